From an optimization exercise on the open Yosys and OpenROAD flow, aimed at small area; shortcuts taken in it are not production practice.
At most, simulation tests tie the RTL to the original design; equivalence was not proved.
The runs stand in the order in which they began. Some may have run side by side, so a run need not build on the results above it, and the first need not be the original design.
Some runs may be left out. An edit can pass the tests and still lose a function that they never use.
For runs 5, 6 and 9, only the layout was checked, not whether the RTL still works.

$ cat design.v
module line_buf
    #(
    parameter DEPTH = 64
    )
    (
        input               clock,
        input       [7:0]   data,
        input               rdreq,
        input               wrreq,
        input               sclr,
        output reg  [7:0]   q
    );
    localparam AW = $clog2(DEPTH);
    reg [7:0]   mem [0:DEPTH-1];
    reg [AW-1:0] wr_ptr;
    reg [AW-1:0] rd_ptr;
    reg [AW:0]   count;
    wire empty = (count == 0);
    wire full  = (count == DEPTH);
    wire do_rd = rdreq && !empty;
    wire do_wr = wrreq && !full;
    always @(posedge clock) begin
        if (do_wr)
            mem[wr_ptr] <= data;
        if (do_rd)
            q <= mem[rd_ptr];
        if (sclr) begin
            wr_ptr <= 0;
            rd_ptr <= 0;
            count  <= 0;
        end else begin
            if (do_wr)
                wr_ptr <= (wr_ptr == DEPTH - 1) ? 0 : wr_ptr + 1;
            if (do_rd)
                rd_ptr <= (rd_ptr == DEPTH - 1) ? 0 : rd_ptr + 1;
            count <= count + do_wr - do_rd;
        end
    end
endmodule
module debayer
    #(
    parameter line_length = 64
    )
    (
        input               clk,
        input               reset,
        input               sof_in,
        input [9:0]         pixel_data,
        input               pixel_data_valid,
        output logic [15:0] pixel_out_data,
        output logic        pixel_out_data_valid,
        output logic        sof,
        output logic        sof_2
    );
    assign sof_2 = sof;
    typedef enum {ST_WAITFIRSTLINES, ST_WAITFIRSTPIX, ST_G_B, ST_G_R, ST_R, ST_B} statetype_debayer;
    statetype_debayer db_state;
    statetype_debayer last_db_state;
    logic [23:0]    pixels_received;
    logic [3:0][23:0] pixels_recd_delay;
    logic [9:0]     pixel;
    logic [5:0]     pixel_valid;
    logic flip_bit_old;
    logic [3:0]         fifo_wr;
    logic [3:0]         fifo_rd;
    logic [3:0]         fifo_rd_data_valid;
    logic [3:0][9:0]    fifo_wr_data;
    logic [3:0][9:0]    fifo_out;
    logic [2:0][9:0]    colors;    
    logic [9:0] buf_pixel;
    logic [9:0] buf2_pixel;
    logic [4:0][4:0][9:0]   pix_sreg;
    logic [19:0]            center_pix_buf;
    logic [31:0]            pixel_x;
    logic [15:0]            line_num;
    logic [9:0]     gatrb;
    logic [11:0]    gatrb_4x1accum;
    logic [11:0]    gatrb_1x4accum;
    logic [12:0]    gatrb_4x2accum;
    logic [14:0]    gatrb_accum;
    logic [9:0]     ratg_r_b;
    logic [12:0]    ratg_r_b_2x4_accum;
    logic [12:0]    ratg_r_b_1x5_accum;
    logic [12:0]    ratg_r_b_6x1_accum;
    logic [12:0]    ratg_r_b_2x0p5_accum;
    logic [14:0]    ratg_r_b_accum;
    logic [9:0]     ratg_b_r;
    logic [12:0]    ratg_b_r_2x4_accum;
    logic [12:0]    ratg_b_r_6x1_accum;
    logic [12:0]    ratg_b_r_2x0p5_accum;
    logic [14:0]    ratg_b_r_accum;
    logic [9:0]     ratb_b_b;
    logic [12:0]    ratb_b_b_4x2_accum;
    logic [12:0]    ratb_b_b_1x6_accum;
    logic [12:0]    ratb_b_b_4x1p5_accum_neg;
    logic [14:0]    ratb_b_b_accum;
    logic [9:0]     batg_b_r;  
    logic [9:0]     batg_r_b;  
    logic [29:0] rgb_pixel;
    logic        rgb_pixel_valid;
    assign rgb_pixel = {colors[2], colors[1], colors[0]};  
    logic sclr;
    logic [3:0][7:0] fifo_out_i;
    assign fifo_out[0] = {fifo_out_i[0], 2'b10};
    assign fifo_out[1] = {fifo_out_i[1], 2'b10};
    assign fifo_out[2] = {fifo_out_i[2], 2'b10};
    assign fifo_out[3] = {fifo_out_i[3], 2'b10};
    genvar lb;
    generate
        for (lb = 0; lb < 4; lb++) begin : line_bufs
            line_buf #(.DEPTH(line_length)) line_buf_i (
                .clock(clk),
                .data ( fifo_wr_data[lb][9:2] ),
                .rdreq ( fifo_rd[lb] ),
                .wrreq ( fifo_wr[lb] ),
                .q ( fifo_out_i[lb] ),
                .sclr( sclr )
                );
        end
    endgenerate
    assign pixel = pixel_data;
    assign pixel_valid[0] = pixel_data_valid;
    logic [15:0] rgb_pix_count;
    always @(posedge clk)
    begin
        if ((reset) || (sof_in)) begin
            db_state            <= ST_WAITFIRSTLINES;
            pixels_received     <= 0;
            pixels_recd_delay   <= 0;
            fifo_wr             <= 0;
            fifo_rd             <= 0;
            pixel_x             <= 0;
            line_num            <= 0;
            pixel_valid[5:1]    <= 0;
            rgb_pix_count       <= 0;
            sclr                <= 1;
            sof                     <= 0;
            pixel_out_data_valid    <= 0;
            rgb_pixel_valid         <= 0;
        end else begin
            pixel_out_data_valid    <= rgb_pixel_valid;
            pixel_out_data          <= {rgb_pixel[29:25], rgb_pixel[19:14], rgb_pixel[9:5]};
            sclr <= 0;
            if (rgb_pixel_valid) rgb_pix_count <= rgb_pix_count + 1;
            pixel_valid[5:1]    <= pixel_valid[4:0];
            pixels_recd_delay   <= {pixels_recd_delay[2:0], pixels_received};
            buf_pixel           <= pixel;
            buf2_pixel          <= buf_pixel;
            center_pix_buf[19:10] <= pix_sreg[2][2];
            center_pix_buf[9:0]   <= center_pix_buf[19:10];
            fifo_rd <= 0;
            if (pixel_valid[0]) begin
                pixels_received     <= pixels_received + 1;
                if (pixels_received > (line_length - 2)) begin  
                    fifo_rd[3]      <= 1;
                    if (pixels_received > (line_length * 2 - 7)) begin
                        fifo_rd[2]  <= 1;
                        if (pixels_received > (line_length * 3 - 12)) begin
                            fifo_rd[1] <= 1;
                            if (pixels_received > (line_length * 4 - 17))
                                fifo_rd[0] <= 1;
                        end
                    end
                end
            end
            if (pixel_valid[2]) begin
                pix_sreg[4][4]      <= buf2_pixel;
                pix_sreg[4][3:0]    <= pix_sreg[4][4:1];
                if (pixels_recd_delay[0] > 4) begin
                    fifo_wr[3]          <= 1;
                    fifo_wr_data[3]     <= pix_sreg[4][0];
                end
            end else begin 
                fifo_wr[3] <= 0;
            end
            if (pixel_valid[4]) begin
                if (pixels_recd_delay[2] == (line_length * 4 + 5)) begin
                    db_state <= ST_G_R; 
                    sof      <= 1;
                end
            end
            for (int i = 0; i < 4; i++) begin
                if (fifo_rd[i]) begin
                    fifo_rd_data_valid[i]   <= 1;
                end else fifo_rd_data_valid[i] <= 0;
                if (fifo_rd_data_valid[i]) begin
                    pix_sreg[i][4]      <= fifo_out[i];
                    pix_sreg[i][3:0]    <= pix_sreg[i][4:1];
                    if (i > 0) begin
                        fifo_wr_data[i - 1] <= pix_sreg[i][0];
                        fifo_wr[i - 1]      <= 1;
                    end
                end else if (i > 0) fifo_wr[i - 1] <= 0;
            end
            case (db_state)
                ST_WAITFIRSTLINES: begin
                    rgb_pixel_valid <= 0;
                end
                ST_R: begin
                    sof <= 0;
                    colors[0] <= center_pix_buf[9:0];
                    colors[1] <= gatrb;
                    colors[2] <= ratb_b_b;
                    if (pixel_valid[5]) begin
                        rgb_pixel_valid <= 1;
                        if (pixel_x == (line_length - 6)) begin
                            db_state        <= ST_WAITFIRSTPIX;
                            last_db_state   <= ST_R;
                            pixel_x         <= pixel_x + 2;
                        end else begin
                            db_state    <= ST_G_R;
                            pixel_x     <= pixel_x + 2;
                        end
                    end else rgb_pixel_valid    <= 0;
                end
                ST_G_R: begin
                    colors[0] <= ratg_r_b;
                    colors[1] <= center_pix_buf[9:0];
                    colors[2] <= batg_r_b;
                    if (pixel_valid[5]) begin
                        rgb_pixel_valid      <= 1;
                        db_state             <= ST_R;
                    end else rgb_pixel_valid <= 0;
                end
                ST_G_B: begin
                    colors[0] <= ratg_b_r;
                    colors[1] <= center_pix_buf[9:0];
                    colors[2] <= batg_b_r;
                    if (pixel_valid[5]) begin
                        rgb_pixel_valid     <= 1;
                        if (pixel_x == (line_length - 6)) begin
                            db_state        <= ST_WAITFIRSTPIX;
                            last_db_state   <= ST_G_B;
                            pixel_x         <= pixel_x + 2;
                        end else begin
                            db_state    <= ST_B;
                            pixel_x     <= pixel_x + 2;
                        end
                    end else rgb_pixel_valid    <= 0;
                end
                ST_B: begin  
                    colors[0] <= ratb_b_b;
                    colors[1] <= gatrb;  
                    colors[2] <= center_pix_buf[9:0];
                    if (pixel_valid[5]) begin
                        rgb_pixel_valid      <= 1;
                        db_state            <= ST_G_B;
                    end else rgb_pixel_valid <= 0;
                end
                ST_WAITFIRSTPIX: begin
                    rgb_pixel_valid <= 0;
                    if (pixel_valid[5]) begin
                        if (pixel_x == (line_length - 1)) begin
                            pixel_x     <= 0;
                            if (last_db_state == ST_G_B)
                                db_state    <= ST_G_R;
                            else
                                db_state    <= ST_B;
                        end else pixel_x <= pixel_x + 1;
                    end
                end
            endcase
        end
    end
    always @(posedge clk) begin
        gatrb_1x4accum  <= pix_sreg[2][2] << 2;
        gatrb_4x2accum  <= (pix_sreg[1][2] + pix_sreg[2][1] + pix_sreg[2][3] + pix_sreg[3][2]) << 1;
        gatrb_4x1accum  <= pix_sreg[0][2] + pix_sreg[2][0] + pix_sreg[2][4] + pix_sreg[4][2];
        gatrb_accum     <= (gatrb_1x4accum + gatrb_4x2accum - gatrb_4x1accum);  
        ratg_r_b_1x5_accum  <= (pix_sreg[2][2] << 2) + pix_sreg[2][2];
        ratg_r_b_2x4_accum  <= (pix_sreg[2][1] + pix_sreg[2][3]) << 2;
        ratg_r_b_6x1_accum  <= pix_sreg[2][0] + pix_sreg[1][1] + pix_sreg[3][1] + pix_sreg[1][3] + pix_sreg[2][4] + pix_sreg[3][3];
        ratg_r_b_2x0p5_accum <= (pix_sreg[0][2] + pix_sreg[4][2]) >> 1;
        ratg_r_b_accum      <= ratg_r_b_1x5_accum + ratg_r_b_2x4_accum + ratg_r_b_2x0p5_accum - ratg_r_b_6x1_accum;  
        ratg_b_r_2x4_accum  <= (pix_sreg[1][2] + pix_sreg[3][2]) << 2;
        ratg_b_r_2x0p5_accum <= (pix_sreg[2][0] + pix_sreg[2][4]) >> 1;
        ratg_b_r_6x1_accum  <= pix_sreg[0][2] + pix_sreg[1][1] + pix_sreg[3][1] + pix_sreg[1][3] + pix_sreg[4][2] + pix_sreg[3][3];
        ratg_b_r_accum      <= ratg_r_b_1x5_accum + ratg_b_r_2x4_accum + ratg_b_r_2x0p5_accum - ratg_b_r_6x1_accum;  
        ratb_b_b_1x6_accum      <= (pix_sreg[2][2] << 2) + (pix_sreg[2][2] << 1);
        ratb_b_b_4x2_accum      <= (pix_sreg[1][1] + pix_sreg[1][3] + pix_sreg[3][1] + pix_sreg[3][3]) << 1;
        ratb_b_b_4x1p5_accum_neg  <= (pix_sreg[0][2] + (pix_sreg[0][2] >> 1))
                                    + (pix_sreg[2][0] + (pix_sreg[2][0] >> 1))
                                    + (pix_sreg[2][4] + (pix_sreg[2][4] >> 1))
                                    + (pix_sreg[4][2] + (pix_sreg[4][2] >> 1));
        ratb_b_b_accum          <= ratb_b_b_1x6_accum + ratb_b_b_4x2_accum - ratb_b_b_4x1p5_accum_neg;  
    end
    always_comb begin
        ratb_b_b    = ratb_b_b_accum[14] ? 0 : (ratb_b_b_accum[13] ? 10'h3FF : ratb_b_b_accum[12:3]);
        ratg_b_r    = ratg_b_r_accum[14] ? 0 : (ratg_b_r_accum[13] ? 10'h3FF : ratg_b_r_accum[12:3]);
        ratg_r_b    = ratg_r_b_accum[14] ? 0 : (ratg_r_b_accum[13] ? 10'h3FF : ratg_r_b_accum[12:3]);
        gatrb       = gatrb_accum[14] ? 0 : (gatrb_accum[13] ? 10'h3FF : gatrb_accum[12:3]);
        batg_b_r    = ratg_r_b;  
        batg_r_b    = ratg_b_r;  
    end
endmodule
$ cat run.sh
#!/bin/bash
# synth_recipe.tcl (not shown) runs the flow's synth.tcl, then flattens the netlist and writes it again
# the make line also repeats each setting of config.mk as NAME=value (left out here)
make -C /OpenROAD-flow-scripts/flow DESIGN_CONFIG=/design/flow/config.mk WORK_HOME=/design/flow/orfs CLKGATE_MAP_FILE= SYNTH_SCRIPT=/design/flow/synth_recipe.tcl finish
$ cat config.mk
export PLATFORM = sky130hd
export DESIGN_NAME = debayer
export DESIGN_NICKNAME = debayer
export VERILOG_FILES = /design/flow/design.v
export SDC_FILE = /design/flow/constraint.sdc
export NUM_CORES = 4
export LEC_CHECK = 0
export CAP_MARGIN = 20
export CORE_MARGIN = 2
export CORE_UTILIZATION = 40
export SLEW_MARGIN = 20
$ cat constraint.sdc
create_clock -name core_clock -period 6.0 [get_ports {clk}]
set_input_delay 1.2000 -clock core_clock [delete_from_list [all_inputs] [get_ports {clk}]]
set_output_delay 1.2000 -clock core_clock [all_outputs]
set_load 0.01 [all_outputs]
==> results of run 1 <==
## critical path, delay by kind of cell, from the launching register on
family | cells | cell delay, ns
DFF | 1 | 0.49
and+or+nand+nor | 2 | 0.14
buffers and inverters | 4 | 0.29
adders and majority gates | 6 | 2.67
AOI/OAI and AO/OA | 5 | 0.92
## logic make-up after synthesis
group / Yosys count
muxes: 684
and+or+nand+nor: 1007
buffers and inverters: 741
adders and majority gates: 478
AOI/OAI and AO/OA: 406
DFF: 2784
xor gates and xnor gates: 165
## metrics by stage
step	hold WS, ns	utilization	cell area [um2]	std cells
finish	0.414	0.452	128000	10400
CTS	0.412	0.451	128000	10400
floorplan	0.348	-	114000	6265
global placement	0.401	0.418	119000	9888
detailed placement	0.405	0.418	119000	9888
global route	0.423	0.452	128000	10400
## final cells by class
class	instances	area [um2]
fillers	24000	156000
flip-flops and latches	2784	79500
multi-input cells	2740	31700
clock buffers	372	7880
well taps	3762	4710
inverters	494	1860
clock inverters	161	1630
repair buffers	108	991
diodes	6	15.0
## worst paths after layout
kind | startpoint | endpoint | slack, ns | cells after the start
max | pix_sreg[144] | ratb_b_b_4x1p5_accum_neg[12] | 1.41 | 17
min | pix_sreg[99] | pix_sreg[89] | 0.41 | 0
max reg2reg | pix_sreg[144] | ratb_b_b_4x1p5_accum_neg[12] | 1.41 | 17
min reg2reg | pix_sreg[99] | pix_sreg[89] | 0.41 | 0
## placed cells by master (no fill, tap or decap), types with 30 or more instances in the layout
master,instances
edfxtp_1,2372
mux4_2,672
inv_1,493
nor2_1,427
dfxtp_1,399
clkbuf_16,298
ha_1,260
fa_1,218
a21oi_1,138
nand2_1,128
and2_1,115
o21ai_0,103
xnor2_1,88
xor2_1,77
buf_4,68
nand3_1,65
clkbuf_1,58
clkinv_2,50
clkinv_1,42
nor3_1,40
a21o_1,35
nand4_1,35
or3_1,35
o21bai_1,33
clkdlybuf4s50_1,32
nor4_1,30
## sequential cells by signal, indices dropped and copies added (netlist names), 11 cells and up
register                     cells
colors                          16
ratg_r_b_6x1_accum              11
line_bufs.line_buf_i.mem      2048
pix_sreg                       190
pixels_received                 24
line_bufs.line_buf_i.q          32
pixel_x                         32
fifo_wr_data                    32
pixel_out_data                  16
center_pix_buf                  12
ratb_b_b_4x1p5_accum_neg        13
pixels_recd_delay               72
line_bufs.line_buf_i.rd_ptr     24
line_bufs.line_buf_i.wr_ptr     24
ratg_b_r_6x1_accum              13
db_state                        32
line_bufs.line_buf_i.count      28
## cells in the mapped netlist (41+ instances only)
cell type  number
a21oi_1       138
nand3_1        65
o21ai_0       103
xnor2_1        88
ha_1          260
dfxtp_1       412
nand2_1       128
and2_1        119
fa_1          218
buf_1          72
edfxtp_1     2372
inv_1         494
nor3_1         41
xor2_1         77
mux4_2        672
clkbuf_1      169
nor2_1        428
## routing by layer
| layer | vias up | track usage |
|---|---|---|
| met4 | 0 | 0.0400 |
| met1 | 29200 | 0.250 |
| met2 | 1426 | 0.279 |
| li1 | 24400 | - |
| met3 | 338 | 0.0251 |
| met5 | - | 0 |
==> flow_metrics.tcl, run 1 <==
set metrics [dict create \
    cts_hold_buffers 0 \
    synthSimpleGateAreaFrac 0.0430 \
    synth_ff_type "edfxtp_1" \
    num_io_pins 33 \
    maxSlewHeadroom 0.267 \
    worst-endpoint-arrival_ns 5.34 \
    grt_util_all_layers 0.173 \
    hold_path.class "flip-flop to flip-flop" \
    yosysUniqueCellTypes 70 \
    start_util 0.401 \
    tns_ns 0 \
    finalCritPeriodShare 0.764 \
    synthAdderAreaFrac 0.0668 \
    die-area_um2 289000 \
    drt-met1-wl_mm 113 \
    wirelength_mm 251 \
    grt_pass1_vias 56600 \
    drc 0 \
    final_nets 6915 \
    path_clk_slew_ns 0.06 \
    die_h_um 538 \
    synth_area_leader_cell "edfxtp_1" \
    synthArstFlopShare 0 \
    area_growth_pct 12.6 \
    dp_hpwl_mm 160 \
    yosys_warnings 2 \
    synth_seq_cells 2784 \
    clock-sinks 2784 \
    end_kind "flip-flop" \
    avgSynthCellArea_um2 18.2 \
    drive_gt1_frac 0.184 \
    drtIter0Drc 5070 \
    synth_top_family_by_area "multiplexers" \
    setup_ws_ns 1.41 \
    clockBufferDepth 4 \
    fin_crit_ns 4.59 \
    setup_viol 0 \
    grt_max_degree 72 \
    cts_inserted_buffers 295 \
    synth_edf_count 2372 \
    synth.area.mux_share 0.134 \
    rows 196 \
    core_um2 284000 \
    post-place-ws_ns 1.40 \
    crit_chain "inv_1 -> fa_1 -> inv_1 -> fa_1 -> fa_1 -> inv_1 -> fa_1 -> inv_1 -> ha_1 -> fa_1 -> a21o_1 -> a21oi_1 -> o21bai_1 -> a21oi_1 -> nor2b_1 -> o21ai_0 -> nand2b_1" \
    cp_common_cell "fa_1" \
    grt.overflow.total 0 \
    highest_layer "met4" \
    slowest_stage "fa_1" \
    synth-xor-area-share 0.0127 \
    hold_violations 0 \
    wl_met2_mm 120 \
    vias 55300 \
    ant_nets 0 \
    place_congestion 0.841 \
    yosys.area.top_type_share 0.625 \
    slowest_delay_ns 0.52 \
    antenna_found_initial 12 \
    clock_latency_ns 0.87 \
    postCtsSetupBuffers 0 \
    die_w_um 538 \
    status "timing/DRC/antenna clean" \
    fmax_ghz 0.218 \
    crit_fanout 5 \
    cts-root-buf "clkbuf_16" \
    cts_tree "done" \
    start_kind "flip-flop" \
    worst_pin_slew_ns 1.10 \
    crit_required_ns 6.76 \
    netlist_area_um2 114000 \
    port_buffers 32 \
    grt_first_pass_wirelength_mm 375 \
    rsz0062_at_grt "false" \
    dr_wl_met3_mm 12.9 \
    wl_per_cell_um 24.1 \
    first_pass_iters 5 \
    slew_viol_final 0 \
    drv_cap 0 \
    synth_compound_area_frac 0.0220 \
    seq_area_frac_synth 0.697 \
    ctsHtreeMaxLevel 5 \
    syn_inst 6265 \
    synthTopCellsByArea "edfxtp_1, mux4_2, dfxtp_1" \
    cts_resized 0 \
    path_class "flip-flop to flip-flop" \
    via_per_inst 5.30 \
    worst_clock_skew_ns 0.0810 \
]
Power of run 1 is not shown: the default activity estimate is doubtful for this run.
==> inputs of run 2 (changes only) <==
==> design.v (replaced) <==
module debayer
    #(
    parameter line_length = 64
    )
    (
        input               clk,
        input               reset,
        input               sof_in,
        input [9:0]         pixel_data,
        input               pixel_data_valid,
        output logic [15:0] pixel_out_data,
        output logic        pixel_out_data_valid,
        output logic        sof,
        output logic        sof_2
    );
    assign sof_2 = sof;
    localparam [2:0] ST_WAITFIRSTLINES = 3'd0,
                     ST_WAITFIRSTPIX   = 3'd1,
                     ST_G_B            = 3'd2,
                     ST_G_R            = 3'd3,
                     ST_R              = 3'd4,
                     ST_B              = 3'd5;
    localparam SEG = line_length - 5;    
    wire rst = reset | sof_in;
    logic [2:0]  db_state;
    logic        last_gb;
    logic [5:0]  pixel_x;
    logic [5:1]  pixel_valid;
    logic [8:0]  pixels_received;        
    logic [4:1]  hit;                    
    logic        sclr;
    logic [1:0]  rd_lvl;                 
    logic [1:0]  rd_lvl_d;
    logic [2:0]  xtra;                   
    logic        rgb_pixel_valid;
    logic [9:0]  buf_pixel, buf2_pixel;
    wire sh = pixel_valid[2] & ~rst;
    logic [4:0][9:0] w4;
    logic [4:0][7:0] w3, w2, w1;
    logic [4:2][7:0] w0;
    logic [SEG-1:0][7:0] d3;
    logic [SEG:0][7:0]   d2, d1, d0;
    always @(posedge clk) begin
        if (sh) begin
            w4 <= {buf2_pixel, w4[4:1]};
            d3 <= {d3[SEG-2:0], w4[0][9:2]};
            w3 <= {d3[SEG-1], w3[4:1]};
            d2 <= {d2[SEG-1:0], w3[0]};
            w2 <= {(xtra[2] ? d2[SEG] : d2[SEG-1]), w2[4:1]};
            d1 <= {d1[SEG-1:0], w2[0]};
            w1 <= {(xtra[1] ? d1[SEG] : d1[SEG-1]), w1[4:1]};
            d0 <= {d0[SEG-1:0], w1[0]};
            w0 <= {(xtra[0] ? d0[SEG] : d0[SEG-1]), w0[4:3]};
        end
    end
    function automatic [9:0] ex(input [7:0] v);
        ex = {v, 2'b10};
    endfunction
    wire [9:0] p02 = ex(w0[2]);
    wire [9:0] p11 = ex(w1[1]), p12 = ex(w1[2]), p13 = ex(w1[3]);
    wire [9:0] p20 = ex(w2[0]), p21 = ex(w2[1]), p22 = ex(w2[2]), p23 = ex(w2[3]), p24 = ex(w2[4]);
    wire [9:0] p31 = ex(w3[1]), p32 = ex(w3[2]), p33 = ex(w3[3]);
    wire [9:0] p42 = w4[2];
    wire signed [15:0] s_gatrb = 16'sd0 + (p22 << 2) + ((p12 + p21 + p23 + p32) << 1)
                                 - (p02 + p20 + p24 + p42);
    wire signed [15:0] s_ratg_r_b = 16'sd0 + (p22 << 2) + p22 + ((p21 + p23) << 2)
                                 + ((p02 + p42) >> 1)
                                 - (p20 + p11 + p31 + p13 + p24 + p33);
    wire signed [15:0] s_ratg_b_r = 16'sd0 + (p22 << 2) + p22 + ((p12 + p32) << 2)
                                 + ((p20 + p24) >> 1)
                                 - (p02 + p11 + p31 + p13 + p42 + p33);
    wire signed [15:0] s_ratb = 16'sd0 + (p22 << 2) + (p22 << 1) + ((p11 + p13 + p31 + p33) << 1)
                                 - ((p02 + (p02 >> 1)) + (p20 + (p20 >> 1))
                                  + (p24 + (p24 >> 1)) + (p42 + (p42 >> 1)));
    function automatic [5:0] top6(input signed [15:0] s);
        top6 = s[15] ? 6'd0 : (s[14] | s[13]) ? 6'h3F : s[12:7];
    endfunction
    logic [5:0] k_g;         
    logic [4:0] k_b;         
    logic [4:0] k_rgb;       
    logic [4:0] k_rgr;       
    logic [5:0] k_c;         
    always @(posedge clk) begin
        k_g   <= top6(s_gatrb);
        k_b   <= top6(s_ratb) >> 1;
        k_rgb <= top6(s_ratg_r_b) >> 1;
        k_rgr <= top6(s_ratg_b_r) >> 1;
        k_c   <= p22[9:4];
    end
    logic [2:0] nstate;
    logic       n_last_gb;
    logic [5:0] n_pixel_x;
    always_comb begin
        nstate    = db_state;
        n_last_gb = last_gb;
        n_pixel_x = pixel_x;
        if (pixel_valid[4] && hit[4])
            nstate = ST_G_R;
        case (db_state)
            ST_R: if (pixel_valid[5]) begin
                n_pixel_x = pixel_x + 6'd2;
                if (pixel_x == line_length - 6) begin
                    nstate    = ST_WAITFIRSTPIX;
                    n_last_gb = 1'b0;
                end else
                    nstate = ST_G_R;
            end
            ST_G_R: if (pixel_valid[5]) nstate = ST_R;
            ST_G_B: if (pixel_valid[5]) begin
                n_pixel_x = pixel_x + 6'd2;
                if (pixel_x == line_length - 6) begin
                    nstate    = ST_WAITFIRSTPIX;
                    n_last_gb = 1'b1;
                end else
                    nstate = ST_B;
            end
            ST_B: if (pixel_valid[5]) nstate = ST_G_B;
            ST_WAITFIRSTPIX: if (pixel_valid[5]) begin
                if (pixel_x == line_length - 1) begin
                    n_pixel_x = 6'd0;
                    nstate    = last_gb ? ST_G_R : ST_B;
                end else
                    n_pixel_x = pixel_x + 6'd1;
            end
            default: ;
        endcase
    end
    logic [15:0] c1, colors;
    always @(posedge clk) begin
        case (nstate)
            ST_R:    c1 <= {k_b,          k_g,      k_c[5:1]};
            ST_G_R:  c1 <= {k_rgr,        k_c,      k_rgb};
            ST_G_B:  c1 <= {k_rgb,        k_c,      k_rgr};
            default: c1 <= {k_c[5:1],     k_g,      k_b};
        endcase
        colors         <= c1;
        pixel_out_data <= colors;
    end
    always @(posedge clk) begin
        buf_pixel  <= pixel_data;
        buf2_pixel <= buf_pixel;
        sclr       <= rst;
        if (rst) begin
            db_state             <= ST_WAITFIRSTLINES;
            pixel_x              <= 6'd0;
            pixel_valid          <= 5'd0;
            pixels_received      <= 9'd0;
            hit                  <= 4'd0;
            rd_lvl               <= 2'd0;
            sof                  <= 1'b0;
            rgb_pixel_valid      <= 1'b0;
            pixel_out_data_valid <= 1'b0;
        end else begin
            pixel_valid          <= {pixel_valid[4:1], pixel_data_valid};
            pixel_out_data_valid <= rgb_pixel_valid;
            rd_lvl_d             <= rd_lvl;
            if (sclr)
                xtra <= (rd_lvl_d == 2'd3) ? 3'b111 : (rd_lvl_d == 2'd2) ? 3'b110 :
                        (rd_lvl_d == 2'd1) ? 3'b100 : 3'b000;
            rd_lvl <= 2'd0;
            hit    <= {hit[3:1], 1'b0};
            if (pixel_data_valid) begin
                if (pixels_received != 9'd261)
                    pixels_received <= pixels_received + 9'd1;
                hit[1] <= (pixels_received == 9'd260);
                rd_lvl <= (pixels_received > 9'd180) ? 2'd3 :
                          (pixels_received > 9'd121) ? 2'd2 :
                          (pixels_received > 9'd62)  ? 2'd1 : 2'd0;
            end
            if (pixel_valid[4] && hit[4])
                sof <= 1'b1;
            if (db_state == ST_R)
                sof <= 1'b0;
            db_state <= nstate;
            last_gb  <= n_last_gb;
            pixel_x  <= n_pixel_x;
            rgb_pixel_valid <= (db_state == ST_R || db_state == ST_G_R ||
                                db_state == ST_G_B || db_state == ST_B) && pixel_valid[5];
        end
    end
endmodule
==> run 2 against run 1 <==
The layout now fails its checks (setup timing); die area decreased by 31%; global-route usage is 5.0 points lower; first-iteration DRC count shrank 48%; critical endpoint is now k_rgr[1]; highest routed layer unchanged.
==> flow_metrics.tcl, run 2 <==
set metrics [dict create \
    drc 0 \
    start_kind "flip-flop" \
    fmax_ghz 0.157 \
    yosys.area.top_type_share 0.808 \
    drive_gt1_frac 0.173 \
    dp_hpwl_mm 76.8 \
    final_cell_mix "edfxtp_1, inv_1, buf_4" \
    die-area_um2 200000 \
    place_congestion 0.850 \
    rsz0062_at_grt "true" \
    worst-endpoint-arrival_ns 7.02 \
    avgSynthCellArea_um2 21.6 \
    core_um2 195000 \
    wirelength_mm 122 \
    slowest_stage "fa_1" \
    crit_required_ns 6.66 \
    slew_viol_final 0 \
    first_pass_iters 5 \
    synth_area_leader_cell "edfxtp_1" \
    drv_cap 0 \
    netlist_area_um2 78400 \
    path_clk_slew_ns 0.07 \
    slowest_delay_ns 0.52 \
    synth_most_common_cell "edfxtp_1" \
    grt_max_degree 132 \
    synth_common_cells "edfxtp_1, inv_1, fa_1, ha_1, dfxtp_1" \
    cts_inserted_buffers 200 \
    clockBufferDepth 3 \
    fin_crit_ns 6.37 \
    final_nets 4581 \
    finalCritPeriodShare 1.06 \
    final_common_cell "edfxtp_1" \
    crit_fanout 4 \
    setup_viol 10 \
    reg.largest.list "d0 x480, d1 x480, d2 x480" \
    path_class "flip-flop to flip-flop" \
    grt_util_all_layers 0.123 \
    wl_per_cell_um 17.6 \
    yosysUniqueCellTypes 75 \
    ctsHtreeMaxLevel 4 \
    worst_clock_skew_ns 0.0367 \
    port_buffers 32 \
    clock-sinks 2236 \
    die_h_um 447 \
    num_io_pins 33 \
    dpl.cell_count 6511 \
    via_per_inst 4.49 \
    status "finished with violations" \
    synth_ff_type "edfxtp_1" \
    setup_ws_ns -0.367 \
    hold_violations 0 \
    synthTopCellsByArea "edfxtp_1, fa_1, dfxtp_1" \
    end_kind "flip-flop" \
    grt_pass1_vias 31600 \
    hold_path.class "flip-flop to flip-flop" \
    cts-root-buf "clkbuf_16" \
    ant_nets 0 \
    violations "setup timing" \
    die_w_um 447 \
    drtIter0Drc 2646 \
    antenna_found_initial 4 \
    cts_hold_buffers 0 \
    cts_tree "done" \
    start_util 0.402 \
    clock_latency_ns 0.82 \
    seq_area_frac_synth 0.840 \
    worst_pin_slew_ns 1.10 \
    synth_seq_cells 2236 \
    yosys_warnings 1 \
    vias 31100 \
    holdWs_ns 0.325 \
    maxSlewHeadroom 0.269 \
    synthArstFlopShare 0 \
    area_growth_pct 16.8 \
    rows 162 \
    syn_inst 3634 \
    synth_edf_count 2108 \
    instances_no_fill 6926 \
    grt.overflow.total 0 \
    grt_first_pass_wirelength_mm 187 \
]
-- run 2: cell count changes after synthesis, moves of 53 or more --
cell / before / now
mux4_2: 672 / 0
edfxtp_1: 2372 / 2108
nor2_1: 428 / 74
nand2_1: 128 / 37
ha_1: 260 / 192
and2_1: 119 / 17
dfxtp_1: 412 / 128
o21ai_0: 103 / 38
clkbuf_1: 169 / 10
inv_1: 494 / 394
buf_1: 72 / 0
nand3_1: 65 / 12
a21oi_1: 138 / 53
-- run 2: per-stage QoR --
stage,setup slack (ns),setup TNS (ns),util,cell area (um2)
5_1_grt,-0.584,-5.70,0.470,91500
6_report,-0.367,-2.12,0.470,91500
4_1_cts,-0.291,-2.13,0.467,91000
3_3_place_gp,-0.545,-8.73,0.431,84000
2_1_floorplan,-10.37,-,-,78400
3_5_place_dp,-0.637,-10.79,0.431,84000
-- run 2: repair_timing --
item,in CTS,in global routing
setup buffers,25,22
resized for setup,109,73
pin swaps,102,94
setup endpoints to repair,21,21
-- run 2: cell families after synthesis --
logic type / Yosys count / share of synthesized area
AOI/OAI and AO/OA: 221 / 0.0197
muxes: 44 / 0.00610
DFF: 2236 / 0.840
buffers and inverters: 413 / 0.0200
xor gates and xnor gates: 66 / 0.00747
and+or+nand+nor: 221 / 0.0143
adders and majority gates: 433 / 0.0922
-- run 2: cell type report --
| type | instances | area [um2] |
|---|---|---|
| Tap cell | 2624 | 3280 |
| Sequential cell | 2236 | 65900 |
| Clock buffer | 247 | 5250 |
| Antenna cell | 4 | 10.0 |
| Multi-Input combinational cell | 985 | 11800 |
| Fill cell | 16000 | 103000 |
| Timing Repair Buffer | 316 | 2780 |
| Inverter | 395 | 1500 |
| Clock inverter | 119 | 1100 |
-- run 2: final timing paths --
kind                  start           endpoint  slack (ns)  cells past startpoint
setup / recovery     w2[33]           k_rgr[1]       -0.37                     27
hold / removal    colors[5]  pixel_out_data[5]        0.33                      0
setup reg to reg     w2[33]           k_rgr[1]       -0.37                     27
hold reg to reg   colors[5]  pixel_out_data[5]        0.33                      0
-- run 2: critical path, delay by kind of cell, from the launching register on --
kind	cells	cell delay [ns]
AO/OA/AOI/OAI	10	1.61
XOR/XNOR	1	0.09
adder cells (fa/ha/maj)	6	2.54
buffers and inverters	5	0.53
flip-flops	1	0.43
AND/OR/NAND/NOR	5	1.00
-- run 2: routing by layer --
layer | wire, um | share of wire | GRT usage | vias to the layer above
met2 | 53800 | 0.44 | 0.181 | 516
li1 | - | - | - | 14500
met4 | 2590 | 0.021 | 0.0336 | 0
met1 | 60300 | 0.49 | 0.186 | 15900
met5 | 0 | 0 | 0 | -
met3 | 5160 | 0.042 | 0.0247 | 190
Power of run 2 is not shown: the default activity estimate is doubtful for this run.
==> inputs of run 3 (changes only) <==
--- a/design.v
+++ b/design.v
@@ -53,27 +53,31 @@
             w0 <= {(xtra[0] ? d0[SEG] : d0[SEG-1]), w0[4:3]};
         end
     end
-    function automatic [9:0] ex(input [7:0] v);
-        ex = {v, 2'b10};
+    wire [7:0] q02 = w0[2];
+    wire [7:0] q11 = w1[1], q12 = w1[2], q13 = w1[3];
+    wire [7:0] q20 = w2[0], q21 = w2[1], q22 = w2[2], q23 = w2[3], q24 = w2[4];
+    wire [7:0] q31 = w3[1], q32 = w3[2], q33 = w3[3];
+    wire [9:0] r   = w4[2];
+    wire [15:0] s_gatrb = 16'd18 + {q22, 4'd0}
+                        + {q12, 3'd0} + {q21, 3'd0} + {q23, 3'd0} + {q32, 3'd0}
+                        - {q02, 2'd0} - {q20, 2'd0} - {q24, 2'd0} - r;
+    wire [15:0] s2_ratg_r_b = 16'd30 + {q22, 5'd0} + {q22, 3'd0}
+                        + {q21, 5'd0} + {q23, 5'd0} + {q02, 2'd0} + {r[9:1], 1'b0}
+                        - {q20, 3'd0} - {q24, 3'd0}
+                        - {q11, 3'd0} - {q13, 3'd0} - {q31, 3'd0} - {q33, 3'd0};
+    wire [15:0] s2_ratg_b_r = 16'd36 + {q22, 5'd0} + {q22, 3'd0}
+                        + {q12, 5'd0} + {q32, 5'd0} + {q20, 2'd0} + {q24, 2'd0}
+                        - {q02, 3'd0} - {r, 1'b0}
+                        - {q11, 3'd0} - {q13, 3'd0} - {q31, 3'd0} - {q33, 3'd0};
+    wire [15:0] s2_ratb = 16'd38 + {q22, 5'd0} + {q22, 4'd0}
+                        + {q11, 4'd0} + {q13, 4'd0} + {q31, 4'd0} + {q33, 4'd0}
+                        - {q02, 3'd0} - {q02, 2'd0} - {q20, 3'd0} - {q20, 2'd0}
+                        - {q24, 3'd0} - {q24, 2'd0} - {r, 1'b0} - r + r[0];
+    function automatic [5:0] top6(input [15:0] s);
+        top6 = s[15] ? 6'd0 : (s[14] | s[13]) ? 6'h3F : s[12:7];
     endfunction
-    wire [9:0] p02 = ex(w0[2]);
-    wire [9:0] p11 = ex(w1[1]), p12 = ex(w1[2]), p13 = ex(w1[3]);
-    wire [9:0] p20 = ex(w2[0]), p21 = ex(w2[1]), p22 = ex(w2[2]), p23 = ex(w2[3]), p24 = ex(w2[4]);
-    wire [9:0] p31 = ex(w3[1]), p32 = ex(w3[2]), p33 = ex(w3[3]);
-    wire [9:0] p42 = w4[2];
-    wire signed [15:0] s_gatrb = 16'sd0 + (p22 << 2) + ((p12 + p21 + p23 + p32) << 1)
-                                 - (p02 + p20 + p24 + p42);
-    wire signed [15:0] s_ratg_r_b = 16'sd0 + (p22 << 2) + p22 + ((p21 + p23) << 2)
-                                 + ((p02 + p42) >> 1)
-                                 - (p20 + p11 + p31 + p13 + p24 + p33);
-    wire signed [15:0] s_ratg_b_r = 16'sd0 + (p22 << 2) + p22 + ((p12 + p32) << 2)
-                                 + ((p20 + p24) >> 1)
-                                 - (p02 + p11 + p31 + p13 + p42 + p33);
-    wire signed [15:0] s_ratb = 16'sd0 + (p22 << 2) + (p22 << 1) + ((p11 + p13 + p31 + p33) << 1)
-                                 - ((p02 + (p02 >> 1)) + (p20 + (p20 >> 1))
-                                  + (p24 + (p24 >> 1)) + (p42 + (p42 >> 1)));
-    function automatic [5:0] top6(input signed [15:0] s);
-        top6 = s[15] ? 6'd0 : (s[14] | s[13]) ? 6'h3F : s[12:7];
+    function automatic [5:0] top6x2(input [15:0] s2);
+        top6x2 = s2[15] ? 6'd0 : s2[14] ? 6'h3F : s2[13:8];
     endfunction
     logic [5:0] k_g;         
     logic [4:0] k_b;         
@@ -82,10 +86,10 @@
     logic [5:0] k_c;         
     always @(posedge clk) begin
         k_g   <= top6(s_gatrb);
-        k_b   <= top6(s_ratb) >> 1;
-        k_rgb <= top6(s_ratg_r_b) >> 1;
-        k_rgr <= top6(s_ratg_b_r) >> 1;
-        k_c   <= p22[9:4];
+        k_b   <= top6x2(s2_ratb) >> 1;
+        k_rgb <= top6x2(s2_ratg_r_b) >> 1;
+        k_rgr <= top6x2(s2_ratg_b_r) >> 1;
+        k_c   <= q22[7:2];
     end
     logic [2:0] nstate;
     logic       n_last_gb;
--- a/config.mk
+++ b/config.mk
@@ -8,4 +8,6 @@
 export CAP_MARGIN = 20
 export CORE_MARGIN = 2
 export CORE_UTILIZATION = 40
+export CTS_BUF_LIST = sky130_fd_sc_hd__clkbuf_4 sky130_fd_sc_hd__clkbuf_8
+export CTS_CLUSTER_SIZE = 30
 export SLEW_MARGIN = 20
==> run 3 against run 2 <==
The run now finishes clean; synthesized cell count shrank 5.2%; via count fell by 3.3%; routed wire length decreased by 0.69%; area after synthesis decreased by 1.2%; global-route usage up 0.065 points; worst setup slack gained 0.64 ns; maximum frequency up 11%; first-iteration DRC count down 11%; critical path depth is 10 lower; clock-buffer cell count is 248 higher; critical path type unchanged; critical endpoint is now k_rgb[1]; largest cell class unchanged; highest routed layer is now met5.
==> flow_metrics.tcl, run 3 <==
set metrics [dict create \
    synth_most_common_cell "edfxtp_1" \
    worst_pin_slew_ns 0.878 \
    via_per_inst 4.50 \
    grt_first_pass_wirelength_mm 185 \
    synthArstFlopShare 0 \
    drtIter0Drc 2356 \
    area_growth_pct 14.4 \
    finalCritPeriodShare 0.955 \
    die_h_um 444 \
    num_io_pins 33 \
    reg.largest.list "d0 x480, d1 x480, d2 x480" \
    grt_pass1_vias 31100 \
    drive_gt1_frac 0.162 \
    synth_seq_cells 2236 \
    drc 0 \
    wirelength_mm 121 \
    avgSynthCellArea_um2 22.5 \
    rows 161 \
    yosys_warnings 1 \
    syn_inst 3445 \
    instances_no_fill 6688 \
    reg2regPathDepth 17 \
    seq_area_frac_synth 0.850 \
    crit_fanout 4 \
    r2r-start "w2[4]" \
    synth_common_cells "edfxtp_1, inv_1, fa_1, dfxtp_1, ha_1" \
    path_class "flip-flop to flip-flop" \
    synth_ff_type "edfxtp_1" \
    slew_viol_final 0 \
    dp_hpwl_mm 72.1 \
    core_um2 193000 \
    cp-startpoint "w2[4]" \
    drv_cap 0 \
    wl_per_cell_um 18.1 \
    crit_required_ns 6.96 \
    synth_area_leader_cell "edfxtp_1" \
    cts_inserted_buffers 363 \
    clock_latency_ns 1.04 \
    reg2reg_slack_ns 0.27 \
    synthTopCellsByArea "edfxtp_1, fa_1, dfxtp_1" \
    rr_endpoint "k_rgb[1]" \
    die_w_um 444 \
    cts-root-buf "clkbuf_8" \
    hold_violations 0 \
    fin_crit_ns 5.73 \
    antenna_found_initial 8 \
    holdWs_ns 0.325 \
    final_nets 4320 \
    final_cell_mix "edfxtp_1, inv_1, clkbuf_8" \
    end_kind "flip-flop" \
    port_buffers 32 \
    clockBufferDepth 4 \
    clock-sinks 2236 \
    first_pass_iters 7 \
    rsz0062_at_grt "false" \
    worst_clock_skew_ns 0.110 \
    final_common_cell "edfxtp_1" \
    grt.overflow.total 0 \
    place_congestion 0.849 \
    cts_tree "done" \
    grt_max_degree 158 \
    start_kind "flip-flop" \
    fmax_ghz 0.175 \
    yosys.area.top_type_share 0.817 \
    grt_util_all_layers 0.123 \
    fill_cells 16000 \
    ant_nets 0 \
    status "timing/DRC/antenna clean" \
    postCtsSetupBuffers 0 \
    dpl.cell_count 6050 \
    path_clk_slew_ns 0.06 \
    hold_path.class "flip-flop to flip-flop" \
    tns_ns 0 \
    yosysUniqueCellTypes 83 \
    die-area_um2 197000 \
    vias 30100 \
    synth_edf_count 2108 \
    ctsHtreeMaxLevel 5 \
    netlist_area_um2 77500 \
    cts_resized 0 \
    start_util 0.402 \
    crit_end "k_rgb[1]" \
    maxSlewHeadroom 0.415 \
    cts_hold_buffers 0 \
    worst-endpoint-arrival_ns 6.69 \
    setup_viol 0 \
]
==> run 3: cell types whose count changed after synthesis, sizes merged, moves of 11 or more <==
cell	delta
xor2	-14
mux2i	-13
nand2b	-11
ha	-65
fa	+49
xnor2	-22
a21oi	-34
o21ai	-18
nor2	-28
o21bai	-12
a21o	-19
nor2b	-13
==> run 3: critical path, stage by stage, from the launching register on <==
cell and delay, ns:
edfxtp_1 0.49, inv_1 0.18, fa_1 0.53, inv_1 0.06
fa_1 0.50, fa_1 0.57, inv_1 0.07, fa_1 0.53
inv_1 0.05, fa_1 0.52, inv_1 0.04, ha_1 0.27
o21a_1 0.20, o21ai_0 0.41, a211oi_1 0.22, o31a_1 0.31
or3b_2 0.50, a32oi_1 0.24
==> run 3: worst min path at each step <==
stage / startpoint / end / slack, ns / depth (start not counted)
2_1_floorplan: buf_pixel[0] / buf2_pixel[0] / 0.31 / 0
3_3_place_gp: colors[12] / pixel_out_data[12] / 0.31 / 0
6_report: c1[8] / colors[8] / 0.32 / 0
4_1_cts: colors[8] / pixel_out_data[8] / 0.32 / 0
3_5_place_dp: colors[12] / pixel_out_data[12] / 0.31 / 0
5_1_grt: c1[5] / colors[5] / 0.33 / 0
==> run 3: kinds of logic (layout without fill, tap and decap cells) <==
group,Yosys count,count (layout),synth area share
AOI/OAI and AO/OA,152,152,0.0150
xor gates and xnor gates,30,30,0.00339
adders and majority gates,417,417,0.0955
buffers and inverters,419,1131,0.0205
DFF,2236,2236,0.850
muxes,31,31,0.00449
other,0,5,0
and+or+nand+nor,160,160,0.0110
==> run 3: routing by layer <==
| metal | wire [um] | vias up | global-route usage |
|---|---|---|---|
| met5 | 12 | - | 0 |
| met1 | 59000 | 15500 | 0.184 |
| met4 | 3500 | 2 | 0.0504 |
| met2 | 52700 | 575 | 0.172 |
| li1 | - | 13700 | - |
| met3 | 5890 | 257 | 0.0326 |
==> run 3: per-stage QoR <==
stage          worst slack [ns]  instance area [um2]  utilization
2_1_floorplan            -10.43                77500            -
3_3_place_gp              0.274                81600        0.424
3_5_place_dp              0.208                81600        0.424
4_1_cts                   0.224                88600        0.460
5_1_grt                  0.0108                88600        0.460
6_report                  0.272                88700        0.460
==> run 3: cell type report <==
type	count	area, um2	area share
clock buffers	495	6140	0.0692
multi-input cells	790	10000	0.113
flip-flops and latches	2236	65900	0.743
repair buffers	95	1030	0.0116
well taps	2526	3160	0.0357
clock inverters	138	913	0.0103
diodes	5	12.5	0.000141
inverters	403	1510	0.0171
Power of run 3 is not shown: the default activity estimate is doubtful for this run.
==> inputs of run 4 (changes only) <==
--- a/config.mk
+++ b/config.mk
@@ -8,6 +8,4 @@
 export CAP_MARGIN = 20
 export CORE_MARGIN = 2
 export CORE_UTILIZATION = 40
-export CTS_BUF_LIST = sky130_fd_sc_hd__clkbuf_4 sky130_fd_sc_hd__clkbuf_8
-export CTS_CLUSTER_SIZE = 30
 export SLEW_MARGIN = 20
==> run 4 against run 3 <==
Still clean on timing, DRC and antenna; worst setup slack gained 0.0035 ns; non-clock buffer count rose by 1; utilization increased by 0.053 points; sequential share of layout area decreased by 0.085 points; critical path type unchanged; critical endpoint is now k_b[0]; largest cell class unchanged.
==> flow_metrics.tcl, run 4 <==
set metrics [dict create \
    status "timing/DRC/antenna clean" \
    crit_fanout 4 \
    wl_per_cell_um 18.4 \
    hold_path.startpoint "colors[14]" \
    synthArstFlopShare 0 \
    dp_hpwl_mm 72.1 \
    start_kind "flip-flop" \
    cp_common_cell "fa_1" \
    maxSlewHeadroom 0.416 \
    fill_cells 15900 \
    fmax_ghz 0.175 \
    dpl.cell_count 6050 \
    post-place-ws_ns 0.208 \
    synthAdderAreaFrac 0.0955 \
    synth_ff_type "edfxtp_1" \
    reg.largest.list "d0 x480, d1 x480, d2 x480" \
    yosysUniqueCellTypes 83 \
    die-area_um2 197000 \
    num_io_pins 33 \
    synth_common_cells "edfxtp_1, inv_1, fa_1, dfxtp_1, ha_1" \
    antenna_found_initial 7 \
    avgSynthCellArea_um2 22.5 \
    utilization 0.461 \
    seq_area_frac_synth 0.850 \
    r2r-start "w4[25]" \
    start_util 0.402 \
    setup_ws_ns 0.275 \
    drtIter0Drc 2325 \
    synthSimpleGateAreaFrac 0.0110 \
    path_clk_slew_ns 0.06 \
    cts_inserted_buffers 217 \
    hold_violations 0 \
    instances_no_fill 6456 \
    clockBufferDepth 3 \
    grt_first_pass_wirelength_mm 181 \
    tns_ns 0 \
    crit_required_ns 6.74 \
    cpLargestDelayFamily "adder cells" \
    cts_tree "done" \
    worst_clock_skew_ns 0.0713 \
    grt_max_degree 158 \
    clock_latency_ns 0.84 \
    netlist_area_um2 77500 \
    slowest_delay_ns 0.55 \
    synth-xor-area-share 0.00339 \
    grt_pass1_vias 29800 \
    via_per_inst 4.54 \
    final_cell_mix "edfxtp_1, inv_1, fa_1" \
    port_buffers 32 \
    drive_gt1_frac 0.109 \
    slowest_stage "fa_1" \
    finalCritPeriodShare 0.954 \
    multi_input_area_um2 10000 \
    cp-startpoint "w4[25]" \
    drv_cap 0 \
    synthTopCellsByArea "edfxtp_1, fa_1, dfxtp_1" \
    core_um2 193000 \
    final_common_cell "edfxtp_1" \
    slew_viol_final 0 \
    path_class "flip-flop to flip-flop" \
    synth_top_family_by_area "adder cells" \
    grt.overflow.total 0 \
    cp_num_buf_inv 6 \
    drc 0 \
    grt_util_all_layers 0.121 \
    wirelength_mm 119 \
    cts_hold_buffers 0 \
    synth_most_common_cell "edfxtp_1" \
    cts-root-buf "clkbuf_16" \
    rows 161 \
    end_kind "flip-flop" \
    hold_path.class "flip-flop to flip-flop" \
    first_pass_iters 5 \
    synth_seq_cells 2236 \
    ant_nets 0 \
    area_growth_pct 14.6 \
    worst_pin_slew_ns 0.875 \
    crit_chain "inv_1 -> fa_1 -> inv_1 -> fa_1 -> inv_1 -> fa_1 -> fa_1 -> fa_1 -> inv_1 -> fa_1 -> inv_1 -> ha_1 -> nand4_1 -> a221oi_1 -> buf_4 -> a21o_1 -> a21oi_1 -> a211oi_1 -> o21a_1" \
    setup_viol 0 \
    yosys.area.top_type_share 0.817 \
    place_congestion 0.849 \
    synth.area.mux_share 0.00449 \
    synth_edf_count 2108 \
    clock-sinks 2236 \
    final_nets 4175 \
    synth_compound_area_frac 0.0150 \
    rsz0062_at_grt "false" \
    worst-endpoint-arrival_ns 6.47 \
    ff_latch_area_um2 65900 \
    syn_inst 3445 \
    synth_area_leader_cell "edfxtp_1" \
    vias 29300 \
    die_h_um 444 \
    yosys_warnings 1 \
    fin_crit_ns 5.72 \
    ctsHtreeMaxLevel 4 \
    die_w_um 444 \
]
## run 4: cell counts after synthesis
No cell type changed its count.
## run 4: path summary, 6_finish.rpt
check | end | slack [ns] | cells past startpoint
min | pixel_out_data[14] | 0.31 | 0
max reg2reg | k_b[0] | 0.28 | 19
max | k_b[0] | 0.28 | 19
min reg2reg | pixel_out_data[14] | 0.31 | 0
## run 4: timing repair
action | CTS | global route
buffers inserted | 0 | 1
gates resized for setup | 0 | 1
endpoints found under the setup margin | 0 | 3
## run 4: layout make-up
class / instances / share of cell area
Antenna cell: 2 / 0.0000564
Clock buffer: 269 / 0.0647
Inverter: 403 / 0.0170
Multi-Input combinational cell: 790 / 0.113
Timing Repair Buffer: 96 / 0.0117
Clock inverter: 134 / 0.0159
Tap cell: 2526 / 0.0356
Sequential cell: 2236 / 0.742
## run 4: through the flow
| stage | instance area (um2) | hold WS, ns |
|---|---|---|
| 5_1_grt | 88800 | 0.332 |
| 6_report | 88800 | 0.313 |
| 3_5_place_dp | 81600 | 0.313 |
| 4_1_cts | 88700 | 0.326 |
| 2_1_floorplan | 77500 | 0.310 |
| 3_3_place_gp | 81600 | 0.313 |
## run 4: worst reg2reg max path, cell delays in order, from the launching register on
cell	delay (ns)
edfxtp_1	0.46
inv_1	0.15
fa_1	0.53
inv_1	0.06
fa_1	0.51
inv_1	0.06
fa_1	0.55
fa_1	0.44
fa_1	0.50
inv_1	0.05
fa_1	0.47
inv_1	0.04
ha_1	0.26
nand4_1	0.16
a221oi_1	0.41
buf_4	0.20
a21o_1	0.14
a21oi_1	0.08
a211oi_1	0.41
o21a_1	0.19
## run 4: kinds of logic after synthesis
logic type / count (synthesis)
compound gates: 152
fa+ha+maj: 417
mux: 31
xor+xnor: 30
buf+inv: 419
flops: 2236
simple gates: 160
## run 4: routing by layer
metal | share of wire | GRT usage | routed length (um) | vias up
met5 | 0.00010 | 0 | 12 | -
met4 | 0.028 | 0.0418 | 3330 | 2
met3 | 0.046 | 0.0299 | 5480 | 234
met2 | 0.43 | 0.170 | 51100 | 455
met1 | 0.49 | 0.182 | 58600 | 15200
li1 | - | - | - | 13400
Power of run 4 is not shown: the default activity estimate is doubtful for this run.
==> inputs of run 5 (changes only) <==
--- a/design.v
+++ b/design.v
@@ -58,39 +58,39 @@
     wire [7:0] q20 = w2[0], q21 = w2[1], q22 = w2[2], q23 = w2[3], q24 = w2[4];
     wire [7:0] q31 = w3[1], q32 = w3[2], q33 = w3[3];
     wire [9:0] r   = w4[2];
-    wire [15:0] s_gatrb = 16'd18 + {q22, 4'd0}
-                        + {q12, 3'd0} + {q21, 3'd0} + {q23, 3'd0} + {q32, 3'd0}
-                        - {q02, 2'd0} - {q20, 2'd0} - {q24, 2'd0} - r;
-    wire [15:0] s2_ratg_r_b = 16'd30 + {q22, 5'd0} + {q22, 3'd0}
-                        + {q21, 5'd0} + {q23, 5'd0} + {q02, 2'd0} + {r[9:1], 1'b0}
-                        - {q20, 3'd0} - {q24, 3'd0}
-                        - {q11, 3'd0} - {q13, 3'd0} - {q31, 3'd0} - {q33, 3'd0};
-    wire [15:0] s2_ratg_b_r = 16'd36 + {q22, 5'd0} + {q22, 3'd0}
-                        + {q12, 5'd0} + {q32, 5'd0} + {q20, 2'd0} + {q24, 2'd0}
-                        - {q02, 3'd0} - {r, 1'b0}
-                        - {q11, 3'd0} - {q13, 3'd0} - {q31, 3'd0} - {q33, 3'd0};
-    wire [15:0] s2_ratb = 16'd38 + {q22, 5'd0} + {q22, 4'd0}
-                        + {q11, 4'd0} + {q13, 4'd0} + {q31, 4'd0} + {q33, 4'd0}
-                        - {q02, 3'd0} - {q02, 2'd0} - {q20, 3'd0} - {q20, 2'd0}
-                        - {q24, 3'd0} - {q24, 2'd0} - {r, 1'b0} - r + r[0];
+    logic [7:0] pa, pb;          
+    logic [8:0] pnh, pnv, pfh;   
+    logic [9:0] pr, pd;          
+    always @(posedge clk) begin
+        pa  <= q22;
+        pb  <= q02;
+        pnh <= q21 + q23;
+        pnv <= q12 + q32;
+        pfh <= q20 + q24;
+        pr  <= r;
+        pd  <= q11 + q13 + q31 + q33;
+    end
+    wire [15:0] s_gatrb = 16'd18 + {pa, 4'd0} + {pnh, 3'd0} + {pnv, 3'd0}
+                        - {pfh, 2'd0} - {pb, 2'd0} - pr;
+    wire [15:0] x40 = {pa, 5'd0} + {pa, 3'd0} - {pd, 3'd0};
+    wire [15:0] s2_ratg_r_b = 16'd30 + x40 + {pnh, 5'd0}
+                        + {pb, 2'd0} + {pr[9:1], 1'b0} - {pfh, 3'd0};
+    wire [15:0] s2_ratg_b_r = 16'd36 + x40 + {pnv, 5'd0}
+                        + {pfh, 2'd0} - {pb, 3'd0} - {pr, 1'b0};
+    wire [15:0] s2_ratb = 16'd38 + {pa, 5'd0} + {pa, 4'd0} + {pd, 4'd0}
+                        - {pfh, 3'd0} - {pfh, 2'd0} - {pb, 3'd0} - {pb, 2'd0}
+                        - {pr, 1'b0} - pr + pr[0];
     function automatic [5:0] top6(input [15:0] s);
         top6 = s[15] ? 6'd0 : (s[14] | s[13]) ? 6'h3F : s[12:7];
     endfunction
     function automatic [5:0] top6x2(input [15:0] s2);
         top6x2 = s2[15] ? 6'd0 : s2[14] ? 6'h3F : s2[13:8];
     endfunction
-    logic [5:0] k_g;         
-    logic [4:0] k_b;         
-    logic [4:0] k_rgb;       
-    logic [4:0] k_rgr;       
-    logic [5:0] k_c;         
-    always @(posedge clk) begin
-        k_g   <= top6(s_gatrb);
-        k_b   <= top6x2(s2_ratb) >> 1;
-        k_rgb <= top6x2(s2_ratg_r_b) >> 1;
-        k_rgr <= top6x2(s2_ratg_b_r) >> 1;
-        k_c   <= q22[7:2];
-    end
+    wire [5:0] k_g   = top6(s_gatrb);            
+    wire [4:0] k_b   = top6x2(s2_ratb) >> 1;      
+    wire [4:0] k_rgb = top6x2(s2_ratg_r_b) >> 1;  
+    wire [4:0] k_rgr = top6x2(s2_ratg_b_r) >> 1;  
+    wire [5:0] k_c   = pa[7:2];                   
     logic [2:0] nstate;
     logic       n_last_gb;
     logic [5:0] n_pixel_x;
--- a/config.mk
+++ b/config.mk
@@ -8,4 +8,6 @@
 export CAP_MARGIN = 20
 export CORE_MARGIN = 2
 export CORE_UTILIZATION = 40
+export CTS_CLUSTER_DIAMETER = 100
+export CTS_CLUSTER_SIZE = 30
 export SLEW_MARGIN = 20
==> run 5 against run 4 <==
Register-to-register slack improved by 0.04 ns; critical path depth rose by 5; global-route usage fell by 1.6 points; final area fell by 6.3%; critical path type unchanged; sequential share of layout area rose by 5.9 points; clock skew fell by 0.014 ns; non-clock buffer count fell by 4; via count fell by 4.9%; clock-buffer cell count fell by 138; still clean; maximum frequency rose by 0.78%.
==> flow_metrics.tcl, run 5 <==
set metrics [dict create \
    hold_path.class "flip-flop to flip-flop" \
    maxSlewHeadroom 0.392 \
    slew_viol_final 0 \
    via_per_inst 4.56 \
    grt_max_degree 144 \
    setup_viol 0 \
    crit_fanout 4 \
    avgSynthCellArea_um2 22.6 \
    synthTopCellsByArea "edfxtp_1, dfxtp_1, fa_1" \
    path_clk_slew_ns 0.12 \
    drv_cap 0 \
    seq_area_frac_synth 0.874 \
    cts_hold_buffers 0 \
    synthArstFlopShare 0 \
    cts_inserted_buffers 89 \
    rows 160 \
    hold_violations 0 \
    final_common_cell "edfxtp_1" \
    synth_edf_count 2108 \
    die-area_um2 194000 \
    cts-root-buf "clkbuf_16" \
    cts_tree "done" \
    start_util 0.402 \
    synth_common_cells "edfxtp_1, inv_1, ha_1, dfxtp_1, fa_1" \
    worst-endpoint-arrival_ns 6.33 \
    worst_pin_slew_ns 0.911 \
    crit_required_ns 6.65 \
    stdcell_area_um2 83100 \
    wl_per_cell_um 16.8 \
    setup_ws_ns 0.319 \
    clock_latency_ns 0.77 \
    syn_inst 3373 \
    netlist_area_um2 76100 \
    yosys_warnings 1 \
    start_kind "flip-flop" \
    area_growth_pct 9.16 \
    first_pass_iters 5 \
    yosysUniqueCellTypes 72 \
    ff_latch_area_um2 66600 \
    wirelength_mm 103 \
    yosys.area.top_type_share 0.831 \
    fmax_ghz 0.176 \
    ant_nets 0 \
    num_io_pins 33 \
    end_kind "flip-flop" \
    placed_area_um2 80200 \
    finalCritPeriodShare 0.947 \
    holdWs_ns 0.325 \
    reg2regPathDepth 24 \
    vias 27900 \
    grt_first_pass_wirelength_mm 158 \
    grt_pass1_vias 27300 \
    ctsHtreeMaxLevel 3 \
    clock-sinks 2272 \
    reg.largest.list "d0 x480, d1 x480, d2 x480" \
    synth_ff_type "edfxtp_1" \
    worst_clock_skew_ns 0.0571 \
    place_congestion 0.804 \
    fin_crit_ns 5.68 \
    fill_cells 15900 \
    drive_gt1_frac 0.0650 \
    hold_depth 0 \
    status "timing/DRC/antenna clean" \
    antenna_found_initial 8 \
    dp_hpwl_mm 61.5 \
    final_nets 3882 \
    die_h_um 440 \
    grt_util_all_layers 0.105 \
    path_class "flip-flop to flip-flop" \
    port_buffers 32 \
    drtIter0Drc 2541 \
    drc 0 \
    post-place-ws_ns 0.107 \
    tns_ns 0 \
    multi_input_area_um2 8690 \
    synth_area_leader_cell "edfxtp_1" \
    die_w_um 440 \
    synth_most_common_cell "edfxtp_1" \
    clockBufferDepth 3 \
    rsz0062_at_grt "false" \
    core_um2 190000 \
    synth_seq_cells 2272 \
    grt.overflow.total 0 \
    final_cell_mix "edfxtp_1, inv_1, ha_1" \
]
==> run 5: cell count changes after synthesis, moves of 19 or more <==
| cell | before | now |
|---|---|---|
| inv_1 | 403 | 255 |
| xnor2_1 | 16 | 40 |
| nor2_1 | 46 | 65 |
| fa_1 | 290 | 155 |
| dfxtp_1 | 128 | 164 |
| a21oi_1 | 20 | 55 |
| ha_1 | 127 | 171 |
==> run 5: through the flow <==
| stage | util | std cells |
|---|---|---|
| after global placement | 0.423 | 5960 |
| after floorplan | - | 3373 |
| after global routing | 0.438 | 6111 |
| final | 0.438 | 6111 |
| after CTS | 0.438 | 6108 |
| after detailed placement | 0.423 | 5960 |
==> run 5: path summary, 6_finish.rpt <==
| path | startpoint | endpoint | slack, ns |
|---|---|---|---|
| max | pa[0] | c1[12] | 0.32 |
| min | buf_pixel[0] | buf2_pixel[0] | 0.32 |
| max reg2reg | pa[0] | c1[12] | 0.32 |
| min reg2reg | buf_pixel[0] | buf2_pixel[0] | 0.32 |
==> run 5: layout make-up <==
class	count	area share
flip-flops and latches	2272	0.801
multi-input cells	831	0.104
well taps	2511	0.0378
clock buffers	131	0.0288
repair buffers	92	0.0123
inverters	256	0.0116
clock inverters	17	0.00403
diodes	1	0.0000301
==> run 5: logic make-up (layout without fill, tap and decap cells) <==
group	count (synthesis)	in the layout	synth area share
adders and majority gates	326	326	0.0688
AOI/OAI and AO/OA	213	213	0.0189
muxes	27	27	0.00396
xor gates and xnor gates	62	62	0.00713
and+or+nand+nor	203	203	0.0133
DFF	2272	2272	0.874
other	0	1	0
buffers and inverters	270	496	0.0135
==> run 5: timing repair <==
| action | in CTS | in global routing |
|---|---|---|
| buffers inserted | 0 | 2 |
| gates resized for setup | 0 | 31 |
| endpoints found under the setup margin | 0 | 10 |
| endpoints found under the hold margin | 0 | 0 |
==> run 5: layer usage <==
layer	part of all wire	GRT usage	routed length (um)	vias to the layer above
li1	-	-	-	13000
met1	0.52	0.168	53300	14400
met2	0.42	0.146	43200	337
met3	0.038	0.0184	3900	122
met4	0.023	0.0289	2410	0
met5	0	0	0	-
==> run 5: worst max-delay path, cell delays in order, from the launching register on <==
cell and delay [ns]:
dfxtp_2 0.36, inv_1 0.08, fa_1 0.53, inv_1 0.04
ha_1 0.35, o21a_1 0.12, o21ai_0 0.15, nand2b_1 0.10
a21oi_1 0.22, o21bai_1 0.09, a21o_1 0.19, a21oi_2 0.18
xor2_2 0.22, fa_1 0.44, inv_1 0.06, ha_1 0.23
ha_1 0.30, ha_1 0.33, and3_1 0.17, a31oi_2 0.19
and2_1 0.18, o21ai_0 0.13, or3_4 0.43, o21a_1 0.21
a221oi_2 0.26
Power of run 5 is not shown: the default activity estimate is doubtful for this run.
==> inputs of run 6 (changes only) <==
--- a/config.mk
+++ b/config.mk
@@ -7,7 +7,7 @@
 export LEC_CHECK = 0
 export CAP_MARGIN = 20
 export CORE_MARGIN = 2
-export CORE_UTILIZATION = 40
+export CORE_UTILIZATION = 60
 export CTS_CLUSTER_DIAMETER = 100
 export CTS_CLUSTER_SIZE = 30
 export SLEW_MARGIN = 20
==> run 6 against run 5 <==
Critical path depth is the same; utilization increased by 21 points; maximum frequency is 1.2% lower; global-route usage rose by 5.8 points; clock-buffer cell count increased by 20; clock skew is 0.028 ns lower; final cell count is 14% lower; synthesized cell count unchanged; flip-flop and latch count is the same; non-clock buffer count rose by 12; first-iteration DRC count shrank 6.0%.
==> flow_metrics.tcl, run 6 <==
set metrics [dict create \
    status "timing/DRC/antenna clean" \
    start_util 0.606 \
    cts_hold_buffers 0 \
    worst-endpoint-arrival_ns 6.37 \
    path_class "flip-flop to flip-flop" \
    slew_viol_final 0 \
    hold_depth 0 \
    synth_ff_type "edfxtp_1" \
    drtIter0Drc 2388 \
    hold_path.startpoint "buf_pixel[6]" \
    syn_inst 3373 \
    reg2reg_slack_ns 0.25 \
    maxSlewHeadroom 0.405 \
    insertedDiodeCount 0 \
    drv_cap 0 \
    hold_violations 0 \
    final_nets 3891 \
    hold_end "buf2_pixel[6]" \
    vias 28000 \
    cts-root-buf "clkbuf_16" \
    num_io_pins 33 \
    multi_input_area_um2 8660 \
    crit_fanout 9 \
    avgSynthCellArea_um2 22.6 \
    holdWs_ns 0.324 \
    worst_clock_skew_ns 0.0286 \
    reg.largest.list "d0 x480, d1 x480, d2 x480" \
    synthTopCellsByArea "edfxtp_1, dfxtp_1, fa_1" \
    grt_first_pass_wirelength_mm 162 \
    fill_cells 8109 \
    wl_per_cell_um 19.9 \
    ff_latch_area_um2 66600 \
    die_h_um 360 \
    drc 0 \
    setup_viol 0 \
    synth_seq_cells 2272 \
    via_per_inst 5.31 \
    synthArstFlopShare 0 \
    crit_required_ns 6.62 \
    yosys_warnings 1 \
    fin_crit_ns 5.75 \
    port_buffers 32 \
    rows 130 \
    clock-sinks 2272 \
    clock_latency_ns 0.73 \
    grt_max_degree 150 \
    seq_area_frac_synth 0.874 \
    ctsHtreeMaxLevel 3 \
    end_kind "flip-flop" \
    area_growth_pct 7.59 \
    utilization 0.652 \
    clockBufferDepth 3 \
    cts_inserted_buffers 86 \
    worst_pin_slew_ns 0.893 \
    dr_wl_met3_mm 3.54 \
    path_clk_slew_ns 0.10 \
    ant_nets 0 \
    dp_hpwl_mm 65.0 \
    hold_path.class "flip-flop to flip-flop" \
    finalCritPeriodShare 0.958 \
    rr_endpoint "c1[12]" \
    antenna_found_initial 5 \
    r2r-start "pa[0]" \
    drive_gt1_frac 0.0643 \
    synth_common_cells "edfxtp_1, inv_1, ha_1, dfxtp_1, fa_1" \
    die_w_um 360 \
    grt_pass1_vias 28000 \
    drt-met1-wl_mm 52.7 \
    grt.overflow.total 0 \
    grt_util_all_layers 0.163 \
    core_um2 126000 \
    synth_most_common_cell "edfxtp_1" \
    yosysUniqueCellTypes 72 \
    wirelength_mm 105 \
    reg2regPathDepth 24 \
    place_congestion 0.834 \
    netlist_area_um2 76100 \
    start_kind "flip-flop" \
    fmax_ghz 0.174 \
    yosys.area.top_type_share 0.831 \
    die-area_um2 130000 \
    wl_met2_mm 46.6 \
    final_common_cell "edfxtp_1" \
    synth_edf_count 2108 \
    final_cell_mix "edfxtp_1, inv_1, ha_1" \
    highest_layer "met4" \
    synth_area_leader_cell "edfxtp_1" \
    first_pass_iters 8 \
    cts_tree "done" \
]
run 6: cell count changes in the layout (fill, tap and decap cells not counted), sizes merged:
cell    previous run  this run
clkbuf           131       151
buf               60        72
inv              262       258
bufinv             2         0
clkinv             9         7
diode              1         0
run 6: worst max-delay path by stage:
stage | startpoint | endpoint | slack [ns] | cells past startpoint
2_1_floorplan | sof_in | d0[0] | -10.45 | 3
3_3_place_gp | pa[0] | c1[12] | -0.004 | 24
3_5_place_dp | pa[0] | c1[12] | -0.12 | 24
4_1_cts | pa[0] | c1[12] | 0.005 | 24
5_1_grt | pa[0] | c1[12] | -0.03 | 25
6_report | pa[0] | c1[12] | 0.25 | 24
run 6: logic make-up after synthesis:
kind of cell	share of synthesized area
AO/OA/AOI/OAI	0.0189
XOR/XNOR	0.00713
adder cells (fa/ha/maj)	0.0688
buffers and inverters	0.0135
flip-flops	0.874
multiplexers	0.00396
AND/OR/NAND/NOR	0.0133
run 6: area by class of cell:
| class | instances | area share |
|---|---|---|
| clock inverter | 9 | 0.00168 |
| timing repair buffer | 104 | 0.0133 |
| sequential | 2272 | 0.813 |
| tap | 1650 | 0.0252 |
| multi-input combinational | 831 | 0.106 |
| inverter | 256 | 0.0117 |
| clock buffer | 151 | 0.0296 |
run 6: critical path, cell delays in order (launching register included):
cell and delay [ns]:
dfxtp_2 0.36, inv_2 0.07, fa_1 0.53, inv_1 0.04
ha_1 0.35, a21oi_1 0.17, o21bai_1 0.10, a21oi_2 0.18
nor2_1 0.06, nor2_1 0.19, o21ai_0 0.18, a2111oi_1 0.42
nand3b_1 0.21, ha_1 0.25, inv_1 0.06, ha_1 0.16
fa_1 0.42, ha_2 0.42, nor2b_1 0.17, nor2_1 0.07
xnor2_1 0.17, o21ai_1 0.14, or3_4 0.43, o21a_1 0.22
a221oi_2 0.28
run 6: metal layers:
layer,track usage,up-vias
met5,0,-
met4,0.0413,0
met3,0.0232,139
met2,0.238,444
met1,0.264,14400
li1,-,13000
run 6: what timing repair did:
item,4_1_cts,5_1_grt
setup buffers,1,0
pin swaps,2,3
endpoints found under the setup margin,6,10
resized for setup,5,26
run 6: stage by stage:
step / setup TNS [ns] / cells / instance area (um2) / worst slack [ns]
2_1_floorplan: - / 3373 / 76200 / -10.45
3_3_place_gp: -0.00447 / 5112 / 79200 / -0.00447
3_5_place_dp: -0.328 / 5112 / 79200 / -0.123
4_1_cts: 0 / 5273 / 81800 / 0.00465
5_1_grt: -0.0314 / 5273 / 81900 / -0.0314
6_report: 0 / 5273 / 81900 / 0.252
Power of run 6 is not shown: the default activity estimate is doubtful for this run.
==> inputs of run 7 (changes only) <==
--- a/design.v
+++ b/design.v
@@ -70,16 +70,16 @@
         pr  <= r;
         pd  <= q11 + q13 + q31 + q33;
     end
+    wire [15:0] x40 = {pa, 5'd0} + {pa, 3'd0} - {pd, 3'd0};    
+    wire [15:0] g   = pfh + pb;
     wire [15:0] s_gatrb = 16'd18 + {pa, 4'd0} + {pnh, 3'd0} + {pnv, 3'd0}
-                        - {pfh, 2'd0} - {pb, 2'd0} - pr;
-    wire [15:0] x40 = {pa, 5'd0} + {pa, 3'd0} - {pd, 3'd0};
+                        - {g, 2'd0} - pr;
     wire [15:0] s2_ratg_r_b = 16'd30 + x40 + {pnh, 5'd0}
                         + {pb, 2'd0} + {pr[9:1], 1'b0} - {pfh, 3'd0};
     wire [15:0] s2_ratg_b_r = 16'd36 + x40 + {pnv, 5'd0}
                         + {pfh, 2'd0} - {pb, 3'd0} - {pr, 1'b0};
-    wire [15:0] s2_ratb = 16'd38 + {pa, 5'd0} + {pa, 4'd0} + {pd, 4'd0}
-                        - {pfh, 3'd0} - {pfh, 2'd0} - {pb, 3'd0} - {pb, 2'd0}
-                        - {pr, 1'b0} - pr + pr[0];
+    wire [15:0] s2_ratb = 16'd38 + {pa, 7'd0} - {x40, 1'b0}
+                        - {g, 3'd0} - {g, 2'd0} - {pr, 1'b0} - pr + pr[0];
     function automatic [5:0] top6(input [15:0] s);
         top6 = s[15] ? 6'd0 : (s[14] | s[13]) ? 6'h3F : s[12:7];
     endfunction
--- a/config.mk
+++ b/config.mk
@@ -9,5 +9,5 @@
 export CORE_MARGIN = 2
 export CORE_UTILIZATION = 60
 export CTS_CLUSTER_DIAMETER = 100
-export CTS_CLUSTER_SIZE = 30
+export CTS_CLUSTER_SIZE = 25
 export SLEW_MARGIN = 20
==> run 7 against run 6 <==
Still clean; via count shrank 0.40%; routed wire length shrank 0.36%; worst hold slack gained 0.010 ns; utilization grew 0.20 points.
==> flow_metrics.tcl, run 7 <==
set metrics [dict create \
    synth_common_cells "edfxtp_1, inv_1, dfxtp_1, ha_1, fa_1" \
    hold_path.startpoint "buf_pixel[3]" \
    dp_hpwl_mm 63.1 \
    die-area_um2 129000 \
    setup_viol 0 \
    crit_chain "inv_1 -> fa_1 -> inv_1 -> ha_1 -> o21a_1 -> o21a_1 -> o22ai_1 -> xnor2_1 -> inv_1 -> fa_1 -> inv_1 -> fa_1 -> fa_1 -> inv_1 -> ha_1 -> a21o_1 -> a21oi_2 -> a21boi_2 -> or3_4 -> o2bb2a_2 -> o221ai_1" \
    hold_path.class "flip-flop to flip-flop" \
    clock-sinks 2272 \
    port_buffers 32 \
    hold_violations 0 \
    hold_depth 0 \
    ant_nets 0 \
    fin_crit_ns 5.72 \
    slew_viol_final 0 \
    synth_ff_type "edfxtp_1" \
    die_w_um 359 \
    grt_pass1_vias 28400 \
    via_per_inst 5.27 \
    netlist_area_um2 75700 \
    core_um2 125000 \
    syn_inst 3372 \
    path_class "flip-flop to flip-flop" \
    worst_pin_slew_ns 1.04 \
    hold_end "buf2_pixel[3]" \
    rows 130 \
    synthTopCellsByArea "edfxtp_1, dfxtp_1, fa_1" \
    final_common_cell "edfxtp_1" \
    instances_no_fill 5294 \
    clockBufferDepth 3 \
    final_cell_mix "edfxtp_1, inv_1, dfxtp_1" \
    end_kind "flip-flop" \
    grt_first_pass_wirelength_mm 163 \
    cp_common_cell "inv_1" \
    avgSynthCellArea_um2 22.5 \
    final_nets 3884 \
    yosysUniqueCellTypes 76 \
    drive_gt1_frac 0.0757 \
    num_io_pins 33 \
    vias 27900 \
    cts-root-buf "clkbuf_16" \
    synth_most_common_cell "edfxtp_1" \
    yosys_warnings 1 \
    path_clk_slew_ns 0.09 \
    clock_latency_ns 0.74 \
    reg2regPathDepth 21 \
    r2r-start "pa[4]" \
    place_congestion 0.818 \
    slowest_stage "fa_1" \
    reg2reg_slack_ns 0.28 \
    antenna_found_initial 3 \
    first_pass_iters 6 \
    maxSlewHeadroom 0.308 \
    status "timing/DRC/antenna clean" \
    synth_seq_cells 2272 \
    grt.overflow.total 0 \
    tns_ns 0 \
    reg.largest.list "d0 x480, d1 x480, d2 x480" \
    worst_clock_skew_ns 0.0309 \
    finalCritPeriodShare 0.953 \
    drc 0 \
    rr_endpoint "c1[4]" \
    die_h_um 359 \
    cts_inserted_buffers 101 \
    ctsHtreeMaxLevel 3 \
    area_growth_pct 8.26 \
    fmax_ghz 0.175 \
    wirelength_mm 104 \
    insertedDiodeCount 0 \
    yosys.area.top_type_share 0.836 \
    drv_cap 0 \
    dpl.cell_count 5127 \
    wl_per_cell_um 19.7 \
    worst-endpoint-arrival_ns 6.31 \
    synthArstFlopShare 0 \
    start_kind "flip-flop" \
    synth_edf_count 2108 \
    slowest_delay_ns 0.56 \
    grt_max_degree 156 \
    grt_util_all_layers 0.164 \
    seq_area_frac_synth 0.879 \
    cts_tree "done" \
    crit_required_ns 6.59 \
    start_util 0.604 \
    crit_fanout 5 \
    synth_area_leader_cell "edfxtp_1" \
    drtIter0Drc 2363 \
]
## run 7: changes by cell type after synthesis, sizes merged, moves of 8 or more
cell,delta
ha,-8
a21oi,+16
fa,-30
a31oi,-9
xnor2,+9
inv,+17
## run 7: timing repair
action,CTS,global route
hold buffers,0,0
setup buffers,0,2
resized for setup,0,35
setup endpoints to repair,0,15
## run 7: layer usage
metal | up-vias | routed length [um] | global-route usage
met2 | 396 | 46900 | 0.243
met5 | - | 0 | 0
met3 | 118 | 3260 | 0.0210
li1 | 13100 | - | -
met4 | 0 | 1940 | 0.0437
met1 | 14300 | 52200 | 0.263
## run 7: stage by stage
step | util | instance area (um2) | setup slack (ns) | hold WS (ns)
floorplan | - | 75700 | -10.44 | 0.310
global placement | 0.629 | 78900 | 0.0642 | 0.311
detailed placement | 0.629 | 78900 | 0.0482 | 0.312
CTS | 0.652 | 81800 | 0.0302 | 0.334
global route | 0.654 | 82000 | -0.0138 | 0.341
finish | 0.654 | 82000 | 0.282 | 0.334
## run 7: critical path: cells and delay by family (launching register included)
family / cells / cell delay [ns]
simple gates: 1 / 0.37
xor+xnor: 1 / 0.20
compound gates: 8 / 1.48
flops: 1 / 0.37
fa+ha+maj: 6 / 2.76
buf+inv: 5 / 0.39
## run 7: logic make-up after synthesis
group / synth area share
AOI/OAI and AO/OA: 0.0195
adders and majority gates: 0.0607
DFF: 0.879
buffers and inverters: 0.0144
muxes: 0.00411
xor gates and xnor gates: 0.00844
and+or+nand+nor: 0.0135
## run 7: final cells by class
class,instances,area [um2]
Clock inverter,9,155
Clock buffer,156,2730
Inverter,273,1020
Tap cell,1650,2060
Fill cell,8046,43400
Timing Repair Buffer,120,1180
Sequential cell,2272,66600
Multi-Input combinational cell,814,8220
## run 7: worst max-delay path by stage
stage / from / end / cells past startpoint
2_1_floorplan: sof_in / d0[0] / 3
3_3_place_gp: pa[0] / c1[4] / 23
3_5_place_dp: pa[0] / c1[13] / 25
4_1_cts: pa[0] / c1[13] / 25
5_1_grt: pfh[0] / c1[4] / 23
6_report: pa[4] / c1[4] / 21
Power of run 7 is not shown: the default activity estimate is doubtful for this run.
==> inputs of run 8 (changes only) <==
==> flow/run.sh (new file) <==
#!/bin/bash
set -euo pipefail
export CTS_ARGS="-sink_clustering_enable -repair_clock_nets -dont_use_dummy_load -buf_list sky130_fd_sc_hd__clkbuf_8 -sink_clustering_size 18 -sink_clustering_max_diameter 60 -sink_clustering_levels 2"
bash standard.sh > run_standard.log 2>&1
==> standard.sh (new file) <==
#!/bin/bash
# synth_recipe.tcl (not shown) runs the flow's synth.tcl, then flattens the netlist and writes it again
# the make line also repeats each setting of config.mk as NAME=value (left out here)
make -C /OpenROAD-flow-scripts/flow DESIGN_CONFIG=/design/flow/config.mk WORK_HOME=/design/flow/orfs CLKGATE_MAP_FILE= SYNTH_SCRIPT=/design/flow/synth_recipe.tcl "${@:-finish}"
--- a/config.mk
+++ b/config.mk
@@ -8,6 +8,4 @@
 export CAP_MARGIN = 20
 export CORE_MARGIN = 2
 export CORE_UTILIZATION = 60
-export CTS_CLUSTER_DIAMETER = 100
-export CTS_CLUSTER_SIZE = 25
 export SLEW_MARGIN = 20
removed: run.sh
==> run 8 against run 7 <==
Critical endpoint is now c1[11]; utilization is 0.64 points lower; die area stayed put; flip-flop and latch count stayed put; critical path type unchanged; worst setup slack worse by 0.023 ns; first-iteration DRC count is 0.13% lower.
==> flow_metrics.tcl, run 8 <==
set metrics [dict create \
    status "timing/DRC/antenna clean" \
    slowest_stage "fa_1" \
    end_kind "flip-flop" \
    cp_common_cell "a21o_1" \
    placed_area_um2 78900 \
    drc 0 \
    stdcell_area_um2 81200 \
    drive_gt1_frac 0.0873 \
    rows 130 \
    hold_path.class "flip-flop to flip-flop" \
    worst_clock_skew_ns 0.0798 \
    synth_edf_count 2108 \
    wirelength_mm 106 \
    crit_required_ns 6.69 \
    netlist_area_um2 75700 \
    place_congestion 0.818 \
    drv_cap 0 \
    grt_first_pass_wirelength_mm 164 \
    path_clk_slew_ns 0.10 \
    fmax_ghz 0.174 \
    clock-sinks 2272 \
    fill_cells 8090 \
    die_w_um 359 \
    final_common_cell "edfxtp_1" \
    slew_viol_final 0 \
    finalCritPeriodShare 0.957 \
    cts-root-buf "clkbuf_8" \
    crit_fanout 5 \
    ant_nets 0 \
    drtIter0Drc 2360 \
    fin_crit_ns 5.74 \
    cpLargestDelayFamily "adder cells" \
    grt.overflow.total 0 \
    clockBufferDepth 3 \
    synthTopCellsByArea "edfxtp_1, dfxtp_1, fa_1" \
    maxSlewHeadroom 0.317 \
    area_growth_pct 7.20 \
    cts_tree "done" \
    cts_hold_buffers 0 \
    cp_num_buf_inv 4 \
    setup_viol 0 \
    worst-endpoint-arrival_ns 6.43 \
    first_pass_iters 5 \
    start_kind "flip-flop" \
    num_io_pins 33 \
    hold_violations 0 \
    ctsHtreeMaxLevel 4 \
    synth_most_common_cell "edfxtp_1" \
    cts_inserted_buffers 150 \
    core_um2 125000 \
    clock_latency_ns 0.90 \
    synthArstFlopShare 0 \
    wl_per_cell_um 20.0 \
    syn_inst 3372 \
    dp_hpwl_mm 63.1 \
    die_h_um 359 \
    final_cell_mix "edfxtp_1, inv_1, ha_1, dfxtp_1, clkbuf_8" \
    crit_chain "buf_4 -> fa_1 -> ha_1 -> o21ai_1 -> nand2b_1 -> a21o_1 -> a21o_1 -> a21o_1 -> a21o_1 -> xnor2_2 -> buf_4 -> fa_1 -> inv_1 -> fa_1 -> ha_4 -> nand3_1 -> or3b_4 -> o211ai_4 -> o21ai_2 -> a311oi_4 -> buf_4 -> a211oi_1 -> a21oi_1 -> o211ai_1" \
    reg.largest.list "d0 x480, d1 x480, d2 x480" \
    worst_pin_slew_ns 1.03 \
    start_util 0.604 \
    yosysUniqueCellTypes 76 \
    synth_seq_cells 2272 \
    port_buffers 32 \
    via_per_inst 5.31 \
    avgSynthCellArea_um2 22.5 \
    antenna_found_initial 4 \
    yosys.area.top_type_share 0.836 \
    grt_max_degree 156 \
    tns_ns 0 \
    reg2reg_slack_ns 0.26 \
    slowest_delay_ns 0.51 \
    grt_pass1_vias 28900 \
    yosys_warnings 1 \
    utilization 0.647 \
    synth_area_leader_cell "edfxtp_1" \
    grt_util_all_layers 0.166 \
    synth_common_cells "edfxtp_1, inv_1, dfxtp_1, ha_1, fa_1" \
    final_nets 3934 \
    path_class "flip-flop to flip-flop" \
    seq_area_frac_synth 0.879 \
    vias 28100 \
    synth_ff_type "edfxtp_1" \
    die-area_um2 129000 \
]
run 8: repair_timing:
| item | in CTS | in global routing |
|---|---|---|
| gates resized for setup | 0 | 36 |
| endpoints found under the setup margin | 1 | 15 |
| setup buffers | 0 | 3 |
| pin swaps | 1 | 10 |
run 8: area by class of cell:
cell class                 count  area [um2]  share of cell area
sequential                  2272       66600               0.820
multi-input combinational    814        8230               0.101
clock buffer                 150        2060              0.0254
tap                         1650        2060              0.0254
timing repair buffer         121        1190              0.0146
inverter                     273        1020              0.0126
antenna                        1        2.50           0.0000308
run 8: stage by stage:
stage,hold slack (ns),setup WS (ns),std cells
CTS,0.307,0.0143,5277
floorplan,0.310,-10.44,3372
finish,0.314,0.259,5281
global route,0.317,-0.00703,5281
detailed placement,0.312,0.0482,5127
global placement,0.311,0.0642,5127
run 8: cells by family after synthesis:
group,Yosys count,synth area share
buffers and inverters,286,0.0144
XOR/XNOR,73,0.00844
flip-flops,2272,0.879
multiplexers,28,0.00411
adder cells (fa/ha/maj),293,0.0607
AO/OA/AOI/OAI,221,0.0195
AND/OR/NAND/NOR,199,0.0135
run 8: final timing paths:
kind | startpoint | endpoint | cells past startpoint
min reg2reg | buf_pixel[2] | buf2_pixel[2] | 0
max | pa[1] | c1[11] | 24
max reg2reg | pa[1] | c1[11] | 24
min | buf_pixel[2] | buf2_pixel[2] | 0
run 8: routing by layer:
layer	global-route usage	vias up	share of wire
met3	0.0294	186	0.036
met1	0.263	14400	0.50
met4	0.0477	0	0.022
met2	0.243	434	0.45
met5	0	-	0
li1	-	13100	-
Power of run 8 is not shown: the default activity estimate is doubtful for this run.
==> inputs of run 9 (changes only) <==
--- a/design.v
+++ b/design.v
@@ -33,25 +33,36 @@
     logic [1:0]  rd_lvl_d;
     logic [2:0]  xtra;                   
     logic        rgb_pixel_valid;
-    logic [9:0]  buf_pixel, buf2_pixel;
-    wire sh = pixel_valid[2] & ~rst;
+    logic [9:0]  buf_pixel, buf2_pixel, buf3_pixel;
+    logic sh, hold;
+    always @(posedge clk) begin
+        sh   <= pixel_valid[2] & ~rst;
+        hold <= ~(pixel_valid[2] & ~rst);
+    end
     logic [4:0][9:0] w4;
     logic [4:0][7:0] w3, w2, w1;
     logic [4:2][7:0] w0;
     logic [SEG-1:0][7:0] d3;
     logic [SEG:0][7:0]   d2, d1, d0;
+    wire [4:0][9:0]     w4_n = {buf3_pixel, w4[4:1]};
+    wire [SEG-1:0][7:0] d3_n = {d3[SEG-2:0], w4[0][9:2]};
+    wire [4:0][7:0]     w3_n = {d3[SEG-1], w3[4:1]};
+    wire [SEG:0][7:0]   d2_n = {d2[SEG-1:0], w3[0]};
+    wire [4:0][7:0]     w2_n = {(xtra[2] ? d2[SEG] : d2[SEG-1]), w2[4:1]};
+    wire [SEG:0][7:0]   d1_n = {d1[SEG-1:0], w2[0]};
+    wire [4:0][7:0]     w1_n = {(xtra[1] ? d1[SEG] : d1[SEG-1]), w1[4:1]};
+    wire [SEG:0][7:0]   d0_n = {d0[SEG-1:0], w1[0]};
+    wire [4:2][7:0]     w0_n = {(xtra[0] ? d0[SEG] : d0[SEG-1]), w0[4:3]};
     always @(posedge clk) begin
-        if (sh) begin
-            w4 <= {buf2_pixel, w4[4:1]};
-            d3 <= {d3[SEG-2:0], w4[0][9:2]};
-            w3 <= {d3[SEG-1], w3[4:1]};
-            d2 <= {d2[SEG-1:0], w3[0]};
-            w2 <= {(xtra[2] ? d2[SEG] : d2[SEG-1]), w2[4:1]};
-            d1 <= {d1[SEG-1:0], w2[0]};
-            w1 <= {(xtra[1] ? d1[SEG] : d1[SEG-1]), w1[4:1]};
-            d0 <= {d0[SEG-1:0], w1[0]};
-            w0 <= {(xtra[0] ? d0[SEG] : d0[SEG-1]), w0[4:3]};
-        end
+        w4 <= (w4_n & {$bits(w4){sh}}) | (w4 & {$bits(w4){hold}});
+        d3 <= (d3_n & {$bits(d3){sh}}) | (d3 & {$bits(d3){hold}});
+        w3 <= (w3_n & {$bits(w3){sh}}) | (w3 & {$bits(w3){hold}});
+        d2 <= (d2_n & {$bits(d2){sh}}) | (d2 & {$bits(d2){hold}});
+        w2 <= (w2_n & {$bits(w2){sh}}) | (w2 & {$bits(w2){hold}});
+        d1 <= (d1_n & {$bits(d1){sh}}) | (d1 & {$bits(d1){hold}});
+        w1 <= (w1_n & {$bits(w1){sh}}) | (w1 & {$bits(w1){hold}});
+        d0 <= (d0_n & {$bits(d0){sh}}) | (d0 & {$bits(d0){hold}});
+        w0 <= (w0_n & {$bits(w0){sh}}) | (w0 & {$bits(w0){hold}});
     end
     wire [7:0] q02 = w0[2];
     wire [7:0] q11 = w1[1], q12 = w1[2], q13 = w1[3];
@@ -129,20 +140,20 @@
             default: ;
         endcase
     end
-    logic [15:0] c1, colors;
+    logic [15:0] colors;
     always @(posedge clk) begin
-        case (nstate)
-            ST_R:    c1 <= {k_b,          k_g,      k_c[5:1]};
-            ST_G_R:  c1 <= {k_rgr,        k_c,      k_rgb};
-            ST_G_B:  c1 <= {k_rgb,        k_c,      k_rgr};
-            default: c1 <= {k_c[5:1],     k_g,      k_b};
+        case (db_state)
+            ST_R:    colors <= {k_b,          k_g,      k_c[5:1]};
+            ST_G_R:  colors <= {k_rgr,        k_c,      k_rgb};
+            ST_G_B:  colors <= {k_rgb,        k_c,      k_rgr};
+            default: colors <= {k_c[5:1],     k_g,      k_b};
         endcase
-        colors         <= c1;
         pixel_out_data <= colors;
     end
     always @(posedge clk) begin
         buf_pixel  <= pixel_data;
         buf2_pixel <= buf_pixel;
+        buf3_pixel <= buf2_pixel;
         sclr       <= rst;
         if (rst) begin
             db_state             <= ST_WAITFIRSTLINES;
==> run.sh (new file) <==
#!/bin/bash
# synth_recipe.tcl (not shown) runs the flow's synth.tcl, then flattens the netlist and writes it again
# the make line also repeats each setting of config.mk as NAME=value (left out here)
make -C /OpenROAD-flow-scripts/flow DESIGN_CONFIG=/design/flow/config.mk WORK_HOME=/design/flow/orfs CLKGATE_MAP_FILE= SYNTH_SCRIPT=/design/flow/synth_recipe.tcl finish
--- a/config.mk
+++ b/config.mk
@@ -8,4 +8,6 @@
 export CAP_MARGIN = 20
 export CORE_MARGIN = 2
 export CORE_UTILIZATION = 60
+export CTS_CLUSTER_DIAMETER = 100
+export CTS_CLUSTER_SIZE = 25
 export SLEW_MARGIN = 20
removed: flow/run.sh
removed: standard.sh
==> run 9 against run 8 <==
Non-clock buffer count fell by 20; critical path depth stayed put; clock skew fell by 0.054 ns; utilization down 0.99 points; routed wire length increased by 28%; synthesized cell count grew 76%; worst hold slack better by 0.015 ns; maximum frequency shrank 0.47%; area after synthesis fell by 1.4%; flip-flop and latch count decreased by 4; clock-buffer cell count fell by 43.
==> flow_metrics.tcl, run 9 <==
set metrics [dict create \
    status "timing/DRC/antenna clean" \
    core_um2 124000 \
    synth.area.mux_share 0.00391 \
    worst_pin_slew_ns 1.08 \
    grt_util_all_layers 0.208 \
    synthSimpleGateAreaFrac 0.0124 \
    dp_hpwl_mm 85.2 \
    drtIter0Drc 3288 \
    final_nets 5960 \
    num_io_pins 33 \
    path_class "flip-flop to flip-flop" \
    start_util 0.604 \
    syn_inst 5937 \
    place_congestion 0.874 \
    yosys_warnings 1 \
    netlist_area_um2 74700 \
    synth-xor-area-share 0.00845 \
    die_w_um 357 \
    ant_nets 0 \
    slowest_delay_ns 0.53 \
    synthTopCellsByArea "dfxtp_1, a22o_1, fa_1" \
    post-place-ws_ns 0.157 \
    synthAdderAreaFrac 0.0615 \
    final_common_cell "dfxtp_1" \
    synth_compound_area_frac 0.266 \
    cts_tree "done" \
    fmax_ghz 0.173 \
    grt_max_degree 234 \
    synth_top_family_by_area "compound AO/OA/AOI/OAI gates" \
    clock-sinks 2268 \
    synth_edf_count 6 \
    synthArstFlopShare 0 \
    crit_chain "inv_1 -> fa_1 -> inv_1 -> ha_1 -> nor2b_1 -> o21a_1 -> o21a_1 -> o21ai_1 -> nand2b_1 -> xnor2_1 -> buf_4 -> fa_1 -> inv_1 -> fa_1 -> inv_1 -> fa_1 -> ha_4 -> nand2_1 -> a211o_1 -> a31o_1 -> a221o_1 -> xor2_1 -> a21boi_1 -> a221o_1" \
    drc 0 \
    worst_clock_skew_ns 0.0259 \
    rows 129 \
    grt_pass1_vias 40800 \
    start_kind "flip-flop" \
    drv_cap 0 \
    final_cell_mix "dfxtp_1, a22o_1, inv_1" \
    crit_required_ns 6.63 \
    cts-root-buf "clkbuf_16" \
    grt.overflow.total 0 \
    first_pass_iters 5 \
    seq_area_frac_synth 0.609 \
    cts_hold_buffers 0 \
    slowest_stage "fa_1" \
    area_growth_pct 5.55 \
    synth_common_cells "dfxtp_1, a22o_1, clkbuf_1, inv_1, ha_1" \
    finalCritPeriodShare 0.961 \
    avgSynthCellArea_um2 12.6 \
    cts_inserted_buffers 101 \
    port_buffers 32 \
    die-area_um2 127000 \
    via_per_inst 5.88 \
    multi_input_area_um2 26400 \
    wl_per_cell_um 18.5 \
    ctsHtreeMaxLevel 3 \
    setup_viol 0 \
    drive_gt1_frac 0.0408 \
    synth_ff_type "dfxtp_1" \
    worst-endpoint-arrival_ns 6.40 \
    hold_violations 0 \
    grt_first_pass_wirelength_mm 220 \
    yosysUniqueCellTypes 61 \
    yosys.area.top_type_share 0.607 \
    crit_fanout 4 \
    clockBufferDepth 3 \
    hold_path.class "flip-flop to flip-flop" \
    slew_viol_final 0 \
    clock_latency_ns 0.73 \
    die_h_um 357 \
    vias 42900 \
    synth_most_common_cell "dfxtp_1" \
    wirelength_mm 135 \
    insertedDiodeCount 0 \
    fill_cells 9742 \
    reg.largest.list "d0 x480, d1 x480, d2 x480" \
    antenna_found_initial 2 \
    end_kind "flip-flop" \
    path_clk_slew_ns 0.10 \
    fin_crit_ns 5.77 \
    setup_ws_ns 0.231 \
    synth_seq_cells 2268 \
    ff_latch_area_um2 45500 \
    maxSlewHeadroom 0.283 \
    synth_area_leader_cell "dfxtp_1" \
]
run 9: cell types whose count changed in the layout (fill, tap and decap cells not counted), moves of 10 or more:
cell       previous run  this run
a22o_1                1      2104
clkbuf_8            150         0
dfxtp_1             159      2259
o21ai_0              22        40
clkbuf_16             0       103
a21oi_1              68        56
buf_4                73        46
inv_1               271       281
edfxtp_1           2108         6
run 9: final timing paths:
path,startpoint,endpoint,slack (ns),cells past startpoint
max,pa[0],colors[3],0.23,24
min reg2reg,buf_pixel[0],buf2_pixel[0],0.33,0
max reg2reg,pa[0],colors[3],0.23,24
min,buf_pixel[0],buf2_pixel[0],0.33,0
run 9: routing by layer:
layer  up-vias  global-route usage  share of wire
li1      21500                   -              -
met1     21000               0.302           0.50
met2       308               0.330           0.46
met3       147              0.0249          0.023
met4         0              0.0583          0.022
met5         -                   0              0
run 9: what timing repair did:
action | 4_1_cts | 5_1_grt
setup endpoints to repair | 0 | 15
buffers inserted | 0 | 4
gates resized for setup | 0 | 20
endpoints found under the hold margin | 0 | 0
run 9: worst max-delay path: cells and delay by family (launching register included):
kind | cells | cell delay (ns)
adder cells (fa/ha/maj) | 6 | 2.56
AO/OA/AOI/OAI | 8 | 1.82
buffers and inverters | 5 | 0.35
flip-flops | 1 | 0.33
XOR/XNOR | 2 | 0.32
AND/OR/NAND/NOR | 3 | 0.30
run 9: kinds of logic (layout without fill, tap and decap cells):
kind of cell / Yosys count / in the layout
XOR/XNOR: 72 / 72
AND/OR/NAND/NOR: 189 / 189
flip-flops: 2268 / 2268
multiplexers: 26 / 26
buffers and inverters: 764 / 495
AO/OA/AOI/OAI: 2325 / 2325
adder cells (fa/ha/maj): 293 / 293
run 9: cell type report:
cell class | count | area share
clock buffer | 107 | 0.0329
clock inverter | 6 | 0.00113
tap | 1637 | 0.0260
multi-input combinational | 2905 | 0.335
inverter | 281 | 0.0134
timing repair buffer | 101 | 0.0143
sequential | 2268 | 0.577
run 9: metrics by stage:
stage / hold slack (ns) / setup TNS [ns] / instances / cell area (um2) / util
6_report: 0.328 / 0 / 7305 / 78800 / 0.637
5_1_grt: 0.341 / -0.00652 / 7305 / 78800 / 0.637
4_1_cts: 0.332 / 0 / 7301 / 78700 / 0.636
3_5_place_dp: 0.313 / 0 / 7188 / 76000 / 0.615
3_3_place_gp: 0.312 / 0 / 7188 / 76000 / 0.615
2_1_floorplan: 0.310 / 0 / 5937 / 74700 / -
Power of run 9 is not shown: the default activity estimate is doubtful for this run.
==> inputs of run 10 (changes only) <==
--- a/design.v
+++ b/design.v
@@ -54,15 +54,15 @@
     wire [SEG:0][7:0]   d0_n = {d0[SEG-1:0], w1[0]};
     wire [4:2][7:0]     w0_n = {(xtra[0] ? d0[SEG] : d0[SEG-1]), w0[4:3]};
     always @(posedge clk) begin
-        w4 <= (w4_n & {$bits(w4){sh}}) | (w4 & {$bits(w4){hold}});
-        d3 <= (d3_n & {$bits(d3){sh}}) | (d3 & {$bits(d3){hold}});
-        w3 <= (w3_n & {$bits(w3){sh}}) | (w3 & {$bits(w3){hold}});
-        d2 <= (d2_n & {$bits(d2){sh}}) | (d2 & {$bits(d2){hold}});
-        w2 <= (w2_n & {$bits(w2){sh}}) | (w2 & {$bits(w2){hold}});
-        d1 <= (d1_n & {$bits(d1){sh}}) | (d1 & {$bits(d1){hold}});
-        w1 <= (w1_n & {$bits(w1){sh}}) | (w1 & {$bits(w1){hold}});
-        d0 <= (d0_n & {$bits(d0){sh}}) | (d0 & {$bits(d0){hold}});
-        w0 <= (w0_n & {$bits(w0){sh}}) | (w0 & {$bits(w0){hold}});
+        w4 <= (w4_n & {50{sh}}) | (w4 & {50{hold}});
+        d3 <= (d3_n & {SEG*8{sh}}) | (d3 & {SEG*8{hold}});
+        w3 <= (w3_n & {40{sh}}) | (w3 & {40{hold}});
+        d2 <= (d2_n & {(SEG+1)*8{sh}}) | (d2 & {(SEG+1)*8{hold}});
+        w2 <= (w2_n & {40{sh}}) | (w2 & {40{hold}});
+        d1 <= (d1_n & {(SEG+1)*8{sh}}) | (d1 & {(SEG+1)*8{hold}});
+        w1 <= (w1_n & {40{sh}}) | (w1 & {40{hold}});
+        d0 <= (d0_n & {(SEG+1)*8{sh}}) | (d0 & {(SEG+1)*8{hold}});
+        w0 <= (w0_n & {24{sh}}) | (w0 & {24{hold}});
     end
     wire [7:0] q02 = w0[2];
     wire [7:0] q11 = w1[1], q12 = w1[2], q13 = w1[3];
==> run 10 against run 9 <==
Register-to-register slack is essentially flat; synthesized cell count stayed put; via count unchanged; maximum frequency did not move; worst hold slack unchanged; die area did not move; utilization is the same; final cell count unchanged; first-iteration DRC count is the same; final area did not move; area after synthesis unchanged.
==> flow_metrics.tcl, run 10 <==
set metrics [dict create \
    start_kind "flip-flop" \
    finalCritPeriodShare 0.961 \
    cts_inserted_buffers 101 \
    grt_util_all_layers 0.208 \
    synth_edf_count 6 \
    area_growth_pct 5.55 \
    cts_tree "done" \
    insertedDiodeCount 0 \
    synth_area_leader_cell "dfxtp_1" \
    grt_first_pass_wirelength_mm 220 \
    drc 0 \
    final_common_cell "dfxtp_1" \
    avgSynthCellArea_um2 12.6 \
    via_per_inst 5.88 \
    instances_no_fill 7305 \
    clock_latency_ns 0.73 \
    seq_area_frac_synth 0.609 \
    synth_ff_type "dfxtp_1" \
    yosys.area.top_type_share 0.607 \
    die-area_um2 127000 \
    crit_required_ns 6.63 \
    synth_common_cells "dfxtp_1, a22o_1, clkbuf_1, inv_1, ha_1" \
    slew_viol_final 0 \
    antenna_found_initial 2 \
    synth_most_common_cell "dfxtp_1" \
    grt_pass1_vias 40800 \
    crit_fanout 4 \
    fin_crit_ns 5.77 \
    num_io_pins 33 \
    drive_gt1_frac 0.0408 \
    die_h_um 357 \
    synth_seq_cells 2268 \
    crit_chain "inv_1 -> fa_1 -> inv_1 -> ha_1 -> nor2b_1 -> o21a_1 -> o21a_1 -> o21ai_1 -> nand2b_1 -> xnor2_1 -> buf_4 -> fa_1 -> inv_1 -> fa_1 -> inv_1 -> fa_1 -> ha_4 -> nand2_1 -> a211o_1 -> a31o_1 -> a221o_1 -> xor2_1 -> a21boi_1 -> a221o_1" \
    worst_clock_skew_ns 0.0259 \
    first_pass_iters 5 \
    slowest_delay_ns 0.53 \
    ff_latch_area_um2 45500 \
    clockBufferDepth 3 \
    reg2reg_slack_ns 0.23 \
    fill_cells 9742 \
    status "timing/DRC/antenna clean" \
    final_cell_mix "dfxtp_1, a22o_1, inv_1" \
    final_nets 5960 \
    worst-endpoint-arrival_ns 6.40 \
    synthTopCellsByArea "dfxtp_1, a22o_1, fa_1" \
    ctsHtreeMaxLevel 3 \
    path_clk_slew_ns 0.10 \
    clock-sinks 2268 \
    worst_pin_slew_ns 1.08 \
    wirelength_mm 135 \
    vias 42900 \
    place_congestion 0.874 \
    dpl.cell_count 7188 \
    hold_violations 0 \
    netlist_area_um2 74700 \
    dp_hpwl_mm 85.2 \
    fmax_ghz 0.173 \
    yosysUniqueCellTypes 61 \
    setup_viol 0 \
    slowest_stage "fa_1" \
    die_w_um 357 \
    drtIter0Drc 3288 \
    drv_cap 0 \
    syn_inst 5937 \
    cts-root-buf "clkbuf_16" \
    hold_path.class "flip-flop to flip-flop" \
    path_class "flip-flop to flip-flop" \
    maxSlewHeadroom 0.283 \
    wl_per_cell_um 18.5 \
    grt.overflow.total 0 \
    rows 129 \
    ant_nets 0 \
    grt_max_degree 234 \
    yosys_warnings 1 \
    multi_input_area_um2 26400 \
    end_kind "flip-flop" \
    start_util 0.604 \
    core_um2 124000 \
    reg.largest.list "d0 x480, d1 x480, d2 x480" \
    port_buffers 32 \
    synthArstFlopShare 0 \
]
-- run 10: cell families after synthesis --
kind of cell    synth area share
compound gates             0.266
xor+xnor                 0.00845
fa+ha+maj                 0.0615
buf+inv                   0.0385
flops                      0.609
mux                      0.00391
simple gates              0.0124
-- run 10: layer usage --
metal	routed length [um]	global-route usage	part of all wire
met1	67100	0.302	0.50
met2	62100	0.330	0.46
met3	3160	0.0249	0.023
met4	3020	0.0583	0.022
met5	0	0	0
-- run 10: layout make-up --
cell class	instances	share of cell area
flip-flops and latches	2268	0.577
well taps	1637	0.0260
clock buffers	107	0.0329
clock inverters	6	0.00113
multi-input cells	2905	0.335
repair buffers	101	0.0143
inverters	281	0.0134
-- run 10: critical path: cells and delay by family (launching register included) --
kind / cells / cell delay (ns)
buffers and inverters: 5 / 0.35
XOR/XNOR: 2 / 0.32
AO/OA/AOI/OAI: 8 / 1.82
flip-flops: 1 / 0.33
adder cells (fa/ha/maj): 6 / 2.56
AND/OR/NAND/NOR: 3 / 0.30
-- run 10: through the flow --
stage	setup TNS (ns)	util	cell area [um2]	hold slack (ns)	worst slack (ns)
2_1_floorplan	0	-	74700	0.310	0.412
3_3_place_gp	0	0.615	76000	0.312	0.184
3_5_place_dp	0	0.615	76000	0.313	0.157
4_1_cts	0	0.636	78700	0.332	0.144
5_1_grt	-0.00652	0.637	78800	0.341	-0.00652
6_report	0	0.637	78800	0.328	0.231
-- run 10: final timing paths --
kind / to / startpoint / cells past startpoint
setup reg to reg: colors[3] / pa[0] / 24
hold / removal: buf2_pixel[0] / buf_pixel[0] / 0
setup / recovery: colors[3] / pa[0] / 24
hold reg to reg: buf2_pixel[0] / buf_pixel[0] / 0
-- run 10: repair_timing --
| action | 4_1_cts | 5_1_grt |
|---|---|---|
| resized for setup | 0 | 20 |
| endpoints found under the setup margin | 0 | 15 |
| setup buffers | 0 | 4 |
| hold buffers | 0 | 0 |
Power of run 10 is not shown: the default activity estimate is doubtful for this run.
==> inputs of run 11 (changes only) <==
==> flow/run.sh (new file) <==
#!/bin/bash
set -euo pipefail
export CTS_ARGS="-sink_clustering_enable -repair_clock_nets -dont_use_dummy_load -buf_list sky130_fd_sc_hd__clkbuf_8 -sink_clustering_size 18 -sink_clustering_max_diameter 60 -sink_clustering_levels 2"
bash standard.sh > run_standard.log 2>&1
==> standard.sh (new file) <==
#!/bin/bash
# synth_recipe.tcl (not shown) runs the flow's synth.tcl, then flattens the netlist and writes it again
# the make line also repeats each setting of config.mk as NAME=value (left out here)
make -C /OpenROAD-flow-scripts/flow DESIGN_CONFIG=/design/flow/config.mk WORK_HOME=/design/flow/orfs CLKGATE_MAP_FILE= SYNTH_SCRIPT=/design/flow/synth_recipe.tcl "${@:-finish}"
--- a/config.mk
+++ b/config.mk
@@ -8,6 +8,4 @@
 export CAP_MARGIN = 20
 export CORE_MARGIN = 2
 export CORE_UTILIZATION = 60
-export CTS_CLUSTER_DIAMETER = 100
-export CTS_CLUSTER_SIZE = 25
 export SLEW_MARGIN = 20
removed: run.sh
==> run 11 against run 10 <==
Still clean; utilization shrank 0.46 points; sequential share of layout area grew 0.42 points; area after synthesis is the same; clock skew grew 0.076 ns; routed wire length grew 0.29%; global-route usage grew 0.057 points; critical path depth is the same; highest routed layer unchanged.
==> flow_metrics.tcl, run 11 <==
set metrics [dict create \
    setup_viol 0 \
    synth_seq_cells 2268 \
    area_growth_pct 4.79 \
    syn_inst 5937 \
    synth_common_cells "dfxtp_1, a22o_1, clkbuf_1, inv_1, ha_1" \
    maxSlewHeadroom 0.281 \
    rr_endpoint "colors[3]" \
    vias 43200 \
    slowest_stage "fa_1" \
    wirelength_mm 136 \
    worst_pin_slew_ns 1.08 \
    via_per_inst 5.88 \
    die-area_um2 127000 \
    path_class "flip-flop to flip-flop" \
    seq_area_frac_synth 0.609 \
    synthArstFlopShare 0 \
    reg2regPathDepth 24 \
    grt.overflow.total 0 \
    hold_path.startpoint "w2[16]" \
    wl_per_cell_um 18.5 \
    final_common_cell "dfxtp_1" \
    grt_max_degree 234 \
    cts_hold_buffers 0 \
    rows 129 \
    core_um2 124000 \
    cts_inserted_buffers 150 \
    grt_util_all_layers 0.209 \
    yosysUniqueCellTypes 61 \
    clock-sinks 2268 \
    finalCritPeriodShare 0.961 \
    crit_required_ns 6.70 \
    hold_depth 0 \
    clockBufferDepth 3 \
    slowest_delay_ns 0.53 \
    end_kind "flip-flop" \
    cp_num_buf_inv 5 \
    num_io_pins 33 \
    synth_edf_count 6 \
    reg.largest.list "d0 x480, d1 x480, d2 x480" \
    hold_end "pa[0]" \
    synthTopCellsByArea "dfxtp_1, a22o_1, fa_1" \
    synth_most_common_cell "dfxtp_1" \
    drive_gt1_frac 0.0487 \
    dp_hpwl_mm 85.2 \
    ctsHtreeMaxLevel 4 \
    tns_ns 0 \
    place_congestion 0.874 \
    start_util 0.604 \
    final_nets 6009 \
    cts-root-buf "clkbuf_8" \
    die_h_um 357 \
    reg2reg_slack_ns 0.24 \
    synth_area_leader_cell "dfxtp_1" \
    cpLargestDelayFamily "adder cells" \
    final_cell_mix "dfxtp_1, a22o_1, inv_1" \
    yosys.area.top_type_share 0.607 \
    crit_fanout 4 \
    first_pass_iters 5 \
    worst_clock_skew_ns 0.102 \
    crit_chain "inv_1 -> fa_1 -> inv_1 -> ha_4 -> nor2b_1 -> o21a_1 -> o21a_1 -> o21ai_1 -> nand2b_1 -> xnor2_1 -> buf_4 -> fa_1 -> inv_1 -> fa_1 -> inv_1 -> fa_1 -> ha_4 -> nand2_1 -> a211o_1 -> a31o_1 -> a221o_1 -> xor2_1 -> a21boi_2 -> a221o_1" \
    clock_latency_ns 0.86 \
    avgSynthCellArea_um2 12.6 \
    hold_violations 0 \
    grt_first_pass_wirelength_mm 220 \
    start_kind "flip-flop" \
    synth_ff_type "dfxtp_1" \
    fmax_ghz 0.173 \
    drc 0 \
    fin_crit_ns 5.76 \
    path_clk_slew_ns 0.11 \
    antenna_found_initial 3 \
    drv_cap 0 \
    status "timing/DRC/antenna clean" \
    grt_pass1_vias 41000 \
    port_buffers 32 \
    cts_tree "done" \
    yosys_warnings 1 \
    drtIter0Drc 3296 \
    ant_nets 0 \
    holdWs_ns 0.289 \
    netlist_area_um2 74700 \
    worst-endpoint-arrival_ns 6.47 \
    die_w_um 357 \
    hold_path.class "flip-flop to flip-flop" \
    slew_viol_final 0 \
    r2r-start "pa[0]" \
]
[run 11: logic make-up (layout without fill, tap and decap cells)]
group | after synthesis | count (layout) | share of synthesized area
compound gates | 2325 | 2325 | 0.266
flops | 2268 | 2268 | 0.609
buf+inv | 764 | 532 | 0.0385
fa+ha+maj | 293 | 293 | 0.0615
simple gates | 189 | 189 | 0.0124
xor+xnor | 72 | 72 | 0.00845
mux | 26 | 26 | 0.00391
other cells | 0 | 1 | 0
[run 11: stage by stage]
stage          cells  area [um2]  utilization  setup WS [ns]
4_1_cts         7338       78100        0.631         0.0634
3_3_place_gp    7188       76000        0.615          0.184
2_1_floorplan   5937       74700            -          0.412
6_report        7343       78200        0.633          0.235
3_5_place_dp    7188       76000        0.615          0.157
5_1_grt         7343       78200        0.633        -0.0246
[run 11: cell type report]
class	instances	area (um2)
fill	9849	45400
antenna	1	2.50
timing repair buffer	101	1130
clock buffer	150	2060
sequential	2268	45500
inverter	281	1050
multi-input combinational	2905	26500
tap	1637	2050
[run 11: repair_timing]
action                                  in CTS  in global routing
endpoints found under the setup margin       0                 15
gates resized for setup                      0                 28
setup buffers                                0                  4
[run 11: worst max-delay path by stage]
stage,start,to,slack [ns],depth (start not counted)
global placement,pa[0],colors[3],0.18,24
detailed placement,pa[0],colors[3],0.16,24
CTS,pa[0],colors[3],0.06,24
global route,pa[0],colors[3],-0.02,24
finish,pa[0],colors[3],0.24,24
floorplan,pa[0],colors[3],0.41,23
[run 11: routing by layer]
metal / share of wire / GRT usage / wire length [um] / up-vias
met5: 0 / 0 / 0 / -
met4: 0.022 / 0.0584 / 2970 / 0
met3: 0.022 / 0.0291 / 3030 / 166
met2: 0.46 / 0.328 / 61800 / 350
met1: 0.50 / 0.302 / 68000 / 21100
li1: - / - / - / 21600
Power of run 11 is not shown: the default activity estimate is doubtful for this run.
==> inputs of run 12 (changes only) <==
--- a/config.mk
+++ b/config.mk
@@ -7,5 +7,5 @@
 export LEC_CHECK = 0
 export CAP_MARGIN = 20
 export CORE_MARGIN = 2
-export CORE_UTILIZATION = 60
+export CORE_UTILIZATION = 70
 export SLEW_MARGIN = 20
==> run 12 against run 11 <==
Critical path depth decreased by 2; maximum frequency rose by 0.47%; utilization is 10 points higher; clock-buffer cell count decreased by 1; flip-flop and latch count stayed put; area after synthesis unchanged; first-iteration DRC count is 1.7% higher; die area down 14%; non-clock buffer count rose by 10; still clean on timing, DRC and antenna; sequential share of layout area up 0.27 points; routed wire length grew 1.3%.
==> flow_metrics.tcl, run 12 <==
set metrics [dict create \
    fin_crit_ns 5.74 \
    netlist_area_um2 74700 \
    final_cell_mix "dfxtp_1, a22o_1, inv_1" \
    clock-sinks 2268 \
    reg.largest.list "d0 x480, d1 x480, d2 x480" \
    ctsHtreeMaxLevel 4 \
    slowest_stage "fa_1" \
    grt_max_degree 246 \
    seq_area_frac_synth 0.609 \
    place_congestion 0.892 \
    fmax_ghz 0.174 \
    cp_common_cell "fa_1" \
    area_growth_pct 4.31 \
    start_util 0.707 \
    grt_util_all_layers 0.248 \
    rows 119 \
    finalCritPeriodShare 0.956 \
    yosys_warnings 1 \
    clockBufferDepth 3 \
    vias 43600 \
    grt.overflow.total 0 \
    core_um2 106000 \
    grt_pass1_vias 41600 \
    end_kind "flip-flop" \
    synth_edf_count 6 \
    setup_viol 0 \
    ff_latch_area_um2 45500 \
    slew_viol_final 0 \
    clock_latency_ns 0.85 \
    first_pass_iters 5 \
    synth_area_leader_cell "dfxtp_1" \
    path_clk_slew_ns 0.10 \
    die_h_um 331 \
    wirelength_mm 138 \
    synth_most_common_cell "dfxtp_1" \
    synthTopCellsByArea "dfxtp_1, a22o_1, fa_1" \
    cts_tree "done" \
    hold_path.class "flip-flop to flip-flop" \
    antenna_found_initial 4 \
    drv_cap 0 \
    utilization 0.738 \
    fill_cells 7229 \
    crit_required_ns 6.65 \
    synth_common_cells "dfxtp_1, a22o_1, clkbuf_1, inv_1, ha_1" \
    synth_ff_type "dfxtp_1" \
    die_w_um 331 \
    slowest_delay_ns 0.51 \
    ant_nets 0 \
    crit_chain "ha_1 -> a21o_1 -> a21oi_1 -> o21ai_0 -> a21oi_2 -> o21bai_1 -> a21oi_1 -> xor2_1 -> buf_4 -> fa_1 -> inv_1 -> fa_1 -> inv_1 -> fa_1 -> ha_1 -> o221ai_2 -> a211o_1 -> a31o_1 -> a221o_2 -> xor2_2 -> a21boi_4 -> a221o_1" \
    drtIter0Drc 3352 \
    syn_inst 5937 \
    start_kind "flip-flop" \
    worst_pin_slew_ns 1.14 \
    cts_hold_buffers 0 \
    avgSynthCellArea_um2 12.6 \
    reg2reg_slack_ns 0.26 \
    hold_violations 0 \
    status "timing/DRC/antenna clean" \
    final_common_cell "dfxtp_1" \
    yosysUniqueCellTypes 61 \
    via_per_inst 6.14 \
    maxSlewHeadroom 0.241 \
    drc 0 \
    synth_seq_cells 2268 \
    drive_gt1_frac 0.0494 \
    multi_input_area_um2 26400 \
    port_buffers 32 \
    worst_clock_skew_ns 0.0920 \
    dp_hpwl_mm 88.5 \
    final_nets 6018 \
    cts-root-buf "clkbuf_8" \
    path_class "flip-flop to flip-flop" \
    crit_fanout 4 \
    cts_inserted_buffers 149 \
    die-area_um2 109000 \
    synthArstFlopShare 0 \
    grt_first_pass_wirelength_mm 222 \
    wl_per_cell_um 19.4 \
    num_io_pins 33 \
    yosys.area.top_type_share 0.607 \
    worst-endpoint-arrival_ns 6.39 \
]
-- run 12: worst max-delay path, delay by kind of cell (launching register included) --
kind | cells | cell delay, ns
flip-flops | 1 | 0.40
XOR/XNOR | 2 | 0.31
AO/OA/AOI/OAI | 12 | 2.61
adder cells (fa/ha/maj) | 5 | 2.03
buffers and inverters | 3 | 0.27
-- run 12: final timing paths --
path,startpoint,endpoint,depth (start not counted)
max,pfh[1],colors[3],22
min,colors[13],pixel_out_data[13],0
max reg2reg,pfh[1],colors[3],22
min reg2reg,colors[13],pixel_out_data[13],0
-- run 12: area by class of cell --
type	count	area share
diodes	2	0.0000643
repair buffers	111	0.0143
inverters	281	0.0135
well taps	1391	0.0223
multi-input cells	2905	0.339
flip-flops and latches	2268	0.584
clock buffers	149	0.0263
-- run 12: cells by family (layout without fill, tap and decap cells) --
group,Yosys count,after routing,synth area share
AOI/OAI and AO/OA,2325,2325,0.266
xor gates and xnor gates,72,72,0.00845
adders and majority gates,293,293,0.0615
buffers and inverters,764,541,0.0385
DFF,2268,2268,0.609
muxes,26,26,0.00391
other,0,2,0
and+or+nand+nor,189,189,0.0124
-- run 12: timing repair --
action                                 CTS  global route
setup buffers                            0             1
endpoints found under the hold margin    0             0
setup endpoints to repair                1            10
gates resized for setup                  1            24
pin swaps                                0             8
-- run 12: routing by layer --
layer  wire length [um]  GRT usage  share of wire
met3               3540     0.0305          0.026
met4               3610     0.0749          0.026
met1              65300      0.351           0.47
met5                  0          0              0
met2              65100      0.402           0.47
-- run 12: stage by stage --
stage                     instance area (um2)  setup TNS, ns  worst slack, ns  instances  hold WS [ns]
after floorplan                         74700              0            0.412       5937         0.310
after global placement                  75700              0            0.162       6955         0.311
after detailed placement                75700              0            0.140       6955         0.312
after CTS                               77700              0           0.0356       7104         0.302
after global routing                    77900       -0.00248         -0.00248       7107         0.319
final                                   77900              0            0.262       7107         0.310
Power of run 12 is not shown: the default activity estimate is doubtful for this run.
==> inputs of run 13 (changes only) <==
==> config.mk (replaced) <==
export PLATFORM = sky130hd
export DESIGN_NAME = debayer
export DESIGN_NICKNAME = debayer
export VERILOG_FILES = /design/flow/design.v
export SDC_FILE = /design/flow/constraint.sdc
export NUM_CORES = 4
export LEC_CHECK = 0
export CAP_MARGIN = 5
export CORE_MARGIN = 2
export CORE_UTILIZATION = 60
export SLEW_MARGIN = 5
==> run 13 against run 12 <==
Still clean; routed wire length shrank 1.3%; first-iteration DRC count decreased by 4.4%; clock skew grew 0.011 ns; clock-buffer cell count up 1; final cell count increased by 3.3%; worst setup slack got worse by 0.029 ns; maximum frequency fell by 0.51%; synthesized cell count unchanged; global-route usage is 3.9 points lower; critical path depth increased by 2; via count shrank 0.94%; highest routed layer unchanged.
==> flow_metrics.tcl, run 13 <==
set metrics [dict create \
    status "timing/DRC/antenna clean" \
    start_kind "flip-flop" \
    drive_gt1_frac 0.0493 \
    hold_path.class "flip-flop to flip-flop" \
    clock-sinks 2268 \
    synth_top_family_by_area "compound AO/OA/AOI/OAI gates" \
    dpl.cell_count 7188 \
    wirelength_mm 136 \
    final_cell_mix "dfxtp_1, a22o_1, inv_1" \
    grt_max_degree 234 \
    drv_cap 0 \
    cts_inserted_buffers 150 \
    synthSimpleGateAreaFrac 0.0124 \
    worst_pin_slew_ns 1.12 \
    hold_violations 0 \
    grt_first_pass_wirelength_mm 220 \
    die_h_um 357 \
    antenna_found_initial 3 \
    instances_no_fill 7343 \
    die-area_um2 127000 \
    reg2reg_slack_ns 0.23 \
    synth_compound_area_frac 0.266 \
    finalCritPeriodShare 0.961 \
    first_pass_iters 5 \
    synth_edf_count 6 \
    drc 0 \
    synth_ff_type "dfxtp_1" \
    num_io_pins 33 \
    hold_end "pa[0]" \
    die_w_um 357 \
    worst_clock_skew_ns 0.103 \
    yosys_warnings 1 \
    synth-xor-area-share 0.00845 \
    ctsHtreeMaxLevel 4 \
    avgSynthCellArea_um2 12.6 \
    crit_required_ns 6.70 \
    yosys.area.top_type_share 0.607 \
    clock_latency_ns 0.86 \
    vias 43200 \
    rr_endpoint "colors[3]" \
    synth_area_leader_cell "dfxtp_1" \
    ant_nets 0 \
    rows 129 \
    synth_most_common_cell "dfxtp_1" \
    crit_chain "inv_1 -> fa_1 -> inv_2 -> ha_4 -> nor2b_1 -> o21a_1 -> o21a_1 -> o21ai_1 -> nand2b_1 -> xnor2_1 -> buf_4 -> fa_1 -> inv_1 -> fa_1 -> inv_1 -> fa_1 -> ha_4 -> nand2_1 -> a211o_1 -> a31o_1 -> a221o_1 -> xor2_1 -> a21boi_2 -> a221o_1" \
    cp_common_cell "fa_1" \
    drtIter0Drc 3204 \
    holdWs_ns 0.290 \
    cts-root-buf "clkbuf_8" \
    via_per_inst 5.89 \
    maxSlewHeadroom 0.254 \
    reg.largest.list "d0 x480, d1 x480, d2 x480" \
    synth_common_cells "dfxtp_1, a22o_1, clkbuf_1, inv_1, ha_1" \
    end_kind "flip-flop" \
    setup_viol 0 \
    grt_pass1_vias 41000 \
    slowest_delay_ns 0.54 \
    synth_seq_cells 2268 \
    grt_util_all_layers 0.209 \
    start_util 0.604 \
    path_clk_slew_ns 0.11 \
    dp_hpwl_mm 85.2 \
    cts_tree "done" \
    hold_depth 0 \
    reg2regPathDepth 24 \
    synthAdderAreaFrac 0.0615 \
    fill_cells 9848 \
    worst-endpoint-arrival_ns 6.47 \
    clockBufferDepth 3 \
    grt.overflow.total 0 \
    core_um2 124000 \
    seq_area_frac_synth 0.609 \
    fmax_ghz 0.173 \
    area_growth_pct 4.81 \
    syn_inst 5937 \
    final_common_cell "dfxtp_1" \
    fin_crit_ns 5.77 \
    cpLargestDelayFamily "adder cells" \
    slowest_stage "fa_1" \
    synth.area.mux_share 0.00391 \
    port_buffers 32 \
    cp_num_buf_inv 5 \
    yosysUniqueCellTypes 61 \
    crit_fanout 4 \
    synthArstFlopShare 0 \
    netlist_area_um2 74700 \
    final_nets 6009 \
    path_class "flip-flop to flip-flop" \
    wl_per_cell_um 18.5 \
    r2r-start "pa[0]" \
    place_congestion 0.874 \
    slew_viol_final 0 \
    hold_path.startpoint "w2[16]" \
    synthTopCellsByArea "dfxtp_1, a22o_1, fa_1" \
]
## run 13: cell types whose count changed in the layout (fill, tap and decap cells not counted), sizes merged
| cell | before | now |
|---|---|---|
| diode | 2 | 1 |
| buf | 79 | 69 |
| clkbuf | 149 | 150 |
## run 13: worst register-to-register path, delay by kind of cell, from the launching register on
| kind | cells | cell delay [ns] |
|---|---|---|
| xor gates and xnor gates | 2 | 0.33 |
| AOI/OAI and AO/OA | 8 | 1.83 |
| buffers and inverters | 5 | 0.35 |
| DFF | 1 | 0.34 |
| and+or+nand+nor | 3 | 0.29 |
| adders and majority gates | 6 | 2.49 |
## run 13: how the worst max path moves through the flow
stage / start / to / cells past startpoint
floorplan: pa[0] / colors[3] / 23
global placement: pa[0] / colors[3] / 24
detailed placement: pa[0] / colors[3] / 24
CTS: pa[0] / colors[3] / 24
global route: pa[0] / colors[3] / 24
finish: pa[0] / colors[3] / 24
## run 13: cells by family (layout without fill, tap and decap cells)
group	Yosys count	in the layout
buffers and inverters	764	532
AOI/OAI and AO/OA	2325	2325
DFF	2268	2268
muxes	26	26
xor gates and xnor gates	72	72
adders and majority gates	293	293
and+or+nand+nor	189	189
other	0	1
## run 13: area by class of cell
type,count,area [um2],share of cell area
diodes,1,2.50,0.0000320
repair buffers,101,1130,0.0144
well taps,1637,2050,0.0262
clock buffers,150,2060,0.0264
inverters,281,1050,0.0135
multi-input cells,2905,26500,0.338
flip-flops and latches,2268,45500,0.581
## run 13: metal layers
layer,up-vias,track usage,part of all wire
li1,21600,-,-
met1,21200,0.302,0.50
met2,332,0.328,0.46
met3,169,0.0291,0.022
met4,0,0.0584,0.022
met5,-,0,0
## run 13: stage by stage
stage	setup WS (ns)	setup TNS (ns)	instance area, um2	utilization
final	0.233	0	78200	0.633
after floorplan	0.412	0	74700	-
after global placement	0.184	0	76000	0.615
after detailed placement	0.157	0	76000	0.615
after CTS	0.0634	0	78100	0.631
after global routing	-0.0201	-0.0201	78200	0.633
## run 13: timing repair
action                     in CTS  in global routing
setup endpoints to repair       0                 15
hold endpoints to repair        0                  0
buffers inserted                0                  4
gates resized for setup         0                 31
hold buffers                    0                  0
Power of run 13 is not shown: the default activity estimate is doubtful for this run.
==> inputs of run 14 (changes only) <==
--- a/design.v
+++ b/design.v
@@ -81,27 +81,32 @@
         pr  <= r;
         pd  <= q11 + q13 + q31 + q33;
     end
-    wire [15:0] x40 = {pa, 5'd0} + {pa, 3'd0} - {pd, 3'd0};    
-    wire [15:0] g   = pfh + pb;
-    wire [15:0] s_gatrb = 16'd18 + {pa, 4'd0} + {pnh, 3'd0} + {pnv, 3'd0}
-                        - {g, 2'd0} - pr;
-    wire [15:0] s2_ratg_r_b = 16'd30 + x40 + {pnh, 5'd0}
-                        + {pb, 2'd0} + {pr[9:1], 1'b0} - {pfh, 3'd0};
-    wire [15:0] s2_ratg_b_r = 16'd36 + x40 + {pnv, 5'd0}
-                        + {pfh, 2'd0} - {pb, 3'd0} - {pr, 1'b0};
-    wire [15:0] s2_ratb = 16'd38 + {pa, 7'd0} - {x40, 1'b0}
-                        - {g, 3'd0} - {g, 2'd0} - {pr, 1'b0} - pr + pr[0];
-    function automatic [5:0] top6(input [15:0] s);
-        top6 = s[15] ? 6'd0 : (s[14] | s[13]) ? 6'h3F : s[12:7];
-    endfunction
+    logic is_g;              
+    always_comb is_g = (db_state == ST_G_R) || (db_state == ST_G_B);
+    wire [15:0] x = (is_g ? 16'd53294 : 16'd57398)
+                  + {pa, 5'd0} + {~pfh, 3'd0}
+                  + (is_g ? {pnh, 5'd0} : {pnh, 4'd0})
+                  + (is_g ? 16'd0 : {pnv, 4'd0})
+                  + (is_g ? {pb, 2'd0} : {~pb, 3'd0})
+                  + (is_g ? {pr[9:1], 1'b0} : {~pr, 1'b0})
+                  + (is_g ? {~pd, 3'd0} : 16'd0)
+                  + (is_g ? {pa, 3'd0} : 16'd0);
+    wire [15:0] y = (is_g ? 16'd53302 : 16'd53313)
+                  + {pa, 5'd0} + {pa, 3'd0} + {~pb, 3'd0} + {~pr, 1'b0}
+                  + (is_g ? {~pd, 3'd0} : {pd, 4'd0})
+                  + (is_g ? {pnv, 5'd0} : 16'd0)
+                  + (is_g ? {pfh, 2'd0} : {~pfh, 2'd0})
+                  + (is_g ? 16'd0 : {~pfh, 3'd0})
+                  + (is_g ? 16'd0 : {pa, 3'd0})
+                  + (is_g ? 16'd0 : {~pb, 2'd0})
+                  + (is_g ? 16'd0 : {6'd0, ~pr})
+                  + (is_g ? 16'd0 : {15'd0, pr[0]});
     function automatic [5:0] top6x2(input [15:0] s2);
         top6x2 = s2[15] ? 6'd0 : s2[14] ? 6'h3F : s2[13:8];
     endfunction
-    wire [5:0] k_g   = top6(s_gatrb);            
-    wire [4:0] k_b   = top6x2(s2_ratb) >> 1;      
-    wire [4:0] k_rgb = top6x2(s2_ratg_r_b) >> 1;  
-    wire [4:0] k_rgr = top6x2(s2_ratg_b_r) >> 1;  
-    wire [5:0] k_c   = pa[7:2];                   
+    wire [5:0] kx = top6x2(x);       
+    wire [4:0] ky = top6x2(y) >> 1;  
+    wire [5:0] k_c = pa[7:2];        
     logic [2:0] nstate;
     logic       n_last_gb;
     logic [5:0] n_pixel_x;
@@ -143,10 +148,10 @@
     logic [15:0] colors;
     always @(posedge clk) begin
         case (db_state)
-            ST_R:    colors <= {k_b,          k_g,      k_c[5:1]};
-            ST_G_R:  colors <= {k_rgr,        k_c,      k_rgb};
-            ST_G_B:  colors <= {k_rgb,        k_c,      k_rgr};
-            default: colors <= {k_c[5:1],     k_g,      k_b};
+            ST_R:    colors <= {ky,           kx,       k_c[5:1]};
+            ST_G_R:  colors <= {ky,           k_c,      kx[5:1]};
+            ST_G_B:  colors <= {kx[5:1],      k_c,      ky};
+            default: colors <= {k_c[5:1],     kx,       ky};
         endcase
         pixel_out_data <= colors;
     end
--- a/config.mk
+++ b/config.mk
@@ -5,7 +5,7 @@
 export SDC_FILE = /design/flow/constraint.sdc
 export NUM_CORES = 4
 export LEC_CHECK = 0
-export CAP_MARGIN = 5
+export CAP_MARGIN = 20
 export CORE_MARGIN = 2
-export CORE_UTILIZATION = 60
-export SLEW_MARGIN = 5
+export CORE_UTILIZATION = 70
+export SLEW_MARGIN = 20
==> run 14 against run 13 <==
Synthesized cell count decreased by 2.2%; area after synthesis shrank 1.2%; maximum frequency grew 1.5%; worst hold slack gained 0.0026 ns; final area shrank 2.0%; highest routed layer unchanged; critical endpoint is now colors[13].
==> flow_metrics.tcl, run 14 <==
set metrics [dict create \
    cp_common_cell "fa_1" \
    die_w_um 329 \
    rsz0062_at_grt "false" \
    grt_max_degree 264 \
    reg2regPathDepth 20 \
    fin_crit_ns 5.68 \
    core_um2 105000 \
    dp_hpwl_mm 73.5 \
    syn_inst 5806 \
    grt.overflow.total 0 \
    synth_ff_type "dfxtp_1" \
    status "timing/DRC/antenna clean" \
    drv_cap 0 \
    antenna_found_initial 3 \
    grt_pass1_vias 39900 \
    slew_viol_final 0 \
    vias 42400 \
    cpLargestDelayFamily "adder cells" \
    cp-startpoint "db_state[1]" \
    crit_fanout 18 \
    drc 0 \
    r2r-start "db_state[1]" \
    die-area_um2 108000 \
    setup_viol 0 \
    clockBufferDepth 3 \
    synth_area_leader_cell "dfxtp_1" \
    hold_depth 0 \
    final_nets 5800 \
    wl_per_cell_um 17.5 \
    reg.largest.list "d0 x480, d1 x480, d2 x480" \
    cp_num_buf_inv 6 \
    wirelength_mm 122 \
    ant_nets 0 \
    final_cell_mix "dfxtp_1, a22o_1, inv_1" \
    clock_latency_ns 0.85 \
    via_per_inst 6.12 \
    crit_required_ns 6.73 \
    placed_area_um2 74600 \
    synth_most_common_cell "dfxtp_1" \
    path_class "flip-flop to flip-flop" \
    stdcell_area_um2 76700 \
    ctsHtreeMaxLevel 4 \
    synth_common_cells "dfxtp_1, a22o_1, clkbuf_1, inv_1, fa_1" \
    synth_edf_count 6 \
    crit_chain "nor2b_4 -> inv_4 -> buf_4 -> and2_1 -> fa_1 -> inv_1 -> fa_1 -> inv_1 -> fa_1 -> fa_1 -> inv_1 -> fa_1 -> inv_1 -> ha_1 -> and3_1 -> and3_1 -> o41ai_2 -> mux2i_1 -> or2_2 -> o211ai_1" \
    yosysUniqueCellTypes 71 \
    fmax_ghz 0.176 \
    grt_util_all_layers 0.222 \
    worst-endpoint-arrival_ns 6.41 \
    cts_tree "done" \
    yosys_warnings 1 \
    die_h_um 329 \
    yosys.area.top_type_share 0.614 \
    slowest_delay_ns 0.52 \
    port_buffers 32 \
    path_clk_slew_ns 0.10 \
    num_io_pins 33 \
    end_kind "flip-flop" \
    clock-sinks 2268 \
    start_util 0.703 \
    slowest_stage "fa_1" \
    synth_seq_cells 2268 \
    hold_path.startpoint "colors[14]" \
    area_growth_pct 3.98 \
    worst_pin_slew_ns 1.10 \
    netlist_area_um2 73700 \
    cp.depth 20 \
    rows 119 \
    avgSynthCellArea_um2 12.7 \
    drive_gt1_frac 0.0460 \
    grt_first_pass_wirelength_mm 203 \
    first_pass_iters 7 \
    cts-root-buf "clkbuf_8" \
    maxSlewHeadroom 0.269 \
    drtIter0Drc 3184 \
    hold_path.class "flip-flop to flip-flop" \
    tns_ns 0 \
    place_congestion 0.860 \
    worst_clock_skew_ns 0.0870 \
    seq_area_frac_synth 0.617 \
    hold_violations 0 \
    synthArstFlopShare 0 \
    fill_cells 7331 \
    start_kind "flip-flop" \
    final_common_cell "dfxtp_1" \
    cts_inserted_buffers 150 \
    synthTopCellsByArea "dfxtp_1, a22o_1, fa_1" \
    finalCritPeriodShare 0.947 \
]
run 14: changes by cell type after synthesis, sizes merged, moves of 15 or more:
cell,delta
xnor2,-17
inv,-107
ha,-61
nand2,+62
a21oi,-15
run 14: timing repair:
action	in CTS	in global routing
resized for setup	0	1
hold buffers	0	0
setup endpoints to repair	0	1
setup buffers	0	0
run 14: logic make-up (layout without fill, tap and decap cells):
group	Yosys count	after routing	share of synthesized area
fa+ha+maj	240	240	0.0548
mux	32	32	0.00477
xor+xnor	47	47	0.00584
flops	2268	2268	0.617
compound gates	2280	2280	0.266
other cells	1	4	0.0000509
buf+inv	672	409	0.0345
simple gates	266	266	0.0174
run 14: area by class of cell:
class                      count  area, um2  area share
antenna                        2       5.00   0.0000653
sequential                  2268      45500       0.593
clock buffer                 150       2060      0.0269
timing repair buffer          85        988      0.0129
tap                         1391       1740      0.0227
inverter                     174        656     0.00855
multi-input combinational   2867      25700       0.336
run 14: worst paths after layout:
path,end,slack [ns]
worst max-delay path,colors[13],0.32
worst min-delay path,pixel_out_data[14],0.29
worst max register to register,colors[13],0.32
worst min register to register,pixel_out_data[14],0.29
run 14: metrics by stage:
| step | setup slack, ns | std cells | utilization | hold slack (ns) |
|---|---|---|---|---|
| 6_report | 0.320 | 6937 | 0.731 | 0.293 |
| 3_5_place_dp | 0.260 | 6784 | 0.711 | 0.312 |
| 5_1_grt | 0.0445 | 6936 | 0.731 | 0.287 |
| 3_3_place_gp | 0.323 | 6784 | 0.711 | 0.311 |
| 2_1_floorplan | 0.0722 | 5807 | - | 0.310 |
| 4_1_cts | 0.285 | 6934 | 0.731 | 0.298 |
run 14: worst register-to-register path: stages (launching register included):
cell      delay, ns
dfxtp_1        0.33
nor2b_4        0.24
inv_4          0.13
buf_4          0.23
and2_1         0.18
fa_1           0.50
inv_1          0.06
fa_1           0.52
inv_1          0.05
fa_1           0.45
fa_1           0.49
inv_1          0.05
fa_1           0.48
inv_1          0.05
ha_1           0.34
and3_1         0.19
and3_1         0.21
o41ai_2        0.41
mux2i_1        0.43
or2_2          0.18
o211ai_1       0.07
run 14: per-layer routing:
metal  vias up  share of wire  global-route usage
met5         -              0                   0
met4         0          0.018              0.0557
met3       168          0.030              0.0326
met2       446           0.44               0.331
met1     20800           0.51               0.339
li1      21000              -                   -
Power of run 14 is not shown: the default activity estimate is doubtful for this run.
==> inputs of run 15 (changes only) <==
--- a/design.v
+++ b/design.v
@@ -174,9 +174,15 @@
             pixel_valid          <= {pixel_valid[4:1], pixel_data_valid};
             pixel_out_data_valid <= rgb_pixel_valid;
             rd_lvl_d             <= rd_lvl;
-            if (sclr)
-                xtra <= (rd_lvl_d == 2'd3) ? 3'b111 : (rd_lvl_d == 2'd2) ? 3'b110 :
-                        (rd_lvl_d == 2'd1) ? 3'b100 : 3'b000;
+            if (sclr) begin
+                xtra <= 3'b000;
+                if (rd_lvl_d[1] | rd_lvl_d[0])
+                    xtra[2] <= 1'b1;
+                if (rd_lvl_d[1])
+                    xtra[1] <= 1'b1;
+                if (rd_lvl_d[1] & rd_lvl_d[0])
+                    xtra[0] <= 1'b1;
+            end
             rd_lvl <= 2'd0;
             hit    <= {hit[3:1], 1'b0};
             if (pixel_data_valid) begin
==> flow/run.sh (replaced) <==
#!/bin/bash
set -euo pipefail
export BUFFER_PORTS_ARGS="-buffer_cell sky130_fd_sc_hd__buf_1"
export CTS_ARGS="-sink_clustering_enable -repair_clock_nets -dont_use_dummy_load -buf_list sky130_fd_sc_hd__clkbuf_8 -sink_clustering_size 18 -sink_clustering_max_diameter 60 -sink_clustering_levels 2"
bash standard.sh > run_standard.log 2>&1
--- a/config.mk
+++ b/config.mk
@@ -7,5 +7,5 @@
 export LEC_CHECK = 0
 export CAP_MARGIN = 20
 export CORE_MARGIN = 2
-export CORE_UTILIZATION = 70
+export CORE_UTILIZATION = 80
 export SLEW_MARGIN = 20
==> run 15 against run 14 <==
Sequential share of layout area up 0.29 points; critical endpoint is now colors[3]; clock skew fell by 0.0092 ns; largest cell class unchanged; final cell count is 2.7% lower; routed wire length rose by 7.7%; non-clock buffer count is 16 higher.
==> flow_metrics.tcl, run 15 <==
set metrics [dict create \
    slowest_stage "fa_1" \
    seq_area_frac_synth 0.616 \
    first_pass_iters 5 \
    core_um2 91500 \
    final_common_cell "dfxtp_1" \
    vias 43500 \
    dr_wl_met3_mm 4.17 \
    drive_gt1_frac 0.0464 \
    rows 111 \
    fin_crit_ns 5.75 \
    utilization 0.834 \
    highest_layer "met4" \
    worst_pin_slew_ns 1.23 \
    slew_viol_final 0 \
    hold_violations 0 \
    drv_cap 0 \
    die_w_um 308 \
    synth.area.mux_share 0.00463 \
    hold_path.class "flip-flop to flip-flop" \
    cp_common_cell "fa_1" \
    clock-sinks 2268 \
    setup_ws_ns 0.249 \
    status "timing/DRC/antenna clean" \
    final_nets 5821 \
    yosys.area.top_type_share 0.614 \
    crit_fanout 21 \
    avgSynthCellArea_um2 12.7 \
    yosysUniqueCellTypes 63 \
    fmax_ghz 0.174 \
    final_cell_mix "dfxtp_1, a22o_1, inv_1" \
    crit_required_ns 6.74 \
    synthTopCellsByArea "dfxtp_1, a22o_1, fa_1" \
    synthSimpleGateAreaFrac 0.0161 \
    ctsHtreeMaxLevel 4 \
    post-place-ws_ns 0.0257 \
    start_kind "flip-flop" \
    slowest_delay_ns 0.57 \
    clock_latency_ns 0.86 \
    wl_per_cell_um 19.4 \
    end_kind "flip-flop" \
    syn_inst 5818 \
    yosys_warnings 1 \
    port_buffers 32 \
    maxSlewHeadroom 0.179 \
    clockBufferDepth 3 \
    die_h_um 308 \
    synthArstFlopShare 0 \
    dp_hpwl_mm 81.3 \
    wirelength_mm 131 \
    synth_common_cells "dfxtp_1, a22o_1, clkbuf_1, inv_1, fa_1" \
    synth_top_family_by_area "compound AO/OA/AOI/OAI gates" \
    path_class "flip-flop to flip-flop" \
    die-area_um2 94600 \
    cp_num_buf_inv 3 \
    ant_nets 0 \
    via_per_inst 6.44 \
    grt_util_all_layers 0.272 \
    finalCritPeriodShare 0.958 \
    drtIter0Drc 3650 \
    place_congestion 0.887 \
    cpLargestDelayFamily "adder cells" \
    num_io_pins 33 \
    area_growth_pct 3.45 \
    synth_ff_type "dfxtp_1" \
    drc 0 \
    cts_tree "done" \
    cts-root-buf "clkbuf_8" \
    synth_compound_area_frac 0.268 \
    start_util 0.806 \
    grt.overflow.total 0 \
    cts_inserted_buffers 146 \
    synth_seq_cells 2268 \
    setup_viol 0 \
    path_clk_slew_ns 0.10 \
    grt_first_pass_wirelength_mm 215 \
    synthAdderAreaFrac 0.0548 \
    crit_chain "nor2b_4 -> inv_4 -> buf_12 -> and2_1 -> fa_1 -> fa_1 -> fa_1 -> fa_1 -> fa_1 -> ha_1 -> a211o_1 -> a41oi_2 -> o21bai_1 -> a211oi_1 -> xnor2_1 -> o21ai_0 -> buf_4 -> o21a_1 -> a211oi_1" \
    worst-endpoint-arrival_ns 6.50 \
    synth_most_common_cell "dfxtp_1" \
    worst_clock_skew_ns 0.0778 \
    wl_met2_mm 61.8 \
    grt_pass1_vias 41900 \
    netlist_area_um2 73700 \
    synth_edf_count 6 \
    grt_max_degree 266 \
    synth-xor-area-share 0.00570 \
    reg.largest.list "d0 x480, d1 x480, d2 x480" \
    drt-met1-wl_mm 62.4 \
    antenna_found_initial 1 \
    synth_area_leader_cell "dfxtp_1" \
]
## run 15: cell types whose count changed in the layout (fill, tap and decap cells not counted), moves of 5 or more
cell,previous run,this run
nand2_1,101,74
a21oi_1,43,62
o21ai_1,5,13
nor2_1,66,58
a21o_1,26,18
o21bai_1,4,19
buf_1,0,32
inv_1,173,178
nand3_1,4,12
clkdlybuf4s50_1,32,0
o211ai_1,8,3
buf_4,32,49
## run 15: per-layer routing
layer | vias to the layer above | GRT usage
met5 | - | 0
met4 | 0 | 0.0774
met3 | 185 | 0.0368
met2 | 637 | 0.435
met1 | 21500 | 0.390
li1 | 21200 | -
## run 15: final timing paths
| kind | to | cells past startpoint | from | slack, ns |
|---|---|---|---|---|
| hold reg to reg | pixel_out_data[10] | 0 | colors[10] | 0.30 |
| setup reg to reg | colors[3] | 19 | db_state[1] | 0.25 |
| setup / recovery | colors[3] | 19 | db_state[1] | 0.25 |
| hold / removal | pixel_out_data[10] | 0 | colors[10] | 0.30 |
## run 15: what timing repair did
| action | CTS | global route |
|---|---|---|
| hold buffers | 0 | 0 |
| setup buffers | 0 | 1 |
| setup endpoints to repair | 0 | 10 |
| gates resized for setup | 0 | 9 |
## run 15: stage by stage
| step | hold slack [ns] | cell area, um2 | setup TNS [ns] | std cells |
|---|---|---|---|---|
| 3_3_place_gp | 0.311 | 74200 | 0 | 6603 |
| 6_report | 0.296 | 76300 | 0 | 6752 |
| 2_1_floorplan | 0.310 | 73800 | 0 | 5819 |
| 5_1_grt | 0.318 | 76300 | -0.0171 | 6752 |
| 4_1_cts | 0.303 | 76200 | 0 | 6749 |
| 3_5_place_dp | 0.313 | 74200 | 0 | 6603 |
## run 15: kinds of logic (layout without fill, tap and decap cells)
family                     after synthesis  in the layout
AOI/OAI and AO/OA                     2307           2307
DFF                                   2268           2268
buffers and inverters                  681            427
and+or+nand+nor                        242            242
adders and majority gates              240            240
xor gates and xnor gates                48             48
muxes                                   31             31
other                                    1              3
## run 15: final cells by class
| type | count | area [um2] |
|---|---|---|
| sequential | 2268 | 45500 |
| multi-input combinational | 2870 | 25800 |
| fill | 5040 | 15200 |
| clock buffer | 146 | 2010 |
| tap | 1186 | 1480 |
| timing repair buffer | 101 | 893 |
| inverter | 180 | 678 |
| antenna | 1 | 2.50 |
Power of run 15 is not shown: the default activity estimate is doubtful for this run.
==> inputs of run 16 (changes only) <==
--- a/config.mk
+++ b/config.mk
@@ -7,5 +7,6 @@
 export LEC_CHECK = 0
 export CAP_MARGIN = 20
 export CORE_MARGIN = 2
-export CORE_UTILIZATION = 80
+export CORE_UTILIZATION = 70
+export GPL_TIMING_DRIVEN = 0
 export SLEW_MARGIN = 20
==> run 16 against run 15 <==
The layout now fails its checks (setup timing); critical path type unchanged; routed wire length increased by 5.0%; final area increased by 2.6%; non-clock buffer count increased by 461; flip-flop and latch count unchanged; worst setup slack got worse by 0.29 ns; synthesized cell count unchanged; maximum frequency decreased by 4.8%.
==> flow_metrics.tcl, run 16 <==
set metrics [dict create \
    post-place-ws_ns -1.04 \
    synth_seq_cells 2268 \
    setup_ws_ns -0.0434 \
    wl_per_cell_um 18.6 \
    hold_path.class "flip-flop to flip-flop" \
    via_per_inst 6.13 \
    grt_util_all_layers 0.250 \
    die-area_um2 108000 \
    grt_max_degree 19 \
    yosys.area.top_type_share 0.614 \
    netlist_area_um2 73700 \
    placed_area_um2 75600 \
    synth_most_common_cell "dfxtp_1" \
    drv_cap 0 \
    clockBufferDepth 3 \
    worst-endpoint-arrival_ns 6.72 \
    crit_required_ns 6.68 \
    place_congestion 0.925 \
    final_nets 6283 \
    end_kind "flip-flop" \
    antenna_found_initial 1 \
    ctsHtreeMaxLevel 4 \
    maxSlewHeadroom 0.277 \
    hold_depth 0 \
    cts-root-buf "clkbuf_8" \
    cts_hold_buffers 0 \
    drtIter0Drc 2896 \
    port_buffers 32 \
    yosysUniqueCellTypes 63 \
    grt_pass1_vias 44500 \
    final_cell_mix "dfxtp_1, a22o_1, clkbuf_1" \
    start_kind "flip-flop" \
    area_growth_pct 6.13 \
    synthTopCellsByArea "dfxtp_1, a22o_1, fa_1" \
    seq_area_frac_synth 0.616 \
    num_io_pins 33 \
    ff_latch_area_um2 45500 \
    start_util 0.704 \
    fin_crit_ns 6.04 \
    dpl.cell_count 7242 \
    dp_hpwl_mm 94.8 \
    reg.largest.list "d0 x480, d1 x480, d2 x480" \
    synth_ff_type "dfxtp_1" \
    die_w_um 329 \
    instances_no_fill 7420 \
    drive_gt1_frac 0.0456 \
    avgSynthCellArea_um2 12.7 \
    cts_inserted_buffers 147 \
    worst_pin_slew_ns 1.08 \
    crit_fanout 6 \
    fill_cells 7169 \
    setup_viol 5 \
    path_clk_slew_ns 0.10 \
    cts_tree "done" \
    core_um2 105000 \
    worst_clock_skew_ns 0.0825 \
    slew_viol_final 0 \
    synth_edf_count 6 \
    multi_input_area_um2 26000 \
    drc 0 \
    synthArstFlopShare 0 \
    finalCritPeriodShare 1.01 \
    die_h_um 329 \
    synth_common_cells "dfxtp_1, a22o_1, clkbuf_1, inv_1, fa_1" \
    clock-sinks 2268 \
    hold_violations 0 \
    vias 45500 \
    first_pass_iters 7 \
    synth_area_leader_cell "dfxtp_1" \
    wirelength_mm 138 \
    grt.overflow.total 0 \
    syn_inst 5818 \
    rows 119 \
    rsz0062_at_grt "true" \
    path_class "flip-flop to flip-flop" \
    clock_latency_ns 0.85 \
    stdcell_area_um2 78300 \
    ant_nets 0 \
    fmax_ghz 0.165 \
    grt_first_pass_wirelength_mm 227 \
    yosys_warnings 1 \
    final_common_cell "dfxtp_1" \
    violations "setup timing" \
    status "finished with violations" \
    reg2regPathDepth 24 \
]
-- run 16: cell counts after synthesis --
Identical to the previous run, type by type.
-- run 16: final timing paths --
| check | startpoint | endpoint | slack, ns |
|---|---|---|---|
| worst min register to register | buf_pixel[3] | buf2_pixel[3] | 0.33 |
| worst max-delay path | db_state[1] | colors[3] | -0.04 |
| worst max register to register | db_state[1] | colors[3] | -0.04 |
| worst min-delay path | buf_pixel[3] | buf2_pixel[3] | 0.33 |
-- run 16: area by class of cell --
type / instances / share of cell area
antenna: 2 / 0.0000639
clock buffer: 147 / 0.0259
timing repair buffer: 63 / 0.00473
inverter: 180 / 0.00873
buffer: 499 / 0.0255
sequential: 2268 / 0.581
tap: 1391 / 0.0222
multi-input combinational: 2870 / 0.332
-- run 16: kinds of logic (layout without fill, tap and decap cells) --
| kind of cell | after synthesis | after routing | share of synthesized area |
|---|---|---|---|
| AO/OA/AOI/OAI | 2307 | 2307 | 0.268 |
| flip-flops | 2268 | 2268 | 0.616 |
| buffers and inverters | 681 | 889 | 0.0348 |
| AND/OR/NAND/NOR | 242 | 242 | 0.0161 |
| adder cells (fa/ha/maj) | 240 | 240 | 0.0548 |
| XOR/XNOR | 48 | 48 | 0.00570 |
| multiplexers | 31 | 31 | 0.00463 |
| other | 1 | 4 | 0.0000508 |
-- run 16: metal layers --
| metal | GRT usage | share of wire | wire length [um] |
|---|---|---|---|
| met5 | 0 | 0 | 0 |
| met1 | 0.361 | 0.48 | 66700 |
| met2 | 0.396 | 0.45 | 62300 |
| met4 | 0.0652 | 0.021 | 2940 |
| met3 | 0.0393 | 0.042 | 5820 |
-- run 16: timing repair --
action                                  in CTS  in global routing
endpoints found under the setup margin      16                 15
gates cloned                                 0                  1
gates resized for setup                     58                 44
buffers inserted                             7                 23
pin swaps                                   12                 34
-- run 16: metrics by stage --
stage | hold slack (ns) | TNS [ns] | util
floorplan | 0.310 | 0 | -
global placement | 0.310 | -11.66 | 0.721
detailed placement | 0.312 | -13.08 | 0.721
CTS | 0.327 | 0 | 0.744
global route | 0.333 | -1.90 | 0.747
finish | 0.328 | -0.115 | 0.747
-- run 16: critical path, cell delays in order, from the launching register on --
cell       delay [ns]
dfxtp_4          0.39
nor2b_4          0.14
buf_6            0.14
inv_8            0.04
clkbuf_16        0.15
clkbuf_16        0.16
buf_12           0.14
ha_4             0.26
inv_2            0.03
fa_1             0.46
fa_1             0.54
fa_1             0.44
fa_1             0.53
inv_2            0.04
fa_1             0.51
inv_2            0.05
ha_4             0.16
a211o_1          0.34
a41oi_4          0.32
o21ai_2          0.13
a21oi_2          0.16
mux2_2           0.36
o21ai_2          0.15
and3_4           0.20
a211oi_2         0.05
Power of run 16 is not shown: the default activity estimate is doubtful for this run.
==> inputs of run 17 (changes only) <==
--- a/config.mk
+++ b/config.mk
@@ -8,5 +8,4 @@
 export CAP_MARGIN = 20
 export CORE_MARGIN = 2
 export CORE_UTILIZATION = 70
-export GPL_TIMING_DRIVEN = 0
 export SLEW_MARGIN = 20
==> run 17 against run 16 <==
The run now finishes clean; clock skew increased by 0.0013 ns; sequential share of layout area increased by 1.3 points; utilization decreased by 1.6 points; worst hold slack got worse by 0.041 ns.
==> flow_metrics.tcl, run 17 <==
set metrics [dict create \
    status "timing/DRC/antenna clean" \
    synth_seq_cells 2268 \
    die_w_um 329 \
    grt_max_degree 248 \
    end_kind "flip-flop" \
    cts_inserted_buffers 148 \
    fin_crit_ns 5.78 \
    multi_input_area_um2 25800 \
    dp_hpwl_mm 78.7 \
    drtIter0Drc 3087 \
    grt_util_all_layers 0.234 \
    cts_hold_buffers 0 \
    clock-sinks 2268 \
    worst-endpoint-arrival_ns 6.43 \
    yosys.area.top_type_share 0.614 \
    fmax_ghz 0.173 \
    ant_nets 0 \
    die_h_um 329 \
    die-area_um2 108000 \
    hold_path.class "flip-flop to flip-flop" \
    yosysUniqueCellTypes 63 \
    hold_depth 0 \
    grt_pass1_vias 40200 \
    final_cell_mix "dfxtp_1, a22o_1, inv_1" \
    final_common_cell "dfxtp_1" \
    seq_area_frac_synth 0.616 \
    clockBufferDepth 3 \
    maxSlewHeadroom 0.213 \
    netlist_area_um2 73700 \
    ff_latch_area_um2 45500 \
    slew_viol_final 0 \
    via_per_inst 6.13 \
    clock_latency_ns 0.84 \
    reg2reg_slack_ns 0.22 \
    reg2regPathDepth 19 \
    start_kind "flip-flop" \
    synth_most_common_cell "dfxtp_1" \
    fill_cells 7337 \
    syn_inst 5818 \
    first_pass_iters 7 \
    setup_viol 0 \
    yosys_warnings 1 \
    drc 0 \
    synth_area_leader_cell "dfxtp_1" \
    path_class "flip-flop to flip-flop" \
    r2r-start "db_state[1]" \
    hold_path.startpoint "colors[8]" \
    tns_ns 0 \
    crit_required_ns 6.64 \
    synthTopCellsByArea "dfxtp_1, a22o_1, fa_1" \
    grt.overflow.total 0 \
    rows 119 \
    cts_tree "done" \
    cts-root-buf "clkbuf_8" \
    finalCritPeriodShare 0.964 \
    avgSynthCellArea_um2 12.7 \
    rsz0062_at_grt "false" \
    hold_end "pixel_out_data[8]" \
    synthArstFlopShare 0 \
    ctsHtreeMaxLevel 4 \
    grt_first_pass_wirelength_mm 211 \
    vias 42600 \
    synth_ff_type "dfxtp_1" \
    worst_clock_skew_ns 0.0838 \
    synth_common_cells "dfxtp_1, a22o_1, clkbuf_1, inv_1, fa_1" \
    worst_pin_slew_ns 1.18 \
    reg.largest.list "d0 x480, d1 x480, d2 x480" \
    path_clk_slew_ns 0.10 \
    start_util 0.704 \
    rr_endpoint "colors[3]" \
    wirelength_mm 128 \
    crit_fanout 32 \
    drv_cap 0 \
    area_growth_pct 3.79 \
    final_nets 5809 \
    core_um2 105000 \
    hold_violations 0 \
    port_buffers 32 \
    place_congestion 0.846 \
    num_io_pins 33 \
    antenna_found_initial 2 \
    wl_per_cell_um 18.5 \
    drive_gt1_frac 0.0443 \
    synth_edf_count 6 \
]
[run 17: logic make-up after synthesis]
| group | count (synthesis) | synth area share |
|---|---|---|
| XOR/XNOR | 48 | 0.00570 |
| AO/OA/AOI/OAI | 2307 | 0.268 |
| AND/OR/NAND/NOR | 242 | 0.0161 |
| flip-flops | 2268 | 0.616 |
| other | 1 | 0.0000508 |
| adder cells (fa/ha/maj) | 240 | 0.0548 |
| multiplexers | 31 | 0.00463 |
| buffers and inverters | 681 | 0.0348 |
[run 17: final cells by class]
class                      instances  area share
sequential                      2268       0.594
multi-input combinational       2870       0.337
clock buffer                     148      0.0266
tap                             1391      0.0227
timing repair buffer              87      0.0110
inverter                         180     0.00886
antenna                            2   0.0000654
[run 17: through the flow]
stage | instance area, um2 | hold WS [ns] | std cells | utilization | worst slack [ns]
after global placement | 74400 | 0.310 | 6792 | 0.710 | 0.170
after floorplan | 73800 | 0.310 | 5819 | - | 0.0848
after detailed placement | 74400 | 0.312 | 6792 | 0.710 | 0.0172
after CTS | 76500 | 0.293 | 6940 | 0.729 | 0.0741
after global routing | 76500 | 0.276 | 6945 | 0.730 | 0.0223
final | 76500 | 0.288 | 6946 | 0.730 | 0.215
[run 17: timing repair]
item | 4_1_cts | 5_1_grt
pin swaps | 0 | 1
gates resized for setup | 1 | 8
gates cloned | 0 | 1
setup endpoints to repair | 3 | 10
setup buffers | 0 | 3
[run 17: worst max path at each step]
stage | from | slack, ns | cells after the start | to
floorplan | db_state[2] | 0.08 | 23 | colors[3]
global placement | db_state[1] | 0.17 | 20 | colors[1]
detailed placement | db_state[2] | 0.02 | 19 | colors[2]
CTS | db_state[1] | 0.07 | 21 | colors[1]
global route | db_state[1] | 0.02 | 21 | colors[3]
finish | db_state[1] | 0.22 | 19 | colors[3]
[run 17: critical path, stage by stage (launching register included)]
cell	delay, ns
dfxtp_1	0.35
nor2b_4	0.20
buf_4	0.14
buf_12	0.19
nand2b_1	0.13
nand2_1	0.10
fa_1	0.43
fa_1	0.52
fa_1	0.45
fa_1	0.52
fa_1	0.42
ha_1	0.32
a211o_1	0.31
a41oi_2	0.25
o21ai_1	0.14
a21oi_1	0.21
mux2_1	0.33
o21ai_0	0.33
and3_1	0.21
a211oi_1	0.04
[run 17: layer usage]
| metal | up-vias | global-route usage | share of wire |
|---|---|---|---|
| met5 | - | 0 | 0 |
| met4 | 0 | 0.0532 | 0.017 |
| met3 | 163 | 0.0324 | 0.028 |
| met2 | 433 | 0.361 | 0.45 |
| met1 | 20900 | 0.351 | 0.50 |
| li1 | 21100 | - | - |
Power of run 17 is not shown: the default activity estimate is doubtful for this run.
==> inputs of run 18 (changes only) <==
--- a/design.v
+++ b/design.v
@@ -72,14 +72,32 @@
     logic [7:0] pa, pb;          
     logic [8:0] pnh, pnv, pfh;   
     logic [9:0] pr, pd;          
+    function automatic [8:0] radd8(input [7:0] a, input [7:0] b);
+        logic c;
+        c = 1'b0;
+        for (int i = 0; i < 8; i++) begin
+            radd8[i] = a[i] ^ b[i] ^ c;
+            c = (a[i] & b[i]) | (c & (a[i] ^ b[i]));
+        end
+        radd8[8] = c;
+    endfunction
+    function automatic [9:0] radd9(input [8:0] a, input [8:0] b);
+        logic c;
+        c = 1'b0;
+        for (int i = 0; i < 9; i++) begin
+            radd9[i] = a[i] ^ b[i] ^ c;
+            c = (a[i] & b[i]) | (c & (a[i] ^ b[i]));
+        end
+        radd9[9] = c;
+    endfunction
     always @(posedge clk) begin
         pa  <= q22;
         pb  <= q02;
-        pnh <= q21 + q23;
-        pnv <= q12 + q32;
-        pfh <= q20 + q24;
+        pnh <= radd8(q21, q23);
+        pnv <= radd8(q12, q32);
+        pfh <= radd8(q20, q24);
         pr  <= r;
-        pd  <= q11 + q13 + q31 + q33;
+        pd  <= radd9(radd8(q11, q13), radd8(q31, q33));
     end
     logic is_g;              
     always_comb is_g = (db_state == ST_G_R) || (db_state == ST_G_B);
==> run 18 against run 17 <==
Non-clock buffer count increased by 26; utilization rose by 0.61 points; global-route usage grew 0.18 points; synthesized cell count shrank 0.98%.
==> flow_metrics.tcl, run 18 <==
set metrics [dict create \
    start_util 0.708 \
    cp_num_buf_inv 5 \
    use_met2 0.376 \
    dpl.cell_count 6756 \
    drv_cap 0 \
    fill_cells 7181 \
    cts-root-buf "clkbuf_8" \
    rows 118 \
    seq_area_frac_synth 0.618 \
    synth_area_leader_cell "dfxtp_1" \
    port_buffers 32 \
    via_per_inst 6.14 \
    grt_util_all_layers 0.236 \
    final_cell_mix "dfxtp_1, a22o_1, inv_1" \
    clock-sinks 2268 \
    die_h_um 328 \
    grt-busiest-layer "met2" \
    clock_latency_ns 0.86 \
    rsz0062_at_grt "false" \
    slew_viol_final 0 \
    maxSlewHeadroom 0.326 \
    ant_nets 0 \
    grt_pass1_vias 40600 \
    hold_path.class "flip-flop to flip-flop" \
    die-area_um2 108000 \
    path_clk_slew_ns 0.11 \
    final_nets 5778 \
    dp_hpwl_mm 80.0 \
    yosys_warnings 1 \
    wirelength_mm 128 \
    worst_pin_slew_ns 1.01 \
    yosysUniqueCellTypes 74 \
    status "timing/DRC/antenna clean" \
    instances_no_fill 6907 \
    fin_crit_ns 5.77 \
    synthArstFlopShare 0 \
    tns_ns 0 \
    grt_first_pass_wirelength_mm 211 \
    netlist_area_um2 73500 \
    path_class "flip-flop to flip-flop" \
    vias 42400 \
    setup_viol 0 \
    drive_gt1_frac 0.0499 \
    crit_fanout 15 \
    synth_most_common_cell "dfxtp_1" \
    ctsHtreeMaxLevel 4 \
    area_growth_pct 3.96 \
    reg.largest.list "d0 x480, d1 x480, d2 x480" \
    grt_max_degree 236 \
    cpLargestDelayFamily "adder cells" \
    slowest_delay_ns 0.56 \
    num_io_pins 33 \
    place_congestion 0.850 \
    worst_clock_skew_ns 0.0988 \
    cts_inserted_buffers 148 \
    slowest_stage "fa_1" \
    met3_usage 0.0321 \
    synthTopCellsByArea "dfxtp_1, a22o_1, fa_1" \
    clockBufferDepth 3 \
    use_met1 0.340 \
    worst-endpoint-arrival_ns 6.50 \
    final_common_cell "dfxtp_1" \
    wl_per_cell_um 18.5 \
    fmax_ghz 0.173 \
    crit_required_ns 6.73 \
    drc 0 \
    synth_common_cells "dfxtp_1, a22o_1, clkbuf_1, inv_1, fa_1" \
    antenna_found_initial 1 \
    crit_chain "nor2b_4 -> clkinvlp_4 -> buf_4 -> nand2_1 -> fa_1 -> fa_1 -> inv_1 -> fa_1 -> fa_1 -> fa_1 -> ha_1 -> inv_1 -> o41ai_4 -> a31oi_4 -> o21ba_4 -> o311ai_4 -> o211a_1 -> buf_4 -> a21oi_1 -> o22ai_1" \
    end_kind "flip-flop" \
    synth_edf_count 6 \
    cts_tree "done" \
    synth_ff_type "dfxtp_1" \
    drtIter0Drc 2996 \
    cp_common_cell "fa_1" \
    core_um2 104000 \
    hold_violations 0 \
    synth_seq_cells 2268 \
    die_w_um 328 \
    first_pass_iters 5 \
    syn_inst 5761 \
    grt.overflow.total 0 \
    start_kind "flip-flop" \
    yosys.area.top_type_share 0.616 \
    avgSynthCellArea_um2 12.8 \
    finalCritPeriodShare 0.962 \
]
==> run 18: cell count changes in the layout (fill, tap and decap cells not counted), sizes merged, moves of 22 or more <==
cell	change
a21oi	-22
buf	+27
fa	+26
ha	-30
inv	+49
o21ai	-22
==> run 18: cells by family after synthesis <==
logic type                 after synthesis  share of synthesized area
AOI/OAI and AO/OA                     2237                      0.263
buffers and inverters                  727                     0.0376
adders and majority gates              236                     0.0569
and+or+nand+nor                        226                     0.0147
xor gates and xnor gates                29                    0.00345
muxes                                   37                    0.00553
DFF                                   2268                      0.618
other                                    1                  0.0000510
==> run 18: metrics by stage <==
| stage | area, um2 | setup WS [ns] | utilization | hold slack, ns |
|---|---|---|---|---|
| final | 76400 | 0.231 | 0.736 | 0.325 |
| after CTS | 76400 | 0.222 | 0.736 | 0.334 |
| after floorplan | 73500 | 0.0226 | - | 0.310 |
| after global routing | 76400 | 0.00284 | 0.736 | 0.341 |
| after global placement | 74300 | 0.242 | 0.716 | 0.311 |
| after detailed placement | 74300 | 0.185 | 0.716 | 0.312 |
==> run 18: area by class of cell <==
cell class	count	area, um2	share of cell area
flip-flops and latches	2268	45500	0.595
multi-input cells	2767	25300	0.331
clock buffers	148	2040	0.0267
well taps	1380	1730	0.0226
repair buffers	113	1010	0.0132
inverters	230	867	0.0113
diodes	1	2.50	0.0000327
==> run 18: path summary, 6_finish.rpt <==
| check | start | to | slack (ns) | cells after the start |
|---|---|---|---|---|
| worst max-delay path | db_state[1] | colors[12] | 0.23 | 20 |
| worst min-delay path | w0[5] | pb[5] | 0.32 | 0 |
| worst max register to register | db_state[1] | colors[12] | 0.23 | 20 |
| worst min register to register | w0[5] | pb[5] | 0.32 | 0 |
==> run 18: repair_timing <==
item	in CTS	in global routing
gates resized for setup	0	4
hold endpoints to repair	0	0
buffers inserted	0	1
hold buffers	0	0
setup endpoints to repair	0	2
==> run 18: worst register-to-register path: cells and delay by family, from the launching register on <==
family | cells | cell delay, ns
compound gates | 7 | 1.65
flops | 1 | 0.33
simple gates | 2 | 0.34
fa+ha+maj | 6 | 2.68
buf+inv | 5 | 0.73
==> run 18: per-layer routing <==
layer  part of all wire  wire [um]  up-vias
met5                  0          0        -
met4              0.020       2570        0
met3              0.029       3690      171
met2               0.47      60100      509
met1               0.48      61600    20800
li1                   -          -    20900
Power of run 18 is not shown: the default activity estimate is doubtful for this run.
==> inputs of run 19 (changes only) <==
--- a/design.v
+++ b/design.v
@@ -100,7 +100,6 @@
         pd  <= radd9(radd8(q11, q13), radd8(q31, q33));
     end
     logic is_g;              
-    always_comb is_g = (db_state == ST_G_R) || (db_state == ST_G_B);
     wire [15:0] x = (is_g ? 16'd53294 : 16'd57398)
                   + {pa, 5'd0} + {~pfh, 3'd0}
                   + (is_g ? {pnh, 5'd0} : {pnh, 4'd0})
@@ -216,6 +215,7 @@
             if (db_state == ST_R)
                 sof <= 1'b0;
             db_state <= nstate;
+            is_g     <= (nstate == ST_G_R) || (nstate == ST_G_B);
             last_gb  <= n_last_gb;
             pixel_x  <= n_pixel_x;
             rgb_pixel_valid <= (db_state == ST_R || db_state == ST_G_R ||
==> run 19 against run 18 <==
Worst hold slack lost 0.044 ns; maximum frequency grew 4.2%; highest routed layer unchanged; critical endpoint is now colors[1]; still clean; clock-buffer cell count is the same; worst setup slack gained 0.23 ns; largest cell class unchanged; final area shrank 0.13%.
==> flow_metrics.tcl, run 19 <==
set metrics [dict create \
    first_pass_iters 7 \
    clock-sinks 2269 \
    rows 119 \
    worst-endpoint-arrival_ns 6.24 \
    hold_violations 0 \
    grt_max_degree 268 \
    end_kind "flip-flop" \
    finalCritPeriodShare 0.922 \
    ctsHtreeMaxLevel 4 \
    synth_seq_cells 2269 \
    final_nets 5753 \
    netlist_area_um2 73700 \
    wirelength_mm 126 \
    die_w_um 329 \
    wl_per_cell_um 18.2 \
    synth_edf_count 7 \
    ant_nets 0 \
    status "timing/DRC/antenna clean" \
    synth_ff_type "dfxtp_1" \
    vias 42100 \
    rsz0062_at_grt "false" \
    fmax_ghz 0.181 \
    setup_viol 0 \
    die_h_um 329 \
    cts-root-buf "clkbuf_8" \
    path_clk_slew_ns 0.10 \
    cts_resized 0 \
    final_cell_mix "dfxtp_1, a22o_1, inv_1" \
    tns_ns 0 \
    grt_first_pass_wirelength_mm 206 \
    setup_ws_ns 0.465 \
    synthTopCellsByArea "dfxtp_1, a22o_1, fa_1" \
    slowest_stage "fa_1" \
    slew_viol_final 0 \
    worst_clock_skew_ns 0.0756 \
    num_io_pins 33 \
    final_common_cell "dfxtp_1" \
    crit_required_ns 6.71 \
    placed_area_um2 74300 \
    crit_chain "clkinv_1 -> buf_12 -> ha_1 -> inv_1 -> fa_1 -> inv_1 -> fa_1 -> fa_1 -> fa_1 -> inv_1 -> fa_1 -> inv_1 -> ha_1 -> o211ai_1 -> a21o_2 -> o21a_4 -> o21ai_2 -> mux2_4 -> nor2b_4 -> a211o_1" \
    crit_fanout 53 \
    drc 0 \
    clockBufferDepth 3 \
    slowest_delay_ns 0.57 \
    hold_path.class "flip-flop to flip-flop" \
    synth_area_leader_cell "dfxtp_1" \
    maxSlewHeadroom 0.176 \
    synth_most_common_cell "dfxtp_1" \
    yosys.area.top_type_share 0.614 \
    grt.overflow.total 0 \
    avgSynthCellArea_um2 12.8 \
    place_congestion 0.824 \
    dp_hpwl_mm 77.3 \
    stdcell_area_um2 76300 \
    die-area_um2 108000 \
    postCtsSetupBuffers 0 \
    start_kind "flip-flop" \
    core_um2 105000 \
    path_class "flip-flop to flip-flop" \
    fin_crit_ns 5.53 \
    yosysUniqueCellTypes 77 \
    yosys_warnings 1 \
    seq_area_frac_synth 0.617 \
    antenna_found_initial 2 \
    cts_hold_buffers 0 \
    synthArstFlopShare 0 \
    drv_cap 0 \
    synth_common_cells "dfxtp_1, a22o_1, clkbuf_1, inv_1, fa_1" \
    reg.largest.list "d0 x480, d1 x480, d2 x480" \
    worst_pin_slew_ns 1.24 \
    drive_gt1_frac 0.0457 \
    clock_latency_ns 0.84 \
    syn_inst 5765 \
    cts_tree "done" \
    cp_common_cell "fa_1" \
    start_util 0.703 \
    via_per_inst 6.11 \
    cts_inserted_buffers 148 \
    grt_pass1_vias 39700 \
    drtIter0Drc 2914 \
    post-place-ws_ns 0.413 \
    grt_util_all_layers 0.229 \
    area_growth_pct 3.55 \
    port_buffers 32 \
]
==> run 19: cell types whose count changed in the layout (fill, tap and decap cells not counted), moves of 8 or more <==
cell     previous run  this run
buf_4              59        22
nand2_1            79        60
a21oi_1            39        26
nand3_1             7        17
ha_1               72        81
o22ai_1             8         0
==> run 19: kinds of logic (layout without fill, tap and decap cells) <==
group / count (synthesis) / count (layout) / share of synthesized area
adders and majority gates: 243 / 243 / 0.0577
other: 1 / 4 / 0.0000509
buffers and inverters: 729 / 457 / 0.0375
muxes: 50 / 50 / 0.00740
AOI/OAI and AO/OA: 2229 / 2229 / 0.262
DFF: 2269 / 2269 / 0.617
xor gates and xnor gates: 25 / 25 / 0.00307
and+or+nand+nor: 219 / 219 / 0.0149
==> run 19: per-layer routing <==
layer  GRT usage  up-vias  part of all wire
met5           0        -                 0
met4      0.0654        0             0.022
met3      0.0298      182             0.027
met2       0.361      437              0.46
met1       0.333    20600              0.49
li1            -    20800                 -
==> run 19: worst max-delay path: cells and delay by family, from the launching register on <==
family,cells,cell delay (ns)
simple gates,1,0.13
flops,1,0.43
mux,1,0.35
compound gates,5,0.99
buf+inv,6,0.56
fa+ha+maj,7,2.99
==> run 19: layout make-up <==
type,instances,area (um2)
flip-flops and latches,2269,45500
clock buffers,148,2040
fillers,7304,28500
well taps,1391,1740
diodes,2,5.00
inverters,234,878
multi-input cells,2768,25500
repair buffers,75,706
==> run 19: final timing paths <==
kind                            startpoint                  to  slack, ns  cells after the start
worst min register to register  colors[13]  pixel_out_data[13]       0.28                      0
worst max register to register        is_g           colors[1]       0.47                     20
worst max-delay path                  is_g           colors[1]       0.47                     20
worst min-delay path            colors[13]  pixel_out_data[13]       0.28                      0
==> run 19: per-stage QoR <==
step / hold WS [ns] / instances / util
global route: 0.270 / 6887 / 0.728
global placement: 0.310 / 6737 / 0.709
floorplan: 0.310 / 5766 / -
CTS: 0.284 / 6885 / 0.728
finish: 0.281 / 6887 / 0.728
detailed placement: 0.312 / 6737 / 0.709
Power of run 19 is not shown: the default activity estimate is doubtful for this run.
==> inputs of run 20 (changes only) <==
==> run.sh (new file) <==
#!/bin/bash
# synth_recipe.tcl (not shown) runs the flow's synth.tcl, then flattens the netlist and writes it again
# the make line also repeats each setting of config.mk as NAME=value (left out here)
make -C /OpenROAD-flow-scripts/flow DESIGN_CONFIG=/design/flow/config.mk WORK_HOME=/design/flow/orfs CLKGATE_MAP_FILE= SYNTH_SCRIPT=/design/flow/synth_recipe.tcl finish
--- a/config.mk
+++ b/config.mk
@@ -8,4 +8,6 @@
 export CAP_MARGIN = 20
 export CORE_MARGIN = 2
 export CORE_UTILIZATION = 70
+export CTS_CLUSTER_DIAMETER = 100
+export CTS_CLUSTER_SIZE = 25
 export SLEW_MARGIN = 20
removed: flow/run.sh
removed: standard.sh
==> run 20 against run 19 <==
Maximum frequency is 0.90% lower; global-route usage grew 0.53 points; largest cell class unchanged; critical endpoint unchanged; non-clock buffer count up 8; sequential share of layout area fell by 0.75 points; die area unchanged; still clean on timing, DRC and antenna; via count is 0.22% higher; worst setup slack lost 0.050 ns; clock skew decreased by 0.043 ns; flip-flop and latch count unchanged.
==> flow_metrics.tcl, run 20 <==
set metrics [dict create \
    rows 119 \
    fin_crit_ns 5.58 \
    hold_path.class "flip-flop to flip-flop" \
    yosys_warnings 1 \
    postCtsSetupBuffers 0 \
    num_io_pins 33 \
    yosysUniqueCellTypes 77 \
    rr_endpoint "colors[1]" \
    path_class "flip-flop to flip-flop" \
    place_congestion 0.833 \
    final_cell_mix "dfxtp_1, a22o_1, inv_1" \
    area_growth_pct 4.87 \
    reg.largest.list "d0 x480, d1 x480, d2 x480" \
    vias 42200 \
    utilization 0.737 \
    drc 0 \
    wl_per_cell_um 18.8 \
    synth_area_leader_cell "dfxtp_1" \
    crit_chain "clkinv_1 -> buf_12 -> ha_1 -> inv_1 -> fa_1 -> fa_1 -> fa_1 -> fa_1 -> fa_1 -> ha_1 -> a2111oi_4 -> a21boi_2 -> o21a_4 -> o21ai_2 -> mux2_4 -> nor2b_4 -> a211o_1" \
    cts_resized 0 \
    drtIter0Drc 3167 \
    yosys.area.top_type_share 0.614 \
    cp_num_buf_inv 3 \
    cts-root-buf "clkbuf_16" \
    end_kind "flip-flop" \
    start_util 0.703 \
    clock_latency_ns 0.72 \
    finalCritPeriodShare 0.931 \
    crit_fanout 53 \
    die_w_um 329 \
    slowest_delay_ns 0.55 \
    hold_violations 0 \
    status "timing/DRC/antenna clean" \
    slowest_stage "fa_1" \
    ant_nets 0 \
    tns_ns 0 \
    avgSynthCellArea_um2 12.8 \
    final_nets 5714 \
    die_h_um 329 \
    final_common_cell "dfxtp_1" \
    drv_cap 0 \
    seq_area_frac_synth 0.617 \
    syn_inst 5765 \
    die-area_um2 108000 \
    antenna_found_initial 3 \
    grt_util_all_layers 0.234 \
    start_kind "flip-flop" \
    clock-sinks 2269 \
    placed_area_um2 74600 \
    cpLargestDelayFamily "adder cells" \
    synth_seq_cells 2269 \
    cp-startpoint "is_g" \
    first_pass_iters 5 \
    r2r-start "is_g" \
    core_um2 105000 \
    crit_end "colors[1]" \
    maxSlewHeadroom 0.244 \
    drive_gt1_frac 0.0401 \
    rsz0062_at_grt "false" \
    worst-endpoint-arrival_ns 6.20 \
    slew_viol_final 0 \
    stdcell_area_um2 77300 \
    netlist_area_um2 73700 \
    port_buffers 32 \
    cts_hold_buffers 0 \
    fmax_ghz 0.179 \
    cts_inserted_buffers 101 \
    crit_required_ns 6.62 \
    wirelength_mm 129 \
    cp.depth 17 \
    insertedDiodeCount 0 \
    via_per_inst 6.15 \
    ctsHtreeMaxLevel 3 \
    grt_first_pass_wirelength_mm 211 \
    synth_common_cells "dfxtp_1, a22o_1, clkbuf_1, inv_1, fa_1" \
    synthArstFlopShare 0 \
    dp_hpwl_mm 79.9 \
    grt.overflow.total 0 \
    setup_viol 0 \
    grt_max_degree 282 \
    synth_ff_type "dfxtp_1" \
    clockBufferDepth 3 \
    reg2reg_slack_ns 0.42 \
    grt_pass1_vias 40300 \
    synthTopCellsByArea "dfxtp_1, a22o_1, fa_1" \
    path_clk_slew_ns 0.10 \
    synth_edf_count 7 \
    synth_most_common_cell "dfxtp_1" \
    reg2regPathDepth 17 \
    worst_pin_slew_ns 1.13 \
    worst_clock_skew_ns 0.0322 \
    cts_tree "done" \
    cp_common_cell "fa_1" \
]
-- run 20: changes by cell type in the layout (fill, tap and decap cells not counted), moves of 5 or more --
cell,before,now
clkbuf_8,148,0
buf_1,32,0
clkbuf_1,0,5
buf_4,22,27
clkdlybuf4s50_1,0,32
clkbuf_16,0,104
-- run 20: worst min-delay path by stage --
stage,endpoint,cells past startpoint,slack [ns],startpoint
2_1_floorplan,buf2_pixel[0],0,0.31,buf_pixel[0]
3_3_place_gp,buf2_pixel[9],0,0.31,buf_pixel[9]
3_5_place_dp,buf3_pixel[6],0,0.31,buf2_pixel[6]
4_1_cts,buf2_pixel[2],0,0.33,buf_pixel[2]
5_1_grt,buf3_pixel[6],0,0.34,buf2_pixel[6]
6_report,buf2_pixel[2],0,0.33,buf_pixel[2]
-- run 20: per-layer routing --
metal  track usage  wire [um]  vias up
met3        0.0311       3600      149
met4        0.0721       3490        6
met1         0.330      61300    20800
met5             0         40        -
li1              -          -    20800
met2         0.378      60500      392
-- run 20: per-stage QoR --
step                      instances  setup WS, ns  hold slack, ns
after floorplan                5766         0.110           0.310
after global placement         6744         0.458           0.311
after detailed placement       6744         0.454           0.312
after CTS                      6858         0.419           0.331
after global routing           6859         0.111           0.337
final                          6859         0.415           0.329
-- run 20: final cells by class --
cell class	count	area, um2
Multi-Input combinational cell	2768	25500
Clock buffer	109	2620
Inverter	234	878
Clock inverter	5	86.3
Tap cell	1391	1740
Fill cell	7171	27500
Sequential cell	2269	45500
Timing Repair Buffer	83	1010
-- run 20: cell families after synthesis --
| family | count (synthesis) | synth area share |
|---|---|---|
| flops | 2269 | 0.617 |
| buf+inv | 729 | 0.0375 |
| fa+ha+maj | 243 | 0.0577 |
| simple gates | 219 | 0.0149 |
| mux | 50 | 0.00740 |
| compound gates | 2229 | 0.262 |
| xor+xnor | 25 | 0.00307 |
| other cells | 1 | 0.0000509 |
Power of run 20 is not shown: the default activity estimate is doubtful for this run.
==> inputs of run 21 (changes only) <==
--- a/design.v
+++ b/design.v
@@ -100,24 +100,305 @@
         pd  <= radd9(radd8(q11, q13), radd8(q31, q33));
     end
     logic is_g;              
-    wire [15:0] x = (is_g ? 16'd53294 : 16'd57398)
-                  + {pa, 5'd0} + {~pfh, 3'd0}
-                  + (is_g ? {pnh, 5'd0} : {pnh, 4'd0})
-                  + (is_g ? 16'd0 : {pnv, 4'd0})
-                  + (is_g ? {pb, 2'd0} : {~pb, 3'd0})
-                  + (is_g ? {pr[9:1], 1'b0} : {~pr, 1'b0})
-                  + (is_g ? {~pd, 3'd0} : 16'd0)
-                  + (is_g ? {pa, 3'd0} : 16'd0);
-    wire [15:0] y = (is_g ? 16'd53302 : 16'd53313)
-                  + {pa, 5'd0} + {pa, 3'd0} + {~pb, 3'd0} + {~pr, 1'b0}
-                  + (is_g ? {~pd, 3'd0} : {pd, 4'd0})
-                  + (is_g ? {pnv, 5'd0} : 16'd0)
-                  + (is_g ? {pfh, 2'd0} : {~pfh, 2'd0})
-                  + (is_g ? 16'd0 : {~pfh, 3'd0})
-                  + (is_g ? 16'd0 : {pa, 3'd0})
-                  + (is_g ? 16'd0 : {~pb, 2'd0})
-                  + (is_g ? 16'd0 : {6'd0, ~pr})
-                  + (is_g ? 16'd0 : {15'd0, pr[0]});
+    wire [8:0] pr_h = pr[9:1];
+    wire x_t1 = (is_g & pa[1]) ^ (is_g & ~pd[1]) ^ (is_g ? pr_h[3] : ~pr[3]);
+    wire x_t2 = ((is_g & pa[1]) & (is_g & ~pd[1])) | ((is_g ? pr_h[3] : ~pr[3]) & ((is_g & pa[1]) ^ (is_g & ~pd[1])));
+    wire x_t3 = (is_g & pa[2]) ^ (is_g & ~pd[2]) ^ (is_g ? pr_h[4] : ~pr[4]);
+    wire x_t4 = ((is_g & pa[2]) & (is_g & ~pd[2])) | ((is_g ? pr_h[4] : ~pr[4]) & ((is_g & pa[2]) ^ (is_g & ~pd[2])));
+    wire x_t5 = (is_g ? pb[3] : ~pb[2]) ^ (~is_g & pnv[1]) ^ (is_g ? pnh[0] : pnh[1]);
+    wire x_t6 = ((is_g ? pb[3] : ~pb[2]) & (~is_g & pnv[1])) | ((is_g ? pnh[0] : pnh[1]) & ((is_g ? pb[3] : ~pb[2]) ^ (~is_g & pnv[1])));
+    wire x_t7 = (is_g & pa[3]) ^ (is_g & ~pd[3]) ^ (is_g ? pr_h[5] : ~pr[5]);
+    wire x_t8 = ((is_g & pa[3]) & (is_g & ~pd[3])) | ((is_g ? pr_h[5] : ~pr[5]) & ((is_g & pa[3]) ^ (is_g & ~pd[3])));
+    wire x_t9 = (is_g ? pb[4] : ~pb[3]) ^ (~is_g & pnv[2]) ^ (is_g ? pnh[1] : pnh[2]);
+    wire x_t10 = ((is_g ? pb[4] : ~pb[3]) & (~is_g & pnv[2])) | ((is_g ? pnh[1] : pnh[2]) & ((is_g ? pb[4] : ~pb[3]) ^ (~is_g & pnv[2])));
+    wire x_t11 = (is_g & pa[4]) ^ (is_g & ~pd[4]) ^ (is_g ? pr_h[6] : ~pr[6]);
+    wire x_t12 = ((is_g & pa[4]) & (is_g & ~pd[4])) | ((is_g ? pr_h[6] : ~pr[6]) & ((is_g & pa[4]) ^ (is_g & ~pd[4])));
+    wire x_t13 = (is_g ? pb[5] : ~pb[4]) ^ (~is_g & pnv[3]) ^ (is_g ? pnh[2] : pnh[3]);
+    wire x_t14 = ((is_g ? pb[5] : ~pb[4]) & (~is_g & pnv[3])) | ((is_g ? pnh[2] : pnh[3]) & ((is_g ? pb[5] : ~pb[4]) ^ (~is_g & pnv[3])));
+    wire x_t15 = (is_g & pa[5]) ^ (is_g & ~pd[5]) ^ (is_g ? pr_h[7] : ~pr[7]);
+    wire x_t16 = ((is_g & pa[5]) & (is_g & ~pd[5])) | ((is_g ? pr_h[7] : ~pr[7]) & ((is_g & pa[5]) ^ (is_g & ~pd[5])));
+    wire x_t17 = (is_g ? pb[6] : ~pb[5]) ^ (~is_g & pnv[4]) ^ (is_g ? pnh[3] : pnh[4]);
+    wire x_t18 = ((is_g ? pb[6] : ~pb[5]) & (~is_g & pnv[4])) | ((is_g ? pnh[3] : pnh[4]) & ((is_g ? pb[6] : ~pb[5]) ^ (~is_g & pnv[4])));
+    wire x_t19 = (is_g & pa[6]) ^ (is_g & ~pd[6]) ^ (is_g ? pr_h[8] : ~pr[8]);
+    wire x_t20 = ((is_g & pa[6]) & (is_g & ~pd[6])) | ((is_g ? pr_h[8] : ~pr[8]) & ((is_g & pa[6]) ^ (is_g & ~pd[6])));
+    wire x_t21 = (is_g ? pb[7] : ~pb[6]) ^ (~is_g & pnv[5]) ^ (is_g ? pnh[4] : pnh[5]);
+    wire x_t22 = ((is_g ? pb[7] : ~pb[6]) & (~is_g & pnv[5])) | ((is_g ? pnh[4] : pnh[5]) & ((is_g ? pb[7] : ~pb[6]) ^ (~is_g & pnv[5])));
+    wire x_t23 = (is_g & pa[7]) ^ (is_g & ~pd[7]) ^ (~is_g & ~pr[9]);
+    wire x_t24 = ((is_g & pa[7]) & (is_g & ~pd[7])) | ((~is_g & ~pr[9]) & ((is_g & pa[7]) ^ (is_g & ~pd[7])));
+    wire x_t25 = (~is_g & ~pb[7]) ^ (~is_g & pnv[6]) ^ (is_g ? pnh[5] : pnh[6]);
+    wire x_t26 = ((~is_g & ~pb[7]) & (~is_g & pnv[6])) | ((is_g ? pnh[5] : pnh[6]) & ((~is_g & ~pb[7]) ^ (~is_g & pnv[6])));
+    wire x_t27 = (is_g & ~pd[8]) ^ (~is_g & pnv[7]);
+    wire x_t28 = (is_g & ~pd[8]) & (~is_g & pnv[7]);
+    wire x_t29 = (is_g & pa[0]) ^ (is_g & ~pd[0]) ^ (is_g ? pr_h[2] : ~pr[2]);
+    wire x_t30 = ((is_g & pa[0]) & (is_g & ~pd[0])) | ((is_g ? pr_h[2] : ~pr[2]) & ((is_g & pa[0]) ^ (is_g & ~pd[0])));
+    wire x_t31 = (is_g ? pb[2] : ~pb[1]) ^ (~is_g & pnv[0]) ^ (~is_g & pnh[0]);
+    wire x_t32 = ((is_g ? pb[2] : ~pb[1]) & (~is_g & pnv[0])) | ((~is_g & pnh[0]) & ((is_g ? pb[2] : ~pb[1]) ^ (~is_g & pnv[0])));
+    wire x_t33 = ~pfh[1] ^ ~is_g;
+    wire x_t34 = ~pfh[1] & ~is_g;
+    wire x_t35 = ~pfh[2] ^ pa[0] ^ 1'b1;
+    wire x_t36 = (~pfh[2] & pa[0]) | (1'b1 & (~pfh[2] ^ pa[0]));
+    wire x_t37 = x_t5 ^ x_t3 ^ x_t2;
+    wire x_t38 = (x_t5 & x_t3) | (x_t2 & (x_t5 ^ x_t3));
+    wire x_t39 = ~pfh[3] ^ pa[1] ^ x_t9;
+    wire x_t40 = (~pfh[3] & pa[1]) | (x_t9 & (~pfh[3] ^ pa[1]));
+    wire x_t41 = x_t7 ^ x_t6 ^ x_t4;
+    wire x_t42 = (x_t7 & x_t6) | (x_t4 & (x_t7 ^ x_t6));
+    wire x_t43 = ~pfh[4] ^ pa[2] ^ x_t13;
+    wire x_t44 = (~pfh[4] & pa[2]) | (x_t13 & (~pfh[4] ^ pa[2]));
+    wire x_t45 = x_t11 ^ x_t10 ^ x_t8;
+    wire x_t46 = (x_t11 & x_t10) | (x_t8 & (x_t11 ^ x_t10));
+    wire x_t47 = ~pfh[5] ^ pa[3] ^ x_t17;
+    wire x_t48 = (~pfh[5] & pa[3]) | (x_t17 & (~pfh[5] ^ pa[3]));
+    wire x_t49 = x_t15 ^ x_t14 ^ x_t12;
+    wire x_t50 = (x_t15 & x_t14) | (x_t12 & (x_t15 ^ x_t14));
+    wire x_t51 = ~pfh[6] ^ pa[4] ^ x_t21;
+    wire x_t52 = (~pfh[6] & pa[4]) | (x_t21 & (~pfh[6] ^ pa[4]));
+    wire x_t53 = x_t19 ^ x_t18 ^ x_t16;
+    wire x_t54 = (x_t19 & x_t18) | (x_t16 & (x_t19 ^ x_t18));
+    wire x_t55 = ~pfh[7] ^ pa[5] ^ x_t25;
+    wire x_t56 = (~pfh[7] & pa[5]) | (x_t25 & (~pfh[7] ^ pa[5]));
+    wire x_t57 = x_t23 ^ x_t22 ^ x_t20;
+    wire x_t58 = (x_t23 & x_t22) | (x_t20 & (x_t23 ^ x_t22));
+    wire x_t59 = (is_g ? pnh[6] : pnh[7]) ^ ~pfh[8] ^ pa[6];
+    wire x_t60 = ((is_g ? pnh[6] : pnh[7]) & ~pfh[8]) | (pa[6] & ((is_g ? pnh[6] : pnh[7]) ^ ~pfh[8]));
+    wire x_t61 = x_t27 ^ x_t26 ^ x_t24;
+    wire x_t62 = (x_t27 & x_t26) | (x_t24 & (x_t27 ^ x_t26));
+    wire x_t63 = (is_g & ~pd[9]) ^ (~is_g & pnv[8]) ^ (is_g ? pnh[7] : pnh[8]);
+    wire x_t64 = ((is_g & ~pd[9]) & (~is_g & pnv[8])) | ((is_g ? pnh[7] : pnh[8]) & ((is_g & ~pd[9]) ^ (~is_g & pnv[8])));
+    wire x_t65 = pa[7] ^ is_g ^ x_t28;
+    wire x_t66 = (pa[7] & is_g) | (x_t28 & (pa[7] ^ is_g));
+    wire x_t67 = (is_g ? pb[1] : ~pb[0]) ^ ~pfh[0];
+    wire x_t68 = (is_g ? pb[1] : ~pb[0]) & ~pfh[0];
+    wire x_t69 = x_t1 ^ x_t33 ^ x_t31;
+    wire x_t70 = (x_t1 & x_t33) | (x_t31 & (x_t1 ^ x_t33));
+    wire x_t71 = x_t37 ^ x_t35 ^ x_t34;
+    wire x_t72 = (x_t37 & x_t35) | (x_t34 & (x_t37 ^ x_t35));
+    wire x_t73 = x_t41 ^ x_t39 ^ x_t38;
+    wire x_t74 = (x_t41 & x_t39) | (x_t38 & (x_t41 ^ x_t39));
+    wire x_t75 = x_t45 ^ x_t43 ^ x_t42;
+    wire x_t76 = (x_t45 & x_t43) | (x_t42 & (x_t45 ^ x_t43));
+    wire x_t77 = x_t49 ^ x_t47 ^ x_t46;
+    wire x_t78 = (x_t49 & x_t47) | (x_t46 & (x_t49 ^ x_t47));
+    wire x_t79 = x_t53 ^ x_t51 ^ x_t50;
+    wire x_t80 = (x_t53 & x_t51) | (x_t50 & (x_t53 ^ x_t51));
+    wire x_t81 = x_t57 ^ x_t55 ^ x_t54;
+    wire x_t82 = (x_t57 & x_t55) | (x_t54 & (x_t57 ^ x_t55));
+    wire x_t83 = x_t61 ^ x_t59 ^ x_t58;
+    wire x_t84 = (x_t61 & x_t59) | (x_t58 & (x_t61 ^ x_t59));
+    wire x_t85 = x_t65 ^ x_t63 ^ x_t62;
+    wire x_t86 = (x_t65 & x_t63) | (x_t62 & (x_t65 ^ x_t63));
+    wire x_t87 = (is_g & pnh[8]) ^ ~is_g ^ x_t66;
+    wire x_t88 = ((is_g & pnh[8]) & ~is_g) | (x_t66 & ((is_g & pnh[8]) ^ ~is_g));
+    wire x_t89 = (is_g ? pr_h[1] : ~pr[1]) ^ (is_g & pb[0]);
+    wire x_t90 = (is_g ? pr_h[1] : ~pr[1]) & (is_g & pb[0]);
+    wire x_t91 = is_g ^ x_t29 ^ x_t67;
+    wire x_t92 = (is_g & x_t29) | (x_t67 & (is_g ^ x_t29));
+    wire x_t93 = x_t30 ^ x_t69 ^ x_t68;
+    wire x_t94 = (x_t30 & x_t69) | (x_t68 & (x_t30 ^ x_t69));
+    wire x_t95 = x_t32 ^ x_t71 ^ x_t70;
+    wire x_t96 = (x_t32 & x_t71) | (x_t70 & (x_t32 ^ x_t71));
+    wire x_t97 = x_t36 ^ x_t73 ^ x_t72;
+    wire x_t98 = (x_t36 & x_t73) | (x_t72 & (x_t36 ^ x_t73));
+    wire x_t99 = x_t40 ^ x_t75 ^ x_t74;
+    wire x_t100 = (x_t40 & x_t75) | (x_t74 & (x_t40 ^ x_t75));
+    wire x_t101 = x_t44 ^ x_t77 ^ x_t76;
+    wire x_t102 = (x_t44 & x_t77) | (x_t76 & (x_t44 ^ x_t77));
+    wire x_t103 = x_t48 ^ x_t79 ^ x_t78;
+    wire x_t104 = (x_t48 & x_t79) | (x_t78 & (x_t48 ^ x_t79));
+    wire x_t105 = x_t52 ^ x_t81 ^ x_t80;
+    wire x_t106 = (x_t52 & x_t81) | (x_t80 & (x_t52 ^ x_t81));
+    wire x_t107 = x_t56 ^ x_t83 ^ x_t82;
+    wire x_t108 = (x_t56 & x_t83) | (x_t82 & (x_t56 ^ x_t83));
+    wire x_t109 = x_t60 ^ x_t85 ^ x_t84;
+    wire x_t110 = (x_t60 & x_t85) | (x_t84 & (x_t60 ^ x_t85));
+    wire x_t111 = x_t64 ^ x_t87 ^ x_t86;
+    wire x_t112 = (x_t64 & x_t87) | (x_t86 & (x_t64 ^ x_t87));
+    wire x_t113 = 1'b1 ^ x_t88;
+    wire x_t114 = 1'b1 & x_t88;
+    wire [15:0] x = {x_t114 , x_t112 , x_t110 , x_t108 , x_t106 , x_t104 , x_t102 , x_t100 , x_t98 , x_t96 , x_t94 , x_t92 , x_t90 , x_t89 , 1'b1 , 1'b0}
+                    + {1'b1 , x_t113 , x_t111 , x_t109 , x_t107 , x_t105 , x_t103 , x_t101 , x_t99 , x_t97 , x_t95 , x_t93 , x_t91 , 1'b1 , (is_g ? pr_h[0] : ~pr[0]) , 1'b0};
+    wire y_t1 = (~is_g & ~pr[4]) ^ (~is_g & ~pb[2]);
+    wire y_t2 = (~is_g & ~pr[4]) & (~is_g & ~pb[2]);
+    wire y_t3 = (~is_g & ~pr[5]) ^ (~is_g & ~pb[3]) ^ (~is_g & pa[2]);
+    wire y_t4 = ((~is_g & ~pr[5]) & (~is_g & ~pb[3])) | ((~is_g & pa[2]) & ((~is_g & ~pr[5]) ^ (~is_g & ~pb[3])));
+    wire y_t5 = (~is_g & ~pfh[2]) ^ (is_g ? pfh[3] : ~pfh[3]) ^ (is_g & pnv[0]);
+    wire y_t6 = ((~is_g & ~pfh[2]) & (is_g ? pfh[3] : ~pfh[3])) | ((is_g & pnv[0]) & ((~is_g & ~pfh[2]) ^ (is_g ? pfh[3] : ~pfh[3])));
+    wire y_t7 = (~is_g & ~pr[6]) ^ (~is_g & ~pb[4]) ^ (~is_g & pa[3]);
+    wire y_t8 = ((~is_g & ~pr[6]) & (~is_g & ~pb[4])) | ((~is_g & pa[3]) & ((~is_g & ~pr[6]) ^ (~is_g & ~pb[4])));
+    wire y_t9 = (~is_g & ~pfh[3]) ^ (is_g ? pfh[4] : ~pfh[4]) ^ (is_g & pnv[1]);
+    wire y_t10 = ((~is_g & ~pfh[3]) & (is_g ? pfh[4] : ~pfh[4])) | ((is_g & pnv[1]) & ((~is_g & ~pfh[3]) ^ (is_g ? pfh[4] : ~pfh[4])));
+    wire y_t11 = (is_g ? ~pd[3] : pd[2]) ^ ~pr[5];
+    wire y_t12 = (is_g ? ~pd[3] : pd[2]) & ~pr[5];
+    wire y_t13 = (~is_g & ~pr[7]) ^ (~is_g & ~pb[5]) ^ (~is_g & pa[4]);
+    wire y_t14 = ((~is_g & ~pr[7]) & (~is_g & ~pb[5])) | ((~is_g & pa[4]) & ((~is_g & ~pr[7]) ^ (~is_g & ~pb[5])));
+    wire y_t15 = (~is_g & ~pfh[4]) ^ (is_g ? pfh[5] : ~pfh[5]) ^ (is_g & pnv[2]);
+    wire y_t16 = ((~is_g & ~pfh[4]) & (is_g ? pfh[5] : ~pfh[5])) | ((is_g & pnv[2]) & ((~is_g & ~pfh[4]) ^ (is_g ? pfh[5] : ~pfh[5])));
+    wire y_t17 = (is_g ? ~pd[4] : pd[3]) ^ ~pr[6];
+    wire y_t18 = (is_g ? ~pd[4] : pd[3]) & ~pr[6];
+    wire y_t19 = (~is_g & ~pr[8]) ^ (~is_g & ~pb[6]) ^ (~is_g & pa[5]);
+    wire y_t20 = ((~is_g & ~pr[8]) & (~is_g & ~pb[6])) | ((~is_g & pa[5]) & ((~is_g & ~pr[8]) ^ (~is_g & ~pb[6])));
+    wire y_t21 = (~is_g & ~pfh[5]) ^ (is_g ? pfh[6] : ~pfh[6]) ^ (is_g & pnv[3]);
+    wire y_t22 = ((~is_g & ~pfh[5]) & (is_g ? pfh[6] : ~pfh[6])) | ((is_g & pnv[3]) & ((~is_g & ~pfh[5]) ^ (is_g ? pfh[6] : ~pfh[6])));
+    wire y_t23 = (is_g ? ~pd[5] : pd[4]) ^ ~pr[7];
+    wire y_t24 = (is_g ? ~pd[5] : pd[4]) & ~pr[7];
+    wire y_t25 = (~is_g & ~pr[9]) ^ (~is_g & ~pb[7]) ^ (~is_g & pa[6]);
+    wire y_t26 = ((~is_g & ~pr[9]) & (~is_g & ~pb[7])) | ((~is_g & pa[6]) & ((~is_g & ~pr[9]) ^ (~is_g & ~pb[7])));
+    wire y_t27 = (~is_g & ~pfh[6]) ^ (is_g ? pfh[7] : ~pfh[7]) ^ (is_g & pnv[4]);
+    wire y_t28 = ((~is_g & ~pfh[6]) & (is_g ? pfh[7] : ~pfh[7])) | ((is_g & pnv[4]) & ((~is_g & ~pfh[6]) ^ (is_g ? pfh[7] : ~pfh[7])));
+    wire y_t29 = (is_g ? ~pd[6] : pd[5]) ^ ~pr[8];
+    wire y_t30 = (is_g ? ~pd[6] : pd[5]) & ~pr[8];
+    wire y_t31 = (~is_g & pa[7]) ^ (~is_g & ~pfh[7]) ^ (is_g ? pfh[8] : ~pfh[8]);
+    wire y_t32 = ((~is_g & pa[7]) & (~is_g & ~pfh[7])) | ((is_g ? pfh[8] : ~pfh[8]) & ((~is_g & pa[7]) ^ (~is_g & ~pfh[7])));
+    wire y_t33 = (is_g & pnv[5]) ^ (is_g ? ~pd[7] : pd[6]);
+    wire y_t34 = (is_g & pnv[5]) & (is_g ? ~pd[7] : pd[6]);
+    wire y_t35 = (~is_g & ~pr[3]) ^ (~is_g & ~pb[1]) ^ (~is_g & pa[0]);
+    wire y_t36 = ((~is_g & ~pr[3]) & (~is_g & ~pb[1])) | ((~is_g & pa[0]) & ((~is_g & ~pr[3]) ^ (~is_g & ~pb[1])));
+    wire y_t37 = (~is_g & ~pfh[0]) ^ (is_g ? pfh[1] : ~pfh[1]);
+    wire y_t38 = (~is_g & ~pfh[0]) & (is_g ? pfh[1] : ~pfh[1]);
+    wire y_t39 = (~is_g & pa[1]) ^ (~is_g & ~pfh[1]) ^ (is_g ? pfh[2] : ~pfh[2]);
+    wire y_t40 = ((~is_g & pa[1]) & (~is_g & ~pfh[1])) | ((is_g ? pfh[2] : ~pfh[2]) & ((~is_g & pa[1]) ^ (~is_g & ~pfh[1])));
+    wire y_t41 = (is_g ? ~pd[1] : pd[0]) ^ ~pr[3] ^ ~pb[1];
+    wire y_t42 = ((is_g ? ~pd[1] : pd[0]) & ~pr[3]) | (~pb[1] & ((is_g ? ~pd[1] : pd[0]) ^ ~pr[3]));
+    wire y_t43 = pa[1] ^ is_g;
+    wire y_t44 = pa[1] & is_g;
+    wire y_t45 = (is_g ? ~pd[2] : pd[1]) ^ ~pr[4] ^ ~pb[2];
+    wire y_t46 = ((is_g ? ~pd[2] : pd[1]) & ~pr[4]) | (~pb[2] & ((is_g ? ~pd[2] : pd[1]) ^ ~pr[4]));
+    wire y_t47 = pa[2] ^ pa[0] ^ is_g;
+    wire y_t48 = (pa[2] & pa[0]) | (is_g & (pa[2] ^ pa[0]));
+    wire y_t49 = y_t5 ^ y_t3 ^ y_t2;
+    wire y_t50 = (y_t5 & y_t3) | (y_t2 & (y_t5 ^ y_t3));
+    wire y_t51 = ~pb[3] ^ pa[3] ^ pa[1];
+    wire y_t52 = (~pb[3] & pa[3]) | (pa[1] & (~pb[3] ^ pa[3]));
+    wire y_t53 = ~is_g ^ y_t11 ^ y_t9;
+    wire y_t54 = (~is_g & y_t11) | (y_t9 & (~is_g ^ y_t11));
+    wire y_t55 = y_t7 ^ y_t6 ^ y_t4;
+    wire y_t56 = (y_t7 & y_t6) | (y_t4 & (y_t7 ^ y_t6));
+    wire y_t57 = ~pb[4] ^ pa[4] ^ pa[2];
+    wire y_t58 = (~pb[4] & pa[4]) | (pa[2] & (~pb[4] ^ pa[4]));
+    wire y_t59 = y_t17 ^ y_t15 ^ y_t13;
+    wire y_t60 = (y_t17 & y_t15) | (y_t13 & (y_t17 ^ y_t15));
+    wire y_t61 = y_t12 ^ y_t10 ^ y_t8;
+    wire y_t62 = (y_t12 & y_t10) | (y_t8 & (y_t12 ^ y_t10));
+    wire y_t63 = ~pb[5] ^ pa[5] ^ pa[3];
+    wire y_t64 = (~pb[5] & pa[5]) | (pa[3] & (~pb[5] ^ pa[5]));
+    wire y_t65 = y_t23 ^ y_t21 ^ y_t19;
+    wire y_t66 = (y_t23 & y_t21) | (y_t19 & (y_t23 ^ y_t21));
+    wire y_t67 = y_t18 ^ y_t16 ^ y_t14;
+    wire y_t68 = (y_t18 & y_t16) | (y_t14 & (y_t18 ^ y_t16));
+    wire y_t69 = ~pb[6] ^ pa[6] ^ pa[4];
+    wire y_t70 = (~pb[6] & pa[6]) | (pa[4] & (~pb[6] ^ pa[6]));
+    wire y_t71 = y_t29 ^ y_t27 ^ y_t25;
+    wire y_t72 = (y_t29 & y_t27) | (y_t25 & (y_t29 ^ y_t27));
+    wire y_t73 = y_t24 ^ y_t22 ^ y_t20;
+    wire y_t74 = (y_t24 & y_t22) | (y_t20 & (y_t24 ^ y_t22));
+    wire y_t75 = ~pr[9] ^ ~pb[7] ^ pa[7];
+    wire y_t76 = (~pr[9] & ~pb[7]) | (pa[7] & (~pr[9] ^ ~pb[7]));
+    wire y_t77 = pa[5] ^ y_t33 ^ y_t31;
+    wire y_t78 = (pa[5] & y_t33) | (y_t31 & (pa[5] ^ y_t33));
+    wire y_t79 = y_t30 ^ y_t28 ^ y_t26;
+    wire y_t80 = (y_t30 & y_t28) | (y_t26 & (y_t30 ^ y_t28));
+    wire y_t81 = (~is_g & ~pfh[8]) ^ (is_g & pnv[6]) ^ (is_g ? ~pd[8] : pd[7]);
+    wire y_t82 = ((~is_g & ~pfh[8]) & (is_g & pnv[6])) | ((is_g ? ~pd[8] : pd[7]) & ((~is_g & ~pfh[8]) ^ (is_g & pnv[6])));
+    wire y_t83 = pa[6] ^ y_t34;
+    wire y_t84 = pa[6] & y_t34;
+    wire y_t85 = (~is_g & ~pr[2]) ^ (~is_g & ~pb[0]);
+    wire y_t86 = (~is_g & ~pr[2]) & (~is_g & ~pb[0]);
+    wire y_t87 = (is_g & ~pd[0]) ^ ~pr[2] ^ ~pb[0];
+    wire y_t88 = ((is_g & ~pd[0]) & ~pr[2]) | (~pb[0] & ((is_g & ~pd[0]) ^ ~pr[2]));
+    wire y_t89 = pa[0] ^ y_t37;
+    wire y_t90 = pa[0] & y_t37;
+    wire y_t91 = y_t1 ^ y_t43 ^ y_t41;
+    wire y_t92 = (y_t1 & y_t43) | (y_t41 & (y_t1 ^ y_t43));
+    wire y_t93 = y_t39 ^ y_t38 ^ y_t36;
+    wire y_t94 = (y_t39 & y_t38) | (y_t36 & (y_t39 ^ y_t38));
+    wire y_t95 = y_t49 ^ y_t47 ^ y_t45;
+    wire y_t96 = (y_t49 & y_t47) | (y_t45 & (y_t49 ^ y_t47));
+    wire y_t97 = y_t44 ^ y_t42 ^ y_t40;
+    wire y_t98 = (y_t44 & y_t42) | (y_t40 & (y_t44 ^ y_t42));
+    wire y_t99 = y_t55 ^ y_t53 ^ y_t51;
+    wire y_t100 = (y_t55 & y_t53) | (y_t51 & (y_t55 ^ y_t53));
+    wire y_t101 = y_t50 ^ y_t48 ^ y_t46;
+    wire y_t102 = (y_t50 & y_t48) | (y_t46 & (y_t50 ^ y_t48));
+    wire y_t103 = y_t61 ^ y_t59 ^ y_t57;
+    wire y_t104 = (y_t61 & y_t59) | (y_t57 & (y_t61 ^ y_t59));
+    wire y_t105 = y_t56 ^ y_t54 ^ y_t52;
+    wire y_t106 = (y_t56 & y_t54) | (y_t52 & (y_t56 ^ y_t54));
+    wire y_t107 = y_t67 ^ y_t65 ^ y_t63;
+    wire y_t108 = (y_t67 & y_t65) | (y_t63 & (y_t67 ^ y_t65));
+    wire y_t109 = y_t62 ^ y_t60 ^ y_t58;
+    wire y_t110 = (y_t62 & y_t60) | (y_t58 & (y_t62 ^ y_t60));
+    wire y_t111 = y_t73 ^ y_t71 ^ y_t69;
+    wire y_t112 = (y_t73 & y_t71) | (y_t69 & (y_t73 ^ y_t71));
+    wire y_t113 = y_t68 ^ y_t66 ^ y_t64;
+    wire y_t114 = (y_t68 & y_t66) | (y_t64 & (y_t68 ^ y_t66));
+    wire y_t115 = y_t79 ^ y_t77 ^ y_t75;
+    wire y_t116 = (y_t79 & y_t77) | (y_t75 & (y_t79 ^ y_t77));
+    wire y_t117 = y_t74 ^ y_t72 ^ y_t70;
+    wire y_t118 = (y_t74 & y_t72) | (y_t70 & (y_t74 ^ y_t72));
+    wire y_t119 = y_t32 ^ y_t83 ^ y_t81;
+    wire y_t120 = (y_t32 & y_t83) | (y_t81 & (y_t32 ^ y_t83));
+    wire y_t121 = y_t80 ^ y_t78 ^ y_t76;
+    wire y_t122 = (y_t80 & y_t78) | (y_t76 & (y_t80 ^ y_t78));
+    wire y_t123 = (is_g & pnv[7]) ^ (is_g ? ~pd[9] : pd[8]) ^ pa[7];
+    wire y_t124 = ((is_g & pnv[7]) & (is_g ? ~pd[9] : pd[8])) | (pa[7] & ((is_g & pnv[7]) ^ (is_g ? ~pd[9] : pd[8])));
+    wire y_t125 = 1'b1 ^ y_t84 ^ y_t82;
+    wire y_t126 = (1'b1 & y_t84) | (y_t82 & (1'b1 ^ y_t84));
+    wire y_t127 = (is_g ? pfh[0] : ~pfh[0]) ^ ~pr[1];
+    wire y_t128 = (is_g ? pfh[0] : ~pfh[0]) & ~pr[1];
+    wire y_t129 = y_t35 ^ y_t89 ^ y_t87;
+    wire y_t130 = (y_t35 & y_t89) | (y_t87 & (y_t35 ^ y_t89));
+    wire y_t131 = y_t93 ^ y_t91 ^ y_t90;
+    wire y_t132 = (y_t93 & y_t91) | (y_t90 & (y_t93 ^ y_t91));
+    wire y_t133 = y_t97 ^ y_t95 ^ y_t94;
+    wire y_t134 = (y_t97 & y_t95) | (y_t94 & (y_t97 ^ y_t95));
+    wire y_t135 = y_t101 ^ y_t99 ^ y_t98;
+    wire y_t136 = (y_t101 & y_t99) | (y_t98 & (y_t101 ^ y_t99));
+    wire y_t137 = y_t105 ^ y_t103 ^ y_t102;
+    wire y_t138 = (y_t105 & y_t103) | (y_t102 & (y_t105 ^ y_t103));
+    wire y_t139 = y_t109 ^ y_t107 ^ y_t106;
+    wire y_t140 = (y_t109 & y_t107) | (y_t106 & (y_t109 ^ y_t107));
+    wire y_t141 = y_t113 ^ y_t111 ^ y_t110;
+    wire y_t142 = (y_t113 & y_t111) | (y_t110 & (y_t113 ^ y_t111));
+    wire y_t143 = y_t117 ^ y_t115 ^ y_t114;
+    wire y_t144 = (y_t117 & y_t115) | (y_t114 & (y_t117 ^ y_t115));
+    wire y_t145 = y_t121 ^ y_t119 ^ y_t118;
+    wire y_t146 = (y_t121 & y_t119) | (y_t118 & (y_t121 ^ y_t119));
+    wire y_t147 = y_t125 ^ y_t123 ^ y_t122;
+    wire y_t148 = (y_t125 & y_t123) | (y_t122 & (y_t125 ^ y_t123));
+    wire y_t149 = (is_g & pnv[8]) ^ (~is_g & pd[9]) ^ y_t126;
+    wire y_t150 = ((is_g & pnv[8]) & (~is_g & pd[9])) | (y_t126 & ((is_g & pnv[8]) ^ (~is_g & pd[9])));
+    wire y_t151 = (~is_g & pr[0]) ^ (~is_g & ~pr[0]);
+    wire y_t152 = (~is_g & pr[0]) & (~is_g & ~pr[0]);
+    wire y_t153 = (~is_g & ~pr[1]) ^ ~pr[0] ^ is_g;
+    wire y_t154 = ((~is_g & ~pr[1]) & ~pr[0]) | (is_g & ((~is_g & ~pr[1]) ^ ~pr[0]));
+    wire y_t155 = is_g ^ y_t85 ^ y_t127;
+    wire y_t156 = (is_g & y_t85) | (y_t127 & (is_g ^ y_t85));
+    wire y_t157 = y_t86 ^ y_t129 ^ y_t128;
+    wire y_t158 = (y_t86 & y_t129) | (y_t128 & (y_t86 ^ y_t129));
+    wire y_t159 = y_t88 ^ y_t131 ^ y_t130;
+    wire y_t160 = (y_t88 & y_t131) | (y_t130 & (y_t88 ^ y_t131));
+    wire y_t161 = y_t92 ^ y_t133 ^ y_t132;
+    wire y_t162 = (y_t92 & y_t133) | (y_t132 & (y_t92 ^ y_t133));
+    wire y_t163 = y_t96 ^ y_t135 ^ y_t134;
+    wire y_t164 = (y_t96 & y_t135) | (y_t134 & (y_t96 ^ y_t135));
+    wire y_t165 = y_t100 ^ y_t137 ^ y_t136;
+    wire y_t166 = (y_t100 & y_t137) | (y_t136 & (y_t100 ^ y_t137));
+    wire y_t167 = y_t104 ^ y_t139 ^ y_t138;
+    wire y_t168 = (y_t104 & y_t139) | (y_t138 & (y_t104 ^ y_t139));
+    wire y_t169 = y_t108 ^ y_t141 ^ y_t140;
+    wire y_t170 = (y_t108 & y_t141) | (y_t140 & (y_t108 ^ y_t141));
+    wire y_t171 = y_t112 ^ y_t143 ^ y_t142;
+    wire y_t172 = (y_t112 & y_t143) | (y_t142 & (y_t112 ^ y_t143));
+    wire y_t173 = y_t116 ^ y_t145 ^ y_t144;
+    wire y_t174 = (y_t116 & y_t145) | (y_t144 & (y_t116 ^ y_t145));
+    wire y_t175 = y_t120 ^ y_t147 ^ y_t146;
+    wire y_t176 = (y_t120 & y_t147) | (y_t146 & (y_t120 ^ y_t147));
+    wire y_t177 = y_t124 ^ y_t149 ^ y_t148;
+    wire y_t178 = (y_t124 & y_t149) | (y_t148 & (y_t124 ^ y_t149));
+    wire y_t179 = 1'b1 ^ y_t150;
+    wire y_t180 = 1'b1 & y_t150;
+    wire [15:0] y = {y_t180 , y_t178 , y_t176 , y_t174 , y_t172 , y_t170 , y_t168 , y_t166 , y_t164 , y_t162 , y_t160 , y_t158 , y_t156 , y_t154 , y_t152 , y_t151}
+                    + {1'b1 , y_t179 , y_t177 , y_t175 , y_t173 , y_t171 , y_t169 , y_t167 , y_t165 , y_t163 , y_t161 , y_t159 , y_t157 , y_t155 , y_t153 , ~is_g};
     function automatic [5:0] top6x2(input [15:0] s2);
         top6x2 = s2[15] ? 6'd0 : s2[14] ? 6'h3F : s2[13:8];
     endfunction
==> flow/run.sh (new file) <==
#!/bin/bash
set -euo pipefail
export BUFFER_PORTS_ARGS="-buffer_cell sky130_fd_sc_hd__buf_1"
export CTS_ARGS="-sink_clustering_enable -repair_clock_nets -dont_use_dummy_load -buf_list sky130_fd_sc_hd__clkbuf_8 -sink_clustering_size 18 -sink_clustering_max_diameter 60 -sink_clustering_levels 2"
bash standard.sh > run_standard.log 2>&1
==> standard.sh (new file) <==
#!/bin/bash
# synth_recipe.tcl (not shown) runs the flow's synth.tcl, then flattens the netlist and writes it again
# the make line also repeats each setting of config.mk as NAME=value (left out here)
make -C /OpenROAD-flow-scripts/flow DESIGN_CONFIG=/design/flow/config.mk WORK_HOME=/design/flow/orfs CLKGATE_MAP_FILE= SYNTH_SCRIPT=/design/flow/synth_recipe.tcl "${@:-finish}"
--- a/config.mk
+++ b/config.mk
@@ -8,6 +8,4 @@
 export CAP_MARGIN = 20
 export CORE_MARGIN = 2
 export CORE_UTILIZATION = 70
-export CTS_CLUSTER_DIAMETER = 100
-export CTS_CLUSTER_SIZE = 25
 export SLEW_MARGIN = 20
removed: run.sh
==> run 21 against run 20 <==
Still clean; global-route usage fell by 0.61 points; worst hold slack got worse by 0.0047 ns; final cell count rose by 0.58%; clock-buffer cell count rose by 41; via count fell by 0.23%; synthesized cell count rose by 0.19%; critical path type unchanged.
==> flow_metrics.tcl, run 21 <==
set metrics [dict create \
    hold_violations 0 \
    netlist_area_um2 73500 \
    area_growth_pct 3.67 \
    slew_viol_final 0 \
    wirelength_mm 123 \
    avgSynthCellArea_um2 12.7 \
    clockBufferDepth 3 \
    cts_resized 0 \
    grt_max_degree 274 \
    reg.largest.list "d0 x480, d1 x480, d2 x480" \
    syn_inst 5776 \
    rows 118 \
    final_cell_mix "dfxtp_1, a22o_1, inv_1" \
    cp_common_cell "fa_1" \
    fin_crit_ns 5.55 \
    drv_cap 0 \
    final_common_cell "dfxtp_1" \
    grt.overflow.total 0 \
    grt_util_all_layers 0.228 \
    slowest_delay_ns 0.54 \
    final_nets 5770 \
    finalCritPeriodShare 0.926 \
    worst_pin_slew_ns 1.18 \
    slowest_stage "fa_1" \
    antenna_found_initial 3 \
    tns_ns 0 \
    clock-sinks 2269 \
    start_kind "flip-flop" \
    cp_num_buf_inv 3 \
    path_clk_slew_ns 0.08 \
    end_kind "flip-flop" \
    rsz0062_at_grt "false" \
    synth_edf_count 7 \
    grt_pass1_vias 40000 \
    place_congestion 0.848 \
    num_io_pins 33 \
    die_h_um 328 \
    vias 42100 \
    synth_seq_cells 2269 \
    synthTopCellsByArea "dfxtp_1, a22o_1, fa_1" \
    synth_area_leader_cell "dfxtp_1" \
    start_util 0.709 \
    synthArstFlopShare 0 \
    grt_first_pass_wirelength_mm 207 \
    first_pass_iters 5 \
    cts_inserted_buffers 150 \
    synth_common_cells "dfxtp_1, a22o_1, clkbuf_1, inv_1, fa_1" \
    crit_required_ns 6.72 \
    cts_tree "done" \
    setup_viol 0 \
    fill_cells 7186 \
    crit_chain "clkinv_1 -> buf_4 -> ha_1 -> fa_1 -> inv_1 -> fa_1 -> fa_1 -> fa_1 -> fa_1 -> ha_1 -> a2111o_1 -> o211ai_1 -> nand3b_1 -> xor2_2 -> nor2_1 -> o221ai_1" \
    die_w_um 328 \
    cpLargestDelayFamily "adder cells" \
    seq_area_frac_synth 0.619 \
    synth_ff_type "dfxtp_1" \
    drc 0 \
    postCtsSetupBuffers 0 \
    core_um2 104000 \
    hold_path.class "flip-flop to flip-flop" \
    wl_per_cell_um 17.9 \
    yosys_warnings 1 \
    yosysUniqueCellTypes 57 \
    ctsHtreeMaxLevel 4 \
    drive_gt1_frac 0.0439 \
    port_buffers 32 \
    via_per_inst 6.10 \
    yosys.area.top_type_share 0.616 \
    synth_most_common_cell "dfxtp_1" \
    ant_nets 0 \
    status "timing/DRC/antenna clean" \
    setup_ws_ns 0.446 \
    die-area_um2 108000 \
    path_class "flip-flop to flip-flop" \
    clock_latency_ns 0.85 \
    worst_clock_skew_ns 0.0968 \
    post-place-ws_ns 0.223 \
    cts_hold_buffers 0 \
    fmax_ghz 0.180 \
    drtIter0Drc 3198 \
    cts-root-buf "clkbuf_8" \
    crit_fanout 11 \
    dp_hpwl_mm 75.2 \
    stdcell_area_um2 76200 \
    placed_area_um2 74100 \
    maxSlewHeadroom 0.217 \
    worst-endpoint-arrival_ns 6.27 \
]
run 21: cell count changes in the layout (fill, tap and decap cells not counted), moves of 9 or more:
cell | before | now
clkbuf_8 | 0 | 150
inv_1 | 232 | 267
ha_1 | 81 | 72
buf_1 | 0 | 32
a21o_1 | 13 | 23
clkdlybuf4s50_1 | 32 | 0
nor2_1 | 57 | 76
o211ai_1 | 7 | 16
clkbuf_16 | 104 | 0
run 21: layout make-up:
type,instances,area [um2],share of cell area
multi-input cells,2749,25200,0.331
flip-flops and latches,2269,45500,0.597
clock buffers,150,2060,0.0271
diodes,2,5.00,0.0000656
inverters,268,1010,0.0132
well taps,1380,1730,0.0226
repair buffers,81,733,0.00962
run 21: final timing paths:
| check | from | depth (start not counted) | endpoint | slack [ns] |
|---|---|---|---|---|
| min reg2reg | w0[2] | 0 | pb[2] | 0.32 |
| max | is_g | 16 | colors[15] | 0.45 |
| max reg2reg | is_g | 16 | colors[15] | 0.45 |
| min | w0[2] | 0 | pb[2] | 0.32 |
run 21: cells by family (layout without fill, tap and decap cells):
group,after synthesis,after routing,share of synthesized area
compound gates,2241,2241,0.264
xor+xnor,16,16,0.00191
fa+ha+maj,237,237,0.0572
buf+inv,758,499,0.0388
flops,2269,2269,0.619
mux,45,45,0.00667
other cells,0,2,0
simple gates,210,210,0.0133
run 21: per-layer routing:
metal | routed length, um | up-vias | global-route usage
met5 | 0 | - | 0
met2 | 56000 | 422 | 0.349
li1 | - | 20800 | -
met3 | 3990 | 177 | 0.0350
met1 | 61000 | 20600 | 0.340
met4 | 2440 | 0 | 0.0584
run 21: metrics by stage:
stage,utilization,std cells,hold slack [ns]
2_1_floorplan,-,5776,0.310
3_5_place_dp,0.714,6746,0.312
5_1_grt,0.735,6899,0.316
4_1_cts,0.734,6896,0.321
6_report,0.735,6899,0.324
3_3_place_gp,0.714,6745,0.310
run 21: worst register-to-register path, cell delays in order (launching register included):
cell,delay [ns]
edfxtp_1,0.38
clkinv_1,0.20
buf_4,0.24
ha_1,0.31
fa_1,0.54
inv_1,0.05
fa_1,0.52
fa_1,0.45
fa_1,0.44
fa_1,0.52
ha_1,0.25
a2111o_1,0.44
o211ai_1,0.27
nand3b_1,0.16
xor2_2,0.40
nor2_1,0.13
o221ai_1,0.19
Power of run 21 is not shown: the default activity estimate is doubtful for this run.
==> inputs of run 22 (changes only) <==
--- a/config.mk
+++ b/config.mk
@@ -8,4 +8,5 @@
 export CAP_MARGIN = 20
 export CORE_MARGIN = 2
 export CORE_UTILIZATION = 70
+export GPL_ROUTABILITY_DRIVEN = 0
 export SLEW_MARGIN = 20
==> run 22 against run 21 <==
Non-clock buffer count fell by 9; final area barely moved; first-iteration DRC count fell by 1.9%; worst setup slack got worse by 0.24 ns; global-route usage fell by 0.30 points; area after synthesis did not move; utilization fell by 0.064 points; maximum frequency fell by 4.1%; critical path type unchanged.
==> flow_metrics.tcl, run 22 <==
set metrics [dict create \
    status "timing/DRC/antenna clean" \
    synthTopCellsByArea "dfxtp_1, a22o_1, fa_1" \
    setup_viol 0 \
    reg2regPathDepth 18 \
    cts_tree "done" \
    rsz0062_at_grt "false" \
    grt_util_all_layers 0.225 \
    avgSynthCellArea_um2 12.7 \
    drtIter0Drc 3138 \
    cts_inserted_buffers 145 \
    hold_depth 0 \
    vias 42100 \
    yosysUniqueCellTypes 57 \
    die_h_um 328 \
    fill_cells 7096 \
    cp_common_cell "fa_1" \
    final_common_cell "dfxtp_1" \
    port_buffers 32 \
    worst-endpoint-arrival_ns 6.48 \
    postCtsSetupBuffers 0 \
    finalCritPeriodShare 0.965 \
    slew_viol_final 0 \
    crit_required_ns 6.69 \
    area_growth_pct 3.58 \
    path_class "flip-flop to flip-flop" \
    start_util 0.709 \
    fmax_ghz 0.173 \
    antenna_found_initial 3 \
    worst_pin_slew_ns 1.17 \
    synth_most_common_cell "dfxtp_1" \
    clock_latency_ns 0.85 \
    grt_pass1_vias 39700 \
    synth_ff_type "dfxtp_1" \
    grt.overflow.total 0 \
    worst_clock_skew_ns 0.0667 \
    yosys.area.top_type_share 0.616 \
    clockBufferDepth 3 \
    core_um2 104000 \
    final_cell_mix "dfxtp_1, a22o_1, inv_1" \
    grt_first_pass_wirelength_mm 204 \
    netlist_area_um2 73500 \
    synth_common_cells "dfxtp_1, a22o_1, clkbuf_1, inv_1, fa_1" \
    drive_gt1_frac 0.0422 \
    hold_violations 0 \
    ant_nets 0 \
    start_kind "flip-flop" \
    wirelength_mm 123 \
    synthSimpleGateAreaFrac 0.0133 \
    cts-root-buf "clkbuf_8" \
    via_per_inst 6.12 \
    cp_num_buf_inv 5 \
    cpLargestDelayFamily "adder cells" \
    synth_compound_area_frac 0.264 \
    synthAdderAreaFrac 0.0572 \
    hold_path.class "flip-flop to flip-flop" \
    crit_fanout 9 \
    ctsHtreeMaxLevel 4 \
    syn_inst 5776 \
    path_clk_slew_ns 0.10 \
    end_kind "flip-flop" \
    dp_hpwl_mm 74.5 \
    final_nets 5756 \
    slowest_stage "fa_1" \
    reg.largest.list "d0 x480, d1 x480, d2 x480" \
    seq_area_frac_synth 0.619 \
    drv_cap 0 \
    synth_seq_cells 2269 \
    rows 118 \
    grt_max_degree 272 \
    synth_area_leader_cell "dfxtp_1" \
    synth_top_family_by_area "compound AO/OA/AOI/OAI gates" \
    synthArstFlopShare 0 \
    drc 0 \
    wl_per_cell_um 17.9 \
    fin_crit_ns 5.79 \
    slowest_delay_ns 0.55 \
    synth.area.mux_share 0.00667 \
    die-area_um2 108000 \
    tns_ns 0 \
    maxSlewHeadroom 0.219 \
    num_io_pins 33 \
    first_pass_iters 7 \
    crit_chain "clkinvlp_4 -> buf_4 -> ha_1 -> fa_1 -> inv_1 -> fa_1 -> inv_1 -> fa_1 -> fa_1 -> fa_1 -> inv_1 -> ha_1 -> a2111o_1 -> o211ai_1 -> nand3b_1 -> xor2_4 -> nor2_1 -> o221ai_1" \
    die_w_um 328 \
    synth-xor-area-share 0.00191 \
    clock-sinks 2269 \
    reg2reg_slack_ns 0.21 \
    cp.depth 18 \
    yosys_warnings 1 \
    synth_edf_count 7 \
]
==> run 22: logic make-up (layout without fill, tap and decap cells) <==
group,after synthesis,after routing
flip-flops,2269,2269
buffers and inverters,758,485
other,0,2
AO/OA/AOI/OAI,2241,2241
adder cells (fa/ha/maj),237,237
XOR/XNOR,16,16
AND/OR/NAND/NOR,210,210
multiplexers,45,45
==> run 22: routing by layer <==
layer	up-vias	routed length, um	part of all wire	track usage
met1	20700	60900	0.49	0.329
met2	426	55400	0.45	0.344
li1	20800	-	-	-
met4	0	3060	0.025	0.0715
met5	-	0	0	0
met3	184	3770	0.031	0.0355
==> run 22: area by class of cell <==
class                           instances  area [um2]  area share
Antenna cell                            2        5.00   0.0000657
Clock buffer                          145        2000      0.0262
Inverter                              268        1010      0.0133
Multi-Input combinational cell       2749       25200       0.331
Sequential cell                      2269       45500       0.597
Tap cell                             1380        1730      0.0227
Timing Repair Buffer                   72         708     0.00930
==> run 22: worst register-to-register path: cells and delay by family, from the launching register on <==
family	cells	cell delay, ns
fa+ha+maj	7	3.00
compound gates	3	0.83
buf+inv	5	0.68
flops	1	0.47
simple gates	2	0.42
xor+xnor	1	0.25
==> run 22: what timing repair did <==
item / 4_1_cts / 5_1_grt
pin swaps: 0 / 0
hold buffers: 0 / 0
gates resized for setup: 1 / 4
endpoints found under the hold margin: 0 / 0
endpoints found under the setup margin: 2 / 10
==> run 22: worst paths after layout <==
check,endpoint,from
hold / removal,pixel_out_data[10],colors[10]
setup / recovery,colors[15],is_g
hold reg to reg,pixel_out_data[10],colors[10]
setup reg to reg,colors[15],is_g
==> run 22: per-stage QoR <==
stage / cell area, um2 / instances / worst slack (ns) / utilization / hold slack, ns
floorplan: 73500 / 5776 / 0.124 / - / 0.310
global placement: 74100 / 6738 / 0.184 / 0.714 / 0.310
detailed placement: 74100 / 6738 / 0.0255 / 0.714 / 0.312
CTS: 76100 / 6883 / 0.122 / 0.734 / 0.310
global route: 76200 / 6884 / 0.0363 / 0.734 / 0.306
finish: 76200 / 6885 / 0.210 / 0.734 / 0.309
Power of run 22 is not shown: the default activity estimate is doubtful for this run.

==> re-timing with driven ports <==
How much do the figures lean on ideal ports? The routed layouts below were timed once more, with nothing changed but the port constraints.
Step 1 sets driving cells, clkbuf_16 on the clock port and buf_2 on the other inputs (assumed; they add their load-dependent delay and slew).
Step 2, shift: input delay + t, output delay - t, t = (earliest + latest rising clock arrival at the registers) / 2. This alone moves slack from input paths to output paths.
a / b / c = no drivers / after step 1 / after step 2; a / b = the first two.
run | shift t [ns] | setup WS [ns] | worst setup path at the end | worst register clock-pin slew, ns
run 1 | 0.923 | 1.414 / 1.414 / 1.414 | register to register | 0.07 / 0.07
run 2 | 0.875 | -0.367 / -0.367 / -0.367 | register to register | 0.07 / 0.07
run 3 | 1.062 | 0.272 / 0.272 / 0.272 | register to register | 0.07 / 0.07
run 4 | 0.879 | 0.275 / 0.275 / 0.275 | register to register | 0.07 / 0.07
run 5 | 0.812 | 0.319 / 0.319 / 0.319 | register to register | 0.12 / 0.12
run 6 | 0.788 | 0.252 / 0.252 / 0.252 | register to register | 0.12 / 0.12
run 7 | 0.794 | 0.282 / 0.282 / 0.282 | register to register | 0.10 / 0.10
run 8 | 0.899 | 0.259 / 0.259 / 0.259 | register to register | 0.11 / 0.11
run 9 | 0.790 | 0.231 / 0.231 / 0.231 | register to register | 0.10 / 0.10
run 10 | 0.790 | 0.231 / 0.231 / 0.231 | register to register | 0.10 / 0.10
run 11 | 0.891 | 0.235 / 0.235 / 0.235 | register to register | 0.11 / 0.11
run 12 | 0.868 | 0.262 / 0.262 / 0.262 | register to register | 0.11 / 0.11
run 13 | 0.891 | 0.233 / 0.233 / 0.233 | register to register | 0.11 / 0.11
run 14 | 0.879 | 0.320 / 0.320 / 0.320 | register to register | 0.11 / 0.11
run 15 | 0.885 | 0.249 / 0.249 / 0.249 | register to register | 0.11 / 0.11
run 16 | 0.887 | -0.043 / -0.043 / -0.043 | register to register | 0.11 / 0.11
run 17 | 0.875 | 0.215 / 0.215 / 0.215 | register to register | 0.11 / 0.11
run 18 | 0.881 | 0.231 / 0.231 / 0.231 | register to register | 0.11 / 0.11
run 19 | 0.883 | 0.465 / 0.465 / 0.465 | register to register | 0.11 / 0.11
run 20 | 0.771 | 0.415 / 0.415 / 0.415 | register to register | 0.10 / 0.10
run 21 | 0.873 | 0.446 / 0.446 / 0.446 | register to register | 0.11 / 0.11
run 22 | 0.891 | 0.210 / 0.210 / 0.210 | register to register | 0.11 / 0.11
